Source: an optimization exercise on an open RTL-to-GDS flow (aim: small area). Production flows keep margins and buffers that such runs may drop.
Where RTL was checked, it was by simulation tests only, not by an equivalence proof against the original.
Runs are listed by start time; runs that overlapped did not see each other's results, and the first one shown may already differ from the original design.
Not every run is shown, and edits may drop behaviour that the tests do not exercise.
Only the layout flow was run in run 7; the RTL was not checked for function there.
The clock port is modelled as an ideal driver; clocking choices that lean on that would not hold on a real chip.
No activity file was given, so power comes from the tool's default toggle rates.

$ cat design/flow/config.mk
export PLATFORM = sky130hd
export DESIGN_NAME = timer_top
export DESIGN_NICKNAME = timer_top
export VERILOG_FILES = /design/flow/design.v
export SDC_FILE = /design/flow/constraint.sdc
export NUM_CORES = 4
export LEC_CHECK = 0
export CAP_MARGIN = 20
export CORE_MARGIN = 2
export CORE_UTILIZATION = 40
export SLEW_MARGIN = 20
$ cat design/flow/constraint.sdc
create_clock -name core_clock -period 5.5 [get_ports {sys_clk}]
set_input_delay 1.1000 -clock core_clock [delete_from_list [all_inputs] [get_ports {sys_clk}]]
set_output_delay 1.1000 -clock core_clock [all_outputs]
set_load 0.01 [all_outputs]
$ cat design/flow/design.v
module apb_slave
(
	input wire sys_clk,
	input wire sys_rst_n,
	input wire tim_pwrite,
	input wire tim_psel,
	input wire tim_penable,
	input wire [11:0] tim_paddr,
	output wire tim_pready,
	output wire tim_pslverr,
	output wire wr_en,
	output wire rd_en
);
parameter TCR = 12'h00;
parameter TDR0 = 12'h04;
parameter TDR1 = 12'h08;
parameter TCMP0 = 12'h0C;
parameter TCMP1 = 12'h10;
parameter TIER = 12'h14;
parameter TISR = 12'h18;
parameter THCSR = 12'h1C;
reg AddrValid;
always @* begin
	case (tim_paddr)
		TCR: AddrValid = 1'b1;
		TDR0: AddrValid = 1'b1;
		TDR1: AddrValid = 1'b1;
		TCMP0: AddrValid = 1'b1;
		TCMP1: AddrValid = 1'b1;
		TIER: AddrValid = 1'b1;
		TISR: AddrValid = 1'b1;
		THCSR: AddrValid = 1'b1;
		default: AddrValid = 1'b0;
	endcase
end
assign tim_pready = 1'b1;
assign tim_pslverr = tim_pready & ~AddrValid;
assign wr_en = tim_psel & tim_penable & tim_pwrite & AddrValid ;
assign rd_en = tim_psel & tim_penable & ~tim_pwrite & AddrValid ;
endmodule
module register
( 
	input wire sys_clk,
	input wire sys_rst_n,
	input wire [63:0] cnt,
	input wire rd_en,
	input wire wr_en,
	input wire [11:0] tim_paddr,
	input wire [31:0] tim_wdata,
	output reg [31:0] tim_rdata,
	input wire halt_ack,
	output reg int_st,
	output reg int_en,
	output reg timer_en,
	output reg [3:0] div_val,
	output reg div_en,
	output reg halt_req,
	output wire tdr0_wr_sel,
	output wire tdr1_wr_sel
);
parameter TCR  = 12'h00;
parameter TDR0 = 12'h04;
parameter TDR1 = 12'h08;
parameter TCMP0 = 12'h0C;
parameter TCMP1 = 12'h10;
parameter TIER = 12'h14;
parameter TISR = 12'h18;
parameter THCSR = 12'h1C;
wire tcr_wr_sel;
wire timer_en_pre;
wire div_en_pre;
wire [3:0] div_val_pre;
always @(posedge sys_clk or negedge sys_rst_n) begin
	if( !sys_rst_n) begin
		timer_en <= 1'b0;
		div_en <= 1'b0;
		div_val <= 4'b0001;
	end else begin
		timer_en <= timer_en_pre;
		div_en <= div_en_pre;
		div_val <= div_val_pre;
	end
end
assign tcr_wr_sel = wr_en & (tim_paddr == TCR);
assign tdr0_wr_sel = wr_en & (tim_paddr == TDR0);
assign tdr1_wr_sel = wr_en & (tim_paddr ==TDR1);
assign timer_en_pre = tcr_wr_sel ? tim_wdata[0] : timer_en;
assign div_en_pre = tcr_wr_sel ? tim_wdata[1] : div_en;
assign div_val_pre = (tcr_wr_sel && (tim_wdata[11:8] < 4'd9)) ? tim_wdata[11:8] : div_val;
wire tcmp0_wr_sel;
wire [31:0] tcmp0_pre;
reg [31:0] tcmp0;
always @(posedge sys_clk or negedge sys_rst_n) begin
	if(!sys_rst_n) begin
		tcmp0 <= 32'hffffffff;
	end else begin
		tcmp0 <= tcmp0_pre;
	end
end
assign tcmp0_wr_sel = wr_en & (tim_paddr == TCMP0);
assign tcmp0_pre = tcmp0_wr_sel ? tim_wdata : tcmp0;
wire tcmp1_wr_sel;
wire [31:0] tcmp1_pre;
reg [31:0] tcmp1;
always @(posedge sys_clk or negedge sys_rst_n) begin
	if(! sys_rst_n) begin
		tcmp1 <= 32'hffffffff;
	end else begin
		tcmp1 <= tcmp1_pre;
	end
end
assign tcmp1_wr_sel = wr_en & ( tim_paddr == TCMP1);
assign tcmp1_pre = tcmp1_wr_sel ? tim_wdata : tcmp1;
wire tier_wr_sel;
wire int_en_pre;
always @(posedge sys_clk or negedge sys_rst_n) begin
	if(!sys_rst_n) begin
		int_en <= 1'b0;
	end else begin
		int_en <= int_en_pre;
	end
end
assign tier_wr_sel = wr_en & (tim_paddr == TIER);
assign int_en_pre = tier_wr_sel ? tim_wdata[0] : int_en;
wire tisr_wr_sel;
wire int_st_pre;
wire value_match;
always @(posedge sys_clk or negedge sys_rst_n) begin
	if(!sys_rst_n) begin
		int_st <= 1'b0;
	end else begin
		int_st <= int_st_pre;
	end
end
assign value_match = cnt == {tcmp1, tcmp0};
assign tisr_wr_sel = wr_en & (tim_paddr == TISR);
assign int_st_pre = (tisr_wr_sel && tim_wdata[0] && int_st) ?1'b0 : ( value_match) ? 1'b1 : int_st;
wire thcsr_wr_sel;
wire halt_req_pre;
always @(posedge sys_clk or negedge sys_rst_n) begin
	if(!sys_rst_n) begin
		halt_req <= 1'b0;
	end else begin
		halt_req <= halt_req_pre;
	end
end
assign thcsr_wr_sel = wr_en & (tim_paddr == THCSR);
assign halt_req_pre = thcsr_wr_sel ? tim_wdata[0] : halt_req;
always @* begin
	if(rd_en) begin
		case(tim_paddr)
			TCR: tim_rdata = {20'b0, div_val, 6'b0, div_en, timer_en};
			TDR0: tim_rdata = cnt[31:0];
			TDR1: tim_rdata = cnt[63:32];
			TCMP0: tim_rdata = tcmp0;
			TCMP1: tim_rdata = tcmp1;
			TIER: tim_rdata = {31'b0, int_en};
			TISR: tim_rdata = {31'b0, int_st};
			THCSR: tim_rdata = {30'b0, halt_ack, halt_req};
			default: tim_rdata = 32'b0;
		endcase
	end else begin
		tim_rdata = 32'b0;
	end
end
endmodule
module counter_control
(
	input wire sys_clk,
	input wire sys_rst_n,
	input wire timer_en,
	input wire div_en,
	input wire halt_req,
	input wire [3:0] div_val,
	output wire cnt_en,
	input wire debug_mode,
	output wire halt_ack
);
reg [7:0] int_cnt;
reg [7:0] int_cnt_max;
wire [7:0] int_cnt_nxt;
wire cnt_rst;
always @* begin
	case (div_val)
		4'd0 : int_cnt_max = 8'd0;
		4'd1 : int_cnt_max = 8'd1;
		4'd2 : int_cnt_max = 8'd3;
		4'd3 : int_cnt_max = 8'd7;
		4'd4 : int_cnt_max = 8'd15;
		4'd5 : int_cnt_max = 8'd31;
		4'd6 : int_cnt_max = 8'd63;
		4'd7 : int_cnt_max = 8'd127;
		4'd8 : int_cnt_max = 8'd255;
		default: int_cnt_max = 8'h00;
	endcase
end
always @(posedge sys_clk or negedge sys_rst_n) begin
	if(!sys_rst_n) begin
		int_cnt <= 8'h00 ;
	end else if (cnt_en) begin 
		int_cnt <= 8'h00;
	end else if (timer_en) begin
		int_cnt <= int_cnt_nxt + 1'b1;
	end else begin
		int_cnt <= int_cnt_nxt;
	end
end
	assign halt_ack = debug_mode & halt_req;
	assign cnt_rst = (int_cnt == int_cnt_max) | (!timer_en) | (!div_en);
	assign int_cnt_nxt = cnt_rst ? 8'h00 : int_cnt;
	assign cnt_en = (!timer_en) ? 1'b0: (div_en == 0) ? 1'b1 : (div_val == 0) ? 1'b1 : (int_cnt == int_cnt_max);
endmodule
module counter
(
	input wire sys_clk,
	input wire sys_rst_n,
	input wire cnt_en,
	input wire halt_ack,
	input wire [31:0] tim_wdata,
	input wire tdr0_wr_sel,
	input wire tdr1_wr_sel,
	output wire [63:0] cnt
);
	wire [63:0] cnt_plus1;
	wire [31:0] tdr0_pre;
	wire [31:0] tdr1_pre;
	reg [31:0] tdr0;
	reg [31:0] tdr1;
	assign cnt_plus1 = cnt +1'b1;
	assign tdr0_pre[31:0] = tdr0_wr_sel ? tim_wdata[31:0] : cnt_en ? cnt_plus1[31:0] : tdr0;
	assign tdr1_pre[31:0] = tdr1_wr_sel ? tim_wdata[31:0] : cnt_en ? cnt_plus1[63:32] : tdr1;
always @(posedge sys_clk or negedge sys_rst_n) begin
	if( !sys_rst_n) begin
		tdr0 <= 32'h0;
		tdr1 <= 32'h0;
	end else begin
		tdr0 <= tdr0_pre;
		tdr1 <= tdr1_pre;
	end
end
assign cnt[63:0] = {tdr1, tdr0};
endmodule
module interrupt 
(
	input wire int_en,
	input wire int_st,
	output wire tim_int
);
assign tim_int = int_en && int_st;
endmodule
module timer_top (
	input wire sys_clk,
	input wire sys_rst_n,
	input wire tim_pwrite,
	input wire tim_psel,
	input wire tim_penable,
	input wire [11:0] tim_paddr,
	input wire [31:0] tim_pwdata,
	input wire [3:0] tim_pstrb,
	input wire dbg_mode,
	output wire [31:0] tim_prdata,
	output wire tim_pready,
	output wire tim_pslverr,
	output wire tim_int
);
wire wr_en, rd_en;
wire timer_en, div_en, halt_req;
wire [3:0] div_val;
wire int_en, int_st;
wire tdr0_wr_sel, tdr1_wr_sel;
wire cnt_en, halt_ack;
wire [63:0] cnt;
apb_slave u_apb_slave
(
	.sys_clk  (sys_clk),
	.sys_rst_n  (sys_rst_n),
	.tim_pwrite (tim_pwrite),
	.tim_psel  (tim_psel),
	.tim_penable  (tim_penable),
	.tim_pready  (tim_pready),
	.tim_paddr  (tim_paddr),
	.tim_pslverr (tim_pslverr),
	.wr_en  (wr_en),
	.rd_en  (rd_en)
);
register u_register
(
	.sys_clk  (sys_clk),
	.sys_rst_n  (sys_rst_n),
	.cnt (cnt),
	.wr_en (wr_en),
	.rd_en (rd_en),
	.tim_paddr (tim_paddr),
	.tim_wdata (tim_pwdata),
	.halt_ack (halt_ack),
	.int_st (int_st),
	.int_en  (int_en),
	.halt_req (halt_req),
	.tim_rdata (tim_prdata),
	.timer_en (timer_en),
	.div_val (div_val),
	.div_en  (div_en),
	.tdr0_wr_sel (tdr0_wr_sel),
	.tdr1_wr_sel (tdr1_wr_sel)
);
counter_control u_counter_control
(
	.sys_clk  (sys_clk),
	.sys_rst_n  (sys_rst_n),
	.debug_mode (dbg_mode),
	.timer_en (timer_en),
	.div_en  (div_en),
	.halt_req  (halt_req),
	.div_val  (div_val),
	.cnt_en (cnt_en),
	.halt_ack (halt_ack)
);
counter  u_counter
(
	.sys_clk  (sys_clk),
	.sys_rst_n (sys_rst_n),
	.cnt_en  (cnt_en),
	.tim_wdata  (tim_pwdata),
	.tdr0_wr_sel (tdr0_wr_sel),
	.tdr1_wr_sel (tdr1_wr_sel),
	.cnt  (cnt),
	.halt_ack ( halt_ack)
);
interrupt u_interrupt
(
	.int_en (int_en),
	.int_st (int_st),
	.tim_int (tim_int)
);
endmodule
$ cat design/flow/run.sh
#!/bin/bash
# synth_recipe.tcl (not shown) runs the flow's synth.tcl, then flattens the netlist and writes it again
# the make line also repeats each setting of config.mk as NAME=value (left out here)
make -C /OpenROAD-flow-scripts/flow DESIGN_CONFIG=/design/flow/config.mk WORK_HOME=/design/flow/orfs CLKGATE_MAP_FILE= SYNTH_SCRIPT=/design/flow/synth_recipe.tcl finish
==> run notes, run 1 <==
Final Non-Filler Cells 1327; ys async rst share 1.000; CP Launch Type input pin; placed inst area 10360 sq um; Commonest cells post-synth a21oi_1, nor2_1, dfrtp_1, xor2_1, dfstp_2; Core Area 22780 sq um; Fin. Hold Viols 0; Final period util 0.8960; Post-Layout Inst Area 11000 sq um; FF-to-FF setup slack 1.93 ns; worst path arrival time 3.83 ns; Mapped Nets 1017; Worst Tran Pin Value 1.133 ns; Yosys top cell area share 0.2147; DRT Pass-1 Iters 5; Lkg Pwr 3.830 nW; pre-CTS setup slack 0.5583 ns; most frequent cell after synthesis a21oi_1; register area share after synthesis 0.3978; distinct cell type count after synthesis 65; clock slew at reported path FFs 0.06 ns; Max H-tree Level 4; cell count after placement 1295; Syn. warnings 4; vias in the first global route 7594; multi-input combinational cell area 5219 sq um; final WL 28.08 mm; DP Wirelength 18.34 mm; # DRC 0; HP Class register to register; Fill cells 2169; CTS tree built; hold path depth 2; Die Y 156.7 um; CTS sink cnt 145; vias per cell 5.796; largest net degree at the start of global routing 109; Initial Util 0.4094; antenna violations before repair 0; status no timing/DRC/antenna violations; Synth area leaders dfrtp_1, dfstp_2, mux2_2; max-slew violation count 0; Antenna Cells 0; fraction of final layout cells sized beyond drive strength 1 0.2229; Layout area overhead 17.94%; first-pass GRT wire length 44.55 mm; clock root buffer clkbuf_16; # hold bufs at CTS 0; routability congestion estimate 0.8284; Worst EP required 4.40 ns; Worst Path Max Fanout 33; post-layout total power 2.426 mW; Slew headroom 0.2445; Skew-Pair Late Insertion Delay 0.43 ns; Yosys reg bits 145; Inserted Clock Buffers 17; worst vdd ir 181.1 uV; Post-synth EDFFs 0; width of the die 156.7 um; fmax 202.9 MHz; final worst slack 0.5719 ns; power density cells 220.6 nW/um^2; Final Skew 0.009870 ns; Max Buffers Root-to-Sink 2; Crit Path Class input pin to primary output; wire per inst 21.16 um; NumNets Final 1057; ANT nets after route 0; R2R depth 9; Top FF cell, synth dfrtp_1; Total GRT Usage 0.2379; Crit. End Element primary output; FF/Latch Area 3710 sq um; setup bufs post-CTS 0; syn avg cell area 9.704 sq um; DR vias 7691; setup violators final 0; Rows 55; Gate Count Post-Synth 961; initial DRC count 566; PortBufs 83; # IOs 89; post-synthesis cell area 9325 sq um; final setup TNS 0 ns; post-route minimum period 4.928 ns; Max Cap Viol 0; area leader, netlist dfrtp_1; Die ar. 24550 sq um; total grt overflow 0; RSZ-0062 raised after global routing false; # resized after CTS 0
## cell usage in the layout (no fill, tap or decap), drive strengths merged, types with 58 or more instances in the layout
cell | synthesis | routed
clkdlybuf4s50 | 0 | 82
a21oi | 105 | 105
xnor2 | 62 | 62
xor2 | 70 | 70
nor4 | 58 | 58
nor2 | 98 | 98
a22oi | 61 | 61
dfstp | 65 | 65
mux2 | 65 | 65
dfrtp | 80 | 80
## cell families after synthesis
| family | after synthesis | share of synthesized area |
|---|---|---|
| compound gates | 200 | 0.1339 |
| xor+xnor | 132 | 0.1240 |
| fa+ha+maj | 3 | 0.003756 |
| buf+inv | 88 | 0.04455 |
| flops | 145 | 0.3978 |
| mux | 67 | 0.08064 |
| other cells | 1 | 0.0004021 |
| simple gates | 325 | 0.2149 |
## critical path, stage by stage
cell             delay, ns
clkdlybuf4s50_1       0.41
or4_1                 0.60
nor3_1                0.26
and2_1                0.22
buf_12                0.24
a22oi_1               0.12
a21oi_1               0.27
clkdlybuf4s50_1       0.60
## worst paths after layout
path,endpoint,start
max in group asynchronous,u_register.tcmp0[24],sys_rst_n
hold reg to reg,u_register.tcmp0[0],u_register.tcmp0[0]
setup / recovery,tim_prdata[3],tim_paddr[8]
hold / removal,u_register.tcmp0[0],u_register.tcmp0[0]
setup reg to reg,u_counter.tdr1[17],u_register.div_val[3]
min in group asynchronous,u_counter_control.int_cnt[0],sys_rst_n
## layout make-up
cell class / instances / area share
inverter: 11 / 0.003754
clock buffer: 22 / 0.04403
tap: 313 / 0.03561
timing repair buffer: 98 / 0.09067
sequential: 145 / 0.3373
clock inverter: 10 / 0.01411
multi-input combinational: 728 / 0.4745
## per-layer routing
layer | part of all wire | global-route usage
met1 | 0.46 | 0.3302
met3 | 0.044 | 0.03351
met5 | 0 | 0
met4 | 0.021 | 0.07427
met2 | 0.48 | 0.3843
## sequential cells by signal (all words and copies together), names as in the netlist
register and flops:
u_counter.tdr0 32, u_register.div_val 4, u_register.div_en 1, u_counter_control.int_cnt 8, u_counter.tdr1 32, u_register.tcmp1 32
u_register.int_st 1, u_register.timer_en 1, u_register.int_en 1, u_register.halt_req 1, u_register.tcmp0 32
## metrics by stage
| stage | util | hold WS [ns] |
|---|---|---|
| 5_1_grt | 0.4828 | 0.5234 |
| 3_3_place_gp | 0.4547 | 0.4861 |
| 6_report | 0.4828 | 0.5010 |
| 4_1_cts | 0.4827 | 0.5014 |
| 2_1_floorplan | - | 0.4727 |
| 3_5_place_dp | 0.4547 | 0.4917 |
## power breakdown
part	internal, mW	leakage (nW)	switching (mW)	total [mW]
Combinational	0.0343	2.07	0.0470	0.0813
Clock	0.805	0.312	0.471	1.28
Sequential	1.07	1.45	0.0000899	1.07
==> run 2: changes to the inputs <==
==> design/flow/design.v (replaced) <==
module timer_top (
	input wire sys_clk,
	input wire sys_rst_n,
	input wire tim_pwrite,
	input wire tim_psel,
	input wire tim_penable,
	input wire [11:0] tim_paddr,
	input wire [31:0] tim_pwdata,
	input wire [3:0] tim_pstrb,
	input wire dbg_mode,
	output reg [31:0] tim_prdata,
	output wire tim_pready,
	output wire tim_pslverr,
	output wire tim_int
);
wire addr_ok = ~(|tim_paddr[11:5]) & ~(|tim_paddr[1:0]);
wire [2:0] ra = tim_paddr[4:2];
wire wr = tim_psel & tim_penable & tim_pwrite & addr_ok;
assign tim_pready = 1'b1;
assign tim_pslverr = ~addr_ok;
wire we_tcr   = wr & (ra == 3'd0);
wire we_tdr0  = wr & (ra == 3'd1);
wire we_tdr1  = wr & (ra == 3'd2);
wire we_tcmp0 = wr & (ra == 3'd3);
wire we_tcmp1 = wr & (ra == 3'd4);
wire we_tier  = wr & (ra == 3'd5);
wire we_tisr  = wr & (ra == 3'd6);
wire we_thcsr = wr & (ra == 3'd7);
reg        timer_en, div_en, int_en, int_st, halt_req;
reg  [3:0] div_val;
reg  [7:0] pcnt;
reg [63:0] cnt;
reg [63:0] ncmp;             
wire [7:0] pmask;
genvar i;
generate
	for (i = 0; i < 8; i = i + 1) begin : g_mask
		assign pmask[i] = (div_val > i);
	end
endgenerate
wire dv0 = (div_val == 4'd0);
wire phit = (pcnt == pmask);
wire cnt_en = timer_en & (~div_en | dv0 | phit);
wire prun = timer_en & div_en & ~dv0 & ~phit;
wire [8:0] pc;
assign pc[0] = 1'b1;
generate
	for (i = 0; i < 8; i = i + 1) begin : g_pinc
		assign pc[i+1] = pc[i] & pcnt[i];
	end
endgenerate
wire [7:0] pcnt_nxt = {8{prun}} & (pcnt ^ pc[7:0]);
wire [64:0] cc;
assign cc[0] = cnt_en;
generate
	for (i = 0; i < 64; i = i + 1) begin : g_cinc
		assign cc[i+1] = cc[i] & cnt[i];
	end
endgenerate
wire [63:0] cinc = cnt ^ cc[63:0];
wire match = &(cnt ^ ncmp);
always @(posedge sys_clk or negedge sys_rst_n) begin
	if (!sys_rst_n) begin
		timer_en <= 1'b0;
		div_en   <= 1'b0;
		div_val  <= 4'd1;
		int_en   <= 1'b0;
		int_st   <= 1'b0;
		halt_req <= 1'b0;
		pcnt     <= 8'd0;
		cnt      <= 64'd0;
		ncmp     <= 64'd0;
	end else begin
		if (we_tcr) begin
			timer_en <= tim_pwdata[0];
			div_en   <= tim_pwdata[1];
			if (tim_pwdata[11:8] < 4'd9)
				div_val <= tim_pwdata[11:8];
		end
		if (we_tier)  int_en   <= tim_pwdata[0];
		if (we_thcsr) halt_req <= tim_pwdata[0];
		int_st <= int_st ? ~(we_tisr & tim_pwdata[0]) : match;
		pcnt <= pcnt_nxt;
		cnt[31:0]  <= we_tdr0 ? tim_pwdata : cinc[31:0];
		cnt[63:32] <= we_tdr1 ? tim_pwdata : cinc[63:32];
		if (we_tcmp0) ncmp[31:0]  <= ~tim_pwdata;
		if (we_tcmp1) ncmp[63:32] <= ~tim_pwdata;
	end
end
assign tim_int = int_st & int_en;
always @* begin
	case (ra)
		3'd0: tim_prdata = {20'd0, div_val, 6'd0, div_en, timer_en};
		3'd1: tim_prdata = cnt[31:0];
		3'd2: tim_prdata = cnt[63:32];
		3'd3: tim_prdata = ~ncmp[31:0];
		3'd4: tim_prdata = ~ncmp[63:32];
		3'd5: tim_prdata = {31'd0, int_en};
		3'd6: tim_prdata = {31'd0, int_st};
		default: tim_prdata = {30'd0, dbg_mode & halt_req, halt_req};
	endcase
end
endmodule
==> run notes, run 2 <==
area leader, netlist dfrtp_1 (unchanged); Die Y 144.0 um (was 156.7 um); FF/Latch Area 3631 sq um (was 3710 sq um); Util after Layout 0.5586 (was 0.4828); commonest non-fill, non-tap cells in the layout dfrtp_1, clkdlybuf4s50_1, nand2_1 (was a21oi_1, nor2_1, clkdlybuf4s50_1); hold path depth 2 (unchanged); vias in the first global route 6741 (was 7594); Final period util 2.095 (was 0.8960); DP Wirelength 17.07 mm (was 18.34 mm); clock slew at reported path FFs 0.06 ns (about the same); final setup TNS -126.21 ns (was 0 ns); worst path buffer plus inverter count 0 (was 3); ys async rst share 1.000 (unchanged); DRT Pass-1 Iters 5 (unchanged); Mapped Nets 827 (was 1017); Worst Tran Pin Value 0.9972 ns (was 1.133 ns); R2R Path Start div_val[1] (was u_register.div_val[3]); commonest non-fill, non-tap cell in the layout dfrtp_1 (was a21oi_1); final WL 23.94 mm (was 28.08 mm); Yosys reg bits 145 (unchanged); worst vdd ir 214.4 uV (was 181.1 uV); Yosys top cell area share 0.4596 (was 0.2147); routability congestion estimate 0.8797 (was 0.8284); Die ar. 20740 sq um (was 24550 sq um); Max Cap Viol 0 (unchanged); Post-Layout Inst Area 10800 sq um (was 11000 sq um); # DRC 0 (unchanged); status complete, but fails checks (was no timing/DRC/antenna violations); RR Endpoint cnt[62] (was u_counter.tdr1[17]); Post-synth EDFFs 0 (unchanged); fraction of final layout cells sized beyond drive strength 1 0.2857 (was 0.2229); CP dominant cell by count ha_4 (was clkdlybuf4s50_1); Worst Path Max Fanout 7 (was 33); Inserted Clock Buffers 17 (unchanged); cell count after placement 1072 (was 1295); vias per cell 5.671 (was 5.796); most frequent cell after synthesis dfrtp_1 (was a21oi_1); first-pass GRT wire length 37.60 mm (was 44.55 mm); Crit Path Class register to register (was input pin to primary output); PortBufs 83 (unchanged); Worst EP required 5.82 ns (was 4.40 ns); top flop regs cnt: 64 flops, ncmp: 64 flops, pcnt: 8 flops; Rows 51 (was 55); NumNets Final 950 (was 1057); Synth area leaders dfrtp_1, ha_1, mux2_2 (was dfrtp_1, dfstp_2, mux2_2); Max Buffers Root-to-Sink 2 (unchanged); DR vias 6266 (was 7691); CP peak stage delay 0.45 ns (was 0.60 ns); Worst Hold End ncmp[58] (was u_register.tcmp0[0]); FF-to-FF setup slack -6.02 ns (was 1.93 ns); syn avg cell area 11.14 sq um (was 9.704 sq um); # IOs 89 (unchanged); hold_sp ncmp[58] (was u_register.tcmp0[0]); HP Class register to register (unchanged); Top FF cell, synth dfrtp_1 (unchanged); Max H-tree Level 4 (unchanged); fmax 86.77 MHz (was 202.9 MHz); register area share after synthesis 0.4629 (was 0.3978); CTS tree built (unchanged); Final Skew 0.009094 ns (was 0.009870 ns); clock root buffer clkbuf_16 (unchanged); width of the die 144.0 um (was 156.7 um); ANT nets after route 0 (unchanged); worst path arrival time 11.84 ns (was 3.83 ns); Slowest-stage cell, CP dfrtp_2 (was or4_1); multi-input combinational cell area 4841 sq um (was 5219 sq um); Antenna Cells 0 (unchanged); antenna violations before repair 0 (unchanged); Total GRT Usage 0.2449 (was 0.2379); total grt overflow 0 (unchanged); CP delay by family, top adder cells (was buffers and inverters); setup violators final 40 (was 0); SO Viols negative setup slack; CP Launch Type register (was input pin); Final Non-Filler Cells 1105 (was 1327); placed inst area 10090 sq um (was 10360 sq um); initial DRC count 518 (was 566); Skew-Pair Late Insertion Delay 0.43 ns (about the same); Slew headroom 0.3352 (was 0.2445); post-synthesis cell area 7841 sq um (was 9325 sq um); largest net degree at the start of global routing 105 (was 109); Core Area 19330 sq um (was 22780 sq um); Fin. Hold Viols 0 (unchanged); final worst slack -6.024 ns (was 0.5719 ns); Fill cells 1635 (was 2169); Commonest cells post-synth dfrtp_1, nand2_1, o21ai_0, ha_1, mux2_2 (was a21oi_1, nor2_1, dfrtp_1, xor2_1, dfstp_2); Gate Count Post-Synth 704 (was 961); Syn. warnings 1 (was 4); Initial Util 0.4056 (was 0.4094); wire per inst 21.67 um (was 21.16 um); pre-CTS setup slack -6.072 ns (was 0.5583 ns); distinct cell type count after synthesis 55 (was 65); Crit. End Element register (was primary output); post-route minimum period 11.52 ns (was 4.928 ns); post-layout total power 2.543 mW (was 2.426 mW); worst hold slack 0.5262 ns (was 0.5010 ns); Layout area overhead 37.74% (was 17.94%); power density cells 235.5 nW/um^2 (was 220.6 nW/um^2); max-slew violation count 0 (unchanged); R2R depth 69 (was 9); RSZ-0062 raised after global routing true (was false); CTS sink cnt 145 (unchanged); Lkg Pwr 4.574 nW (was 3.830 nW)
-- run 2: changes by cell type after synthesis, sizes merged, moves of 55 or more --
cell and change:
o21ai +64, a21oi -100, dfstp -64, ha +67, xor2 -55, dfrtp +64, nor2 -83
-- run 2: tightest hold or removal path, stage by stage (launching register included) --
cell and delay (ns):
dfrtp_1 0.38, nand2_1 0.05, o21ai_0 0.06
-- run 2: routing by layer --
metal	global-route usage	part of all wire
met5	0	0
met1	0.3037	0.43
met3	0.05099	0.049
met4	0.07895	0.023
met2	0.4278	0.50
-- run 2: area by class of cell --
| cell class | count | share of cell area |
|---|---|---|
| multi-input cells | 505 | 0.4482 |
| flip-flops and latches | 145 | 0.3362 |
| repair buffers | 142 | 0.1180 |
| clock buffers | 20 | 0.04228 |
| well taps | 265 | 0.03070 |
| clock inverters | 12 | 0.01900 |
| inverters | 16 | 0.005561 |
-- run 2: worst max-delay path by stage --
stage | from | end | slack [ns] | depth (start not counted)
6_report | div_val[1] | cnt[62] | -6.02 | 69
5_1_grt | div_val[1] | cnt[62] | -6.30 | 69
4_1_cts | div_val[1] | cnt[62] | -6.08 | 69
3_5_place_dp | div_val[1] | cnt[62] | -6.07 | 70
3_3_place_gp | div_val[0] | cnt[62] | -5.93 | 69
2_1_floorplan | div_val[2] | cnt[62] | -5.75 | 70
-- run 2: logic make-up after synthesis --
| group | Yosys count | synth area share |
|---|---|---|
| compound gates | 177 | 0.1532 |
| xor+xnor | 43 | 0.04803 |
| fa+ha+maj | 70 | 0.1114 |
| buf+inv | 54 | 0.02984 |
| flops | 145 | 0.4629 |
| mux | 73 | 0.1104 |
| other cells | 1 | 0.0004782 |
| simple gates | 141 | 0.08377 |
-- run 2: power by group --
part	switching [mW]	internal [mW]	total (mW)
registers	0.00183	1.07	1.07
logic	0.0934	0.0776	0.171
clock network	0.470	0.832	1.30
-- run 2: repair_timing --
action                     in CTS  in global routing
resized for setup               4                  7
setup endpoints to repair      41                 41
pin swaps                       5                  1
setup buffers                   0                  1
hold buffers                    0                  0
==> run 3: changes to the inputs <==
--- a/design/flow/design.v
+++ b/design/flow/design.v
@@ -52,7 +52,17 @@
 wire [7:0] pcnt_nxt = {8{prun}} & (pcnt ^ pc[7:0]);
-wire [64:0] cc;
-assign cc[0] = cnt_en;
+wire [7:0] gall;             
+wire [8:0] gpre;             
+wire [63:0] cc;
+assign gpre[0] = 1'b1;
 generate
+	for (i = 0; i < 8; i = i + 1) begin : g_grp
+		assign gall[i] = &cnt[8*i+7:8*i];
+		assign gpre[i+1] = gpre[i] & gall[i];
+	end
 	for (i = 0; i < 64; i = i + 1) begin : g_cinc
-		assign cc[i+1] = cc[i] & cnt[i];
+		if (i % 8 == 0) begin : g_first
+			assign cc[i] = cnt_en & gpre[i/8];
+		end else begin : g_next
+			assign cc[i] = cc[i-1] & cnt[i-1];
+		end
 	end
==> run notes, run 3 <==
antenna violations before repair 0 (unchanged); multi-input combinational cell area 4200 sq um (was 4841 sq um); register area share after synthesis 0.4514 (was 0.4629); power density cells 242.1 nW/um^2 (was 235.5 nW/um^2); ys async rst share 1.000 (unchanged); power share of the clock group 0.470 (was 0.512); simple-gate portion of the synthesized area 0.1181 (was 0.08377); commonest non-fill, non-tap cell in the layout dfrtp_1 (unchanged); Total GRT Usage 0.2286 (was 0.2449); Fill cells 1754 (was 1635); Layout area overhead 20.68% (was 37.74%); Max Buffers Root-to-Sink 2 (unchanged); total grt overflow 0 (unchanged); first-pass GRT wire length 37.58 mm (was 37.60 mm); RSZ-0062 raised after global routing false (was true); setup violators final 0 (was 40); Fin. Hold Viols 0 (unchanged); post-route minimum period 4.583 ns (was 11.52 ns); commonest non-fill, non-tap cells in the layout dfrtp_1, nand2_1, o21ai_0 (was dfrtp_1, clkdlybuf4s50_1, nand2_1); Die Y 145.8 um (was 144.0 um); initial DRC count 554 (was 518); fraction of final layout cells sized beyond drive strength 1 0.1442 (was 0.2857); Lkg Pwr 4.409 nW (was 4.574 nW); vias in the first global route 6494 (was 6741); Yosys reg bits 145 (unchanged); CTS tree built (unchanged); post-synthesis cell area 8040 sq um (was 7841 sq um); Yosys top cell area share 0.4482 (was 0.4596); Inserted Clock Buffers 17 (unchanged); distinct cell type count after synthesis 66 (was 55); Post-synth EDFFs 0 (unchanged); max-slew violation count 0 (unchanged); DRT Pass-1 Iters 5 (unchanged); Adder-Cell Fraction of Synth Area 0.09648 (was 0.1114); Commonest cells post-synth dfrtp_1, nand2_1, o21ai_0, ha_1, mux2_2 (unchanged); clock slew at reported path FFs 0.06 ns (about the same); setup bufs post-CTS 0 (unchanged); NumNets Final 937 (was 950); Net Switching 0.5481 mW (was 0.5657 mW); Pint 1.801 mW (was 1.978 mW); Max H-tree Level 4 (unchanged); Core Area 19590 sq um (was 19330 sq um); Slew headroom 0.4072 (was 0.3352); CTS sink cnt 145 (unchanged); Antenna Cells 0 (unchanged); FF/Latch Area 3630 sq um (was 3631 sq um); # IOs 89 (unchanged); DR vias 6428 (was 6266); Mapped Nets 866 (was 827); sequential fraction of design power 0.456 (was 0.421); largest net degree at the start of global routing 111 (was 105); Final Skew 0.01030 ns (was 0.009094 ns); Crit Path Class input pin to primary output (was register to register); top flop regs cnt: 64 flops, ncmp: 64 flops, pcnt: 8 flops (unchanged); fmax 218.2 MHz (was 86.77 MHz); switching part of the total 0.2333 (was 0.2224); post-synthesis mux area share 0.09430 (was 0.1104); Top FF cell, synth dfrtp_1 (unchanged); Max Cap Viol 0 (unchanged); Gate Count Post-Synth 750 (was 704); syn avg cell area 10.72 sq um (was 11.14 sq um); vias per cell 5.860 (was 5.671); Worst EP required 4.40 ns (was 5.82 ns); Syn. warnings 1 (unchanged); Final period util 0.8333 (was 2.095); PortBufs 83 (unchanged); worst path arrival time 3.48 ns (was 11.84 ns); CP Launch Type input pin (was register); wire per inst 21.74 um (was 21.67 um); largest family of logic cells by synthesized area compound AO/OA/AOI/OAI gates (unchanged); DP Wirelength 16.90 mm (was 17.07 mm); final setup TNS 0 ns (was -126.21 ns); Synth Area in XOR/XNOR 0.05882 (was 0.04803); Initial Util 0.4104 (was 0.4056); # resized after CTS 0 (was 4); area leader, netlist dfrtp_1 (unchanged); Worst Path Max Fanout 26 (was 7); routability congestion estimate 0.9004 (was 0.8797); Rows 51 (unchanged); Crit. End Element primary output (was register); clock root buffer clkbuf_16 (unchanged); worst vdd ir 190.5 uV (was 214.4 uV); Skew-Pair Late Insertion Delay 0.43 ns (about the same); final WL 23.85 mm (was 23.94 mm); Die ar. 21250 sq um (was 20740 sq um); pre-CTS setup slack 0.9849 ns (was -6.072 ns); most frequent cell after synthesis dfrtp_1 (unchanged); width of the die 145.8 um (was 144.0 um); Synth area leaders dfrtp_1, ha_1, mux2_2 (unchanged); ANT nets after route 0 (unchanged); status no timing/DRC/antenna violations (was complete, but fails checks); HP Class register to register (unchanged); combinational share of power 0.074 (was 0.067); Compound-Gate Fraction of Synth Area 0.1533 (was 0.1532); # DRC 0 (unchanged); final worst slack 0.9169 ns (was -6.024 ns); worst hold slack 0.5267 ns (was 0.5262 ns); Worst Tran Pin Value 0.8891 ns (was 0.9972 ns); # hold bufs at CTS 0 (unchanged)
run 3: cell count changes after synthesis, moves of 7 or more:
cell,previous run,this run
nand2_1,78,90
nor3_1,12,5
o21ai_0,75,83
ha_1,69,62
buf_2,4,12
nand3_1,1,8
inv_1,15,6
mux2_2,67,58
nand4_1,10,23
run 3: path summary, 6_finish.rpt:
kind | end | slack (ns) | depth (start not counted) | from
min reg2reg | ncmp[11] | 0.53 | 2 | ncmp[11]
min in group asynchronous | ncmp[54] | 0.78 | 1 | sys_rst_n
max reg2reg | cnt[62] | 1.58 | 14 | div_val[2]
min | ncmp[11] | 0.53 | 2 | ncmp[11]
max in group asynchronous | ncmp[61] | 3.60 | 2 | sys_rst_n
max | tim_prdata[21] | 0.92 | 8 | tim_paddr[2]
run 3: per-layer routing:
layer	wire [um]	GRT usage
met1	10630	0.3139
met2	11110	0.3594
met3	1710	0.05925
met4	402	0.06176
met5	0	0
run 3: kinds of logic (layout without fill, tap and decap cells):
group,Yosys count,after routing
compound gates,186,186
xor+xnor,54,54
fa+ha+maj,62,62
buf+inv,51,133
flops,145,145
mux,65,65
other cells,1,1
simple gates,186,186
run 3: through the flow:
| step | total power [mW] | utilization | cells | instance area (sq um) |
|---|---|---|---|---|
| after floorplan | 1.140 | - | 750 | 8040 |
| after global placement | 1.263 | 0.4659 | 1066 | 9126 |
| after detailed placement | 1.265 | 0.4659 | 1066 | 9126 |
| after CTS | 2.370 | 0.4942 | 1096 | 9681 |
| after global routing | 2.437 | 0.4953 | 1097 | 9703 |
| final | 2.349 | 0.4953 | 1097 | 9703 |
run 3: cell type report:
cell class	instances	share of cell area
clock buffer	21	0.04848
clock inverter	9	0.008640
inverter	6	0.002321
multi-input combinational	554	0.4329
sequential	145	0.3741
tap	265	0.03417
timing repair buffer	97	0.09942
run 3: worst max-delay path, cell delays in order:
cell and delay (ns):
clkdlybuf4s50_1 0.50, buf_4 0.28, nand2b_1 0.18, nor2_2 0.11, buf_4 0.37, a22oi_1 0.16
o221ai_1 0.16, clkdlybuf4s50_1 0.61
run 3: power groups by stage:
stage          Sequential (mW)  Combinational, mW  Clock (mW)
4_1_cts                   1.07              0.176        1.12
3_3_place_gp              1.09              0.173           0
5_1_grt                   1.07              0.188        1.18
6_report                  1.07              0.174        1.10
3_5_place_dp              1.09              0.175           0
2_1_floorplan             1.09             0.0504           0
==> run 4: changes to the inputs <==
==> design/flow/flow/run.sh (new file) <==
#!/bin/bash
set -o pipefail
export BUFFER_PORTS_ARGS="-buffer_cell sky130_fd_sc_hd__buf_1"
export CTS_ARGS="-sink_clustering_enable -repair_clock_nets -dont_use_dummy_load"
bash standard.sh > standard.log 2>&1
==> design/flow/standard.sh (new file) <==
#!/bin/bash
# synth_recipe.tcl (not shown) runs the flow's synth.tcl, then flattens the netlist and writes it again
# the make line also repeats each setting of config.mk as NAME=value (left out here)
make -C /OpenROAD-flow-scripts/flow DESIGN_CONFIG=/design/flow/config.mk WORK_HOME=/design/flow/orfs CLKGATE_MAP_FILE= SYNTH_SCRIPT=/design/flow/synth_recipe.tcl "${@:-finish}"
removed: design/flow/run.sh
==> run notes, run 4 <==
status no timing/DRC/antenna violations (unchanged); Max Buffers Root-to-Sink 2 (unchanged); power density cells 235.0 nW/um^2 (was 242.1 nW/um^2); Max H-tree Level 4 (unchanged); sequential fraction of design power 0.504 (was 0.456); first-pass GRT wire length 35.71 mm (was 37.58 mm); antenna violations before repair 0 (unchanged); Die Y 145.8 um (unchanged); CP peak stage delay 0.53 ns (was 0.61 ns); area leader, netlist dfrtp_1 (unchanged); switching part of the total 0.2290 (was 0.2333); Antenna Cells 0 (unchanged); setup bufs post-CTS 0 (unchanged); worst vdd ir 195.2 uV (was 190.5 uV); Worst Tran Pin Value 0.9376 ns (was 0.8891 ns); CTS sink cnt 145 (unchanged); Total GRT Usage 0.2184 (was 0.2286); Cell Chain, Critical Path buf_1 > nand2b_1 > nor2_2 > buf_4 > a22oi_1 > o221ai_1 > buf_1 (was clkdlybuf4s50_1 > buf_4 > nand2b_1 > nor2_2 > buf_4 > a22oi_1 > o221ai_1 > clkdlybuf4s50_1); CP dominant cell by count buf_1; HP Class register to register (unchanged); DRT Pass-1 Iters 5 (unchanged); wire per inst 20.93 um (was 21.74 um); max-slew violation count 0 (unchanged); ys async rst share 1.000 (unchanged); NumNets Final 935 (was 937); Slowest-stage cell, CP buf_1 (was clkdlybuf4s50_1); placed inst area 8594 sq um (was 9126 sq um); final WL 22.65 mm (was 23.85 mm); vias in the first global route 6134 (was 6494); multi-input combinational cell area 4200 sq um (unchanged); Post-synth EDFFs 0 (unchanged); vias per cell 5.723 (was 5.860); largest net degree at the start of global routing 77 (was 111); Inserted Clock Buffers 17 (unchanged); Net Switching 0.4870 mW (was 0.5481 mW); total grt overflow 0 (unchanged); Fin. Hold Viols 0 (unchanged); RSZ-0062 raised after global routing false (unchanged); Commonest cells post-synth dfrtp_1, nand2_1, o21ai_0, ha_1, mux2_2 (unchanged); Layout area overhead 12.53% (was 20.68%); initial DRC count 335 (was 554); Initial Util 0.4104 (unchanged); Mapped Nets 866 (unchanged); commonest non-fill, non-tap cells in the layout dfrtp_1, nand2_1, o21ai_0 (unchanged); # IOs 89 (unchanged); PortBufs 83 (unchanged); power share of the clock group 0.436 (was 0.470); Max Cap Viol 0 (unchanged); routability congestion estimate 0.8597 (was 0.9004); Gate Count Post-Synth 750 (unchanged); CTS tree built (unchanged); Die ar. 21250 sq um (unchanged); post-layout total power 2.127 mW (was 2.349 mW); Core Area 19590 sq um (unchanged); Synth area leaders dfrtp_1, ha_1, mux2_2 (unchanged); Crit. End Element primary output (unchanged); Pint 1.640 mW (was 1.801 mW); most frequent cell after synthesis dfrtp_1 (unchanged); DR vias 6192 (was 6428); Lkg Pwr 4.129 nW (was 4.409 nW); CP Launch Type input pin (unchanged); ANT nets after route 0 (unchanged); FF-to-FF setup slack 1.64 ns (was 1.58 ns); Syn. warnings 1 (unchanged); combinational share of power 0.060 (was 0.074); worst path arrival time 2.89 ns (was 3.48 ns); # hold bufs at CTS 0 (unchanged); Worst EP required 4.40 ns (about the same); setup violators final 0 (unchanged); post-synthesis cell area 8040 sq um (unchanged); Worst Path Max Fanout 26 (unchanged); Slew headroom 0.3749 (was 0.4072); DP Wirelength 16.05 mm (was 16.90 mm); Post-Layout Inst Area 9047 sq um (was 9703 sq um); Top FF cell, synth dfrtp_1 (unchanged); Yosys top cell area share 0.4482 (unchanged); width of the die 145.8 um (unchanged); final setup TNS 0 ns (unchanged); syn avg cell area 10.72 sq um (unchanged); distinct cell type count after synthesis 66 (unchanged); Yosys reg bits 145 (unchanged); register area share after synthesis 0.4514 (unchanged); Crit Path Class input pin to primary output (unchanged); Rows 51 (unchanged); Final Skew 0.02054 ns (was 0.01030 ns); clock slew at reported path FFs 0.05 ns (was 0.06 ns); commonest non-fill, non-tap cell in the layout dfrtp_1 (unchanged); # DRC 0 (unchanged); # resized after CTS 0 (unchanged); FF/Latch Area 3630 sq um (unchanged); top flop regs cnt: 64 flops, ncmp: 64 flops, pcnt: 8 flops (unchanged); Fill cells 1893 (was 1754); post-route minimum period 3.987 ns (was 4.583 ns); clock root buffer clkbuf_16 (unchanged); Skew-Pair Late Insertion Delay 0.43 ns (about the same); fmax 250.8 MHz (was 218.2 MHz); Final period util 0.7248 (was 0.8333); fraction of final layout cells sized beyond drive strength 1 0.1297 (was 0.1442)
run 4: final cells by class:
| type | instances | share of cell area |
|---|---|---|
| Clock buffer | 17 | 0.04702 |
| Inverter | 6 | 0.002489 |
| Multi-Input combinational cell | 554 | 0.4643 |
| Sequential cell | 145 | 0.4012 |
| Tap cell | 265 | 0.03665 |
| Timing Repair Buffer | 95 | 0.04840 |
run 4: through the flow:
stage / hold WS [ns] / std cells / worst slack (ns) / util
floorplan: 0.4851 / 750 / 2.128 / -
global placement: 0.5110 / 1064 / 1.604 / 0.4387
detailed placement: 0.5169 / 1064 / 1.537 / 0.4387
CTS: 0.5316 / 1081 / 1.530 / 0.4604
global route: 0.5559 / 1082 / 1.374 / 0.4618
finish: 0.5289 / 1082 / 1.513 / 0.4618
run 4: cell families (layout without fill, tap and decap cells):
logic type / count (synthesis) / count (layout) / synth area share
AOI/OAI and AO/OA: 186 / 186 / 0.1533
and+or+nand+nor: 186 / 186 / 0.1181
DFF: 145 / 145 / 0.4514
muxes: 65 / 65 / 0.09430
adders and majority gates: 62 / 62 / 0.09648
xor gates and xnor gates: 54 / 54 / 0.05882
buffers and inverters: 51 / 118 / 0.02708
other: 1 / 1 / 0.0004664
run 4: worst max-delay path: cells and delay by family:
family | cells | cell delay, ns
AO/OA/AOI/OAI | 2 | 0.44
AND/OR/NAND/NOR | 2 | 0.35
buffers and inverters | 3 | 0.98
run 4: worst paths after layout:
check | from | end | depth (start not counted)
worst max register to register | div_val[1] | cnt[62] | 14
worst min-delay path | ncmp[32] | ncmp[32] | 2
max in group asynchronous | sys_rst_n | div_val[0] | 2
worst max-delay path | tim_paddr[4] | tim_prdata[6] | 7
min in group asynchronous | sys_rst_n | ncmp[25] | 1
worst min register to register | ncmp[32] | ncmp[32] | 2
run 4: power groups by stage:
stage | Sequential [mW] | Clock, mW | Combinational, mW
3_5_place_dp | 1.09 | 0 | 0.130
2_1_floorplan | 1.09 | 0 | 0.0504
6_report | 1.07 | 0.926 | 0.128
3_3_place_gp | 1.09 | 0 | 0.129
5_1_grt | 1.07 | 0.981 | 0.142
4_1_cts | 1.07 | 0.942 | 0.130
run 4: layer usage:
layer	routed length [um]	share of wire	track usage
met1	10580	0.47	0.3083
met4	635	0.028	0.08480
met3	1475	0.065	0.05361
met5	0	0	0
met2	9959	0.44	0.3231
==> run 5: changes to the inputs <==
==> design/flow/flow/run.sh (replaced) <==
#!/bin/bash
# The standard layout (standard.sh, unchanged synthesis) with:
#  - port buffers of the smallest buffer cell instead of the default pick
#  - clock tree without dummy load cells, built from small clock buffers
#  - higher core utilisation (shorter wires)
set -o pipefail
export BUFFER_PORTS_ARGS="-buffer_cell sky130_fd_sc_hd__buf_1"
export CTS_ARGS="-sink_clustering_enable -repair_clock_nets -dont_use_dummy_load -buf_list sky130_fd_sc_hd__clkbuf_4"
bash standard.sh finish > standard.log 2>&1
--- a/design/flow/config.mk
+++ b/design/flow/config.mk
@@ -9,3 +9,4 @@
 export CORE_MARGIN = 2
-export CORE_UTILIZATION = 40
+export CORE_UTILIZATION = 70
+export PLACE_DENSITY = 0.8
 export SLEW_MARGIN = 20
==> run notes, run 5 <==
status no timing/DRC/antenna violations (unchanged); FF-to-FF setup slack 1.83 ns (was 1.64 ns); Crit. path cell count 6 (was 7); worst hold slack 0.5340 ns (was 0.5289 ns); CTS tree built (unchanged); commonest non-fill, non-tap cell in the layout dfrtp_1 (unchanged); CTS sink cnt 145 (unchanged); Top FF cell, synth dfrtp_1 (unchanged); Synth area leaders dfrtp_1, ha_1, mux2_2 (unchanged); final WL 21.49 mm (was 22.65 mm); ys async rst share 1.000 (unchanged); distinct cell type count after synthesis 66 (unchanged); post-synthesis mux area share 0.09430 (unchanged); Synth Area in XOR/XNOR 0.05882 (unchanged); DR vias 6513 (was 6192); RR Endpoint cnt[62] (unchanged); Skew-Pair Late Insertion Delay 0.54 ns (was 0.43 ns); register area share after synthesis 0.4514 (unchanged); Core Area 11320 sq um (was 19590 sq um); syn avg cell area 10.72 sq um (unchanged); worst path arrival time 3.21 ns (was 2.89 ns); Cell Chain, Critical Path buf_1 > nor2_1 > nand2_1 > buf_4 > o221ai_1 > buf_1 (was buf_1 > nand2b_1 > nor2_2 > buf_4 > a22oi_1 > o221ai_1 > buf_1); # hold bufs at CTS 0 (unchanged); Post-synth EDFFs 0 (unchanged); CP Launch Type input pin (unchanged); Crit. End Element primary output (unchanged); antenna violations before repair 1 (was 0); Max H-tree Level 4 (unchanged); CP delay by family, top buffers and inverters (unchanged); Compound-Gate Fraction of Synth Area 0.1533 (unchanged); Yosys top cell area share 0.4482 (unchanged); Die ar. 12360 sq um (was 21250 sq um); Gate Count Post-Synth 750 (unchanged); first-pass GRT wire length 34.70 mm (was 35.71 mm); R2R depth 12 (was 14); clock slew at reported path FFs 0.09 ns (was 0.05 ns); worst path buffer plus inverter count 3 (unchanged); Syn. warnings 1 (unchanged); worst vdd ir 215.7 uV (was 195.2 uV); Initial Util 0.7102 (was 0.4104); Worst EP required 4.40 ns (about the same); post-route minimum period 4.314 ns (was 3.987 ns); Layout area overhead 6.489% (was 12.53%); fmax 231.8 MHz (was 250.8 MHz); Max Buffers Root-to-Sink 2 (unchanged); area leader, netlist dfrtp_1 (unchanged); Slowest-stage cell, CP buf_1 (unchanged); routability congestion estimate 0.9525 (was 0.8597); Slew headroom 0.2532 (was 0.3749); vias in the first global route 6510 (was 6134); clock root buffer clkbuf_4 (was clkbuf_16); Die Y 111.2 um (was 145.8 um); HP Class register to register (unchanged); setup bufs post-CTS 0 (unchanged); width of the die 111.2 um (was 145.8 um); Final period util 0.7844 (was 0.7248); total grt overflow 0 (unchanged); top flop regs cnt: 64 flops, ncmp: 64 flops, pcnt: 8 flops (unchanged); # IOs 89 (unchanged); final setup TNS 0 ns (unchanged); Inserted Clock Buffers 17 (unchanged); post-synthesis cell area 8040 sq um (unchanged); vias per cell 6.799 (was 5.723); largest net degree at the start of global routing 81 (was 77); Setup crit end tim_prdata[18] (was tim_prdata[6]); Total GRT Usage 0.3615 (was 0.2184); crit path launch tim_paddr[2] (was tim_paddr[4]); fraction of final layout cells sized beyond drive strength 1 0.1265 (was 0.1297); most frequent cell after synthesis dfrtp_1 (unchanged); Rows 39 (was 51); simple-gate portion of the synthesized area 0.1181 (unchanged); Crit Path Class input pin to primary output (unchanged); largest family of logic cells by synthesized area compound AO/OA/AOI/OAI gates (unchanged); DRT Pass-1 Iters 9 (was 5); power density cells 194.0 nW/um^2 (was 235.0 nW/um^2); Yosys reg bits 145 (unchanged); Adder-Cell Fraction of Synth Area 0.09648 (unchanged); ANT nets after route 0 (unchanged); # DRC 0 (unchanged); PortBufs 83 (unchanged); commonest non-fill, non-tap cells in the layout dfrtp_1, nand2_1, o21ai_0 (unchanged); # resized after CTS 0 (unchanged); Final Skew 0.02884 ns (was 0.02054 ns); Mapped Nets 866 (unchanged); CP peak stage delay 0.70 ns (was 0.53 ns); RSZ-0062 raised after global routing false (unchanged); DP Wirelength 15.19 mm (was 16.05 mm); Fin. Hold Viols 0 (unchanged); Worst Path Max Fanout 23 (was 26); Worst Tran Pin Value 1.117 ns (was 0.9376 ns); NumNets Final 932 (was 935); max-slew violation count 0 (unchanged); setup violators final 0 (unchanged); wire per inst 22.43 um (was 20.93 um); R2R Path Start cnt[7] (was div_val[1]); Max Cap Viol 0 (unchanged); Lkg Pwr 3.980 nW (was 4.129 nW); CP dominant cell by count buf_1 (unchanged); Commonest cells post-synth dfrtp_1, nand2_1, o21ai_0, ha_1, mux2_2 (unchanged); initial DRC count 878 (was 335)
==> run 5: kinds of logic after synthesis <==
kind of cell,count (synthesis)
buffers and inverters,51
muxes,65
DFF,145
and+or+nand+nor,186
AOI/OAI and AO/OA,186
xor gates and xnor gates,54
other,1
adders and majority gates,62
==> run 5: report_power, final <==
part | total, mW | internal (mW) | switching [mW]
combinational | 0.124 | 0.0362 | 0.0880
sequential | 1.07 | 1.07 | 0.00221
clock | 0.467 | 0.141 | 0.326
total | 1.66 | 1.24 | 0.416
==> run 5: tightest hold or removal path, delay by kind of cell, from the launching register on <==
family | cells | cell delay (ns)
flip-flops | 1 | 0.39
AND/OR/NAND/NOR | 1 | 0.05
AO/OA/AOI/OAI | 1 | 0.06
==> run 5: area by class of cell <==
type                    instances  area, sq um
multi-input cells             554         4205
flip-flops and latches        145         3630
fillers                       821         2759
repair buffers                 92        395.4
well taps                     143        178.9
clock buffers                  17        127.6
inverters                       6        22.52
diodes                          1        2.502
==> run 5: how the worst min path moves through the flow <==
stage,to,depth (start not counted),start,slack (ns)
final,ncmp[11],2,ncmp[11],0.53
after global routing,ncmp[8],2,ncmp[8],0.57
after CTS,ncmp[11],2,ncmp[11],0.54
after detailed placement,ncmp[10],2,ncmp[10],0.52
after global placement,ncmp[40],2,ncmp[40],0.50
after floorplan,ncmp[40],2,ncmp[40],0.49
==> run 5: layer usage <==
layer / track usage / wire (um) / share of wire / up-vias
met5: 0 / 0 / 0 / -
met4: 0.1531 / 776 / 0.036 / 0
met3: 0.07818 / 1873 / 0.087 / 60
met2: 0.5691 / 10180 / 0.47 / 359
met1: 0.4898 / 8656 / 0.40 / 3180
li1: - / - / - / 2914
==> run 5: per-stage QoR <==
stage	total power, mW	utilization	instances	worst slack (ns)	area, sq um
6_report	1.661	0.7563	958	1.186	8562
5_1_grt	1.724	0.7563	958	0.9943	8562
4_1_cts	1.665	0.7556	957	1.216	8554
3_5_place_dp	1.213	0.7444	940	1.236	8427
3_3_place_gp	1.210	0.7444	940	1.245	8427
2_1_floorplan	1.140	-	750	2.128	8040
==> run 6: changes to the inputs <==
--- a/design/flow/flow/run.sh
+++ b/design/flow/flow/run.sh
@@ -7,3 +7,3 @@
 export BUFFER_PORTS_ARGS="-buffer_cell sky130_fd_sc_hd__buf_1"
-export CTS_ARGS="-sink_clustering_enable -repair_clock_nets -dont_use_dummy_load -buf_list sky130_fd_sc_hd__clkbuf_4"
+export CTS_ARGS="-sink_clustering_enable -repair_clock_nets -dont_use_dummy_load -buf_list sky130_fd_sc_hd__clkbuf_8"
 bash standard.sh finish > standard.log 2>&1
==> run notes, run 6 <==
Final Skew 0.01833 ns (was 0.02884 ns); Die ar. 12360 sq um (unchanged); CTS sink cnt 145 (unchanged); Worst Path Max Fanout 23 (unchanged); Post-synth EDFFs 0 (unchanged); Synth area leaders dfrtp_1, ha_1, mux2_2 (unchanged); final WL 21.63 mm (was 21.49 mm); RSZ-0062 raised after global routing false (unchanged); fmax 230.2 MHz (was 231.8 MHz); Final period util 0.7899 (was 0.7844); setup violators final 0 (unchanged); hold path depth 2 (unchanged); ANT nets after route 0 (unchanged); routability congestion estimate 0.9525 (unchanged); M1 GR Usage 0.4948 (was 0.4898); Total GRT Usage 0.3656 (was 0.3615); total grt overflow 0 (unchanged); Initial Util 0.7102 (unchanged); M3 GR Usage 0.08529 (was 0.07818); final worst slack 1.155 ns (was 1.186 ns); Mapped Nets 866 (unchanged); worst vdd ir 198.3 uV (was 215.7 uV); vias in the first global route 6510 (unchanged); PortBufs 83 (unchanged); commonest non-fill, non-tap cells in the layout dfrtp_1, nand2_1, o21ai_0 (unchanged); hold_sp ncmp[11] (unchanged); Worst Tran Pin Value 1.117 ns (about the same); Inserted Clock Buffers 17 (unchanged); status no timing/DRC/antenna violations (unchanged); Slew headroom 0.2538 (was 0.2532); Syn. warnings 1 (unchanged); pre-CTS setup slack 1.236 ns (unchanged); Crit. End Element primary output (unchanged); Core Area 11320 sq um (unchanged); Worst EP required 4.40 ns (about the same); R2R depth 14 (was 12); Die Y 111.2 um (unchanged); CP Launch Type input pin (unchanged); Max Cap Viol 0 (unchanged); DR vias 6532 (was 6513); met2 Use GR 0.5711 (was 0.5691); NumNets Final 932 (unchanged); commonest non-fill, non-tap cell in the layout dfrtp_1 (unchanged); Max H-tree Level 4 (unchanged); Antenna Cells 0 (was 1); CTS tree built (unchanged); width of the die 111.2 um (unchanged); # hold bufs at CTS 0 (unchanged); Skew-Pair Late Insertion Delay 0.45 ns (was 0.54 ns); Fill cells 802 (was 821); top flop regs cnt: 64 flops, ncmp: 64 flops, pcnt: 8 flops (unchanged); ys async rst share 1.000 (unchanged); Rows 39 (unchanged); HP Class register to register (unchanged); distinct cell type count after synthesis 66 (unchanged); post-route minimum period 4.345 ns (was 4.314 ns); antenna violations before repair 0 (was 1); first-pass GRT wire length 34.95 mm (was 34.70 mm); DRT Pass-1 Iters 5 (was 9); FF-to-FF setup slack 1.85 ns (was 1.83 ns); vias per cell 6.825 (was 6.799); wire per inst 22.60 um (was 22.43 um); worst path arrival time 3.24 ns (was 3.21 ns); max-slew violation count 0 (unchanged); Yosys top cell area share 0.4482 (unchanged); post-synthesis cell area 8040 sq um (unchanged); largest net degree at the start of global routing 81 (unchanged); most frequent cell after synthesis dfrtp_1 (unchanged); # DRC 0 (unchanged); clock slew at reported path FFs 0.06 ns (was 0.09 ns); # IOs 89 (unchanged); Gate Count Post-Synth 750 (unchanged); DP Wirelength 15.19 mm (unchanged); Yosys reg bits 145 (unchanged); register area share after synthesis 0.4514 (unchanged); Max Buffers Root-to-Sink 2 (unchanged); setup bufs post-CTS 0 (unchanged); syn avg cell area 10.72 sq um (unchanged); Crit Path Class input pin to primary output (unchanged); clock root buffer clkbuf_8 (was clkbuf_4); RR Endpoint cnt[62] (unchanged); Lkg Pwr 4.024 nW (was 3.980 nW); Top FF cell, synth dfrtp_1 (unchanged); # resized after CTS 0 (unchanged); Layout area overhead 7.781% (was 6.489%); Worst Hold End ncmp[11] (unchanged); area leader, netlist dfrtp_1 (unchanged); fraction of final layout cells sized beyond drive strength 1 0.1265 (unchanged); final setup TNS 0 ns (unchanged); Top Usage Layer GRT met2 (unchanged); R2R Path Start div_val[2] (was cnt[7]); power density cells 209.1 nW/um^2 (was 194.0 nW/um^2); initial DRC count 831 (was 878); Fin. Hold Viols 0 (unchanged); Commonest cells post-synth dfrtp_1, nand2_1, o21ai_0, ha_1, mux2_2 (unchanged)
==> run 6: changes by cell type in the layout (fill, tap and decap cells not counted), sizes merged <==
cell,delta
diode,-1
==> run 6: worst max path at each step <==
stage            startpoint        endpoint  slack (ns)  cells after the start
4_1_cts        tim_paddr[2]  tim_prdata[18]        1.22                      6
5_1_grt        tim_paddr[2]  tim_prdata[18]        0.99                      6
3_3_place_gp   tim_paddr[2]  tim_prdata[18]        1.25                      6
6_report       tim_paddr[2]  tim_prdata[20]        1.16                      6
3_5_place_dp   tim_paddr[2]  tim_prdata[18]        1.24                      6
2_1_floorplan  tim_paddr[3]  tim_prdata[12]        2.13                      6
==> run 6: kinds of logic after synthesis <==
group,after synthesis,synth area share
AND/OR/NAND/NOR,186,0.1181
other,1,0.0004664
adder cells (fa/ha/maj),62,0.09648
AO/OA/AOI/OAI,186,0.1533
multiplexers,65,0.09430
buffers and inverters,51,0.02708
flip-flops,145,0.4514
XOR/XNOR,54,0.05882
==> run 6: area by class of cell <==
cell class,instances,area (sq um),area share
Inverter,6,22.52,0.002599
Multi-Input combinational cell,554,4205,0.4853
Timing Repair Buffer,92,395.4,0.04563
Clock buffer,17,234.0,0.02700
Tap cell,143,178.9,0.02065
Sequential cell,145,3630,0.4189
==> run 6: worst max-delay path: stages <==
cell and delay (ns):
buf_1 0.70, nor2_1 0.08, nand2_1 0.70, buf_4 0.31, o221ai_1 0.15, buf_1 0.19
==> run 6: routing by layer <==
layer	part of all wire	up-vias
met5	0	-
met4	0.041	0
met3	0.087	66
met2	0.48	334
met1	0.39	3227
li1	-	2905
==> run 6: where the power goes <==
group | switching, mW | total, mW | internal [mW]
Sequential | 0.00222 | 1.07 | 1.07
Combinational | 0.0879 | 0.124 | 0.0362
Clock | 0.346 | 0.618 | 0.272
==> run 6: per-stage QoR <==
stage                     hold slack [ns]  cells  instance area, sq um  utilization  power (mW)
after global routing               0.5613    957                  8666       0.7655       1.873
after floorplan                    0.4851    750                  8040            -       1.140
final                              0.5249    957                  8666       0.7655       1.812
after CTS                          0.5314    957                  8661       0.7650       1.816
after global placement             0.5035    940                  8427       0.7444       1.210
after detailed placement           0.5180    940                  8427       0.7444       1.213
==> run 7: changes to the inputs <==
--- a/design/flow/design.v
+++ b/design/flow/design.v
@@ -52,4 +52,4 @@
 wire [7:0] pcnt_nxt = {8{prun}} & (pcnt ^ pc[7:0]);
-wire [7:0] gall;             
-wire [8:0] gpre;             
+wire [3:0] gall;             
+wire [4:0] gpre;             
 wire [63:0] cc;
@@ -57,4 +57,4 @@
 generate
-	for (i = 0; i < 8; i = i + 1) begin : g_grp
-		assign gall[i] = &cnt[8*i+7:8*i];
+	for (i = 0; i < 4; i = i + 1) begin : g_grp
+		assign gall[i] = &cnt[16*i+15:16*i];
 		assign gpre[i+1] = gpre[i] & gall[i];
@@ -62,4 +62,4 @@
 	for (i = 0; i < 64; i = i + 1) begin : g_cinc
-		if (i % 8 == 0) begin : g_first
-			assign cc[i] = cnt_en & gpre[i/8];
+		if (i % 16 == 0) begin : g_first
+			assign cc[i] = cnt_en & gpre[i/16];
 		end else begin : g_next
--- a/design/flow/flow/run.sh
+++ b/design/flow/flow/run.sh
@@ -7,3 +7,3 @@
 export BUFFER_PORTS_ARGS="-buffer_cell sky130_fd_sc_hd__buf_1"
-export CTS_ARGS="-sink_clustering_enable -repair_clock_nets -dont_use_dummy_load -buf_list sky130_fd_sc_hd__clkbuf_8"
+export CTS_ARGS="-sink_clustering_enable -repair_clock_nets -dont_use_dummy_load -buf_list sky130_fd_sc_hd__clkbuf_4"
 bash standard.sh finish > standard.log 2>&1
==> run notes, run 7 <==
worst path buffer plus inverter count 0 (was 3); Rows 38 (was 39); Layout area overhead 6.560% (was 7.781%); Yosys reg bits 145 (unchanged); Worst Path Max Fanout 10 (was 23); Gate Count Post-Synth 726 (was 750); worst vdd ir 196.2 uV (was 198.3 uV); syn avg cell area 10.98 sq um (was 10.72 sq um); Total GRT Usage 0.3651 (was 0.3656); Lkg Pwr 4.185 nW (was 4.024 nW); wire per inst 23.20 um (was 22.60 um); Worst EP required 5.97 ns (was 4.40 ns); DRT Pass-1 Iters 5 (unchanged); Initial Util 0.7259 (was 0.7102); ANT nets after route 0 (unchanged); worst path arrival time 5.63 ns (was 3.24 ns); Mapped Nets 846 (was 866); CP Launch Type register (was input pin); antenna violations before repair 0 (unchanged); power density cells 195.2 nW/um^2 (was 209.1 nW/um^2); Slew headroom 0.4019 (was 0.2538); ys async rst share 1.000 (unchanged); Syn. warnings 1 (unchanged); Antenna Cells 0 (unchanged); DR vias 6389 (was 6532); DP Wirelength 15.17 mm (was 15.19 mm); wl on met1 8.979 mm (was 8.539 mm); Die ar. 12260 sq um (was 12360 sq um); final worst slack 0.3447 ns (was 1.155 ns); distinct cell type count after synthesis 53 (was 66); CP peak stage delay 0.52 ns (was 0.70 ns); CP dominant cell by count ha_1 (was buf_1); top flop regs cnt: 64 flops, ncmp: 64 flops, pcnt: 8 flops (unchanged); area leader, netlist dfrtp_1 (unchanged); Yosys top cell area share 0.4520 (was 0.4482); Max Buffers Root-to-Sink 2 (unchanged); Post-synth EDFFs 0 (unchanged); register area share after synthesis 0.4553 (was 0.4514); fraction of final layout cells sized beyond drive strength 1 0.1337 (was 0.1265); Max Cap Viol 0 (unchanged); commonest non-fill, non-tap cell in the layout dfrtp_1 (unchanged); Max H-tree Level 4 (unchanged); PortBufs 83 (unchanged); CTS sink cnt 145 (unchanged); routability congestion estimate 0.9812 (was 0.9525); vias per cell 6.848 (was 6.825); final WL 21.64 mm (was 21.63 mm); CP delay by family, top adder cells (was buffers and inverters); clock slew at reported path FFs 0.12 ns (was 0.06 ns); DR WL met2 10.21 mm (was 10.32 mm); # DRC 0 (unchanged); RSZ-0062 raised after global routing false (unchanged); status no timing/DRC/antenna violations (unchanged); CTS tree built (unchanged); HP Class register to register (unchanged); R2R depth 21 (was 14); Inserted Clock Buffers 17 (unchanged); width of the die 110.7 um (was 111.2 um); Slowest-stage cell, CP dfrtp_1 (was buf_1); Cell Chain, Critical Path or3_1 > o2111ai_1 > o21ai_0 > a31oi_2 > and2b_1 > ha_1 > ha_1 > ha_1 > ha_1 > ha_1 > ha_1 > ha_1 > ha_1 > ha_1 > ha_1 > ha_1 > ha_1 > ha_1 > ha_1 > ha_1 > mux2_2 (was buf_1 > nor2_1 > nand2_1 > buf_4 > o221ai_1 > buf_1); Skew-Pair Late Insertion Delay 0.57 ns (was 0.45 ns); first-pass GRT wire length 34.51 mm (was 34.95 mm); Top FF cell, synth dfrtp_1 (unchanged); commonest non-fill, non-tap cells in the layout dfrtp_1, nand2_1, buf_1 (was dfrtp_1, nand2_1, o21ai_0); pre-CTS setup slack 0.2266 ns (was 1.236 ns); fmax 194.0 MHz (was 230.2 MHz); Commonest cells post-synth dfrtp_1, nand2_1, o21ai_0, ha_1, mux2_2 (unchanged); total grt overflow 0 (unchanged); Fin. Hold Viols 0 (unchanged); clock root buffer clkbuf_4 (was clkbuf_8); setup bufs post-CTS 0 (unchanged); hold path depth 2 (unchanged); Crit Path Class register to register (was input pin to primary output); final setup TNS 0 ns (unchanged); Worst Tran Pin Value 0.8971 ns (was 1.117 ns); Die Y 110.7 um (was 111.2 um); Core Area 10980 sq um (was 11320 sq um); Crit. path cell count 21 (was 6); setup violators final 0 (unchanged); Final period util 0.9373 (was 0.7899); most frequent cell after synthesis dfrtp_1 (unchanged); NumNets Final 915 (was 932); max-slew violation count 0 (unchanged); # IOs 89 (unchanged); worst hold slack 0.5387 ns (was 0.5249 ns); post-synthesis cell area 7973 sq um (was 8040 sq um); Crit. End Element register (was primary output); met3 wire length 1.708 mm (was 1.880 mm); Top Metal Used met4 (unchanged); post-route minimum period 5.155 ns (was 4.345 ns); Util after Layout 0.7735 (was 0.7655); # hold bufs at CTS 0 (unchanged); Final Skew 0.04324 ns (was 0.01833 ns); vias in the first global route 6392 (was 6510); largest net degree at the start of global routing 146 (was 81); initial DRC count 806 (was 831); Synth area leaders dfrtp_1, ha_1, mux2_2 (unchanged)
-- run 7: area by class of cell --
class / count / area (sq um)
sequential: 145 / 3630
timing repair buffer: 95 / 417.9
multi-input combinational: 528 / 4115
inverter: 8 / 30.03
tap: 140 / 175.2
fill: 743 / 2487
clock buffer: 17 / 127.6
-- run 7: what timing repair did --
item | 4_1_cts | 5_1_grt
endpoints found under the hold margin | 0 | 0
setup endpoints to repair | 0 | 3
resized for setup | 0 | 1
-- run 7: report_power, final --
group	leakage (nW)	internal (mW)	switching [mW]
combinational	2.11	0.0367	0.0841
clock	0.0782	0.141	0.327
sequential	2.00	1.07	0.00233
total	4.19	1.24	0.414
-- run 7: layer usage --
layer  up-vias  GRT usage
li1       2827          -
met1      3196     0.5011
met2       309     0.5697
met3        57    0.08639
met4         0     0.1408
met5         -          0
-- run 7: worst paths after layout --
kind                       startpoint       end  slack (ns)
max in group asynchronous   sys_rst_n  ncmp[21]        4.22
setup / recovery           div_val[2]   cnt[14]        0.34
min in group asynchronous   sys_rst_n  ncmp[58]        0.65
setup reg to reg           div_val[2]   cnt[14]        0.34
hold / removal               ncmp[63]  ncmp[63]        0.54
hold reg to reg              ncmp[63]  ncmp[63]        0.54
-- run 7: kinds of logic (layout without fill, tap and decap cells) --
logic type | count (synthesis) | after routing | synth area share
xor gates and xnor gates | 54 | 54 | 0.05932
DFF | 145 | 145 | 0.4553
AOI/OAI and AO/OA | 172 | 172 | 0.1445
muxes | 70 | 70 | 0.1044
adders and majority gates | 66 | 66 | 0.1036
other | 1 | 1 | 0.0004704
and+or+nand+nor | 165 | 165 | 0.1011
buffers and inverters | 53 | 120 | 0.03139
-- run 7: stage by stage --
step	std cells	instance area [sq um]	total power [mW]
2_1_floorplan	726	7973	1.138
3_3_place_gp	916	8358	1.207
3_5_place_dp	916	8358	1.210
4_1_cts	933	8486	1.661
5_1_grt	933	8496	1.724
6_report	933	8496	1.658
-- run 7: tightest hold or removal path, delay by kind of cell, from the launching register on --
family | cells | cell delay (ns)
AOI/OAI and AO/OA | 1 | 0.06
DFF | 1 | 0.39
and+or+nand+nor | 1 | 0.06
==> run 8: changes to the inputs <==
--- a/design/flow/design.v
+++ b/design/flow/design.v
@@ -79,3 +79,2 @@
 		halt_req <= 1'b0;
-		pcnt     <= 8'd0;
 		cnt      <= 64'd0;
@@ -92,3 +91,2 @@
 		int_st <= int_st ? ~(we_tisr & tim_pwdata[0]) : match;
-		pcnt <= pcnt_nxt;
 		cnt[31:0]  <= we_tdr0 ? tim_pwdata : cinc[31:0];
@@ -98,2 +96,5 @@
 	end
+end
+always @(posedge sys_clk) begin
+	pcnt <= pcnt_nxt;
 end
==> design/flow/flow/run.sh (replaced) <==
#!/bin/bash
# The standard layout (standard.sh, unchanged synthesis) with:
#  - port buffers of the smallest buffer cell instead of the default pick
#  - clock tree without dummy load cells, built from small clock buffers;
#    after CTS, leaf buffers whose flip-flop clock pins see a slow edge are
#    upsized (flow/post_cts.tcl), and data-path cells with spare setup slack
#    are downsized
set -o pipefail
export BUFFER_PORTS_ARGS="-buffer_cell sky130_fd_sc_hd__buf_1"
export CTS_ARGS="-sink_clustering_enable -repair_clock_nets -dont_use_dummy_load -buf_list sky130_fd_sc_hd__clkbuf_4"
export POST_CTS_TCL="$(pwd)/flow/post_cts.tcl"
bash standard.sh finish > standard.log 2>&1
==> design/flow/flow/post_cts.tcl (new file) <==
# Area recovery on data paths with spare setup slack.
repair_timing -recover_power 100
# Upsize clock-tree leaf buffers whose flip-flop clock pins see a slow edge.
estimate_parasitics -placement
foreach inst [get_cells clkbuf_*] {
  set worst 0.0
  foreach pin [get_pins -of_objects $inst -filter "direction==output"] {
    foreach load [get_pins -of_objects [get_nets -of_objects $pin] -filter "direction==input"] {
      set s [get_property $load slew_max]
      if {$s > $worst} { set worst $s }
    }
  }
  if {$worst > 0.10} {
    puts "POST_CTS upsizing [get_name $inst] (clock slew $worst)"
    replace_cell $inst sky130_fd_sc_hd__clkbuf_8
  }
}
estimate_parasitics -placement
detailed_placement
check_placement -verbose
report_design_area
==> run notes, run 8 <==
Setup crit end cnt[62] (was cnt[14]); final worst slack 0.3581 ns (was 0.3447 ns); Worst Tran Pin Value 0.8838 ns (was 0.8971 ns); wire per inst 23.31 um (was 23.20 um); distinct cell type count after synthesis 54 (was 53); Die Y 110.5 um (was 110.7 um); Cell Chain, Critical Path or4_1 > a21oi_1 > a211oi_1 > a2111oi_4 > a31oi_1 > buf_4 > nor3_1 > ha_1 > ha_1 > ha_1 > ha_1 > ha_1 > ha_1 > ha_1 > ha_1 > ha_1 > ha_1 > ha_1 > ha_1 > ha_1 > ha_1 > ha_1 > mux2_2 (was or3_1 > o2111ai_1 > o21ai_0 > a31oi_2 > and2b_1 > ha_1 > ha_1 > ha_1 > ha_1 > ha_1 > ha_1 > ha_1 > ha_1 > ha_1 > ha_1 > ha_1 > ha_1 > ha_1 > ha_1 > ha_1 > mux2_2); # DRC 0 (unchanged); Antenna Cells 0 (unchanged); R2R Path Start div_val[2] (unchanged); Rows 38 (unchanged); Slew headroom 0.4108 (was 0.4019); Post-synth EDFFs 0 (unchanged); Synth area leaders dfrtp_1, ha_1, mux2_2 (unchanged); clock slew at reported path FFs 0.10 ns (was 0.12 ns); syn avg cell area 10.93 sq um (was 10.98 sq um); ys async rst share 0.9448 (was 1.000); Fin. Hold Viols 0 (unchanged); total grt overflow 0 (unchanged); area leader, netlist dfrtp_1 (unchanged); Layout area overhead 7.461% (was 6.560%); RSZ-0062 raised after global routing false (unchanged); first-pass GRT wire length 34.07 mm (was 34.51 mm); crit path launch div_val[2] (unchanged); largest net degree at the start of global routing 76 (was 146); Max Cap Viol 0 (unchanged); final WL 21.80 mm (was 21.64 mm); top flop regs cnt: 64 flops, ncmp: 64 flops, pcnt: 8 flops (unchanged); Yosys top cell area share 0.4290 (was 0.4520); most frequent cell after synthesis dfrtp_1 (unchanged); commonest non-fill, non-tap cell in the layout dfrtp_1 (unchanged); Lkg Pwr 4.172 nW (was 4.185 nW); Net Switching 0.4287 mW (was 0.4138 mW); CP Launch Type register (unchanged); commonest non-fill, non-tap cells in the layout dfrtp_1, nand2_1, buf_1 (unchanged); power share of the clock group 0.308 (was 0.282); fraction of final layout cells sized beyond drive strength 1 0.1321 (was 0.1337); # IOs 89 (unchanged); placed inst area 8298 sq um (was 8358 sq um); Crit. End Element register (unchanged); HP Class register to register (unchanged); vias in the first global route 6427 (was 6392); worst path arrival time 5.48 ns (was 5.63 ns); worst vdd ir 226.6 uV (was 196.2 uV); Commonest cells post-synth dfrtp_1, nand2_1, o21ai_0, ha_1, mux2_2 (unchanged); FF-to-FF setup slack 0.36 ns (was 0.34 ns); Yosys reg bits 145 (unchanged); Syn. warnings 1 (unchanged); DR vias 6366 (was 6389); ANT nets after route 0 (unchanged); final setup TNS 0 ns (unchanged); Worst EP required 5.84 ns (was 5.97 ns); Final Skew 0.03621 ns (was 0.04324 ns); vias per cell 6.809 (was 6.848); sequential fraction of design power 0.621 (was 0.645); CTS tree built (unchanged); Top FF cell, synth dfrtp_1 (unchanged); RR Endpoint cnt[62] (was cnt[14]); max-slew violation count 0 (unchanged); R2R depth 23 (was 21); Final period util 0.9349 (was 0.9373); PortBufs 83 (unchanged); post-route minimum period 5.142 ns (was 5.155 ns); CP peak stage delay 0.56 ns (was 0.52 ns); antenna violations before repair 0 (unchanged); status no timing/DRC/antenna violations (unchanged); Skew-Pair Late Insertion Delay 0.45 ns (was 0.57 ns); CTS sink cnt 145 (unchanged); Core Area 10940 sq um (was 10980 sq um); power density cells 201.8 nW/um^2 (was 195.2 nW/um^2); DRT Pass-1 Iters 5 (unchanged); routability congestion estimate 0.9687 (was 0.9812); register area share after synthesis 0.4525 (was 0.4553); combinational share of power 0.071 (was 0.073); Slowest-stage cell, CP or4_1 (was dfrtp_1); NumNets Final 917 (was 915); width of the die 110.5 um (was 110.7 um); post-synthesis cell area 7933 sq um (was 7973 sq um); pre-CTS setup slack 0.5375 ns (was 0.2266 ns); CP dominant cell by count ha_1 (unchanged); Worst Path Max Fanout 11 (was 10); fmax 194.5 MHz (was 194.0 MHz); DP Wirelength 15.21 mm (was 15.17 mm); Post-Layout Inst Area 8524 sq um (was 8496 sq um); Die ar. 12200 sq um (was 12260 sq um); initial DRC count 663 (was 806); Crit Path Class register to register (unchanged); Mapped Nets 846 (unchanged); setup violators final 0 (unchanged); Pint 1.291 mW (was 1.245 mW); Gate Count Post-Synth 726 (unchanged); Initial Util 0.7254 (was 0.7259); Total GRT Usage 0.3626 (was 0.3651); switching part of the total 0.2492 (was 0.2495)
## run 8: cell count changes after synthesis
cell | before | now
dfrtp_1 | 144 | 136
dfxtp_1 | 0 | 8
## run 8: cell type report
cell class,count,area (sq um)
Clock buffer,17,165.2
Fill cell,742,2411
Inverter,8,30.03
Multi-Input combinational cell,528,4104
Sequential cell,145,3590
Tap cell,140,175.2
Timing Repair Buffer,97,460.4
## run 8: cells by family after synthesis
| family | Yosys count | share of synthesized area |
|---|---|---|
| DFF | 145 | 0.4525 |
| and+or+nand+nor | 165 | 0.1016 |
| other | 1 | 0.0004727 |
| muxes | 70 | 0.1049 |
| adders and majority gates | 66 | 0.1041 |
| buffers and inverters | 53 | 0.03154 |
| AOI/OAI and AO/OA | 172 | 0.1453 |
| xor gates and xnor gates | 54 | 0.05962 |
## run 8: layer usage
layer  vias to the layer above  track usage  routed length [um]
met2                       371       0.5493               10020
li1                       2818            -                   -
met5                         -            0                   0
met1                      3098       0.4824                8535
met3                        79       0.1213                2391
met4                         0       0.1508                 852
## run 8: worst min path at each step
stage               depth (start not counted)  slack [ns]      from  endpoint
finish                                      1        0.54    int_en    int_en
global route                                1        0.56    int_en    int_en
detailed placement                          1        0.51    int_en    int_en
global placement                            1        0.50    int_en    int_en
floorplan                                   2        0.49  ncmp[40]  ncmp[40]
## run 8: worst max-delay path, delay by kind of cell, from the launching register on
kind	cells	cell delay, ns
adder cells (fa/ha/maj)	15	2.40
multiplexers	1	0.26
AO/OA/AOI/OAI	4	0.60
buffers and inverters	1	0.20
AND/OR/NAND/NOR	2	1.03
flip-flops	1	0.53
## run 8: through the flow
step / total power [mW] / util / instances / hold WS, ns
3_5_place_dp: 1.208 / 0.7588 / 915 / 0.5108
6_report: 1.720 / 0.7795 / 935 / 0.5351
3_3_place_gp: 1.205 / 0.7588 / 915 / 0.5031
5_1_grt: 1.777 / 0.7795 / 935 / 0.5630
2_1_floorplan: 1.138 / - / 726 / 0.4852
## run 8: power by group through the flow
stage | logic (mW) | registers, mW | clock network [mW]
3_3_place_gp | 0.115 | 1.09 | 0
5_1_grt | 0.133 | 1.07 | 0.577
6_report | 0.122 | 1.07 | 0.530
3_5_place_dp | 0.119 | 1.09 | 0
2_1_floorplan | 0.0489 | 1.09 | 0
==> run 9: changes to the inputs <==
--- a/design/flow/flow/run.sh
+++ b/design/flow/flow/run.sh
@@ -5,4 +5,3 @@
 #    after CTS, leaf buffers whose flip-flop clock pins see a slow edge are
-#    upsized (flow/post_cts.tcl), and data-path cells with spare setup slack
-#    are downsized
+#    upsized (flow/post_cts.tcl)
 set -o pipefail
--- a/design/flow/flow/post_cts.tcl
+++ b/design/flow/flow/post_cts.tcl
@@ -1,3 +1 @@
-# Area recovery on data paths with spare setup slack.
-repair_timing -recover_power 100
 # Upsize clock-tree leaf buffers whose flip-flop clock pins see a slow edge.
--- a/design/flow/config.mk
+++ b/design/flow/config.mk
@@ -7,3 +7,3 @@
 export LEC_CHECK = 0
-export CAP_MARGIN = 20
+export CAP_MARGIN = 0
 export CORE_MARGIN = 2
@@ -11,2 +11,2 @@
 export PLACE_DENSITY = 0.8
-export SLEW_MARGIN = 20
+export SLEW_MARGIN = 0
==> run notes, run 9 <==
status no timing/DRC/antenna violations (unchanged); syn avg cell area 10.93 sq um (unchanged); Max Cap Viol 0 (unchanged); Worst Path Max Fanout 11 (unchanged); vias in the first global route 6404 (was 6427); Fin. Hold Viols 0 (unchanged); Mapped Nets 846 (unchanged); power density cells 203.2 nW/um^2 (was 201.8 nW/um^2); Total GRT Usage 0.3616 (was 0.3626); post-route minimum period 5.063 ns (was 5.142 ns); Layout area overhead 6.688% (was 7.461%); Post-synth EDFFs 0 (unchanged); wire per inst 23.13 um (was 23.31 um); final setup TNS 0 ns (unchanged); initial DRC count 666 (was 663); Slew headroom 0.2159 (was 0.4108); Initial Util 0.7254 (unchanged); DP Wirelength 15.21 mm (unchanged); Final period util 0.9206 (was 0.9349); RR Endpoint cnt[46] (was cnt[62]); placed inst area 8298 sq um (unchanged); max-slew violation count 0 (unchanged); distinct cell type count after synthesis 54 (unchanged); R2R Path Start div_val[2] (unchanged); Yosys reg bits 145 (unchanged); vias per cell 6.818 (was 6.809); worst path arrival time 5.37 ns (was 5.48 ns); Lkg Pwr 4.143 nW (was 4.172 nW); cell count after placement 915 (unchanged); Crit. End Element register (unchanged); PortBufs 83 (unchanged); FF-to-FF setup slack 0.44 ns (was 0.36 ns); Util after Layout 0.7739 (was 0.7795); top flop regs cnt: 64 flops, ncmp: 64 flops, pcnt: 8 flops (unchanged); most frequent cell after synthesis dfrtp_1 (unchanged); Syn. warnings 1 (unchanged); worst vdd ir 227.9 uV (was 226.6 uV); DR vias 6354 (was 6366); clock slew at reported path FFs 0.10 ns (about the same); Crit Path Class register to register (unchanged); Rows 38 (unchanged); ys async rst share 0.9448 (unchanged); hold path depth 1 (unchanged); Final Skew 0.04028 ns (was 0.03621 ns); total grt overflow 0 (unchanged); ANT nets after route 0 (unchanged); Skew-Pair Late Insertion Delay 0.45 ns (about the same); RSZ-0062 raised after global routing false (unchanged); Fill cells 747 (was 742); Die ar. 12200 sq um (unchanged); DRT Pass-1 Iters 6 (was 5); final worst slack 0.4365 ns (was 0.3581 ns); post-layout total power 1.720 mW (about the same); Worst Tran Pin Value 1.176 ns (was 0.8838 ns); routability congestion estimate 0.9687 (unchanged); Commonest cells post-synth dfrtp_1, nand2_1, o21ai_0, ha_1, mux2_2 (unchanged); HP Class register to register (unchanged); Antenna Cells 0 (unchanged); # DRC 0 (unchanged); hold_sp int_en (unchanged); Worst Hold End int_en (unchanged); CP Launch Type register (unchanged); setup violators final 0 (unchanged); first-pass GRT wire length 34.06 mm (was 34.07 mm); antenna violations before repair 0 (unchanged); area leader, netlist dfrtp_1 (unchanged); Synth area leaders dfrtp_1, ha_1, mux2_2 (unchanged); worst hold slack 0.5341 ns (was 0.5351 ns); post-synthesis cell area 7933 sq um (unchanged); # IOs 89 (unchanged); largest net degree at the start of global routing 76 (unchanged); fraction of final layout cells sized beyond drive strength 1 0.1313 (was 0.1321); final WL 21.56 mm (was 21.80 mm); CTS tree built (unchanged); Die Y 110.5 um (unchanged); Final Non-Filler Cells 932 (was 935); Core Area 10940 sq um (unchanged); Worst EP required 5.81 ns (was 5.84 ns); NumNets Final 914 (was 917); Post-Layout Inst Area 8463 sq um (was 8524 sq um); fmax 197.5 MHz (was 194.5 MHz); commonest non-fill, non-tap cells in the layout dfrtp_1, nand2_1, buf_1 (unchanged); width of the die 110.5 um (unchanged); commonest non-fill, non-tap cell in the layout dfrtp_1 (unchanged); pre-CTS setup slack 0.5375 ns (unchanged); CTS sink cnt 145 (unchanged); Yosys top cell area share 0.4290 (unchanged); register area share after synthesis 0.4525 (unchanged); Gate Count Post-Synth 726 (unchanged); Top FF cell, synth dfrtp_1 (unchanged); R2R depth 23 (unchanged)
## run 9: changes by cell type in the layout (fill, tap and decap cells not counted), sizes merged
cell,previous run,this run
clkbuf,28,18
buf,86,93
## run 9: layer usage
layer / part of all wire / vias to the layer above / routed length, um / global-route usage
met1: 0.40 / 3079 / 8544 / 0.4917
li1: - / 2817 / - / -
met2: 0.46 / 392 / 9846 / 0.5431
met3: 0.11 / 66 / 2394 / 0.1125
met4: 0.036 / 0 / 770 / 0.1492
met5: 0 / - / 0 / 0
## run 9: cells by family (layout without fill, tap and decap cells)
family                     Yosys count  after routing  synth area share
adders and majority gates           66             66            0.1041
other                                1              1         0.0004727
muxes                               70             70            0.1049
DFF                                145            145            0.4525
and+or+nand+nor                    165            165            0.1016
AOI/OAI and AO/OA                  172            172            0.1453
buffers and inverters               53            119           0.03154
xor gates and xnor gates            54             54           0.05962
## run 9: critical path, stage by stage, from the launching register on
cell       delay, ns
dfrtp_1         0.59
or4_1           0.18
a21oi_1         0.06
a211oi_1        0.36
a2111oi_4       0.05
a31oi_1         0.21
buf_4           0.22
nor2_1          0.08
ha_1            0.18
ha_1            0.19
ha_1            0.19
ha_1            0.20
ha_1            0.21
ha_1            0.20
ha_1            0.20
ha_1            0.19
ha_1            0.18
ha_1            0.18
ha_1            0.18
ha_1            0.18
ha_1            0.19
ha_1            0.19
ha_1            0.26
mux2_2          0.26
## run 9: final cells by class
| type | count | area, sq um | area share |
|---|---|---|---|
| Inverter | 8 | 30.03 | 0.003548 |
| Tap cell | 140 | 175.2 | 0.02070 |
| Sequential cell | 145 | 3590 | 0.4242 |
| Multi-Input combinational cell | 528 | 4105 | 0.4851 |
| Timing Repair Buffer | 94 | 397.9 | 0.04701 |
| Clock buffer | 17 | 165.2 | 0.01952 |
## run 9: how the worst max path moves through the flow
stage               start  endpoint  slack [ns]
2_1_floorplan  div_val[1]   cnt[14]        0.92
3_3_place_gp   div_val[0]   cnt[46]        0.60
3_5_place_dp   div_val[0]   cnt[46]        0.54
5_1_grt        div_val[2]   cnt[62]        0.24
6_report       div_val[2]   cnt[46]        0.44
## run 9: power by group
part	internal (mW)	switching, mW	total, mW
Combinational	0.0352	0.0847	0.120
Clock	0.189	0.343	0.532
Sequential	1.07	0.00225	1.07
Total	1.29	0.429	1.72
==> run 10: changes to the inputs <==
--- a/design/flow/config.mk
+++ b/design/flow/config.mk
@@ -7,3 +7,3 @@
 export LEC_CHECK = 0
-export CAP_MARGIN = 0
+export CAP_MARGIN = 20
 export CORE_MARGIN = 2
@@ -11,2 +11,2 @@
 export PLACE_DENSITY = 0.8
-export SLEW_MARGIN = 0
+export SLEW_MARGIN = 20
==> run notes, run 10 <==
# IOs 89 (unchanged); CTS tree built (unchanged); area leader, netlist dfrtp_1 (unchanged); R2R depth 23 (unchanged); post-synthesis cell area 7933 sq um (unchanged); Synth area leaders dfrtp_1, ha_1, mux2_2 (unchanged); combinational share of power 0.070 (about the same); top flop regs cnt: 64 flops, ncmp: 64 flops, pcnt: 8 flops (unchanged); Syn. warnings 1 (unchanged); worst path arrival time 5.36 ns (was 5.37 ns); syn avg cell area 10.93 sq um (unchanged); Crit. End Element register (unchanged); DR vias 6348 (was 6354); Worst EP required 5.81 ns (about the same); pre-CTS setup slack 0.5375 ns (unchanged); routability congestion estimate 0.9687 (unchanged); Net Switching 0.4271 mW (was 0.4295 mW); Mapped Nets 846 (unchanged); final setup TNS 0 ns (unchanged); HP Class register to register (unchanged); Post-Layout Inst Area 8467 sq um (was 8463 sq um); post-route minimum period 5.046 ns (was 5.063 ns); sequential fraction of design power 0.622 (was 0.621); Skew-Pair Late Insertion Delay 0.45 ns (about the same); Fin. Hold Viols 0 (unchanged); Commonest cells post-synth dfrtp_1, nand2_1, o21ai_0, ha_1, mux2_2 (unchanged); setup violators final 0 (unchanged); CP dominant cell by count ha_1 (unchanged); Crit Path Class register to register (unchanged); Yosys top cell area share 0.4290 (unchanged); final worst slack 0.4536 ns (was 0.4365 ns); multi-input combinational cell area 4109 sq um (was 4105 sq um); FF-to-FF setup slack 0.45 ns (was 0.44 ns); FF/Latch Area 3590 sq um (unchanged); Top FF cell, synth dfrtp_1 (unchanged); Fill cells 747 (unchanged); Max Cap Viol 0 (unchanged); Post-synth EDFFs 0 (unchanged); CTS sink cnt 145 (unchanged); Final period util 0.9175 (was 0.9206); CP peak stage delay 0.63 ns (was 0.59 ns); Rows 38 (unchanged); largest family of logic cells by synthesized area compound AO/OA/AOI/OAI gates (unchanged); distinct cell type count after synthesis 54 (unchanged); worst vdd ir 227.5 uV (was 227.9 uV); post-synthesis mux area share 0.1049 (unchanged); power share of the clock group 0.308 (was 0.309); PortBufs 83 (unchanged); CP Launch Type register (unchanged); status no timing/DRC/antenna violations (unchanged); RSZ-0062 raised after global routing false (unchanged); final WL 21.52 mm (was 21.56 mm); Total GRT Usage 0.3616 (unchanged); Die Y 110.5 um (unchanged); RR Endpoint cnt[46] (unchanged); wire per inst 23.09 um (was 23.13 um); Worst Tran Pin Value 0.9564 ns (was 1.176 ns); Final Non-Filler Cells 932 (unchanged); DRT Pass-1 Iters 5 (was 6); fmax 198.2 MHz (was 197.5 MHz); hold_sp int_en (unchanged); vias in the first global route 6404 (unchanged); commonest non-fill, non-tap cells in the layout dfrtp_1, nand2_1, buf_1 (unchanged); total grt overflow 0 (unchanged); initial DRC count 701 (was 666); Yosys reg bits 145 (unchanged); NumNets Final 914 (unchanged); DP Wirelength 15.21 mm (unchanged); post-layout total power 1.718 mW (was 1.720 mW); clock slew at reported path FFs 0.10 ns (about the same); vias per cell 6.811 (was 6.818); simple-gate portion of the synthesized area 0.1016 (unchanged); cell count after placement 915 (unchanged); Initial Util 0.7254 (unchanged); ys async rst share 0.9448 (unchanged); switching part of the total 0.2486 (was 0.2497); commonest non-fill, non-tap cell in the layout dfrtp_1 (unchanged); most frequent cell after synthesis dfrtp_1 (unchanged); Worst Path Max Fanout 11 (unchanged); placed inst area 8298 sq um (unchanged); largest net degree at the start of global routing 76 (unchanged); max-slew violation count 0 (unchanged); Synth Area in XOR/XNOR 0.05962 (unchanged); Die ar. 12200 sq um (unchanged); Cell Chain, Critical Path or4_1 > a21oi_1 > a211oi_1 > a2111oi_4 > a31oi_1 > buf_4 > nor2_1 > ha_1 > ha_1 > ha_1 > ha_1 > ha_1 > ha_1 > ha_1 > ha_1 > ha_1 > ha_1 > ha_1 > ha_1 > ha_1 > ha_1 > ha_1 > mux2_2 (unchanged); Slew headroom 0.3624 (was 0.2159); Worst Hold End int_en (unchanged); power density cells 202.9 nW/um^2 (was 203.2 nW/um^2); Layout area overhead 6.735% (was 6.688%); ANT nets after route 0 (unchanged); register area share after synthesis 0.4525 (unchanged); Pint 1.291 mW (about the same); first-pass GRT wire length 34.06 mm (unchanged); hold path depth 1 (unchanged); width of the die 110.5 um (unchanged); Final Skew 0.03566 ns (was 0.04028 ns); fraction of final layout cells sized beyond drive strength 1 0.1313 (unchanged); Adder-Cell Fraction of Synth Area 0.1041 (unchanged); antenna violations before repair 0 (unchanged); Antenna Cells 0 (unchanged); Lkg Pwr 4.144 nW (was 4.143 nW); Slowest-stage cell, CP dfstp_2 (was dfrtp_1); # DRC 0 (unchanged); Gate Count Post-Synth 726 (unchanged); R2R Path Start div_val[0] (was div_val[2]); Core Area 10940 sq um (unchanged); Compound-Gate Fraction of Synth Area 0.1453 (unchanged)
run 10: changes by cell type in the layout (fill, tap and decap cells not counted):
cell / delta
or3_4: +1
or3_2: -1
clkbuf_4: -1
buf_4: +1
run 10: power by group through the flow:
stage / sequential (mW) / clock, mW / combinational (mW)
floorplan: 1.09 / 0 / 0.0489
global placement: 1.09 / 0 / 0.115
detailed placement: 1.09 / 0 / 0.119
global route: 1.07 / 0.577 / 0.131
finish: 1.07 / 0.529 / 0.120
run 10: final cells by class:
type | instances | share of cell area
multi-input combinational | 528 | 0.4853
clock buffer | 17 | 0.01951
tap | 140 | 0.02069
timing repair buffer | 94 | 0.04699
inverter | 8 | 0.003547
sequential | 145 | 0.4240
run 10: logic make-up after synthesis:
family                   Yosys count
other                              1
AND/OR/NAND/NOR                  165
AO/OA/AOI/OAI                    172
buffers and inverters             53
XOR/XNOR                          54
flip-flops                       145
adder cells (fa/ha/maj)           66
multiplexers                      70
run 10: worst max-delay path: cells and delay by family, from the launching register on:
family | cells | cell delay (ns)
AO/OA/AOI/OAI | 4 | 0.67
adder cells (fa/ha/maj) | 15 | 2.91
buffers and inverters | 1 | 0.22
flip-flops | 1 | 0.63
multiplexers | 1 | 0.26
AND/OR/NAND/NOR | 2 | 0.21
run 10: worst max path at each step:
stage | from | end | slack, ns
after floorplan | div_val[1] | cnt[14] | 0.92
after global placement | div_val[0] | cnt[46] | 0.60
after detailed placement | div_val[0] | cnt[46] | 0.54
after global routing | div_val[2] | cnt[62] | 0.24
final | div_val[0] | cnt[46] | 0.45
run 10: layer usage:
metal	vias to the layer above	global-route usage	routed length [um]	part of all wire
li1	2813	-	-	-
met1	3092	0.4917	8643	0.40
met2	374	0.5431	9846	0.46
met3	69	0.1125	2277	0.11
met4	0	0.1492	750	0.035
met5	-	0	0	0
run 10: through the flow:
stage | utilization | hold WS, ns
after floorplan | - | 0.4852
after global placement | 0.7588 | 0.5031
after detailed placement | 0.7588 | 0.5108
after global routing | 0.7743 | 0.5616
final | 0.7743 | 0.5347
==> run 11: changes to the inputs <==
--- a/design/flow/flow/run.sh
+++ b/design/flow/flow/run.sh
@@ -6,2 +6,4 @@
 #    upsized (flow/post_cts.tcl)
+#  - after floorplan, combinational cells are sized down to the smallest of
+#    their family (flow/post_floorplan.tcl); later repair upsizes as needed
 set -o pipefail
@@ -10,2 +12,3 @@
 export POST_CTS_TCL="$(pwd)/flow/post_cts.tcl"
+export POST_FLOORPLAN_TCL="$(pwd)/flow/post_floorplan.tcl"
 bash standard.sh finish > standard.log 2>&1
==> design/flow/flow/post_floorplan.tcl (new file) <==
# Size every combinational cell down to the smallest cell of its family;
# the placement and CTS repair steps that follow upsize what timing needs.
set ndown 0
foreach inst [get_cells *] {
  set ref [get_property $inst ref_name]
  if {![regexp {^(sky130_fd_sc_hd__[a-z0-9]+)_([0-9]+)$} $ref -> fam drv]} continue
  if {[regexp {__(df|sdf|edf|dl|sdl|clk|conb|tap|fill|decap|buf|probe|lpflow|ebuf|einv)} $fam]} continue
  set best $ref; set barea [get_property [get_lib_cells */$ref] area]
  foreach lc [get_lib_cells */${fam}_*] {
    set n [get_name $lc]
    if {![regexp "^${fam}_\[0-9\]+\$" $n]} continue
    if {[get_property $lc dont_use]} continue
    set a [get_property $lc area]
    if {$a < $barea} { set best $n; set barea $a }
  }
  if {$best != $ref} { replace_cell $inst $best; incr ndown }
}
puts "DOWNSIZE resized $ndown cells"
report_design_area
==> run notes, run 11 <==
max-slew violation count 0 (unchanged); Skew-Pair Late Insertion Delay 0.45 ns (about the same); CP peak stage delay 0.56 ns (was 0.63 ns); Worst Tran Pin Value 0.8551 ns (was 0.9564 ns); antenna violations before repair 0 (unchanged); # DRC 0 (unchanged); syn avg cell area 10.93 sq um (unchanged); DP Wirelength 15.38 mm (was 15.21 mm); setup violators final 0 (unchanged); ANT nets after route 0 (unchanged); commonest non-fill, non-tap cells in the layout dfrtp_1, nand2_1, buf_1 (unchanged); Worst Path Max Fanout 10 (was 11); CTS tree built (unchanged); Cell Chain, Critical Path or4_1 > a21oi_1 > a211oi_1 > a2111oi_0 > a31oi_1 > buf_4 > nor3_1 > ha_1 > ha_1 > ha_1 > ha_1 > ha_1 > ha_1 > ha_1 > ha_1 > ha_1 > ha_1 > ha_1 > ha_1 > ha_1 > ha_1 > ha_1 > mux2_2 (was or4_1 > a21oi_1 > a211oi_1 > a2111oi_4 > a31oi_1 > buf_4 > nor2_1 > ha_1 > ha_1 > ha_1 > ha_1 > ha_1 > ha_1 > ha_1 > ha_1 > ha_1 > ha_1 > ha_1 > ha_1 > ha_1 > ha_1 > ha_1 > mux2_2); FF-to-FF setup slack 0.28 ns (was 0.45 ns); power density cells 205.1 nW/um^2 (was 202.9 nW/um^2); post-synthesis mux area share 0.1049 (unchanged); area leader, netlist dfrtp_1 (unchanged); final worst slack 0.2776 ns (was 0.4536 ns); hold_sp ncmp[7] (was int_en); hold path depth 2 (was 1); simple-gate portion of the synthesized area 0.1016 (unchanged); Initial Util 0.7254 (unchanged); Worst EP required 5.83 ns (was 5.81 ns); post-route minimum period 5.222 ns (was 5.046 ns); largest net degree at the start of global routing 78 (was 76); vias per cell 6.921 (was 6.811); Crit Path Class register to register (unchanged); CP delay by family, top adder cells (unchanged); post-layout total power 1.740 mW (was 1.718 mW); Lkg Pwr 4.158 nW (was 4.144 nW); vias in the first global route 6502 (was 6404); RR Endpoint cnt[62] (was cnt[46]); worst path buffer plus inverter count 1 (unchanged); most frequent cell after synthesis dfrtp_1 (unchanged); worst hold slack 0.5342 ns (was 0.5347 ns); Rows 38 (unchanged); Slew headroom 0.4300 (was 0.3624); worst path arrival time 5.55 ns (was 5.36 ns); CTS sink cnt 145 (unchanged); clock slew at reported path FFs 0.08 ns (was 0.10 ns); Total GRT Usage 0.3646 (was 0.3616); NumNets Final 914 (unchanged); top flop regs cnt: 64 flops, ncmp: 64 flops, pcnt: 8 flops (unchanged); Slowest-stage cell, CP or4_1 (was dfstp_2); commonest non-fill, non-tap cell in the layout dfrtp_1 (unchanged); Worst Hold End ncmp[7] (was int_en); DRT Pass-1 Iters 6 (was 5); HP Class register to register (unchanged); DR vias 6450 (was 6348); Yosys top cell area share 0.4290 (unchanged); PortBufs 83 (unchanged); fmax 191.5 MHz (was 198.2 MHz); final setup TNS 0 ns (unchanged); total grt overflow 0 (unchanged); Core Area 10940 sq um (unchanged); fraction of final layout cells sized beyond drive strength 1 0.1313 (unchanged); Antenna Cells 0 (unchanged); CP dominant cell by count ha_1 (unchanged); Final Skew 0.03340 ns (was 0.03566 ns); Gate Count Post-Synth 726 (unchanged); Commonest cells post-synth dfrtp_1, nand2_1, o21ai_0, ha_1, mux2_2 (unchanged); RSZ-0062 raised after global routing false (unchanged); Util after Layout 0.7756 (was 0.7743); R2R depth 23 (unchanged); Yosys reg bits 145 (unchanged); Mapped Nets 846 (unchanged); Top FF cell, synth dfrtp_1 (unchanged); worst vdd ir 213.7 uV (was 227.5 uV); status no timing/DRC/antenna violations (unchanged); Die ar. 12200 sq um (unchanged); post-synthesis cell area 7933 sq um (unchanged); Final period util 0.9495 (was 0.9175); Die Y 110.5 um (unchanged); first-pass GRT wire length 34.60 mm (was 34.06 mm); largest family of logic cells by synthesized area compound AO/OA/AOI/OAI gates (unchanged); Synth Area in XOR/XNOR 0.05962 (unchanged); width of the die 110.5 um (unchanged); initial DRC count 723 (was 701); ys async rst share 0.9448 (unchanged); Syn. warnings 1 (unchanged); pre-CTS setup slack 0.3722 ns (was 0.5375 ns); register area share after synthesis 0.4525 (unchanged); Fin. Hold Viols 0 (unchanged); R2R Path Start div_val[2] (was div_val[0]); Max Cap Viol 0 (unchanged); CP Launch Type register (unchanged); Adder-Cell Fraction of Synth Area 0.1041 (unchanged); Post-synth EDFFs 0 (unchanged); Compound-Gate Fraction of Synth Area 0.1453 (unchanged); wire per inst 23.16 um (was 23.09 um); final WL 21.58 mm (was 21.52 mm); Synth area leaders dfrtp_1, ha_1, mux2_2 (unchanged); Crit. End Element register (unchanged); Layout area overhead 6.924% (was 6.735%); routability congestion estimate 0.8893 (was 0.9687); # IOs 89 (unchanged); distinct cell type count after synthesis 54 (unchanged)
run 11: cell counts after synthesis:
Identical to the previous run, type by type.
run 11: routing by layer:
layer  GRT usage  vias to the layer above  wire length, um  part of all wire
met3      0.1043                       74             2274              0.11
met1      0.4972                     3167             8649              0.40
met4      0.1617                        0              877             0.041
li1            -                     2824                -                 -
met2      0.5472                      385             9782              0.45
met5           0                        -                0                 0
run 11: where the power goes:
part | switching [mW] | internal [mW] | leakage [nW]
Combinational | 0.0836 | 0.0359 | 2.11
Clock | 0.340 | 0.212 | 0.102
Sequential | 0.00225 | 1.07 | 1.95
run 11: worst min-delay path: cells and delay by family (launching register included):
kind | cells | cell delay (ns)
flip-flops | 1 | 0.38
AND/OR/NAND/NOR | 1 | 0.06
AO/OA/AOI/OAI | 1 | 0.06
run 11: final cells by class:
class                           instances  area (sq um)
Fill cell                             768          2454
Multi-Input combinational cell        528          4079
Timing Repair Buffer                   94         424.2
Clock buffer                           17         183.9
Inverter                                8         30.03
Tap cell                              140         175.2
Sequential cell                       145          3590
run 11: worst max-delay path by stage:
stage              end        from  depth (start not counted)  slack (ns)
3_3_place_gp   cnt[62]  div_val[2]                         23        0.58
5_1_grt        cnt[14]  div_val[1]                         23        0.07
6_report       cnt[62]  div_val[2]                         23        0.28
2_1_floorplan  cnt[14]  div_val[1]                         23        0.92
3_5_place_dp   cnt[62]  div_val[2]                         23        0.37
run 11: logic make-up (layout without fill, tap and decap cells):
logic type / after synthesis / after routing
XOR/XNOR: 54 / 54
other: 1 / 1
multiplexers: 70 / 70
adder cells (fa/ha/maj): 66 / 66
AO/OA/AOI/OAI: 172 / 172
flip-flops: 145 / 145
buffers and inverters: 53 / 119
AND/OR/NAND/NOR: 165 / 165
run 11: stage by stage:
step           cell area (sq um)  instances
2_1_floorplan               7933        726
3_3_place_gp                8293        915
3_5_place_dp                8293        915
5_1_grt                     8482        932
6_report                    8482        932
==> run 12: changes to the inputs <==
--- a/design/flow/design.v
+++ b/design/flow/design.v
@@ -1 +1,10 @@
+module counter (
+	input wire we,
+	input wire we_n,
+	input wire wdata,
+	input wire inc,
+	output wire nxt
+);
+assign nxt = (we & wdata) | (we_n & inc);
+endmodule
 module timer_top (
@@ -70,2 +79,11 @@
 wire [63:0] cinc = cnt ^ cc[63:0];
+wire [63:0] cnxt;
+wire we_tdr0_n = ~we_tdr0;
+wire we_tdr1_n = ~we_tdr1;
+generate
+	for (i = 0; i < 32; i = i + 1) begin : g_csel
+		counter u_lo (.we(we_tdr0), .we_n(we_tdr0_n), .wdata(tim_pwdata[i]), .inc(cinc[i]),    .nxt(cnxt[i]));
+		counter u_hi (.we(we_tdr1), .we_n(we_tdr1_n), .wdata(tim_pwdata[i]), .inc(cinc[i+32]), .nxt(cnxt[i+32]));
+	end
+endgenerate
 wire match = &(cnt ^ ncmp);
@@ -91,4 +109,3 @@
 		int_st <= int_st ? ~(we_tisr & tim_pwdata[0]) : match;
-		cnt[31:0]  <= we_tdr0 ? tim_pwdata : cinc[31:0];
-		cnt[63:32] <= we_tdr1 ? tim_pwdata : cinc[63:32];
+		cnt <= cnxt;
 		if (we_tcmp0) ncmp[31:0]  <= ~tim_pwdata;
--- a/design/flow/flow/run.sh
+++ b/design/flow/flow/run.sh
@@ -6,4 +6,2 @@
 #    upsized (flow/post_cts.tcl)
-#  - after floorplan, combinational cells are sized down to the smallest of
-#    their family (flow/post_floorplan.tcl); later repair upsizes as needed
 set -o pipefail
@@ -12,3 +10,2 @@
 export POST_CTS_TCL="$(pwd)/flow/post_cts.tcl"
-export POST_FLOORPLAN_TCL="$(pwd)/flow/post_floorplan.tcl"
 bash standard.sh finish > standard.log 2>&1
--- a/design/flow/config.mk
+++ b/design/flow/config.mk
@@ -12 +12,2 @@
 export SLEW_MARGIN = 20
+export SYNTH_HIERARCHICAL = 1
removed: design/flow/flow/post_floorplan.tcl
==> run notes, run 12 <==
wire per inst 22.88 um (was 23.16 um); status no timing/DRC/antenna violations (unchanged); CTS tree built (unchanged); post-route minimum period 4.931 ns (was 5.222 ns); DP Wirelength 15.40 mm (was 15.38 mm); worst vdd ir 236.1 uV (was 213.7 uV); Die ar. 12060 sq um (was 12200 sq um); ANT nets after route 0 (unchanged); NumNets Final 932 (was 914); power share of the clock group 0.309 (was 0.317); CP dominant cell by count ha_1 (unchanged); PortBufs 83 (unchanged); Final Skew 0.03213 ns (was 0.03340 ns); fmax 202.8 MHz (was 191.5 MHz); largest net degree at the start of global routing 65 (was 78); first-pass GRT wire length 33.99 mm (was 34.60 mm); Slowest-stage cell, CP dfstp_2 (was or4_1); distinct cell type count after synthesis 64 (was 54); top flop regs cnt: 64 flops, ncmp: 64 flops, pcnt: 8 flops (unchanged); width of the die 109.8 um (was 110.5 um); pre-CTS setup slack 0.5799 ns (was 0.3722 ns); fraction of final layout cells sized beyond drive strength 1 0.06049 (was 0.1313); Crit. End Element register (unchanged); combinational share of power 0.069 (about the same); area leader, netlist dfrtp_1 (unchanged); routability congestion estimate 0.9650 (was 0.8893); Gate Count Post-Synth 735 (was 726); Yosys reg bits 145 (unchanged); power density cells 203.6 nW/um^2 (was 205.1 nW/um^2); Initial Util 0.7198 (was 0.7254); syn avg cell area 10.66 sq um (was 10.93 sq um); CP Launch Type register (unchanged); Total GRT Usage 0.3834 (was 0.3646); Cell Chain, Critical Path nand2_1 > a22oi_1 > a2bb2oi_1 > or4_4 > a21oi_1 > ha_1 > ha_1 > ha_1 > ha_1 > ha_1 > ha_1 > ha_1 > ha_1 > ha_1 > ha_1 > ha_1 > ha_1 > ha_1 > ha_1 > ha_1 > xor2_1 > a22o_1 (was or4_1 > a21oi_1 > a211oi_1 > a2111oi_0 > a31oi_1 > buf_4 > nor3_1 > ha_1 > ha_1 > ha_1 > ha_1 > ha_1 > ha_1 > ha_1 > ha_1 > ha_1 > ha_1 > ha_1 > ha_1 > ha_1 > ha_1 > ha_1 > mux2_2); Fin. Hold Viols 0 (unchanged); Worst Tran Pin Value 0.9553 ns (was 0.8551 ns); switching part of the total 0.2405 (was 0.2447); Yosys top cell area share 0.4342 (was 0.4290); Core Area 10890 sq um (was 10940 sq um); antenna violations before repair 1 (was 0); final worst slack 0.5690 ns (was 0.2776 ns); initial DRC count 740 (was 723); worst path arrival time 5.27 ns (was 5.55 ns); Pint 1.305 mW (was 1.314 mW); setup violators final 0 (unchanged); CP delay by family, top adder cells (unchanged); CP peak stage delay 0.63 ns (was 0.56 ns); clock slew at reported path FFs 0.10 ns (was 0.08 ns); FF-to-FF setup slack 0.57 ns (was 0.28 ns); M3 GR Usage 0.1091 (was 0.1043); commonest non-fill, non-tap cells in the layout dfrtp_1, nand2_1, buf_1 (unchanged); vias in the first global route 6303 (was 6502); Mapped Nets 855 (was 846); post-synthesis cell area 7838 sq um (was 7933 sq um); CTS sink cnt 145 (unchanged); M1 GR Usage 0.5100 (was 0.4972); RSZ-0062 raised after global routing false (unchanged); DRT Pass-1 Iters 5 (was 6); final WL 21.74 mm (was 21.58 mm); Final period util 0.8965 (was 0.9495); total grt overflow 0 (unchanged); Net Switching 0.4130 mW (was 0.4257 mW); worst path buffer plus inverter count 0 (was 1); Layout area overhead 7.663% (was 6.924%); Top Usage Layer GRT met2 (unchanged); Worst Path Max Fanout 9 (was 10); Worst EP required 5.84 ns (was 5.83 ns); met2 Use GR 0.5911 (was 0.5472); Synth area leaders dfrtp_1, ha_1, a22o_1 (was dfrtp_1, ha_1, mux2_2); commonest non-fill, non-tap cell in the layout dfrtp_1 (unchanged); worst hold slack 0.5393 ns (was 0.5342 ns); Rows 38 (unchanged); vias per cell 6.927 (was 6.921); Antenna Cells 0 (unchanged); Syn. warnings 7 (was 1); Commonest cells post-synth dfrtp_1, nand2_1, ha_1, a22o_1, o21ai_0 (was dfrtp_1, nand2_1, o21ai_0, ha_1, mux2_2); Die Y 109.8 um (was 110.5 um); cell count after placement 933 (was 915); max-slew violation count 0 (unchanged); HP Class register to register (unchanged); Top FF cell, synth dfrtp_1 (unchanged); ys async rst share 0.9448 (unchanged); register area share after synthesis 0.4580 (was 0.4525); Final Non-Filler Cells 950 (was 932); most frequent cell after synthesis dfrtp_1 (unchanged); Lkg Pwr 3.980 nW (was 4.158 nW); Slew headroom 0.3632 (was 0.4300); sequential fraction of design power 0.622 (was 0.614); # IOs 89 (unchanged); # DRC 0 (unchanged); Crit Path Class register to register (unchanged); post-layout total power 1.718 mW (was 1.740 mW); final setup TNS 0 ns (unchanged); Skew-Pair Late Insertion Delay 0.44 ns (was 0.45 ns); Post-synth EDFFs 0 (unchanged); Max Cap Viol 0 (unchanged); DR vias 6581 (was 6450)
[run 12: cell count changes after synthesis, sizes merged, moves of 5 or more]
cell    before  now
nor3         2   11
xnor2       22   33
a22o         1   64
xor2        32   23
clkbuf      28   22
o21ai       79   74
and3         7    1
mux2        65    4
[run 12: Yosys stat by module (local to each module, per instance)]
module	cell area, sq um	times used
counter	8.758	64
timer_top	7277	1
[run 12: stage by stage]
stage / util / instance area (sq um)
final: 0.7750 / 8438
after global routing: 0.7750 / 8438
after detailed placement: 0.7582 / 8255
after global placement: 0.7582 / 8255
after floorplan: - / 7838
[run 12: worst min-delay path, delay by kind of cell (launching register included)]
kind	cells	cell delay (ns)
AO/OA/AOI/OAI	1	0.06
flip-flops	1	0.39
AND/OR/NAND/NOR	1	0.06
[run 12: routing by layer]
metal,vias up,wire [um]
li1,2947,-
met1,3212,8538
met2,360,10240
met3,62,2241
met4,0,711
met5,-,0
[run 12: cells by family (layout without fill, tap and decap cells)]
logic type / after synthesis / count (layout) / synth area share
buf+inv: 44 / 119 / 0.02427
xor+xnor: 56 / 56 / 0.06258
other cells: 1 / 1 / 0.0004785
flops: 145 / 145 / 0.4580
simple gates: 177 / 177 / 0.1121
fa+ha+maj: 66 / 66 / 0.1054
compound gates: 237 / 237 / 0.2214
mux: 9 / 9 / 0.01580
[run 12: power by group through the flow]
stage	clock network [mW]	logic, mW	registers (mW)
after floorplan	0	0.0478	1.09
after global placement	0	0.114	1.09
after detailed placement	0	0.118	1.09
after global routing	0.584	0.130	1.07
final	0.531	0.119	1.07
[run 12: area by class of cell]
type / count / area [sq um]
sequential: 145 / 3590
fill: 753 / 2450
tap: 140 / 175.2
multi-input combinational: 546 / 4068
inverter: 8 / 30.03
clock buffer: 17 / 177.7
timing repair buffer: 94 / 397.9
[run 12: path summary, 6_finish.rpt]
path	start	to	cells after the start
worst max-delay path	div_val[0]	cnt[63]	22
worst min-delay path	ncmp[26]	ncmp[26]	2
worst max register to register	div_val[0]	cnt[63]	22
worst min register to register	ncmp[26]	ncmp[26]	2
max in group asynchronous	sys_rst_n	cnt[40]	2
min in group asynchronous	sys_rst_n	ncmp[30]	1
==> run 13: changes to the inputs <==
--- a/design/flow/design.v
+++ b/design/flow/design.v
@@ -1 +1,35 @@
+module apb_slave (
+	input wire s1,
+	input wire s2,
+	input wire ns3,
+	input wire ns4,
+	input wire sf,
+	input wire c0,
+	input wire c1,
+	input wire n0,
+	input wire n1,
+	output wire rd
+);
+wire cnt_n;                  
+counter_control u_cnt (.s1(s1), .s2(s2), .sf(sf), .c0(c0), .c1(c1), .y_n(cnt_n));
+assign rd = ~((ns3 | n0) & (ns4 | n1) & cnt_n);
+endmodule
+module register (
+	input wire we_n,
+	input wire wdata,
+	input wire q,
+	output wire nxt
+);
+assign nxt = we_n ? q : ~wdata;
+endmodule
+module counter_control (
+	input wire s1,
+	input wire s2,
+	input wire sf,
+	input wire c0,
+	input wire c1,
+	output wire y_n
+);
+assign y_n = ~((s1 & c0) | (s2 & c1) | sf);
+endmodule
 module counter (
@@ -42,2 +76,3 @@
 reg [63:0] ncmp;             
+reg        cdef0, cdef1;     
 wire [7:0] pmask;
@@ -88,3 +123,5 @@
 endgenerate
-wire match = &(cnt ^ ncmp);
+wire match_lo = cdef0 ? (gall[0] & gall[1]) : &(cnt[31:0] ^ ncmp[31:0]);
+wire match_hi = cdef1 ? (gall[2] & gall[3]) : &(cnt[63:32] ^ ncmp[63:32]);
+wire match = match_lo & match_hi;
 always @(posedge sys_clk or negedge sys_rst_n) begin
@@ -98,3 +135,4 @@
 		cnt      <= 64'd0;
-		ncmp     <= 64'd0;
+		cdef0    <= 1'b1;
+		cdef1    <= 1'b1;
 	end else begin
@@ -110,5 +148,17 @@
 		cnt <= cnxt;
-		if (we_tcmp0) ncmp[31:0]  <= ~tim_pwdata;
-		if (we_tcmp1) ncmp[63:32] <= ~tim_pwdata;
+		if (we_tcmp0) cdef0 <= 1'b0;
+		if (we_tcmp1) cdef1 <= 1'b0;
 	end
+end
+wire [63:0] ncmp_nxt;
+wire we_tcmp0_n = ~we_tcmp0;
+wire we_tcmp1_n = ~we_tcmp1;
+generate
+	for (i = 0; i < 32; i = i + 1) begin : g_cmp
+		register u_lo (.we_n(we_tcmp0_n), .wdata(tim_pwdata[i]), .q(ncmp[i]),    .nxt(ncmp_nxt[i]));
+		register u_hi (.we_n(we_tcmp1_n), .wdata(tim_pwdata[i]), .q(ncmp[i+32]), .nxt(ncmp_nxt[i+32]));
+	end
+endgenerate
+always @(posedge sys_clk) begin
+	ncmp <= ncmp_nxt;
 end
@@ -118,13 +168,19 @@
 assign tim_int = int_st & int_en;
+wire rs_tcr = (ra == 3'd0), rs_tdr0 = (ra == 3'd1), rs_tdr1 = (ra == 3'd2),
+     rs_cmp0 = (ra == 3'd3), rs_cmp1 = (ra == 3'd4), rs_tier = (ra == 3'd5),
+     rs_tisr = (ra == 3'd6), rs_thcsr = (ra == 3'd7);
+wire rs_cmp0_n = ~rs_cmp0, rs_cmp1_n = ~rs_cmp1;
+wire rs_def = (rs_cmp0 & cdef0) | (rs_cmp1 & cdef1);
+wire [31:0] rd_cc;           
+generate
+	for (i = 0; i < 32; i = i + 1) begin : g_rd
+		apb_slave u_rd (.s1(rs_tdr0), .s2(rs_tdr1), .ns3(rs_cmp0_n), .ns4(rs_cmp1_n), .sf(rs_def),
+		                .c0(cnt[i]), .c1(cnt[i+32]), .n0(ncmp[i]), .n1(ncmp[i+32]), .rd(rd_cc[i]));
+	end
+endgenerate
 always @* begin
-	case (ra)
-		3'd0: tim_prdata = {20'd0, div_val, 6'd0, div_en, timer_en};
-		3'd1: tim_prdata = cnt[31:0];
-		3'd2: tim_prdata = cnt[63:32];
-		3'd3: tim_prdata = ~ncmp[31:0];
-		3'd4: tim_prdata = ~ncmp[63:32];
-		3'd5: tim_prdata = {31'd0, int_en};
-		3'd6: tim_prdata = {31'd0, int_st};
-		default: tim_prdata = {30'd0, dbg_mode & halt_req, halt_req};
-	endcase
+	tim_prdata = rd_cc;
+	tim_prdata[0] = rd_cc[0] | (rs_tcr & timer_en) | (rs_tier & int_en) | (rs_tisr & int_st) | (rs_thcsr & halt_req);
+	tim_prdata[1] = rd_cc[1] | (rs_tcr & div_en) | (rs_thcsr & dbg_mode & halt_req);
+	tim_prdata[11:8] = rd_cc[11:8] | ({4{rs_tcr}} & div_val);
 end
--- a/design/flow/flow/run.sh
+++ b/design/flow/flow/run.sh
@@ -6,2 +6,4 @@
 #    upsized (flow/post_cts.tcl)
+#  - after floorplan, combinational cells are sized down to the smallest of
+#    their family (flow/post_floorplan.tcl); later repair upsizes as needed
 set -o pipefail
@@ -10,2 +12,3 @@
 export POST_CTS_TCL="$(pwd)/flow/post_cts.tcl"
+export POST_FLOORPLAN_TCL="$(pwd)/flow/post_floorplan.tcl"
 bash standard.sh finish > standard.log 2>&1
==> design/flow/flow/post_floorplan.tcl (new file) <==
# Size every combinational cell down to the smallest cell of its family;
# the placement and CTS repair steps that follow upsize what timing needs.
set ndown 0
foreach inst [get_cells *] {
  set ref [get_property $inst ref_name]
  if {![regexp {^(sky130_fd_sc_hd__[a-z0-9]+)_([0-9]+)$} $ref -> fam drv]} continue
  if {[regexp {__(df|sdf|edf|dl|sdl|clk|conb|tap|fill|decap|buf|probe|lpflow|ebuf|einv)} $fam]} continue
  set best $ref; set barea [get_property [get_lib_cells */$ref] area]
  foreach lc [get_lib_cells */${fam}_*] {
    set n [get_name $lc]
    if {![regexp "^${fam}_\[0-9\]+\$" $n]} continue
    if {[get_property $lc dont_use]} continue
    set a [get_property $lc area]
    if {$a < $barea} { set best $n; set barea $a }
  }
  if {$best != $ref} { replace_cell $inst $best; incr ndown }
}
puts "DOWNSIZE resized $ndown cells"
report_design_area
==> run notes, run 13 <==
status no timing/DRC/antenna violations (unchanged); antenna violations before repair 0 (was 1); # DRC 0 (unchanged); PortBufs 83 (unchanged); Fill cells 843 (was 753); Synth area leaders dfrtp_1, dfxtp_1, ha_1 (was dfrtp_1, ha_1, a22o_1); Commonest cells post-synth dfrtp_1, dfxtp_1, nand2_1, ha_1, a22o_1 (was dfrtp_1, nand2_1, ha_1, a22o_1, o21ai_0); commonest non-fill, non-tap cell in the layout buf_1 (was dfrtp_1); # IOs 89 (unchanged); Die Y 111.5 um (was 109.8 um); Top FF cell, synth dfxtp_1 (was dfrtp_1); Worst EP required 5.85 ns (was 5.84 ns); fmax 198.4 MHz (was 202.8 MHz); Crit. End Element register (unchanged); Slew headroom 0.2452 (was 0.3632); DRT Pass-1 Iters 5 (unchanged); final setup TNS 0 ns (unchanged); Layout area overhead 1.329% (was 7.663%); largest net degree at the start of global routing 76 (was 65); Die ar. 12440 sq um (was 12060 sq um); final worst slack 0.4597 ns (was 0.5690 ns); Mapped Nets 851 (was 855); Lkg Pwr 3.463 nW (was 3.980 nW); worst path arrival time 5.39 ns (was 5.27 ns); CTS tree built (unchanged); routability congestion estimate 0.9123 (was 0.9650); first-pass GRT wire length 33.92 mm (was 33.99 mm); top flop regs cnt: 64 flops, ncmp: 64 flops, pcnt: 8 flops (unchanged); total grt overflow 0 (unchanged); Yosys reg bits 147 (was 145); DR vias 6636 (was 6581); power density cells 207.7 nW/um^2 (was 203.6 nW/um^2); CP Launch Type register (unchanged); post-route minimum period 5.040 ns (was 4.931 ns); syn avg cell area 11.08 sq um (was 10.66 sq um); register area share after synthesis 0.4103 (was 0.4580); Syn. warnings 7 (unchanged); area leader, netlist dfrtp_1 (unchanged); clock slew at reported path FFs 0.10 ns (about the same); Final Skew 0.03253 ns (was 0.03213 ns); CP peak stage delay 0.54 ns (was 0.63 ns); post-synthesis cell area 8097 sq um (was 7838 sq um); Yosys top cell area share 0.2225 (was 0.4342); final WL 21.60 mm (was 21.74 mm); fraction of final layout cells sized beyond drive strength 1 0.05432 (was 0.06049); vias in the first global route 6314 (was 6303); distinct cell type count after synthesis 54 (was 64); Initial Util 0.7121 (was 0.7198); DP Wirelength 15.08 mm (was 15.40 mm); setup violators final 0 (unchanged); ANT nets after route 0 (unchanged); Crit Path Class register to register (unchanged); Total GRT Usage 0.3500 (was 0.3834); Rows 39 (was 38); Slowest-stage cell, CP dfrtp_1 (was dfstp_2); CP dominant cell by count ha_1 (unchanged); ys async rst share 0.5102 (was 0.9448); HP Class register to register (unchanged); worst vdd ir 158.3 uV (was 236.1 uV); Post-synth EDFFs 0 (unchanged); vias per cell 6.963 (was 6.927); wire per inst 22.66 um (was 22.88 um); width of the die 111.5 um (was 109.8 um); CTS sink cnt 147 (was 145); pre-CTS setup slack 0.5197 ns (was 0.5799 ns); NumNets Final 932 (unchanged); Fin. Hold Viols 0 (unchanged); Core Area 11370 sq um (was 10890 sq um); Util after Layout 0.7216 (was 0.7750); Worst Path Max Fanout 15 (was 9); max-slew violation count 0 (unchanged); Max Cap Viol 0 (unchanged); RSZ-0062 raised after global routing false (unchanged); Skew-Pair Late Insertion Delay 0.45 ns (was 0.44 ns); Gate Count Post-Synth 731 (was 735); initial DRC count 737 (was 740); Antenna Cells 0 (unchanged); commonest non-fill, non-tap cells in the layout buf_1, nand2_1, dfrtp_1, dfxtp_1, ha_1 (was dfrtp_1, nand2_1, buf_1); Worst Tran Pin Value 1.132 ns (was 0.9553 ns); Final period util 0.9164 (was 0.8965); Cell Chain, Critical Path or3_1 > a32o_1 > a21oi_1 > a2111o_1 > a21oi_1 > ha_1 > ha_1 > ha_1 > ha_1 > ha_1 > ha_1 > ha_1 > ha_1 > ha_1 > ha_1 > ha_1 > ha_1 > ha_1 > ha_1 > ha_1 > xor2_1 > a22o_1 (was nand2_1 > a22oi_1 > a2bb2oi_1 > or4_4 > a21oi_1 > ha_1 > ha_1 > ha_1 > ha_1 > ha_1 > ha_1 > ha_1 > ha_1 > ha_1 > ha_1 > ha_1 > ha_1 > ha_1 > ha_1 > ha_1 > xor2_1 > a22o_1)
run 13: changes by cell type after synthesis, moves of 8 or more:
cell / before / now
dfrtp_1: 136 / 72
dfxtp_1: 8 / 72
o21ai_0: 64 / 5
o21ai_1: 10 / 64
a221oi_2: 0 / 32
o221ai_2: 1 / 32
a22oi_1: 28 / 0
o221ai_1: 28 / 0
xnor2_1: 33 / 61
buf_4: 1 / 27
clkbuf_1: 22 / 3
nand2_1: 88 / 72
xor2_1: 23 / 8
buf_2: 11 / 3
run 13: final timing paths:
path / start / end / slack, ns / depth (start not counted)
min: ncmp[24] / ncmp[24] / 0.49 / 2
max in group asynchronous: sys_rst_n / cnt[0] / 4.18 / 2
min reg2reg: ncmp[24] / ncmp[24] / 0.49 / 2
max reg2reg: div_val[2] / cnt[47] / 0.46 / 22
max: div_val[2] / cnt[47] / 0.46 / 22
min in group asynchronous: sys_rst_n / cnt[57] / 0.79 / 2
run 13: through the flow:
stage / hold slack, ns / power [mW] / std cells / cell area [sq um]
floorplan: 0.4614 / 1.170 / 731 / 8102
global placement: 0.4630 / 1.202 / 935 / 8008
detailed placement: 0.4720 / 1.205 / 936 / 8035
global route: 0.5017 / 1.762 / 953 / 8204
finish: 0.4850 / 1.704 / 953 / 8204
run 13: critical path: cells and delay by family, from the launching register on:
family | cells | cell delay, ns
compound gates | 5 | 0.97
xor+xnor | 1 | 0.15
fa+ha+maj | 15 | 2.87
flops | 1 | 0.54
simple gates | 1 | 0.40
run 13: cells by family (layout without fill, tap and decap cells):
group / count (synthesis) / after routing / synth area share
compound gates: 231 / 231 / 0.2644
simple gates: 171 / 171 / 0.1083
buf+inv: 41 / 120 / 0.03292
fa+ha+maj: 66 / 66 / 0.1020
mux: 5 / 5 / 0.006954
xor+xnor: 69 / 69 / 0.07464
flops: 147 / 147 / 0.4103
other cells: 1 / 1 / 0.0004632
run 13: per-module statistics from Yosys, one instance, submodules excluded:
module / cells / copies in the design
apb_slave: 1 / 32
counter: 1 / 64
counter_control: 1 / 32
register: 2 / 64
timer_top: 475 / 1
run 13: layout make-up:
cell class                 count  area (sq um)  share of cell area
clock buffer                  17         165.2             0.02013
tap                          143         178.9             0.02181
sequential                   147          3322              0.4049
timing repair buffer          96         436.7             0.05323
multi-input combinational    543          4075              0.4967
inverter                       7         26.28            0.003203
run 13: report_power, final:
| group | internal (mW) | leakage, nW | switching, mW |
|---|---|---|---|
| logic | 0.0310 | 1.76 | 0.0768 |
| clock network | 0.189 | 0.0937 | 0.332 |
| registers | 1.07 | 1.61 | 0.00199 |
| total | 1.29 | 3.46 | 0.411 |
run 13: per-layer routing:
layer | part of all wire | global-route usage | routed length, um
met5 | 0 | 0 | 0
met3 | 0.10 | 0.08710 | 2172
met1 | 0.40 | 0.4636 | 8567
met2 | 0.47 | 0.5545 | 10100
met4 | 0.035 | 0.1465 | 753
==> run 14: changes to the inputs <==
--- a/design/flow/design.v
+++ b/design/flow/design.v
@@ -74,3 +74,4 @@
 reg  [7:0] pcnt;
-reg [63:0] cnt;
+reg [63:0] cnt;              
+reg        cnt_clr;          
 reg [63:0] ncmp;             
@@ -115,4 +116,4 @@
 wire [63:0] cnxt;
-wire we_tdr0_n = ~we_tdr0;
-wire we_tdr1_n = ~we_tdr1;
+wire we_tdr0_n = ~we_tdr0 & ~cnt_clr;
+wire we_tdr1_n = ~we_tdr1 & ~cnt_clr;
 generate
@@ -125,3 +126,3 @@
 wire match_hi = cdef1 ? (gall[2] & gall[3]) : &(cnt[63:32] ^ ncmp[63:32]);
-wire match = match_lo & match_hi;
+wire match = ~cnt_clr & match_lo & match_hi;
 always @(posedge sys_clk or negedge sys_rst_n) begin
@@ -134,3 +135,3 @@
 		halt_req <= 1'b0;
-		cnt      <= 64'd0;
+		cnt_clr  <= 1'b1;
 		cdef0    <= 1'b1;
@@ -147,3 +148,3 @@
 		int_st <= int_st ? ~(we_tisr & tim_pwdata[0]) : match;
-		cnt <= cnxt;
+		cnt_clr <= 1'b0;
 		if (we_tcmp0) cdef0 <= 1'b0;
@@ -163,2 +164,3 @@
 	ncmp <= ncmp_nxt;
+	cnt  <= cnxt;
 end
@@ -172,2 +174,3 @@
 wire rs_cmp0_n = ~rs_cmp0, rs_cmp1_n = ~rs_cmp1;
+wire rs_tdr0_v = rs_tdr0 & ~cnt_clr, rs_tdr1_v = rs_tdr1 & ~cnt_clr;
 wire rs_def = (rs_cmp0 & cdef0) | (rs_cmp1 & cdef1);
@@ -176,3 +179,3 @@
 	for (i = 0; i < 32; i = i + 1) begin : g_rd
-		apb_slave u_rd (.s1(rs_tdr0), .s2(rs_tdr1), .ns3(rs_cmp0_n), .ns4(rs_cmp1_n), .sf(rs_def),
+		apb_slave u_rd (.s1(rs_tdr0_v), .s2(rs_tdr1_v), .ns3(rs_cmp0_n), .ns4(rs_cmp1_n), .sf(rs_def),
 		                .c0(cnt[i]), .c1(cnt[i+32]), .n0(ncmp[i]), .n1(ncmp[i+32]), .rd(rd_cc[i]));
==> run notes, run 14 <==
width of the die 109.5 um (was 111.5 um); placed inst area 7674 sq um (was 8035 sq um); area leader, netlist dfxtp_1 (was dfrtp_1); post-synthesis mux area share 0.004176 (was 0.006954); Worst Tran Pin Value 0.8967 ns (was 1.132 ns); RSZ-0062 raised after global routing false (unchanged); final WL 20.71 mm (was 21.60 mm); max-slew violation count 0 (unchanged); largest family of logic cells by synthesized area compound AO/OA/AOI/OAI gates (unchanged); Worst EP required 5.84 ns (was 5.85 ns); cell count after placement 931 (was 936); PortBufs 83 (unchanged); CP peak stage delay 0.51 ns (was 0.54 ns); Gate Count Post-Synth 731 (unchanged); Final period util 0.9210 (was 0.9164); DP Wirelength 14.58 mm (was 15.08 mm); Yosys reg bits 148 (was 147); Yosys top cell area share 0.3495 (was 0.2225); distinct cell type count after synthesis 58 (was 54); # DRC 0 (unchanged); Final Non-Filler Cells 948 (was 953); antenna violations before repair 0 (unchanged); Crit. End Element register (unchanged); fmax 197.4 MHz (was 198.4 MHz); post-synthesis cell area 7790 sq um (was 8097 sq um); routability congestion estimate 0.9780 (was 0.9123); first-pass GRT wire length 32.27 mm (was 33.92 mm); most frequent cell after synthesis dfxtp_1; Cell Chain, Critical Path or3_1 > mux2i_1 > nor3_1 > a31oi_1 > buf_4 > and2b_1 > ha_1 > ha_1 > ha_1 > ha_1 > ha_1 > ha_1 > ha_1 > ha_1 > ha_1 > ha_1 > ha_1 > ha_1 > ha_1 > ha_1 > ha_1 > xor2_1 > a22o_1 (was or3_1 > a32o_1 > a21oi_1 > a2111o_1 > a21oi_1 > ha_1 > ha_1 > ha_1 > ha_1 > ha_1 > ha_1 > ha_1 > ha_1 > ha_1 > ha_1 > ha_1 > ha_1 > ha_1 > ha_1 > ha_1 > xor2_1 > a22o_1); # IOs 89 (unchanged); Max Cap Viol 0 (unchanged); Crit Path Class register to register (unchanged); CTS tree built (unchanged); Post-Layout Inst Area 7858 sq um (was 8204 sq um); Commonest cells post-synth dfxtp_1, nand2_1, ha_1, a22o_1, o21ai_1 (was dfrtp_1, dfxtp_1, nand2_1, ha_1, a22o_1); NumNets Final 930 (was 932); Post-synth EDFFs 0 (unchanged); Initial Util 0.7186 (was 0.7121); Antenna Cells 0 (unchanged); Compound-Gate Fraction of Synth Area 0.2785 (was 0.2644); wire per inst 21.85 um (was 22.66 um); Top FF cell, synth dfxtp_1 (unchanged); Rows 38 (was 39); worst path arrival time 5.41 ns (was 5.39 ns); initial DRC count 531 (was 737); syn avg cell area 10.66 sq um (was 11.08 sq um); post-layout total power 1.750 mW (was 1.704 mW); Synth area leaders dfxtp_1, ha_1, a22o_1 (was dfrtp_1, dfxtp_1, ha_1); setup violators final 0 (unchanged); ANT nets after route 0 (unchanged); HP Class register to register (unchanged); simple-gate portion of the synthesized area 0.1049 (was 0.1083); Syn. warnings 7 (unchanged); Worst Path Max Fanout 12 (was 15); vias in the first global route 6216 (was 6314); Util after Layout 0.7248 (was 0.7216); commonest non-fill, non-tap cell in the layout dfxtp_1 (was buf_1); top flop regs cnt: 64 flops, ncmp: 64 flops, pcnt: 8 flops (unchanged); commonest non-fill, non-tap cells in the layout dfxtp_1, buf_1, nand2_1 (was buf_1, nand2_1, dfrtp_1, dfxtp_1, ha_1); Mapped Nets 851 (unchanged); clock slew at reported path FFs 0.10 ns (about the same); ys async rst share 0.08108 (was 0.5102); CP dominant cell by count ha_1 (unchanged); worst vdd ir 204.1 uV (was 158.3 uV); Adder-Cell Fraction of Synth Area 0.1060 (was 0.1020); Die Y 109.5 um (was 111.5 um); Die ar. 11990 sq um (was 12440 sq um); Lkg Pwr 3.123 nW (was 3.463 nW); Total GRT Usage 0.3565 (was 0.3500); power density cells 222.7 nW/um^2 (was 207.7 nW/um^2); total grt overflow 0 (unchanged); fraction of final layout cells sized beyond drive strength 1 0.05693 (was 0.05432); CP Launch Type register (unchanged); DR vias 6426 (was 6636); Final Skew 0.04111 ns (was 0.03253 ns); Slowest-stage cell, CP dfrtp_1 (unchanged); CTS sink cnt 148 (was 147); status no timing/DRC/antenna violations (unchanged); largest net degree at the start of global routing 37 (was 76); DRT Pass-1 Iters 5 (unchanged); Synth Area in XOR/XNOR 0.07758 (was 0.07464); worst path buffer plus inverter count 1 (was 0); post-route minimum period 5.066 ns (was 5.040 ns); Layout area overhead 0.8674% (was 1.329%); vias per cell 6.778 (was 6.963); Fin. Hold Viols 0 (unchanged); Core Area 10840 sq um (was 11370 sq um); Skew-Pair Late Insertion Delay 0.45 ns (about the same); CP delay by family, top adder cells (unchanged); register area share after synthesis 0.3887 (was 0.4103); Slew headroom 0.4016 (was 0.2452)
[run 14: worst paths after layout]
path                             from        to  slack (ns)  cells after the start
hold reg to reg              ncmp[28]  ncmp[28]        0.48                      2
setup / recovery           div_val[3]   cnt[15]        0.43                     23
setup reg to reg           div_val[3]   cnt[15]        0.43                     23
hold / removal               ncmp[28]  ncmp[28]        0.48                      2
min in group asynchronous   sys_rst_n    int_en        0.65                      1
max in group asynchronous   sys_rst_n    int_st        4.37                      1
[run 14: metrics by stage]
stage | setup TNS (ns) | hold slack (ns) | setup slack [ns]
floorplan | -16.67 | 0.4667 | -0.2605
global placement | 0 | 0.4636 | 0.6153
detailed placement | 0 | 0.4726 | 0.4934
global route | 0 | 0.5043 | 0.2169
finish | 0 | 0.4810 | 0.4343
[run 14: per-module statistics from Yosys, one instance, submodules excluded]
module / flip-flops and latches / area, sq um / cells inside
register: 0 / 8.758 / 2
apb_slave: 0 / 15.01 / 1
counter: 0 / 8.758 / 1
counter_control: 0 / 15.01 / 1
timer_top: 148 / 5708 / 475
[run 14: routing by layer]
metal / GRT usage / vias up / part of all wire
li1: - / 2968 / -
met1: 0.4281 / 3045 / 0.40
met2: 0.5944 / 331 / 0.48
met3: 0.09959 / 82 / 0.077
met4: 0.1591 / 0 / 0.043
met5: 0 / - / 0
[run 14: layout make-up]
type / count / area, sq um
timing repair buffer: 95 / 401.6
clock buffer: 17 / 183.9
fill: 847 / 2983
inverter: 8 / 30.03
tap: 140 / 175.2
multi-input combinational: 540 / 4039
sequential: 148 / 3028
[run 14: power by group]
group | leakage, nW | internal, mW | switching [mW]
clock | 0.102 | 0.212 | 0.339
combinational | 1.78 | 0.0377 | 0.0853
sequential | 1.24 | 1.07 | 0.00179
total | 3.12 | 1.32 | 0.426
[run 14: cells by family after synthesis]
| kind of cell | Yosys count |
|---|---|
| AND/OR/NAND/NOR | 165 |
| flip-flops | 148 |
| adder cells (fa/ha/maj) | 66 |
| XOR/XNOR | 69 |
| other | 2 |
| multiplexers | 3 |
| AO/OA/AOI/OAI | 235 |
| buffers and inverters | 43 |
[run 14: worst min-delay path, delay by kind of cell (launching register included)]
family,cells,cell delay [ns]
AO/OA/AOI/OAI,1,0.05
AND/OR/NAND/NOR,1,0.06
flip-flops,1,0.33
==> run 15: changes to the inputs <==
--- a/design/flow/config.mk
+++ b/design/flow/config.mk
@@ -9,4 +9,4 @@
 export CORE_MARGIN = 2
-export CORE_UTILIZATION = 70
-export PLACE_DENSITY = 0.8
+export CORE_UTILIZATION = 76
+export PLACE_DENSITY = 0.84
 export SLEW_MARGIN = 20
==> run notes, run 15 <==
vias in the first global route 6188 (was 6216); Core Area 9864 sq um (was 10840 sq um); total grt overflow 0 (unchanged); power density cells 221.0 nW/um^2 (was 222.7 nW/um^2); Net Switching 0.4170 mW (was 0.4263 mW); Antenna Cells 0 (unchanged); Total GRT Usage 0.3876 (was 0.3565); Synth area leaders dfxtp_1, ha_1, a22o_1 (unchanged); Die Y 105.2 um (was 109.5 um); # DRC 0 (unchanged); worst hold slack 0.4805 ns (was 0.4810 ns); clock slew at reported path FFs 0.09 ns (was 0.10 ns); Pint 1.316 mW (was 1.324 mW); PortBufs 83 (unchanged); Crit Path Class register to register (unchanged); HP Class register to register (unchanged); Max Cap Viol 0 (unchanged); width of the die 105.2 um (was 109.5 um); worst path arrival time 5.41 ns (about the same); Worst Tran Pin Value 0.9216 ns (was 0.8967 ns); Initial Util 0.7897 (was 0.7186); RSZ-0062 raised after global routing false (unchanged); CTS sink cnt 148 (unchanged); status no timing/DRC/antenna violations (unchanged); DP Wirelength 14.82 mm (was 14.58 mm); setup violators final 0 (unchanged); antenna violations before repair 0 (unchanged); Final Non-Filler Cells 940 (was 948); commonest non-fill, non-tap cells in the layout dfxtp_1, buf_1, nand2_1 (unchanged); worst vdd ir 351.3 uV (was 204.1 uV); CP Launch Type register (unchanged); Layout area overhead 0.6425% (was 0.8674%); Commonest cells post-synth dfxtp_1, nand2_1, ha_1, a22o_1, o21ai_1 (unchanged); vias per cell 7.012 (was 6.778); Worst EP required 5.84 ns (about the same); # IOs 89 (unchanged); syn avg cell area 10.66 sq um (unchanged); sequential fraction of design power 0.621 (was 0.615); final WL 21.05 mm (was 20.71 mm); Rows 36 (was 38); DRT Pass-1 Iters 5 (unchanged); Gate Count Post-Synth 731 (unchanged); first-pass GRT wire length 33.16 mm (was 32.27 mm); Syn. warnings 7 (unchanged); max-slew violation count 0 (unchanged); NumNets Final 929 (was 930); switching part of the total 0.2407 (was 0.2436); initial DRC count 642 (was 531); ANT nets after route 0 (unchanged); commonest non-fill, non-tap cell in the layout dfxtp_1 (unchanged); post-synthesis cell area 7790 sq um (unchanged); top flop regs cnt: 64 flops, ncmp: 64 flops, pcnt: 8 flops (unchanged); Fin. Hold Viols 0 (unchanged); final setup TNS 0 ns (unchanged); distinct cell type count after synthesis 58 (unchanged); fmax 197.2 MHz (was 197.4 MHz); routability congestion estimate 0.9808 (was 0.9780); combinational share of power 0.070 (about the same); CTS tree built (unchanged); Yosys reg bits 148 (unchanged); cell count after placement 923 (was 931); Final period util 0.9220 (was 0.9210); DR vias 6591 (was 6426); Util after Layout 0.7948 (was 0.7248); Mapped Nets 851 (unchanged); register area share after synthesis 0.3887 (unchanged); ys async rst share 0.08108 (unchanged); Worst Path Max Fanout 12 (unchanged); power share of the clock group 0.309 (was 0.315); Skew-Pair Late Insertion Delay 0.44 ns (was 0.45 ns); largest net degree at the start of global routing 46 (was 37); Die ar. 11080 sq um (was 11990 sq um); wire per inst 22.40 um (was 21.85 um); Post-synth EDFFs 0 (unchanged); Yosys top cell area share 0.3495 (unchanged); post-route minimum period 5.071 ns (was 5.066 ns); Crit. End Element register (unchanged); area leader, netlist dfxtp_1 (unchanged); Final Skew 0.03139 ns (was 0.04111 ns); Top FF cell, synth dfxtp_1 (unchanged); Lkg Pwr 3.117 nW (was 3.123 nW); Slew headroom 0.3841 (was 0.4016); fraction of final layout cells sized beyond drive strength 1 0.05576 (was 0.05693); most frequent cell after synthesis dfxtp_1 (unchanged)
[run 15: cell counts after synthesis]
Identical to the previous run, type by type.
[run 15: area by class of cell]
type / count / area (sq um)
timing repair buffer: 94 / 394.1
clock buffer: 17 / 177.7
fill: 674 / 2024
multi-input combinational: 540 / 4044
inverter: 8 / 30.03
tap: 133 / 166.4
sequential: 148 / 3028
[run 15: kinds of logic after synthesis]
logic type / count (synthesis) / share of synthesized area
flip-flops: 148 / 0.3887
AO/OA/AOI/OAI: 235 / 0.2785
AND/OR/NAND/NOR: 165 / 0.1049
multiplexers: 3 / 0.004176
XOR/XNOR: 69 / 0.07758
adder cells (fa/ha/maj): 66 / 0.1060
buffers and inverters: 43 / 0.03919
other: 2 / 0.0009641
[run 15: power groups by stage]
stage	sequential, mW	clock, mW	combinational (mW)
2_1_floorplan	1.10	0	0.0987
3_3_place_gp	1.10	0	0.116
3_5_place_dp	1.10	0	0.118
5_1_grt	1.08	0.582	0.129
6_report	1.08	0.535	0.122
[run 15: critical path, stage by stage (launching register included)]
cell and delay [ns]:
dfstp_2 0.62, inv_1 0.10, a2111oi_0 0.59, o22ai_1 0.19, o31ai_1 0.21, a31oi_1 0.10
buf_4 0.19, nor3_1 0.25, ha_1 0.20, ha_1 0.17, ha_1 0.18, ha_1 0.16
ha_1 0.16, ha_1 0.15, ha_1 0.16, ha_1 0.16, ha_1 0.17, ha_1 0.17
ha_1 0.17, ha_1 0.16, ha_1 0.16, ha_1 0.15, ha_1 0.16, xor2_1 0.07
a22o_1 0.18
[run 15: Yosys stat by module, one instance, submodules excluded]
| module | flops+latches | area, sq um |
|---|---|---|
| timer_top | 148 | 5708 |
| apb_slave | 0 | 15.01 |
| counter | 0 | 8.758 |
| counter_control | 0 | 15.01 |
| register | 0 | 8.758 |
[run 15: metal layers]
layer,GRT usage,routed length [um],up-vias,share of wire
met5,0,0,-,0
met4,0.1857,975,0,0.046
met3,0.1051,2323,91,0.11
met2,0.6138,9777,413,0.46
met1,0.4903,7977,3109,0.38
li1,-,-,2978,-
[run 15: path summary, 6_finish.rpt]
path                            start          to  slack, ns  cells after the start
setup / recovery           div_val[0]     cnt[63]       0.43                     24
hold / removal                ncmp[2]     ncmp[2]       0.48                      2
setup reg to reg           div_val[0]     cnt[63]       0.43                     24
hold reg to reg               ncmp[2]     ncmp[2]       0.48                      2
max in group asynchronous   sys_rst_n  div_val[2]       4.31                      1
min in group asynchronous   sys_rst_n      div_en       0.70                      1
[run 15: per-stage QoR]
stage	power [mW]	cell area, sq um	worst slack, ns
2_1_floorplan	1.198	7804	-0.2605
3_3_place_gp	1.216	7662	0.6301
3_5_place_dp	1.218	7662	0.4969
5_1_grt	1.787	7840	0.07757
6_report	1.733	7840	0.4293
==> run 16: changes to the inputs <==
--- a/design/flow/design.v
+++ b/design/flow/design.v
@@ -18,2 +18,3 @@
 	input wire we_n,
+	input wire hold,
 	input wire wdata,
@@ -22,3 +23,3 @@
 );
-assign nxt = we_n ? q : ~wdata;
+assign nxt = ~((wdata | we_n) & ~(hold & q));
 endmodule
@@ -77,3 +78,2 @@
 reg [63:0] ncmp;             
-reg        cdef0, cdef1;     
 wire [7:0] pmask;
@@ -124,5 +124,3 @@
 endgenerate
-wire match_lo = cdef0 ? (gall[0] & gall[1]) : &(cnt[31:0] ^ ncmp[31:0]);
-wire match_hi = cdef1 ? (gall[2] & gall[3]) : &(cnt[63:32] ^ ncmp[63:32]);
-wire match = ~cnt_clr & match_lo & match_hi;
+wire match = ~cnt_clr & (&(cnt ^ ncmp));
 always @(posedge sys_clk or negedge sys_rst_n) begin
@@ -136,4 +134,2 @@
 		cnt_clr  <= 1'b1;
-		cdef0    <= 1'b1;
-		cdef1    <= 1'b1;
 	end else begin
@@ -149,4 +145,2 @@
 		cnt_clr <= 1'b0;
-		if (we_tcmp0) cdef0 <= 1'b0;
-		if (we_tcmp1) cdef1 <= 1'b0;
 	end
@@ -156,6 +150,8 @@
 wire we_tcmp1_n = ~we_tcmp1;
+wire hold_tcmp0 = ~we_tcmp0 & ~cnt_clr;
+wire hold_tcmp1 = ~we_tcmp1 & ~cnt_clr;
 generate
 	for (i = 0; i < 32; i = i + 1) begin : g_cmp
-		register u_lo (.we_n(we_tcmp0_n), .wdata(tim_pwdata[i]), .q(ncmp[i]),    .nxt(ncmp_nxt[i]));
-		register u_hi (.we_n(we_tcmp1_n), .wdata(tim_pwdata[i]), .q(ncmp[i+32]), .nxt(ncmp_nxt[i+32]));
+		register u_lo (.we_n(we_tcmp0_n), .hold(hold_tcmp0), .wdata(tim_pwdata[i]), .q(ncmp[i]),    .nxt(ncmp_nxt[i]));
+		register u_hi (.we_n(we_tcmp1_n), .hold(hold_tcmp1), .wdata(tim_pwdata[i]), .q(ncmp[i+32]), .nxt(ncmp_nxt[i+32]));
 	end
@@ -175,3 +171,3 @@
 wire rs_tdr0_v = rs_tdr0 & ~cnt_clr, rs_tdr1_v = rs_tdr1 & ~cnt_clr;
-wire rs_def = (rs_cmp0 & cdef0) | (rs_cmp1 & cdef1);
+wire rs_def = (rs_cmp0 | rs_cmp1) & cnt_clr;
 wire [31:0] rd_cc;           
--- a/design/flow/config.mk
+++ b/design/flow/config.mk
@@ -9,4 +9,4 @@
 export CORE_MARGIN = 2
-export CORE_UTILIZATION = 76
-export PLACE_DENSITY = 0.84
+export CORE_UTILIZATION = 70
+export PLACE_DENSITY = 0.8
 export SLEW_MARGIN = 20
==> run notes, run 16 <==
status no timing/DRC/antenna violations (unchanged); initial DRC count 673 (was 642); hold path depth 1 (was 2); cell count after placement 863 (was 923); clock slew at reported path FFs 0.09 ns (about the same); Crit Path Class register to register (unchanged); RR Endpoint cnt[63] (unchanged); Post-synth EDFFs 0 (unchanged); NumNets Final 860 (was 929); Max Cap Viol 0 (unchanged); Mapped Nets 781 (was 851); Rows 39 (was 36); Total GRT Usage 0.3504 (was 0.3876); Skew-Pair Late Insertion Delay 0.45 ns (was 0.44 ns); fraction of final layout cells sized beyond drive strength 1 0.05962 (was 0.05576); worst path arrival time 5.19 ns (was 5.41 ns); setup violators final 0 (unchanged); Gate Count Post-Synth 661 (was 731); Die ar. 12320 sq um (was 11080 sq um); syn avg cell area 12.13 sq um (was 10.66 sq um); CP peak stage delay 0.54 ns (was 0.62 ns); # DRC 0 (unchanged); Crit. End Element register (unchanged); antenna violations before repair 0 (unchanged); Die Y 111.0 um (was 105.2 um); Syn. warnings 7 (unchanged); post-synthesis cell area 8015 sq um (was 7790 sq um); Slew headroom 0.3448 (was 0.3841); area leader, netlist dfxtp_1 (unchanged); most frequent cell after synthesis dfxtp_1 (unchanged); width of the die 111.0 um (was 105.2 um); R2R Path Start div_val[1] (was div_val[0]); PortBufs 83 (unchanged); DR vias 6433 (was 6591); CTS tree built (unchanged); CP delay by family, top adder cells (unchanged); commonest non-fill, non-tap cells in the layout dfxtp_1, buf_1, ha_1 (was dfxtp_1, buf_1, nand2_1); routability congestion estimate 0.9178 (was 0.9808); Util after Layout 0.6902 (was 0.7948); DP Wirelength 14.28 mm (was 14.82 mm); Worst EP required 5.84 ns (about the same); FF/Latch Area 2975 sq um (was 3028 sq um); Initial Util 0.7111 (was 0.7897); Yosys top cell area share 0.3397 (was 0.3495); final setup TNS 0 ns (unchanged); hold_sp pcnt[0] (was ncmp[2]); pre-CTS setup slack 0.6585 ns (was 0.4969 ns); Layout area overhead -2.935% (was 0.6425%); Commonest cells post-synth dfxtp_1, ha_1, a22o_1, o2bb2ai_2, a221oi_2 (was dfxtp_1, nand2_1, ha_1, a22o_1, o21ai_1); Top FF cell, synth dfxtp_1 (unchanged); FF-to-FF setup slack 0.65 ns (was 0.43 ns); RSZ-0062 raised after global routing false (unchanged); ys async rst share 0.06849 (was 0.08108); CP Launch Type register (unchanged); top flop regs cnt: 64 flops, ncmp: 64 flops, pcnt: 8 flops (unchanged); Cell Chain, Critical Path xor2_1 > a22o_1 > a21oi_1 > a211o_1 > a21oi_1 > ha_1 > ha_1 > ha_1 > ha_1 > ha_1 > ha_1 > ha_1 > ha_1 > ha_1 > ha_1 > ha_1 > ha_1 > ha_1 > ha_1 > ha_1 > xor2_1 > a22o_1 (was inv_1 > a2111oi_0 > o22ai_1 > o31ai_1 > a31oi_1 > buf_4 > nor3_1 > ha_1 > ha_1 > ha_1 > ha_1 > ha_1 > ha_1 > ha_1 > ha_1 > ha_1 > ha_1 > ha_1 > ha_1 > ha_1 > ha_1 > ha_1 > xor2_1 > a22o_1); max-slew violation count 0 (unchanged); Slowest-stage cell, CP dfrtp_1 (was dfstp_2); vias in the first global route 6237 (was 6188); wire per inst 24.55 um (was 22.40 um); worst path buffer plus inverter count 0 (was 2); Yosys reg bits 146 (was 148); CTS sink cnt 146 (was 148); Antenna Cells 0 (unchanged); power density cells 223.2 nW/um^2 (was 221.0 nW/um^2); CP dominant cell by count ha_1 (unchanged); worst vdd ir 210.1 uV (was 351.3 uV); Final Non-Filler Cells 881 (was 940); commonest non-fill, non-tap cell in the layout dfxtp_1 (unchanged); total grt overflow 0 (unchanged); first-pass GRT wire length 34.09 mm (was 33.16 mm); post-route minimum period 4.851 ns (was 5.071 ns); R2R depth 22 (was 24); register area share after synthesis 0.3712 (was 0.3887); # IOs 89 (unchanged); Worst Tran Pin Value 0.9769 ns (was 0.9216 ns); final worst slack 0.6493 ns (was 0.4293 ns); Synth area leaders dfxtp_1, o2bb2ai_2, ha_1 (was dfxtp_1, ha_1, a22o_1); Worst Path Max Fanout 12 (unchanged); Fill cells 892 (was 674); Fin. Hold Viols 0 (unchanged); Core Area 11270 sq um (was 9864 sq um); largest net degree at the start of global routing 34 (was 46); DRT Pass-1 Iters 5 (unchanged); ANT nets after route 0 (unchanged); fmax 206.2 MHz (was 197.2 MHz); HP Class register to register (unchanged); distinct cell type count after synthesis 54 (was 58); Worst Hold End pcnt[0] (was ncmp[2]); final WL 21.63 mm (was 21.05 mm); multi-input combinational cell area 4025 sq um (was 4044 sq um); vias per cell 7.302 (was 7.012); Lkg Pwr 3.161 nW (was 3.117 nW); Final period util 0.8820 (was 0.9220); post-layout total power 1.736 mW (was 1.733 mW); Final Skew 0.03555 ns (was 0.03139 ns)
-- run 16: report_power, final --
part | leakage (nW) | switching, mW | internal (mW)
logic | 1.84 | 0.0992 | 0.0433
clock network | 0.0963 | 0.337 | 0.197
registers | 1.22 | 0.00178 | 1.06
-- run 16: Yosys stat by module (local to each module, per instance) --
module	cell area [sq um]	cells	copies in the design
timer_top	5533	469	1
apb_slave	15.01	1	32
counter_control	15.01	1	32
register	15.01	1	64
counter	8.758	1	64
-- run 16: worst max-delay path by stage --
stage	from	to	slack, ns	depth (start not counted)
final	div_val[1]	cnt[63]	0.65	22
after floorplan	tim_paddr[4]	tim_prdata[1]	0.27	7
after global placement	div_val[1]	cnt[63]	0.79	22
after detailed placement	div_val[1]	cnt[63]	0.66	22
after global routing	div_val[1]	cnt[15]	0.42	22
-- run 16: worst reg2reg max path: stages, from the launching register on --
cell,delay [ns]
dfrtp_1,0.54
xor2_1,0.23
a22o_1,0.25
a21oi_1,0.18
a211o_1,0.24
a21oi_1,0.12
ha_1,0.23
ha_1,0.19
ha_1,0.19
ha_1,0.20
ha_1,0.22
ha_1,0.19
ha_1,0.19
ha_1,0.19
ha_1,0.18
ha_1,0.19
ha_1,0.19
ha_1,0.18
ha_1,0.18
ha_1,0.19
ha_1,0.19
xor2_1,0.14
a22o_1,0.18
-- run 16: layer usage --
metal	vias up	track usage	routed length, um	part of all wire
met3	74	0.07709	2352	0.11
met4	0	0.1608	709	0.033
met5	-	0	0	0
li1	2848	-	-	-
met1	3102	0.4630	8669	0.40
met2	409	0.5509	9901	0.46
-- run 16: per-stage QoR --
step | instance area [sq um] | hold WS (ns)
floorplan | 8031 | 0.4268
detailed placement | 7581 | 0.4866
global route | 7780 | 0.5057
global placement | 7581 | 0.4393
finish | 7780 | 0.4972
-- run 16: kinds of logic (layout without fill, tap and decap cells) --
group,after synthesis,after routing,synth area share
simple gates,101,101,0.06713
xor+xnor,55,55,0.06010
compound gates,252,252,0.3639
mux,2,2,0.002810
fa+ha+maj,66,66,0.1030
buf+inv,37,114,0.03091
other cells,2,2,0.0009370
flops,146,146,0.3712
-- run 16: area by class of cell --
cell class	instances	share of cell area
sequential	146	0.3824
multi-input combinational	478	0.5174
timing repair buffer	95	0.05420
clock buffer	17	0.02203
inverter	2	0.0009649
tap	143	0.02300
==> run 17: changes to the inputs <==
--- a/design/flow/config.mk
+++ b/design/flow/config.mk
@@ -9,4 +9,4 @@
 export CORE_MARGIN = 2
-export CORE_UTILIZATION = 70
-export PLACE_DENSITY = 0.8
+export CORE_UTILIZATION = 76
+export PLACE_DENSITY = 0.84
 export SLEW_MARGIN = 20
==> run notes, run 17 <==
status no timing/DRC/antenna violations (unchanged); pre-CTS setup slack 0.7187 ns (was 0.6585 ns); total grt overflow 0 (unchanged); Lkg Pwr 3.156 nW (was 3.161 nW); M3 GR Usage 0.08632 (was 0.07709); DRT Pass-1 Iters 6 (was 5); met2 Use GR 0.5951 (was 0.5509); vias in the first global route 6137 (was 6237); sequential fraction of design power 0.613 (was 0.611); commonest non-fill, non-tap cells in the layout dfxtp_1, buf_1, ha_1 (unchanged); antenna violations before repair 0 (unchanged); largest net degree at the start of global routing 34 (unchanged); area leader, netlist dfxtp_1 (unchanged); Top Usage Layer GRT met2 (unchanged); Worst Tran Pin Value 0.9727 ns (was 0.9769 ns); Cell Chain, Critical Path xnor2_1 > nor4b_1 > o21ai_0 > a211o_1 > a21oi_1 > ha_1 > ha_1 > ha_1 > ha_1 > ha_1 > ha_1 > ha_1 > ha_1 > ha_1 > ha_1 > ha_1 > ha_1 > ha_1 > ha_1 > ha_1 > xor2_1 > a22o_1 (was xor2_1 > a22o_1 > a21oi_1 > a211o_1 > a21oi_1 > ha_1 > ha_1 > ha_1 > ha_1 > ha_1 > ha_1 > ha_1 > ha_1 > ha_1 > ha_1 > ha_1 > ha_1 > ha_1 > ha_1 > ha_1 > xor2_1 > a22o_1); # IOs 89 (unchanged); top flop regs cnt: 64 flops, ncmp: 64 flops, pcnt: 8 flops (unchanged); distinct cell type count after synthesis 54 (unchanged); NumNets Final 859 (was 860); Die ar. 11380 sq um (was 12320 sq um); FF-to-FF setup slack 0.61 ns (was 0.65 ns); M1 GR Usage 0.5078 (was 0.4630); CTS tree built (unchanged); Rows 37 (was 39); vias per cell 7.434 (was 7.302); ys async rst share 0.06849 (unchanged); power share of the clock group 0.305 (was 0.307); Gate Count Post-Synth 661 (unchanged); R2R Path Start div_val[1] (unchanged); Net Switching 0.4312 mW (was 0.4377 mW); register area share after synthesis 0.3712 (unchanged); Slowest-stage cell, CP dfrtp_1 (unchanged); Util after Layout 0.7559 (was 0.6902); Commonest cells post-synth dfxtp_1, ha_1, a22o_1, o2bb2ai_2, a221oi_2 (unchanged); Post-synth EDFFs 0 (unchanged); Initial Util 0.7799 (was 0.7111); hold_sp pcnt[0] (unchanged); Max Cap Viol 0 (unchanged); DR vias 6490 (was 6433); Mapped Nets 781 (unchanged); routability congestion estimate 0.9587 (was 0.9178); worst path arrival time 5.24 ns (was 5.19 ns); combinational share of power 0.082 (about the same); ANT nets after route 0 (unchanged); Fin. Hold Viols 0 (unchanged); Layout area overhead -3.075% (was -2.935%); Skew-Pair Late Insertion Delay 0.45 ns (about the same); width of the die 106.7 um (was 111.0 um); post-synthesis cell area 8015 sq um (unchanged); most frequent cell after synthesis dfxtp_1 (unchanged); worst vdd ir 197.1 uV (was 210.1 uV); RSZ-0062 raised after global routing false (unchanged); final setup TNS 0 ns (unchanged); final WL 21.47 mm (was 21.63 mm); switching part of the total 0.2493 (was 0.2521); CP peak stage delay 0.61 ns (was 0.54 ns); fmax 204.4 MHz (was 206.2 MHz); Antenna Cells 0 (unchanged); # DRC 0 (unchanged); clock slew at reported path FFs 0.09 ns (about the same); Final period util 0.8894 (was 0.8820); setup violators final 0 (unchanged); DP Wirelength 14.21 mm (was 14.28 mm); Pint 1.298 mW (was 1.299 mW); post-route minimum period 4.892 ns (was 4.851 ns); Synth area leaders dfxtp_1, o2bb2ai_2, ha_1 (unchanged); Crit. End Element register (unchanged); power density cells 222.6 nW/um^2 (was 223.2 nW/um^2); wire per inst 24.60 um (was 24.55 um); CTS sink cnt 146 (unchanged); Worst EP required 5.85 ns (was 5.84 ns); PortBufs 83 (unchanged); syn avg cell area 12.13 sq um (unchanged); Die Y 106.7 um (was 111.0 um); Crit Path Class register to register (unchanged); Total GRT Usage 0.3851 (was 0.3504); fraction of final layout cells sized beyond drive strength 1 0.05970 (was 0.05962); first-pass GRT wire length 33.35 mm (was 34.09 mm); Syn. warnings 7 (unchanged); initial DRC count 756 (was 673); CP Launch Type register (unchanged); final worst slack 0.6082 ns (was 0.6493 ns); Yosys top cell area share 0.3397 (unchanged); commonest non-fill, non-tap cell in the layout dfxtp_1 (unchanged); HP Class register to register (unchanged); CP dominant cell by count ha_1 (unchanged); worst hold slack 0.4879 ns (was 0.4972 ns); Final Skew 0.02797 ns (was 0.03555 ns); Slew headroom 0.3515 (was 0.3448); Yosys reg bits 146 (unchanged); post-layout total power 1.729 mW (was 1.736 mW); Core Area 10280 sq um (was 11270 sq um); Top FF cell, synth dfxtp_1 (unchanged); crit path launch div_val[1] (unchanged); Worst Path Max Fanout 12 (unchanged); max-slew violation count 0 (unchanged)
==> run 17: cell counts after synthesis <==
No cell type changed its count.
==> run 17: cell families (layout without fill, tap and decap cells) <==
family                     after synthesis  after routing  synth area share
buffers and inverters                   37            113           0.03091
and+or+nand+nor                        101            101           0.06713
DFF                                    146            146            0.3712
AOI/OAI and AO/OA                      252            252            0.3639
adders and majority gates               66             66            0.1030
other                                    2              2         0.0009370
muxes                                    2              2          0.002810
xor gates and xnor gates                55             55           0.06010
==> run 17: layout make-up <==
cell class	count	area [sq um]
repair buffers	94	414.1
fillers	758	2509
multi-input cells	478	4030
flip-flops and latches	146	2975
inverters	2	7.507
well taps	136	170.2
clock buffers	17	171.4
==> run 17: path summary, 6_finish.rpt <==
kind	to	cells past startpoint
worst max-delay path	cnt[63]	22
worst min-delay path	pcnt[0]	1
worst max register to register	cnt[63]	22
worst min register to register	pcnt[0]	1
max in group asynchronous	int_en	1
min in group asynchronous	div_val[2]	1
==> run 17: power groups by stage <==
stage	Clock [mW]	Sequential [mW]	Combinational (mW)
after global placement	0	1.08	0.133
after global routing	0.568	1.06	0.151
final	0.527	1.06	0.143
after floorplan	0	1.08	0.115
after detailed placement	0	1.08	0.136
==> run 17: per-stage QoR <==
| step | area, sq um | instances |
|---|---|---|
| 2_1_floorplan | 8031 | 661 |
| 3_3_place_gp | 7570 | 855 |
| 3_5_place_dp | 7570 | 855 |
| 5_1_grt | 7769 | 873 |
| 6_report | 7769 | 873 |
==> run 17: metal layers <==
| layer | share of wire | vias to the layer above |
|---|---|---|
| met2 | 0.46 | 451 |
| met1 | 0.39 | 3105 |
| met3 | 0.11 | 88 |
| li1 | - | 2846 |
| met4 | 0.039 | 0 |
| met5 | 0 | - |
==> run 17: per-module statistics from Yosys, one instance, submodules excluded <==
| module | cells | area [sq um] | times used |
|---|---|---|---|
| apb_slave | 1 | 15.01 | 32 |
| counter | 1 | 8.758 | 64 |
| counter_control | 1 | 15.01 | 32 |
| register | 1 | 15.01 | 64 |
| timer_top | 469 | 5533 | 1 |
==> run 17: critical path, delay by kind of cell, from the launching register on <==
family                     cells  cell delay (ns)
xor gates and xnor gates       2             0.33
AOI/OAI and AO/OA              4             0.87
and+or+nand+nor                1             0.07
DFF                            1             0.61
adders and majority gates     15             2.92
==> run 18: changes to the inputs <==
--- a/design/flow/flow/run.sh
+++ b/design/flow/flow/run.sh
@@ -6,4 +6,5 @@
 #    upsized (flow/post_cts.tcl)
-#  - after floorplan, combinational cells are sized down to the smallest of
-#    their family (flow/post_floorplan.tcl); later repair upsizes as needed
+#  - after floorplan, combinational cells with small fanout are sized down to
+#    the smallest of their family (flow/post_floorplan.tcl); later repair
+#    upsizes as needed
 set -o pipefail
--- a/design/flow/flow/post_floorplan.tcl
+++ b/design/flow/flow/post_floorplan.tcl
@@ -1,3 +1,4 @@
-# Size every combinational cell down to the smallest cell of its family;
-# the placement and CTS repair steps that follow upsize what timing needs.
+# Size combinational cells that drive few pins down to the smallest cell of
+# their family; the placement and CTS repair steps that follow upsize what
+# timing needs. Drivers of larger fanouts keep their synthesized size.
 set ndown 0
@@ -7,2 +8,7 @@
   if {[regexp {__(df|sdf|edf|dl|sdl|clk|conb|tap|fill|decap|buf|probe|lpflow|ebuf|einv)} $fam]} continue
+  set fanout 0
+  foreach pin [get_pins -of_objects $inst -filter "direction==output"] {
+    set fanout [expr {$fanout + [llength [get_pins -of_objects [get_nets -of_objects $pin] -filter "direction==input"]]}]
+  }
+  if {$fanout > 4} continue
   set best $ref; set barea [get_property [get_lib_cells */$ref] area]
--- a/design/flow/config.mk
+++ b/design/flow/config.mk
@@ -9,4 +9,4 @@
 export CORE_MARGIN = 2
-export CORE_UTILIZATION = 76
-export PLACE_DENSITY = 0.84
+export CORE_UTILIZATION = 70
+export PLACE_DENSITY = 0.8
 export SLEW_MARGIN = 20
==> run notes, run 18 <==
simple-gate portion of the synthesized area 0.06712 (unchanged); # DRC 0 (unchanged); width of the die 111.0 um (was 106.7 um); Net Switching 0.4382 mW (was 0.4312 mW); Compound-Gate Fraction of Synth Area 0.3639 (unchanged); hold_sp pcnt[0] (unchanged); Max Cap Viol 0 (unchanged); Adder-Cell Fraction of Synth Area 0.1030 (unchanged); post-layout total power 1.752 mW (was 1.729 mW); fmax 200.3 MHz (was 204.4 MHz); # IOs 89 (unchanged); routability congestion estimate 0.9558 (was 0.9587); initial DRC count 724 (was 756); most frequent cell after synthesis dfxtp_1 (unchanged); Yosys reg bits 146 (unchanged); ANT nets after route 0 (unchanged); worst hold slack 0.4997 ns (was 0.4879 ns); Lkg Pwr 3.168 nW (was 3.156 nW); Fin. Hold Viols 0 (unchanged); Commonest cells post-synth dfxtp_1, ha_1, a22o_1, o2bb2ai_2, a221oi_2 (unchanged); vias per cell 7.325 (was 7.434); R2R Path Start div_val[1] (unchanged); wire per inst 24.47 um (was 24.60 um); Syn. warnings 7 (unchanged); commonest non-fill, non-tap cell in the layout dfxtp_1 (unchanged); RR Endpoint cnt[47] (was cnt[63]); combinational share of power 0.082 (about the same); DR vias 6453 (was 6490); largest net degree at the start of global routing 34 (unchanged); ys async rst share 0.06849 (unchanged); Final Non-Filler Cells 881 (was 873); power share of the clock group 0.313 (was 0.305); post-route minimum period 4.993 ns (was 4.892 ns); NumNets Final 860 (was 859); final worst slack 0.5067 ns (was 0.6082 ns); largest family of logic cells by synthesized area compound AO/OA/AOI/OAI gates (unchanged); max-slew violation count 0 (unchanged); Pint 1.313 mW (was 1.298 mW); worst vdd ir 174.7 uV (was 197.1 uV); Util after Layout 0.6922 (was 0.7559); FF/Latch Area 2975 sq um (unchanged); register area share after synthesis 0.3712 (unchanged); fraction of final layout cells sized beyond drive strength 1 0.06233 (was 0.05970); R2R depth 22 (unchanged); Crit. End Element register (unchanged); syn avg cell area 12.13 sq um (unchanged); Yosys top cell area share 0.3397 (unchanged); Skew-Pair Late Insertion Delay 0.45 ns (about the same); CTS sink cnt 146 (unchanged); final setup TNS 0 ns (unchanged); DRT Pass-1 Iters 5 (was 6); Total GRT Usage 0.3474 (was 0.3851); top flop regs cnt: 64 flops, ncmp: 64 flops, pcnt: 8 flops (unchanged); Post-synth EDFFs 0 (unchanged); antenna violations before repair 1 (was 0); CP Launch Type register (unchanged); final WL 21.56 mm (was 21.47 mm); Slew headroom 0.3491 (was 0.3515); vias in the first global route 6172 (was 6137); Final Skew 0.03084 ns (was 0.02797 ns); Fill cells 885 (was 758); commonest non-fill, non-tap cells in the layout dfxtp_1, buf_1, ha_1 (unchanged); Worst Path Max Fanout 12 (unchanged); total grt overflow 0 (unchanged); Rows 39 (was 37); Worst Hold End pcnt[0] (unchanged); Synth area leaders dfxtp_1, o2bb2ai_2, ha_1 (unchanged); DP Wirelength 14.40 mm (was 14.21 mm); Gate Count Post-Synth 661 (unchanged); Worst EP required 5.82 ns (was 5.85 ns); Post-Layout Inst Area 7802 sq um (was 7769 sq um); sequential fraction of design power 0.605 (was 0.613); Worst Tran Pin Value 0.9752 ns (was 0.9727 ns); Core Area 11270 sq um (was 10280 sq um); cell count after placement 863 (was 855); Top FF cell, synth dfxtp_1 (unchanged); HP Class register to register (unchanged); Mapped Nets 781 (unchanged); status no timing/DRC/antenna violations (unchanged); Antenna Cells 0 (unchanged); Final period util 0.9079 (was 0.8894); placed inst area 7604 sq um (was 7570 sq um); power density cells 224.5 nW/um^2 (was 222.6 nW/um^2); distinct cell type count after synthesis 54 (unchanged); Synth Area in XOR/XNOR 0.06010 (unchanged); FF-to-FF setup slack 0.51 ns (was 0.61 ns); Layout area overhead -2.654% (was -3.075%); pre-CTS setup slack 0.6290 ns (was 0.7187 ns); worst path arrival time 5.31 ns (was 5.24 ns); Die ar. 12320 sq um (was 11380 sq um); multi-input combinational cell area 4048 sq um (was 4030 sq um); Crit Path Class register to register (unchanged); Initial Util 0.7111 (was 0.7799); clock slew at reported path FFs 0.10 ns (was 0.09 ns); post-synthesis cell area 8015 sq um (unchanged); switching part of the total 0.2502 (was 0.2493); area leader, netlist dfxtp_1 (unchanged); post-synthesis mux area share 0.002810 (unchanged); setup violators final 0 (unchanged); RSZ-0062 raised after global routing false (unchanged); first-pass GRT wire length 33.48 mm (was 33.35 mm); Die Y 111.0 um (was 106.7 um); PortBufs 83 (unchanged); CTS tree built (unchanged); hold path depth 1 (unchanged)
## run 18: cell types whose count changed in the layout (fill, tap and decap cells not counted)
cell / delta
a211oi_2: +1
buf_4: +1
a211oi_1: -1
nor3_2: -2
nor3_4: +2
clkbuf_4: -2
buf_8: +1
clkbuf_8: +2
buf_16: -1
## run 18: modules after synthesis (local to each module, per instance)
module,cells inside,flops+latches,area [sq um]
counter_control,1,0,15.01
apb_slave,1,0,15.01
timer_top,469,146,5533
register,1,0,15.01
counter,1,0,8.758
## run 18: worst max path at each step
stage,from,endpoint,slack (ns),cells past startpoint
global route,div_val[1],cnt[47],0.31,22
detailed placement,div_val[1],cnt[47],0.63,22
global placement,div_val[1],cnt[63],0.73,22
finish,div_val[1],cnt[47],0.51,22
floorplan,tim_paddr[4],tim_prdata[1],0.27,7
## run 18: critical path, stage by stage, from the launching register on
cell and delay (ns):
dfrtp_1 0.54, xor2_1 0.23, a22o_1 0.25, a21oi_1 0.21, a211o_1 0.26, a21oi_1 0.14, ha_1 0.21, ha_1 0.18
ha_1 0.18, ha_1 0.21, ha_1 0.20, ha_1 0.19, ha_1 0.18, ha_1 0.20, ha_1 0.21, ha_1 0.20
ha_1 0.18, ha_1 0.19, ha_1 0.19, ha_1 0.18, ha_1 0.19, xor2_1 0.15, a22o_1 0.18
## run 18: power groups by stage
stage	clock [mW]	combinational, mW	sequential [mW]
global placement	0	0.135	1.08
finish	0.548	0.144	1.06
detailed placement	0	0.137	1.08
global route	0.594	0.151	1.06
floorplan	0	0.115	1.08
## run 18: area by class of cell
class / count / area share
repair buffers: 95 / 0.05244
inverters: 2 / 0.0009622
well taps: 143 / 0.02293
flip-flops and latches: 146 / 0.3813
multi-input cells: 478 / 0.5188
clock buffers: 17 / 0.02357
## run 18: cell families (layout without fill, tap and decap cells)
group                    after synthesis  count (layout)
AO/OA/AOI/OAI                        252             252
XOR/XNOR                              55              55
adder cells (fa/ha/maj)               66              66
buffers and inverters                 37             114
flip-flops                           146             146
multiplexers                           2               2
other                                  2               2
AND/OR/NAND/NOR                      101             101
## run 18: per-layer routing
metal,track usage,routed length (um)
met1,0.4592,8577
met4,0.1425,665
met5,0,0
met3,0.08803,2356
met2,0.5456,9963

==> afterwards: timing with drivers on the ports <==
No port has a modelled driver above. Below, the same layouts with a new extraction and two added sets of constraints. Step 1, drivers: a clkbuf_16 drives sys_clk and a buf_2 each remaining input, both assumed. Step 2 times the ports against the registers' clock, not the clock port: input delays grow and output delays shrink by t, the midpoint of the rising clock arrivals with the driver on. a / b / c = ideal / step 1 / step 2; a / b = the first two.
run	t (ns)	setup slack, ns	worst setup path after step 2
run 1	0.475	0.572 / 0.551 / 0.551	input to output
run 2	0.471	-6.024 / -6.024 / -6.024	register to register
run 3	0.468	0.917 / 0.884 / 0.884	input to output
run 4	0.467	1.513 / 1.485 / 1.485	input to output
run 5	0.567	1.186 / 1.157 / 1.157	input to output
run 6	0.481	1.155 / 1.127 / 1.127	input to output
run 7	0.585	0.345 / 0.345 / 0.345	register to register
run 8	0.474	0.358 / 0.358 / 0.358	register to register
run 9	0.473	0.437 / 0.437 / 0.437	register to register
run 10	0.468	0.454 / 0.454 / 0.454	register to register
run 11	0.471	0.278 / 0.278 / 0.278	register to register
run 12	0.467	0.569 / 0.569 / 0.569	register to register
run 13	0.475	0.460 / 0.460 / 0.460	register to register
run 14	0.470	0.434 / 0.434 / 0.434	register to register
run 15	0.466	0.429 / 0.429 / 0.429	register to register
run 16	0.469	0.649 / 0.649 / 0.649	register to register
run 17	0.468	0.608 / 0.608 / 0.608	register to register
run 18	0.473	0.507 / 0.507 / 0.507	register to register
The setup slack of run 3, which loses most, moves by -0.033 ns with the drivers and by -0.033 ns with both steps.
